From an optimization exercise on the open Yosys and OpenROAD flow, aimed at small area; shortcuts taken in it are not production practice.
Where RTL was checked, it was by simulation tests only, not by an equivalence proof against the original.
The runs stand in the order in which they began. Some may have run side by side, so a run need not build on the results above it, and the first need not be the original design.
Some runs may be left out. An edit can pass the tests and still lose a function that they never use.
The RTL of runs 4 to 7 was laid out without a check of its function.
Power is estimated from default activity; no workload was simulated.

**design/flow/run.sh**
```bash
#!/bin/bash
# synth_recipe.tcl (not shown) runs the flow's synth.tcl, then flattens the netlist and writes it again
# the make line also repeats each setting of config.mk as NAME=value (left out here)
make -C /OpenROAD-flow-scripts/flow DESIGN_CONFIG=/design/flow/config.mk WORK_HOME=/design/flow/orfs CLKGATE_MAP_FILE= SYNTH_SCRIPT=/design/flow/synth_recipe.tcl finish
```
**design/flow/config.mk**
```make
export PLATFORM = sky130hd
export DESIGN_NAME = top
export DESIGN_NICKNAME = top
export VERILOG_FILES = /design/flow/design.v
export SDC_FILE = /design/flow/constraint.sdc
export NUM_CORES = 4
export LEC_CHECK = 0
export CAP_MARGIN = 20
export CORE_MARGIN = 2
export CORE_UTILIZATION = 55
export SLEW_MARGIN = 20
```
**design/flow/constraint.sdc**
```tcl
create_clock -name core_clock -period 20.0 [get_ports {clk}]
set_input_delay 4.0000 -clock core_clock [delete_from_list [all_inputs] [get_ports {clk}]]
set_output_delay 4.0000 -clock core_clock [all_outputs]
set_load 0.01 [all_outputs]
```
**design/flow/design.v**
```verilog
module  mixer (
    input  wire signed [7:0]  adc_input,
    input  wire signed [7:0] carrier_input,
    output wire signed [15:0] mixer_output
);
assign mixer_output = adc_input*carrier_input;
endmodule
module integrator
    #(parameter NIN     = 16,
      parameter NOUT    = 40,
      parameter SYS_CLK_FREQ = 6400_000,
      parameter MIXING_FREQ  = 320_000,
      parameter DEMOD_FREQ   = 16_000,
      parameter SAMPLE_RATE  = 800 )
    (
      input               clk ,
      input               rstn ,
      input               en ,
      input  signed [NIN-1:0]     din ,
      output              valid ,
      output signed [NOUT-1:0]   dout) ;
   localparam SAMPLE_DIV = SYS_CLK_FREQ / MIXING_FREQ;
   reg [31:0] sample_counter;
   reg sample_en;
   always @(posedge clk or negedge rstn) begin
      if(!rstn) begin
         sample_counter <= 0;
         sample_en <= 0;
      end else begin
         if(sample_counter == SAMPLE_DIV-1) begin
               sample_counter <= 0;
               sample_en <= 1;
         end else begin
               sample_counter <= sample_counter + 1;
               sample_en <= 0;
         end
      end
   end
   reg signed [NOUT-1:0]         int_d0  ;
   reg signed [NOUT-1:0]         int_d1  ;
   wire signed [NIN-1:0]        sxtx;
   assign sxtx = {{(NOUT-NIN){1'b0}}, din} ;
   reg [1:0]              en_r ;
   always @(posedge clk or negedge rstn) begin
      if (!rstn) begin
         en_r   <= 'b0 ;
      end
      else if(sample_en) begin
         en_r   <= {en_r[1:0], en};
      end else begin
         en_r  <= en_r;
      end
   end
   always @(posedge clk or negedge rstn) begin
      if (!rstn) begin
         int_d0        <= 'b0 ;
      end
      else if (sample_en&&en) begin
         int_d0        <= int_d0 + sxtx ;
      end
      else begin
         int_d0        <= int_d0;
      end
   end
   always @(posedge clk or negedge rstn) begin
      if (!rstn) begin
         int_d1        <= 'b0 ;
      end
      else if (sample_en&&en_r[0]) begin
         int_d1         <= int_d1 + int_d0 ;
      end else begin
         int_d1  <= int_d1;
      end
   end
    assign dout  = int_d1 ;
    assign valid = en_r[1];
endmodule
module  decimation
    #(parameter NDEC = 40,
      parameter SYS_CLK_FREQ = 6400_000,
      parameter MIXING_FREQ  = 320_000,
      parameter DEMOD_FREQ   = 16_000,
      parameter SAMPLE_RATE  = 800 )
    (
     input                             clk,
     input                            rstn,
     input                              en,
     input  signed[NDEC-1:0]           din,
     output wire                     valid,
     output wire signed[NDEC-1:0]    dout);
localparam SAMPLE_DIV = SYS_CLK_FREQ / MIXING_FREQ;
reg [31:0] sample_counter; 
reg sample_en; 
always @(posedge clk or negedge rstn) begin
    if(!rstn) begin
        sample_counter <= 0;
        sample_en <= 0;
    end else begin
        if(sample_counter == SAMPLE_DIV-1) begin
            sample_counter <= 0;
            sample_en <= 1;
        end else begin
            sample_counter <= sample_counter + 1;
            sample_en <= 0;
        end
    end
end
   reg                  valid_r ;
   reg [8:0]            cnt ;
   reg [NDEC-1:0]       dout_r ;
   always @(posedge clk or negedge rstn) begin
      if (!rstn) begin
         cnt <= 'b0;
      end else if (sample_en)begin
         if (en) begin
            if (cnt== 'd199) begin
               cnt <= 'b0 ;
            end
            else begin
               cnt <= cnt + 'd1 ;
            end
         end
      end else begin
          cnt <= cnt;
      end
   end
   always @(posedge clk or negedge rstn) begin
      if (!rstn) begin
         valid_r        <= 'd0 ;
         dout_r         <= 'd0 ;
      end
      else if (sample_en) begin
         if (en) begin
            if (cnt== 'd199) begin
               valid_r     <= 1'd1;
               dout_r      <= din;
            end
            else begin
               dout_r      <= dout_r;
               valid_r     <= 1'b0;
            end
         end else begin
               dout_r      <= dout_r;
               valid_r     <= 1'b0 ;
         end
      end else begin
               dout_r      <= dout_r;
               valid_r     <= 1'b0 ;
      end
   end
   assign dout          = dout_r ;
   assign valid         = valid_r ;
endmodule
module comb
    #(parameter NIN  = 40,
      parameter NOUT = 16,
      parameter SYS_CLK_FREQ = 6400_000,
      parameter MIXING_FREQ  = 320_000,
      parameter DEMOD_FREQ   = 16_000,
      parameter SAMPLE_RATE  = 800 )
    (
     input                             clk,
     input                            rstn,
     input                              en,
     input  signed[NIN-1:0]            din,
     output wire                     valid,
     output wire signed[NOUT-1:0]    dout);
   localparam SAMPLE_DIV = SYS_CLK_FREQ / MIXING_FREQ;
   reg [31:0] sample_counter;
   reg sample_en;
   always @(posedge clk or negedge rstn) begin
      if(!rstn) begin
         sample_counter <= 0;
         sample_en <= 0;
      end else begin
         if(sample_counter == SAMPLE_DIV-1) begin
               sample_counter <= 0;
               sample_en <= 0;
         end else if(sample_counter == 0) begin
               sample_counter <= 1;
               sample_en <= 0;
         end else begin
               sample_counter <= sample_counter + 1;
               sample_en <= 0;
         end
      end
   end
   reg [3:0]                 en_r ;
   always @(posedge clk or negedge rstn) begin
      if (!rstn) begin
         en_r <= 'b0 ;
      end
      else if (en) begin
         en_r <= {en_r[2:0], en} ;
      end else begin
         en_r <= en_r;
      end
   end
    reg  signed [NIN-1:0]            d1, d1_d, d2, d2_d ;
   always @(posedge clk or negedge rstn) begin
      if (!rstn)        d1     <= 'b0 ;
      else if (en)      d1     <= din ;
      else              d1 <= d1;
   end
   always @(posedge clk or negedge rstn) begin
      if (!rstn)        d1_d   <= 'b0 ;
      else if (en)      d1_d   <= d1 ;
      else              d1_d <= d1_d;
   end
   wire signed [NIN-1:0]      s1_out;
   assign s1_out = d1 - d1_d ;
   always @(posedge clk or negedge rstn) begin
      if (!rstn)        d2     <= 'b0 ;
      else if (en)      d2     <= s1_out ;
      else              d2 <= d2;
   end
   always @(posedge clk or negedge rstn) begin
      if (!rstn)        d2_d   <= 'b0 ;
      else if (en)      d2_d   <= d2 ;
      else              d2_d <= d2_d;
   end
   wire signed [NIN-1:0]      s2_out;
   assign s2_out = d2 - d2_d ;
    reg [NOUT-1:0]       dout_r ;
    reg                  valid_r ;
    always @(posedge clk or negedge rstn) begin
        if (!rstn) begin
            dout_r         <= 'b0 ;
            valid_r        <= 'b0 ;
        end
        else if (en) begin
            dout_r         <= s2_out[30:15] ;
            valid_r        <= 1'b1 ;
        end
        else begin
            dout_r         <= dout_r ;
            valid_r        <= 1'b0 ;
        end
    end
   assign       dout    = dout_r;
   assign       valid   = valid_r ;
endmodule
module cic
    #(parameter NIN  = 16,
      parameter NMAX = 40,
      parameter NOUT = 16,
      parameter SYS_CLK_FREQ = 6400_000,
      parameter MIXING_FREQ  = 320_000,
      parameter DEMOD_FREQ   = 16_000,
      parameter SAMPLE_RATE  = 800  )
    (
     input               clk,
     input               rstn,
     input               en,
     input signed[NIN-1:0]     din,
     output               valid,
     output signed[NOUT-1:0]   dout);
   wire signed [NMAX-1:0]      itg_out ;
   wire signed [NMAX-1:0]      dec_out ;
   wire [1:0]           en_r ;
   integrator   #(.NIN(NIN), .NOUT(NMAX), .SYS_CLK_FREQ(SYS_CLK_FREQ), .MIXING_FREQ(MIXING_FREQ), .DEMOD_FREQ(DEMOD_FREQ), .SAMPLE_RATE(SAMPLE_RATE))
   u_integrator (
       .clk         (clk),
       .rstn        (rstn),
       .en          (en),
       .din         (din),
       .valid       (en_r[0]),
       .dout        (itg_out));
   decimation   #(.NDEC(NMAX), .SYS_CLK_FREQ(SYS_CLK_FREQ), .MIXING_FREQ(MIXING_FREQ), .DEMOD_FREQ(DEMOD_FREQ), .SAMPLE_RATE(SAMPLE_RATE))
   u_decimator (
       .clk         (clk),
       .rstn        (rstn),
       .en          (en_r[0]),
       .din         (itg_out),
       .dout        (dec_out),
       .valid       (en_r[1]));
   comb         #(.NIN(NMAX), .NOUT(NOUT), .SYS_CLK_FREQ(SYS_CLK_FREQ), .MIXING_FREQ(MIXING_FREQ), .DEMOD_FREQ(DEMOD_FREQ), .SAMPLE_RATE(SAMPLE_RATE))
   u_comb (
       .clk         (clk),
       .rstn        (rstn),
       .en          (en_r[1]),
       .din         (dec_out),
       .valid       (valid),
       .dout        (dout));
endmodule
module hamming_filter#(
    parameter TAPS        = 16,
    parameter DATA_WIDTH  = 16,
    parameter SYS_CLK_FREQ = 6400_000,
    parameter MIXING_FREQ  = 320_000,
    parameter DEMOD_FREQ   = 16_000,
    parameter SAMPLE_RATE  = 800 
)(
    input clk,
    input rst,
    input start,
    input signed [DATA_WIDTH-1:0] sample_in,
    output wire signed [DATA_WIDTH-1:0] sample_out
    );
localparam SAMPLE_DIV = SYS_CLK_FREQ / SAMPLE_RATE;
reg [31:0] sample_counter;
reg sample_en;
always @(posedge clk or negedge rst) begin
    if(!rst) begin
        sample_counter <= 0;
        sample_en <= 0;
    end else begin
        if(sample_counter == SAMPLE_DIV-1) begin
            sample_counter <= 0;
            sample_en <= 1;
        end else begin
            sample_counter <= sample_counter + 1;
            sample_en <= 0;
        end
    end
end
    parameter h0  = 16'sd173;
    parameter h1  = 16'sd288;
    parameter h2  = 16'sd548;
    parameter h3  = 16'sd1001;
    parameter h4  = 16'sd1691;
    parameter h5  = 16'sd2633;
    parameter h6  = 16'sd3787;
    parameter h7  = 16'sd5053;
    parameter h8  = 16'sd5053;
    parameter h9  = 16'sd3787;
    parameter h10 = 16'sd2633;
    parameter h11 = 16'sd1691;
    parameter h12 = 16'sd1001;
    parameter h13 = 16'sd548;
    parameter h14 = 16'sd288;
    parameter h15 = 16'sd173;
    reg signed [DATA_WIDTH - 1:0] FIR [0:TAPS-1];
    reg signed [33:0] acc;
    integer i;
    always @ (posedge clk) begin
        if (!rst) begin  
            for (i = 0; i < TAPS; i = i + 1) FIR[i] <= 0; 
            acc <= 0;
        end
        else if(start && sample_en) begin
            FIR[0] <= sample_in;
            for (i = 1; i < TAPS; i = i + 1) FIR [i] <= FIR[i - 1];
            acc <=      h0   * FIR[0]  +
                        h1   * FIR[1]  +
                        h2   * FIR[2]  +
                        h3   * FIR[3]  +
                        h4   * FIR[4]  +
                        h5   * FIR[5]  +
                        h6   * FIR[6]  +
                        h7   * FIR[7]  +
                        h8   * FIR[8]  +
                        h9   * FIR[9]  +
                        h10  * FIR[10]  +
                        h11  * FIR[11]  +
                        h12  * FIR[12]  +
                        h13  * FIR[13]  +
                        h14  * FIR[14]  +
                        h15  * FIR[15];
        end else begin
            for (i = 0; i < TAPS; i = i + 1) FIR[i] <= FIR[i]; 
            acc <= acc;
        end
    end                
    assign sample_out = acc[32:17];
endmodule
module cordic(
input 			clk,
input 			rst_n,
input	[15:0]	angle,
input			start,
output wire finished,
output reg signed[7:0]	  Sin,
output reg signed[7:0]    Cos
);
parameter angle_0 = 32'd294912000;		 
parameter angle_1 = 32'd174099200;      
parameter angle_2 = 32'd91987200;       
parameter angle_3 = 32'd46694400;       
parameter angle_4 = 32'd23436800;       
parameter angle_5 = 32'd11731200;      
parameter angle_6 = 32'd5868800;       
parameter angle_7 = 32'd2931200;       
parameter pipeline = 8;
parameter K = 32'd3979690;			 
reg signed 	[31:0] 		x0,y0,z0;
reg signed 	[31:0] 		x1,y1,z1;
reg signed 	[31:0] 		x2,y2,z2;
reg signed 	[31:0] 		x3,y3,z3;
reg signed 	[31:0] 		x4,y4,z4;
reg signed 	[31:0] 		x5,y5,z5;
reg signed 	[31:0] 		x6,y6,z6;
reg signed 	[31:0] 		x7,y7,z7;
reg signed 	[31:0] 		x8,y8,z8;
reg  [3:0]           count;
reg  [15:0]           cordic_angle;
reg  sin_sign,cos_sign;
reg  signed [7:0] r_sin,r_cos;    
always @(*) begin
    if (angle <= 'd9000) begin  
        cordic_angle = angle;
        sin_sign = 0;
        cos_sign = 0;
    end else if (angle <= 'd18000) begin  
        cordic_angle = 'd18000 - angle;
        sin_sign = 0;
        cos_sign = 1;
    end else if (angle <= 'd27000) begin  
        cordic_angle = angle - 'd18000;
        sin_sign = 1;
        cos_sign = 1;
    end else begin  
        cordic_angle = 'd36000 - angle;
        sin_sign = 1;
        cos_sign = 0;
    end
end
always@(posedge clk or negedge rst_n)begin
	if(!rst_n)
		count <= 'b0;
	else if(start)begin
		if(count != 4'd8)
			count <= count + 1'b1;
		else if (finished)
			count <= 'b0;
		else 
			count <= count;
	end
end
assign finished = (count == 4'd8)?1'b1:1'b0;
always@(posedge clk or negedge rst_n)begin
	if(!rst_n)begin
		x0 <= 'b0;
		y0 <= 'b0;
		z0 <= 'b0;
	end
	else begin
		x0 <= K;
		y0 <= 32'd0;
		z0 <= cordic_angle << 16;
	end
end 
always@(posedge clk or negedge rst_n)begin
	if(!rst_n)begin
		x1 <= 'b0;
		y1 <= 'b0;
		z1 <= 'b0;
	end
	else if(z0[31]) begin
		x1 <= x0 + y0;
		y1 <= y0 - x0;
		z1 <= z0 + angle_0;
	end
	else begin
		x1 <= x0 - y0;
		y1 <= y0 + x0;
		z1 <= z0 - angle_0;		
	end
end 
always@(posedge clk or negedge rst_n)begin
	if(!rst_n)begin
		x2 <= 'b0;
		y2 <= 'b0;
		z2 <= 'b0;
	end
	else if(z1[31]) begin
		x2 <= x1 + (y1>>>1);
		y2 <= y1 - (x1>>>1);
		z2 <= z1 + angle_1;
	end
	else begin
		x2 <= x1 - (y1>>>1);
		y2 <= y1 + (x1>>>1);
		z2 <= z1 - angle_1;	
	end
end 
always@(posedge clk or negedge rst_n)begin 
	if(!rst_n)begin
		x3 <= 'b0;
		y3 <= 'b0;
		z3 <= 'b0;
	end
	else if(z2[31]) begin
		x3 <= x2 + (y2>>>2);
		y3 <= y2 - (x2>>>2);
		z3 <= z2 + angle_2;
	end
	else begin
		x3 <= x2 - (y2>>>2);
		y3 <= y2 + (x2>>>2);
		z3 <= z2 - angle_2;	
	end
end 
always@(posedge clk or negedge rst_n)begin 
	if(!rst_n)begin
		x4 <= 'b0;
		y4 <= 'b0;
		z4 <= 'b0;
	end
	else if(z3[31]) begin
		x4 <= x3 + (y3>>>3);
		y4 <= y3 - (x3>>>3);
		z4 <= z3 + angle_3;
	end
	else begin
		x4 <= x3 - (y3>>>3);
		y4 <= y3 + (x3>>>3);
		z4 <= z3 - angle_3;	
	end
end 
always@(posedge clk or negedge rst_n)begin 
	if(!rst_n)begin
		x5 <= 'b0;
		y5 <= 'b0;
		z5 <= 'b0;
	end
	else if(z4[31]) begin
		x5 <= x4 + (y4>>>4);
		y5 <= y4 - (x4>>>4);
		z5 <= z4 + angle_4;
	end
	else begin
		x5 <= x4 - (y4>>>4);
		y5 <= y4 + (x4>>>4);
		z5 <= z4 - angle_4;	
	end
end 
always@(posedge clk or negedge rst_n)begin 
	if(!rst_n)begin
		x6 <= 'b0;
		y6 <= 'b0;
		z6 <= 'b0;
	end
	else if(z5[31]) begin
		x6 <= x5 + (y5>>>5);
		y6 <= y5 - (x5>>>5);
		z6 <= z5 + angle_5;
	end
	else begin
		x6 <= x5 - (y5>>>5);
		y6 <= y5 + (x5>>>5);
		z6 <= z5 - angle_5;	
	end
end 
always@(posedge clk or negedge rst_n)begin 
	if(!rst_n)begin
		x7 <= 'b0;
		y7 <= 'b0;
		z7 <= 'b0;
	end
	else if(z6[31]) begin
		x7 <= x6 + (y6>>>6);
		y7 <= y6 - (x6>>>6);
		z7 <= z6 + angle_6;
	end
	else begin
		x7 <= x6 - (y6>>>6);
		y7 <= y6 + (x6>>>6);
		z7 <= z6 - angle_6;	
	end
end 
always@(posedge clk or negedge rst_n)begin 
	if(!rst_n)begin
		x8 <= 'b0;
		y8 <= 'b0;
		z8 <= 'b0;
	end
	else if(z7[31]) begin
		x8 <= x7 + (y7>>>7);
		y8 <= y7 - (x7>>>7);
		z8 <= z7 + angle_7;
	end
	else begin
		x8 <= x7 - (y7>>>7);
		y8 <= y7 + (x7>>>7);
		z8 <= z7 - angle_7;	
	end
end 
reg signed [7:0] x10_temp,y10_temp;
reg signed [7:0] x10_temp_neg,y10_temp_neg;
always@(*) begin
	x10_temp = $signed(x8[23:16]);
	y10_temp = $signed(y8[23:16]);
	x10_temp_neg = -$signed(x8[23:16]);
	y10_temp_neg = -$signed(y8[23:16]);
end
always@(posedge clk)begin
	if(!rst_n)begin
		r_sin <= 'b0;
		r_cos <= 'b0;
	end
	else begin
		if(sin_sign)
         		r_sin <=  y10_temp_neg;
		else	
			r_sin <=  y10_temp;
		if(cos_sign)		
         		r_cos <= x10_temp_neg;
		else
			r_cos <= x10_temp;    
	end
end 
always@(*) begin
	Sin = r_sin;
	Cos = r_cos;
end
endmodule
module dds_cordic
    (
    input           clk,             
    input           rstn ,           
    input           sweep_flag,      
    input [15:0]     f_word ,         
    output wire signed [7:0]    sin_dout,            
    output wire signed [7:0]    cos_dout           
);
    wire                  finished;     
    reg [15:0]            phase_acc_r ;
    parameter    IDLE = 3'd0;
    parameter    INIT= 3'd1;
    parameter    GEN = 3'd2;
    parameter    WAIT = 3'd3;
    parameter    DONE = 3'd4;
    parameter    REVERT = 3'd5;
    reg[2:0] state, next_state;
    always @(posedge clk or negedge rstn) begin
        if(!rstn) begin
            state <=IDLE;
        end else begin
            state <= next_state;
        end
    end
    always @(*) begin
        case (state)
            IDLE:  next_state = GEN;
            INIT:  next_state = GEN;
            GEN:   next_state = WAIT;
            WAIT:  next_state = (finished)? DONE:WAIT; 
            DONE:  next_state = (sweep_flag)? INIT:GEN;
            default: next_state = IDLE;
        endcase
    end
    always @(posedge clk or negedge rstn) begin
        if (!rstn) begin
            phase_acc_r    <= 'b0 ;
        end
        else if (state == INIT) begin
            phase_acc_r    <= 'b0 ;
        end
        else if (state == DONE) begin
                phase_acc_r <= phase_acc_r + f_word ;
        end
        else if (phase_acc_r > 'd36000) begin
                phase_acc_r <= phase_acc_r - 'd36000;
        end
        else begin
            phase_acc_r    <= phase_acc_r ;
        end
    end
   reg start;
    always @(*) begin
        case (state)
            IDLE:  start = 0;
            INIT:  start = 0;
            GEN:   start = 1;
            WAIT:  start = 1; 
            DONE:  start = 0;
            REVERT:start = 1;
            default: start = 0;
        endcase
    end
    wire signed [7:0] sin_dout_temp;
    wire signed [7:0] cos_dout_temp;
    reg signed [7:0] r_sin_out;
    reg signed [7:0] r_cos_out;
    cordic u_cordic(
        .clk (clk),
        .rst_n(rstn),
        .angle(phase_acc_r),
        .start(start),
        .finished(finished),
        .Sin(sin_dout_temp),
        .Cos(cos_dout_temp)
    );
    always @(posedge clk) begin
        if(state == DONE) begin
            r_sin_out <= sin_dout_temp;
            r_cos_out <= cos_dout_temp;
        end
        else begin
            r_sin_out <= r_sin_out;
            r_cos_out <= r_cos_out;
        end
    end
    assign       sin_dout = -1*r_sin_out; 
    assign       cos_dout = r_cos_out; 
endmodule
module downmixer_recovery 
    #(parameter CIC_NIN  = 16,
      parameter CIC_NMAX = 40,
      parameter CIC_NOUT = 16,
      parameter SYS_CLK_FREQ = 3200_000,
      parameter MIXING_FREQ  = 160_000,
      parameter DEMOD_FREQ   = 16_000,
      parameter SAMPLE_RATE  = 800 )(
      input clk,      
      input rst,
      input en,
      input  wire signed [7:0] adc_in,
      output wire signed [CIC_NOUT-1:0] I_out,
      output wire signed [CIC_NOUT-1:0] Q_out,
      output wire sweep_done
);
      localparam SAMPLE_DIV = SYS_CLK_FREQ / MIXING_FREQ;
      reg [31:0] sample_counter;
      reg sample_en;
      always @(posedge clk or negedge rst) begin
      if(!rst) begin
            sample_counter <= 0;
            sample_en <= 0;
      end else begin
            if(sample_counter == SAMPLE_DIV-1) begin
                  sample_counter <= 0;
                  sample_en <= 1;
            end else begin
                  sample_counter <= sample_counter + 1;
                  sample_en <= 0;
            end
      end
      end
      function [15:0] sweep_steps(input [3:0] idx);
            case (idx)
                  4'd0: sweep_steps = 16'd4386;
                  4'd1: sweep_steps = 16'd4410;
                  4'd2: sweep_steps = 16'd4432;
                  4'd3: sweep_steps = 16'd4454;
                  4'd4: sweep_steps = 16'd4476;
                  4'd5: sweep_steps = 16'd4500;
                  4'd6: sweep_steps = 16'd4522;
                  4'd7: sweep_steps = 16'd4546;
                  4'd8: sweep_steps = 16'd4568;
                  4'd9: sweep_steps = 16'd4590;
                  4'd10: sweep_steps = 16'd4612;
                  default: sweep_steps = 16'd0;
            endcase
      endfunction
      localparam IDLE         = 3'd1; 
      localparam START_SWEEP  = 3'd2; 
      localparam ACCUMULATE   = 3'd3; 
      localparam NEXT_FREQ    = 3'd4; 
      localparam DONE_SWEEP   = 3'd5; 
      localparam START_MIXING = 3'd6; 
      localparam MIXING       = 3'd7;
      reg [2:0] state,next_state;
      reg [3:0] sweep_index; 
      reg [15:0] current_step;
      wire signed [CIC_NOUT-1:0] I_out_cic;
      wire signed [CIC_NOUT-1:0] Q_out_cic;
      reg signed [CIC_NOUT-1:0] I_out_reg;
      reg signed [CIC_NOUT-1:0] Q_out_reg;
      wire signed [15:0] I_mixer;
      wire signed [15:0] Q_mixer;
      wire signed [7:0] sin_carrier;
      wire signed [7:0] cos_carrier;
      reg    sweep_flag ;
      reg    sweep_done_flag;
      wire [15:0]    step ;
      wire I_valid,Q_valid;
      reg [7:0] sample_count;    
      parameter SAMPLE_ACCUM_NUM = 50;   
      reg [37:0] best_energy;
      reg [15:0] best_step;
      wire finished_accumulate;
      always @(posedge clk or negedge rst) begin
            if(!rst) begin
                  state <=IDLE;
            end else if(sample_en)begin
                  state <= next_state;
            end else begin
                  state <= state;
            end
      end
    always @(*) begin
        case (state)
            IDLE:         next_state = START_SWEEP;
            START_SWEEP:  next_state = ACCUMULATE;
            ACCUMULATE:   next_state = (finished_accumulate)? NEXT_FREQ : ACCUMULATE;
            NEXT_FREQ:    next_state = (sweep_index == 10)? DONE_SWEEP:START_SWEEP; 
            DONE_SWEEP:   next_state = START_MIXING;
            START_MIXING: next_state = MIXING;
            MIXING:       next_state = MIXING;
            default:      next_state = IDLE;
        endcase
    end
      assign step     = current_step;
      reg unsigned [31:0] I_squared; 
      reg unsigned [31:0] Q_squared; 
      reg unsigned [32:0] magnitude_sq; 
      reg unsigned [37:0] accumulated_energy;
      always @(*) begin
                  I_squared = I_out_reg * I_out_reg;
                  Q_squared = Q_out_reg * Q_out_reg;
                  magnitude_sq = I_squared + Q_squared;
      end
      assign finished_accumulate = (sample_count == SAMPLE_ACCUM_NUM)? 1:0;
      always @(posedge clk) begin
                  if (state == IDLE) begin
                        sample_count       <= 0;
                        accumulated_energy <=0;
                        sweep_index  <= 0;
                        best_energy  <= 0;
                        best_step    <= 0;
                        current_step <= 0;
                        sweep_flag   <= 0;
                        sweep_done_flag <= 0;
                  end else if (state == ACCUMULATE && I_valid && Q_valid) begin
                        sample_count <= sample_count + 1;
                        accumulated_energy <= accumulated_energy + magnitude_sq;
                        sweep_index  <= sweep_index;
                        best_energy  <= best_energy;
                        best_step    <= best_step;
                        current_step <= sweep_steps(sweep_index);
                        sweep_flag   <= 0;
                        sweep_done_flag <= 0;
                  end else if (state == ACCUMULATE && sample_en) begin
                        sample_count <= sample_count;
                        accumulated_energy <= accumulated_energy;
                        sweep_index  <= sweep_index;
                        best_energy  <= best_energy;
                        best_step    <= best_step;
                        current_step <= current_step;
                        sweep_flag   <= 0;
                        sweep_done_flag <= 0;
                  end else if (state == NEXT_FREQ && sample_en) begin
                        sample_count <= sample_count;
                        sweep_index  <= sweep_index;
                        accumulated_energy <= accumulated_energy;
                        if(accumulated_energy > best_energy) begin
                              best_energy <= accumulated_energy;
                              best_step   <= sweep_steps(sweep_index);
                        end else begin
                              best_energy <= best_energy;
                              best_step   <= best_step;
                        end
                        current_step <= sweep_steps(sweep_index);
                        sweep_flag   <= 1;
                        sweep_done_flag <= 0;
                  end else if (state == START_SWEEP && sample_en) begin
                        sample_count <= 0;
                        sweep_index  <= sweep_index+1 ;
                        accumulated_energy <=0;
                        best_energy  <= best_energy;
                        best_step    <= best_step;
                        current_step <= sweep_steps(sweep_index);
                        sweep_flag <= 0;
                        sweep_done_flag <= 0;
                  end else if (state == DONE_SWEEP && sample_en) begin
                        sample_count <= 0;
                        sweep_index  <= 0 ;
                        accumulated_energy <=accumulated_energy;
                        best_energy  <= best_energy;
                        best_step    <= best_step;
                        current_step <= best_step;
                        sweep_flag   <= 0;
                        sweep_done_flag <= 1;
                  end else begin
                        sample_count <= sample_count;
                        sweep_index  <= sweep_index;
                        accumulated_energy <=accumulated_energy;
                        best_energy  <= best_energy;
                        best_step    <= best_step;
                        current_step <= current_step;
                        sweep_flag   <= sweep_flag;
                        sweep_done_flag <= sweep_done_flag;
                  end
      end
      mixer u_mixer_I(
         .adc_input(adc_in),
         .carrier_input(cos_carrier),
         .mixer_output(I_mixer)
      );
      mixer u_mixer_Q(
         .adc_input(adc_in),
         .carrier_input(sin_carrier),
         .mixer_output(Q_mixer)
      );
      dds_cordic u_dds_cordic(
         .clk (clk),
         .rstn(rst),
         .sweep_flag (sweep_flag),
         .f_word(step),
         .sin_dout(sin_carrier),
         .cos_dout(cos_carrier)
      );
      assign sweep_done = sweep_done_flag;
      cic #(.NIN(CIC_NIN), .NMAX(CIC_NMAX), .NOUT(CIC_NOUT), .SYS_CLK_FREQ(SYS_CLK_FREQ), .MIXING_FREQ(MIXING_FREQ), .DEMOD_FREQ(DEMOD_FREQ), .SAMPLE_RATE(SAMPLE_RATE))
      u_cic_I (
            .clk    (clk),
            .rstn   (rst),
            .en     (en),
            .din    (I_mixer),
            .valid  (I_valid),
            .dout   (I_out_cic)
      );
      cic #(.NIN(CIC_NIN), .NMAX(CIC_NMAX), .NOUT(CIC_NOUT), .SYS_CLK_FREQ(SYS_CLK_FREQ), .MIXING_FREQ(MIXING_FREQ), .DEMOD_FREQ(DEMOD_FREQ), .SAMPLE_RATE(SAMPLE_RATE))
      u_cic_Q (
            .clk    (clk),
            .rstn   (rst),
            .en     (en),
            .din    (Q_mixer),
            .valid  (Q_valid),
            .dout   (Q_out_cic)
      );
      hamming_filter #( .SYS_CLK_FREQ(SYS_CLK_FREQ), .MIXING_FREQ(MIXING_FREQ), .DEMOD_FREQ(DEMOD_FREQ), .SAMPLE_RATE(SAMPLE_RATE))
      real_filter (
      .clk        (clk),
      .rst        (rst),
      .start    	(en     ),
      .sample_in  (I_out_cic),
      .sample_out (I_out_reg)
      );
      hamming_filter #( .SYS_CLK_FREQ(SYS_CLK_FREQ), .MIXING_FREQ(MIXING_FREQ), .DEMOD_FREQ(DEMOD_FREQ), .SAMPLE_RATE(SAMPLE_RATE)) 
      imag_filter (
      .clk        (clk),
      .rst        (rst),
      .start    	(en     ),
      .sample_in  (Q_out_cic),
      .sample_out (Q_out_reg)
      );
      assign I_out = I_out_reg;
      assign Q_out = Q_out_reg;
endmodule
module cordic_vector#(
      parameter SYS_CLK_FREQ = 3200_000,
      parameter MIXING_FREQ  = 160_000,
      parameter DEMOD_FREQ   = 8_000,
      parameter SAMPLE_RATE  = 800 
)(
input 						clk,
input 						rst_n,
input	signed [15:0]		x,
input	signed [15:0]		y,
input						start,
output 	reg    [8:0]	    angle,
output	wire				finished
);
localparam SAMPLE_DIV = SYS_CLK_FREQ / DEMOD_FREQ;
reg [31:0] sample_counter;
reg sample_en;
always @(posedge clk or negedge rst_n) begin
    if(!rst_n) begin
        sample_counter <= 0;
        sample_en <= 0;
    end else begin
        if(sample_counter == SAMPLE_DIV-1) begin
            sample_counter <= 0;
            sample_en <= 1;
        end else begin
            sample_counter <= sample_counter + 1;
            sample_en <= 0;
        end
    end
end
    parameter angle_0 = 16'd11520;		 
    parameter angle_1 = 16'd6800;      
    parameter angle_2 = 16'd3593;       
    parameter angle_3 = 16'd1824;       
    parameter angle_4 = 16'd915;       
    parameter angle_5 = 16'd458;      
    parameter angle_6 = 16'd229;       
    parameter angle_7 = 16'd114;       
    reg signed 	[15:0] 		x0,y0,z0;
    reg signed 	[15:0] 		x1,y1,z1;
    reg signed 	[15:0] 		x2,y2,z2;
    reg signed 	[15:0] 		x3,y3,z3;
    reg signed 	[15:0] 		x4,y4,z4;
    reg signed 	[15:0] 		x5,y5,z5;
    reg signed 	[15:0] 		x6,y6,z6;
    reg signed 	[15:0] 		x7,y7,z7;
    reg  [4:0]           count;
    always@(posedge clk or negedge rst_n)begin
        if(!rst_n)
            count <= 'b0;
        else if(start && sample_en)begin
            if(count == 5'd19)
			    count <= 'b0;    
            else
                count <= count + 1'b1;        
        end else 
                count <= count;
    end
    assign finished  = (count == 5'd8)?1'b1:1'b0;
    reg  [8:0] angle_ref;
    reg signed [15:0] x_new,y_new;
    always@(*) begin
         case ({x[15], y[15]})
        2'b00: begin  
            x_new = x;
            y_new = y;
            angle_ref = 'd0;
        end
        2'b10: begin  
            x_new = y;
            y_new = -(x);
            angle_ref = 'd90;
        end
        2'b11: begin  
            x_new = -(x);
            y_new = -(y);
            angle_ref = 'd180;
        end
        2'b01: begin  
            x_new = -(y);
            y_new = (x);
            angle_ref = 'd270;
        end
        default: begin
            x_new = 0;
            y_new = 0;
            angle_ref = 'd0;
        end
    endcase
    end
    always@(posedge clk or negedge rst_n)begin
        if(!rst_n)begin
            x0 <= 'b0;
            y0 <= 'b0;
            z0 <= 'b0;
        end
        else if(start && sample_en)begin
            x0 <= x_new ;
            y0 <= y_new ;
            z0 <= 'b0;
        end else begin
            x0 <= x0;
            y0 <= y0;
            z0 <= z0;
        end
    end 
    always@(posedge clk or negedge rst_n)begin 
        if(!rst_n)begin
            x1 <= 'b0;
            y1 <= 'b0;
            z1 <= 'b0;
        end
        else if (start&&sample_en) begin
            if(!y0[15] ) begin					 
                x1 <= x0 + y0;
                y1 <= y0 - x0;
                z1 <= z0 + angle_0;
            end else begin
                x1 <= x0 - y0;
                y1 <= y0 + x0;
                z1 <= z0 - angle_0;		
            end
        end else begin
            x1 <= x1;
            y1 <= y1;
            z1 <= z1;	
        end
    end 
    always@(posedge clk or negedge rst_n)begin 
        if(!rst_n)begin
            x2 <= 'b0;
            y2 <= 'b0;
            z2 <= 'b0;
        end else if (start&&sample_en) begin
            if(!y1[15]) begin
                x2 <= x1 + (y1>>>1);
                y2 <= y1 - (x1>>>1);
                z2 <= z1 + angle_1;
            end else begin
                x2 <= x1 - (y1>>>1);
                y2 <= y1 + (x1>>>1);
                z2 <= z1 - angle_1;	
            end
        end else begin
            x2 <= x2;
            y2 <= y2;
            z2 <= z2;
        end
    end
    always@(posedge clk or negedge rst_n)begin 
        if(!rst_n)begin
            x3 <= 'b0;
            y3 <= 'b0;
            z3 <= 'b0;
        end else if (start&&sample_en) begin
            if(!y2[15]) begin
                x3 <= x2 + (y2>>>2);
                y3 <= y2 - (x2>>>2);
                z3 <= z2 + angle_2;
            end
            else begin
                x3 <= x2 - (y2>>>2);
                y3 <= y2 + (x2>>>2);
                z3 <= z2 - angle_2;	
            end
        end else begin
            x3 <= x3;
            y3 <= y3;
            z3 <= z3;
        end
    end 
    always@(posedge clk or negedge rst_n)begin 
        if(!rst_n)begin
            x4 <= 'b0;
            y4 <= 'b0;
            z4 <= 'b0;
        end else if (start&&sample_en) begin
            if(!y3[15]) begin
                x4 <= x3 + (y3>>>3);
                y4 <= y3 - (x3>>>3);
                z4 <= z3 + angle_3;
            end
            else begin
                x4 <= x3 - (y3>>>3);
                y4 <= y3 + (x3>>>3);
                z4 <= z3 - angle_3;	
            end
        end else begin
            x4 <= x4;
            y4 <= y4;
            z4 <= z4;
        end
    end 
    always@(posedge clk or negedge rst_n)begin 
        if(!rst_n)begin
            x5 <= 'b0;
            y5 <= 'b0;
            z5 <= 'b0;
        end else if (start&&sample_en) begin
            if(!y4[15]) begin
                x5 <= x4 + (y4>>>4);
                y5 <= y4 - (x4>>>4);
                z5 <= z4 + angle_4;
            end
            else begin
                x5 <= x4 - (y4>>>4);
                y5 <= y4 + (x4>>>4);
                z5 <= z4 - angle_4;	
            end
        end else begin
            x5 <= x5;
            y5 <= y5;
            z5 <= z5;
        end
    end 
    always@(posedge clk or negedge rst_n)begin 
        if(!rst_n)begin
            x6 <= 'b0;
            y6 <= 'b0;
            z6 <= 'b0;
        end else if (start&&sample_en) begin 
            if(!y5[15]) begin
            x6 <= x5 + (y5>>>5);
            y6 <= y5 - (x5>>>5);
            z6 <= z5 + angle_5;
            end
            else begin
                x6 <= x5 - (y5>>>5);
                y6 <= y5 + (x5>>>5);
                z6 <= z5 - angle_5;	
            end
        end else begin
            x6 <= x6;
            y6 <= y6;
            z6 <= z6;
        end
    end 
    always@(posedge clk or negedge rst_n)begin 
        if(!rst_n)begin
            x7 <= 'b0;
            y7 <= 'b0;
            z7 <= 'b0;
        end else if (start&&sample_en) begin 
            if(!y6[15]) begin
            x7 <= x6 + (y6>>>6);
            y7 <= y6 - (x6>>>6);
            z7 <= z6 + angle_6;
            end
            else begin
                x7 <= x6 - (y6>>>6);
                y7 <= y6 + (x6>>>6);
                z7 <= z6 - angle_6;	
            end
        end else begin
            x7 <= x7;
            y7 <= y7;
            z7 <= z7;
        end
    end 
    reg  [15:0]	angle_abs;
    always@(posedge clk or negedge rst_n)begin
        if(!rst_n)begin
            angle_abs <= 'b0;
        end
        else if (start&& sample_en)begin
            angle_abs <= z7;  
        end else begin
            angle_abs  <= angle_abs;
        end
    end 
    always @(*) begin
        if(angle_abs[15]==1)
            angle = angle_ref;
        else
            angle = angle_abs[15:8]+angle_ref;
    end
endmodule
module demod_gmsk #(
      parameter SYS_CLK_FREQ = 6400_000,
      parameter MIXING_FREQ  = 320_000,
      parameter DEMOD_FREQ   = 16_000,
      parameter SAMPLE_RATE  = 800,
      parameter TAPS         = 4 
)(
    input  signed [15:0] I,     
    input  signed [15:0] Q,    
    input         start,
    input         resetn,     
    input         clk,         
    output reg  [8:0] phase,   
    output wire signed  [6:0] freq 
);
localparam SAMPLE_DIV = SYS_CLK_FREQ / SAMPLE_RATE;
reg [31:0] sample_counter;
reg sample_en;
always @(posedge clk or negedge resetn) begin
    if(!resetn) begin
        sample_counter <= 0;
        sample_en <= 0;
    end else begin
        if(sample_counter == SAMPLE_DIV-1) begin
            sample_counter <= 0;
            sample_en <= 1;
        end else begin
            sample_counter <= sample_counter + 1;
            sample_en <= 0;
        end
    end
end
wire       cordic_valid;
wire       one_start;
wire [8:0] cordic_phase;
reg  [8:0]  prev_phase;
reg  signed [6:0]  freq_origin;
always @(posedge clk) begin
    if (!resetn) begin
        phase             <= 0;
        freq_origin       <= 0;
        prev_phase        <= 0;
    end 
    else if (sample_en && start ) begin
        phase               <= cordic_phase;
        if (({cordic_phase[8],cordic_phase[7]}=='b00) &&  (prev_phase[8]==1)) begin
            freq_origin     <= (cordic_phase - prev_phase) + 360;
        end 
        else if ((cordic_phase[8] == 1) &&({prev_phase[8],prev_phase[7]}=='b00)) begin
            freq_origin     <= (cordic_phase - prev_phase) - 360;
        end 
        else begin
            freq_origin     <= cordic_phase - prev_phase;
        end
        prev_phase          <= cordic_phase;
    end else begin
        freq_origin       <= freq_origin;
        prev_phase        <= prev_phase;
        phase             <= phase;
    end
end
cordic_vector#(
    .SYS_CLK_FREQ 	(SYS_CLK_FREQ  ),
    .MIXING_FREQ  	(MIXING_FREQ   ),
    .DEMOD_FREQ   	(DEMOD_FREQ    ),
    .SAMPLE_RATE  	(SAMPLE_RATE   ))
 u_cordic_vector(
    .clk      	(clk       ),
    .rst_n    	(resetn     ),
    .x        	(I         ),
    .y        	(Q         ),
    .start    	(start     ),
    .angle    	(cordic_phase  ),
    .finished 	(cordic_valid  )
);
assign freq = freq_origin;
endmodule
module clk_rec_zerox #(
    parameter IN_WIDTH = 6,
    parameter MAIN_CLK = 6400_000,
    parameter OSR = 8,
    parameter SYS_CLK_FREQ = 6400_000,
    parameter MIXING_FREQ  = 320_000,
    parameter DEMOD_FREQ   = 16_000,
    parameter SAMPLE_RATE  = 800 
)(
    input  wire                       clk,
    input  wire                       rst,
    input  wire                       enable,
    input  wire signed [IN_WIDTH-1:0] diff_phase_in,  
    output reg symbol_sample_tick,   
    output reg out_bit
);
localparam SAMPLE_DIV = SYS_CLK_FREQ / SAMPLE_RATE;
reg [31:0] enable_counter;
reg sample_en ;
always @(posedge clk or negedge rst) begin
    if(!rst) begin
        enable_counter <= 0;
        sample_en <= 0;
    end else begin
        if(enable_counter == SAMPLE_DIV-1) begin
            enable_counter <= 0;
            sample_en <= 1;
        end else begin
            enable_counter <= enable_counter + 1;
            sample_en <= 0;
        end
    end
end
    reg signed [IN_WIDTH-1:0] sample_previous; 
    reg [OSR-1:0] sample_counter;
    reg sample_valid;  
    always@(posedge clk)begin
        if (!rst) begin
        sample_previous <= 0;
        sample_valid <= 0;  
    end else begin
        if(sample_en)begin   
            sample_previous <= diff_phase_in;
            sample_valid <= 1;  
        end else begin
            sample_previous <= sample_previous;
            sample_valid <= sample_valid;  
        end
    end
    end
    localparam 
        IDLE        = 2'b00,
        SP_cross    = 2'b01,
        SP_wait     = 2'b10,
        SP_out      = 2'b11;
    reg [1:0] state,next_state;   
    always@(posedge clk)
     state <= (!rst) ? IDLE : next_state; 
    always @(posedge clk) begin
        if (!rst) begin
            next_state <= IDLE;
        end else begin
            if (sample_en) begin
                case (state)
                IDLE: begin
                    if (enable&&sample_valid&&(diff_phase_in[IN_WIDTH-1] != sample_previous[IN_WIDTH-1])) begin
                        next_state <= SP_cross;
                    end
                    else begin
                        next_state <= IDLE;
                    end
                end
                SP_cross:begin
                        next_state <= SP_wait;
                end
                SP_wait:begin
                    next_state <= (sample_counter==OSR-1)?SP_out:SP_wait;
                end
                SP_out:begin
                    next_state <= SP_wait;
                end
                default:begin
                    next_state <= IDLE;
                end 
                endcase     
            end
            else begin
                next_state <= next_state;
            end
        end
    end
    always @(posedge clk) begin
        if (!rst) begin
            sample_counter <= OSR>>1; 
        end else begin
            if (sample_en) begin
                case (state)
                IDLE: begin
                    if (enable) begin
                        sample_counter <= (sample_counter==OSR)?1:sample_counter+1; 
                    end
                    else begin
                        sample_counter <= sample_counter;
                    end
                end 
                SP_cross:begin
                    sample_counter <= (OSR>>1)+1; 
                end
                SP_wait: begin
                    sample_counter <= sample_counter+1;
                end
                SP_out: begin
                    sample_counter <= 1;
                end
                default: begin
                    sample_counter <= OSR>>1;
                end
                endcase
            end
            else begin
                sample_counter <= sample_counter;       
            end
        end
    end
    always @(posedge clk) begin
        if (!rst) begin
           out_bit <= 'b0;
           symbol_sample_tick <= 0;
        end
        else begin
            if (sample_en) begin
                symbol_sample_tick <= (sample_counter==OSR-1)?1:0;
                out_bit <= (symbol_sample_tick) ? (((diff_phase_in+sample_previous)>>>1)>0):out_bit;
            end
            else begin
                symbol_sample_tick <= symbol_sample_tick;
                out_bit <= out_bit;
            end
        end
    end
endmodule
module varicode_lut (
    input enable,
    input [9:0] varicode, 
    output reg [7:0] ascii  
);
    always @(*) begin
        if(enable==1) begin
        case(varicode)
            10'b1:          ascii = 8'h20;
            10'b111111111:  ascii = 8'h21; 
            10'b101011111:  ascii = 8'h22; 
            10'b111110101:  ascii = 8'h23; 
            10'b111011011:  ascii = 8'h24; 
            10'b1011010101: ascii = 8'h25; 
            10'b1010111011: ascii = 8'h26; 
            10'b101111111:  ascii = 8'h27; 
            10'b11111011:   ascii = 8'h28; 
            10'b11110111:   ascii = 8'h29; 
            10'b101101111:  ascii = 8'h2a; 
            10'b111011111:  ascii = 8'h2b; 
            10'b1110101:    ascii = 8'h2c; 
            10'b110101:     ascii = 8'h2d; 
            10'b1010111:    ascii = 8'h2e; 
            10'b110101111:  ascii = 8'h2f; 
            10'b10110111:   ascii = 8'h30; 
            10'b10111101:   ascii = 8'h31; 
            10'b11101101:   ascii = 8'h32; 
            10'b11111111:   ascii = 8'h33; 
            10'b101110111:  ascii = 8'h34; 
            10'b101011011:  ascii = 8'h35; 
            10'b101101011:  ascii = 8'h36; 
            10'b110101101:  ascii = 8'h37; 
            10'b110101011:  ascii = 8'h38; 
            10'b110110111:  ascii = 8'h39; 
            10'b11110101:   ascii = 8'h3a; 
            10'b110111101:  ascii = 8'h3b; 
            10'b111101101:  ascii = 8'h3c; 
            10'b1010101:    ascii = 8'h3d;
            10'b111010111:  ascii = 8'h3e;
            10'b1010101111: ascii = 8'h3f;
            10'b1010111101: ascii = 8'h40;
            10'b1111101:    ascii = 8'h41;
            10'b11101011:   ascii = 8'h42;
            10'b10101101:   ascii = 8'h43;
            10'b10110101:   ascii = 8'h44;
            10'b1110111:    ascii = 8'h45;
            10'b11011011:   ascii = 8'h46;
            10'b11111101:   ascii = 8'h47;
            10'b101010101:  ascii = 8'h48;
            10'b1111111:    ascii = 8'h49;
            10'b111111101:  ascii = 8'h4a;
            10'b101111101:  ascii = 8'h4b;
            10'b11010111:   ascii = 8'h4c;
            10'b10111011:   ascii = 8'h4d;
            10'b11011101:   ascii = 8'h4e;
            10'b10101011:   ascii = 8'h4f;
            10'b11010101:   ascii = 8'h50;
            10'b111011101:  ascii = 8'h51;
            10'b10101111:   ascii = 8'h52;
            10'b1101111:    ascii = 8'h53;
            10'b1101101:    ascii = 8'h54;
            10'b101010111:  ascii = 8'h55;
            10'b110110101:  ascii = 8'h56;
            10'b101011101:  ascii = 8'h57;
            10'b101110101:  ascii = 8'h58;
            10'b101111011:  ascii = 8'h59;
            10'b1010101101: ascii = 8'h5a;
            10'b111110111:  ascii = 8'h5b;
            10'b111101111:  ascii = 8'h5c;
            10'b111111011:  ascii = 8'h5d;
            10'b1010111111: ascii = 8'h5e;
            10'b101101101:  ascii = 8'h5f;
            10'b1011011111: ascii = 8'h60;
            10'b1011:       ascii = 8'h61;
            10'b1011111:    ascii = 8'h62;
            10'b101111:     ascii = 8'h63;
            10'b101101:     ascii = 8'h64;
            10'b11:         ascii = 8'h65;
            10'b111101:     ascii = 8'h66;
            10'b1011011:    ascii = 8'h67;
            10'b101011:     ascii = 8'h68;
            10'b1101:       ascii = 8'h69;
            10'b111101011:  ascii = 8'h6a;
            10'b10111111:   ascii = 8'h6b;
            10'b11011:      ascii = 8'h6c;
            10'b111011:     ascii = 8'h6d;
            10'b1111:       ascii = 8'h6e;
            10'b111:        ascii = 8'h6f;
            10'b111111:     ascii = 8'h70;
            10'b110111111:  ascii = 8'h71;
            10'b10101:      ascii = 8'h72;
            10'b10111:      ascii = 8'h73;
            10'b101:        ascii = 8'h74;
            10'b110111:     ascii = 8'h75;
            10'b1111011:    ascii = 8'h76;
            10'b1101011:    ascii = 8'h77;
            10'b11011111:   ascii = 8'h78;
            10'b1011101:    ascii = 8'h79;
            10'b111010101:  ascii = 8'h7a;
            10'b1010110111: ascii = 8'h7b;
            10'b110111011:  ascii = 8'h7c;
            10'b1010110101: ascii = 8'h7d;
            10'b1011010111: ascii = 8'h7e;
            10'b1110110101: ascii = 8'h7f;
            default:        ascii = 8'h00;   
        endcase
        end
        else begin
            ascii = 8'h00; 
        end
    end
endmodule
module varicode_decoder#(
    parameter OSR = 8,
    parameter BR  = 100,
    parameter SYS_CLK_FREQ = 6400_000,
    parameter MIXING_FREQ  = 320_000,
    parameter DEMOD_FREQ   = 16_000,
    parameter SAMPLE_RATE  = 800   
)(
    input wire clk,
    input wire rst,
    input wire bit_in,                
    input wire bit_valid,             
    output wire [7:0] char_out,   
    output reg char_valid        
    );
localparam SAMPLE_DIV = SYS_CLK_FREQ / SAMPLE_RATE;
reg [31:0] enable_counter;
reg sample_en;
always @(posedge clk or negedge rst) begin
    if(!rst) begin
        enable_counter <= 0;
        sample_en <= 0;
    end else begin
        if(enable_counter == SAMPLE_DIV-1) begin
            enable_counter <= 0;
            sample_en <= 1;
        end else begin
            enable_counter <= enable_counter + 1;
            sample_en <= 0;
        end
    end
end
reg [15:0] shift_reg;    
reg [3:0] bit_count;      
reg [1:0] zero_count;     
reg [1:0] previous_two;
reg [9:0] varicode; 
wire [7:0] ascii;
varicode_lut u_varicode_lut(
    .enable   	(char_valid),
    .varicode 	(varicode  ),
    .ascii    	(ascii  )
);
localparam 
    IDLE        = 3'b000,
    RECV        = 3'b001,
    END_CHECK   = 3'b010,
    DECODE      = 3'b011,
    ERROR       = 3'b100;
reg [2:0] state;    
always @(posedge clk or negedge rst) begin
    if (!rst) begin
      state<= IDLE;
    end else begin
        if(bit_valid&&sample_en)begin
            case (state)
            IDLE: 
                begin
                    if ((shift_reg[1:0]==2'b00)&&(bit_in!=0)) begin  
                        state<= RECV;
                    end else begin
                        state<= IDLE;
                    end
                end
            RECV:
                begin
                    if (bit_in==1) begin
                        state<= RECV;
                    end else begin
                        state<= END_CHECK;
                    end
                end
            END_CHECK:
                begin
                    if (bit_in==1) begin
                        state<= RECV;
                    end else begin
                        state<= DECODE;
                    end
                end       
            DECODE:
                begin
                    if (bit_in==1) begin
                        state<= RECV;
                    end else begin
                        state<= IDLE;
                    end
                end 
            default: 
                state<= IDLE;
            endcase
        end else begin
            state<= state;
        end
end
end
always @(posedge clk) begin
    if (!rst) begin
        shift_reg <= 16'b11111111_11111111;
    end else begin
        shift_reg <=(bit_valid&&sample_en)?{shift_reg[14:0],bit_in}:shift_reg;
    end
end
always @(posedge clk) begin
    if (!rst) begin
        bit_count <= 0;
        varicode <= 10'b0;
        char_valid <= 0;
    end
    else begin
        if (bit_valid&&sample_en) begin
           case (state)
            IDLE:
            begin
                bit_count  <= 0;
                varicode   <= varicode;
                char_valid <= 0;
            end
            RECV:
            begin
                bit_count<= bit_count+1;
                varicode <= varicode;
                char_valid <= 0;
            end
            END_CHECK:
            begin
                bit_count<= bit_count+1;
                varicode <= varicode;
                char_valid <= 0;
            end       
            DECODE:
            begin 
                case (bit_count-1)
                1: varicode <= {9'd0, shift_reg[2]};
                2: varicode <= {8'd0, shift_reg[3:2]};
                3: varicode <= {7'd0, shift_reg[4:2]};
                4: varicode <= {6'd0, shift_reg[5:2]};
                5: varicode <= {5'd0, shift_reg[6:2]};
                6: varicode <= {4'd0, shift_reg[7:2]};
                7: varicode <= {3'd0, shift_reg[8:2]};
                8: varicode <= {2'd0, shift_reg[9:2]};
                9: varicode <= {1'd0, shift_reg[10:2]};
                10: varicode <= shift_reg[11:2];
                default: varicode <= 10'd0;
                endcase
                bit_count <= 0;  
                char_valid <= 1;
            end
            default: 
            begin
                bit_count <= 0;
                varicode <= 10'b0;
            end   
            endcase   
        end else begin
            bit_count<= bit_count;
            varicode <= varicode;
            char_valid <= char_valid;
        end
    end 
end
assign char_out = ascii;  
endmodule
module top#(
      parameter CIC_NIN  = 16,
      parameter CIC_NMAX = 40,
      parameter CIC_NOUT = 16,
      parameter DEMOD_OUT = 7,
      parameter CLOCK_REC_OSR = 8,
      parameter SYS_CLK_FREQ = 6400_000,
      parameter MIXING_FREQ  = 320_000,
      parameter DEMOD_FREQ   = 8_000,
      parameter SAMPLE_RATE  = 800,
      parameter SWEEP_SAMPLE_ACCUM_NUM = 32,
      parameter TAPS = 12 
)(
    input  clk,      
    input  rst,
    input  en,
    input  signed [7:0] adc_in,
    output wire [7:0] char_out,   
    output wire char_valid,
    output wire signed [CIC_NOUT-1:0] I_out,
    output wire signed [CIC_NOUT-1:0] Q_out,
    output wire sweep_done,
    output wire signed [DEMOD_OUT-1:0] freq,
    output wire bit_tick,
    output wire bit_out
);
    wire [8:0]  phase;
    wire symbol_sample_tick;
    wire out_bit;
    assign bit_tick = symbol_sample_tick;
    assign bit_out  = out_bit;
    downmixer_recovery #(
        .CIC_NIN              	(CIC_NIN                        ),
        .CIC_NMAX             	(CIC_NMAX                       ),
        .CIC_NOUT             	(CIC_NOUT                       ),
        .SYS_CLK_FREQ     	    (SYS_CLK_FREQ                   ),
        .MIXING_FREQ      	    (MIXING_FREQ                    ),
        .DEMOD_FREQ       	    (DEMOD_FREQ                     ),
        .SAMPLE_RATE      	    (SAMPLE_RATE                    ))
    u_downmixer_recovery(
        .clk        	(clk         ),
        .rst        	(rst         ),
        .en         	(en          ),
        .adc_in     	(adc_in      ),
        .I_out      	(I_out       ),
        .Q_out      	(Q_out       ),
        .sweep_done 	(sweep_done  )
    );
    demod_gmsk#(
        .SYS_CLK_FREQ     	    (SYS_CLK_FREQ                   ),
        .MIXING_FREQ      	    (MIXING_FREQ                    ),
        .DEMOD_FREQ       	    (DEMOD_FREQ                     ),
        .SAMPLE_RATE      	    (SAMPLE_RATE                    ))
     u_demod_gmsk(
        .I      	(I_out     ),
        .Q      	(Q_out     ),
        .start      (sweep_done),
        .resetn 	(rst       ),
        .clk    	(clk       ),
        .phase  	(phase     ),
        .freq   	(freq      )
    );
    clk_rec_zerox #(
    .SYS_CLK_FREQ     	    (SYS_CLK_FREQ                   ),
    .MIXING_FREQ      	    (MIXING_FREQ                    ),
    .DEMOD_FREQ       	    (DEMOD_FREQ                     ),
    .SAMPLE_RATE      	    (SAMPLE_RATE                    ),
    .IN_WIDTH 	(DEMOD_OUT  ),
    .OSR      	(CLOCK_REC_OSR  ))
    u_clk_rec_zerox(
        .clk                	(clk                 ),
        .rst                	(rst                 ),
        .enable             	(sweep_done              ),
        .diff_phase_in      	(freq       ),
        .symbol_sample_tick 	(symbol_sample_tick  ),
        .out_bit            	(out_bit             )
    );
    varicode_decoder #(
        .SYS_CLK_FREQ     	    (SYS_CLK_FREQ                   ),
        .MIXING_FREQ      	    (MIXING_FREQ                    ),
        .DEMOD_FREQ       	    (DEMOD_FREQ                     ),
        .SAMPLE_RATE      	    (SAMPLE_RATE                    ))
    u_varicode_decoder(
        .clk        	(clk         ),
        .rst        	(rst         ),
        .bit_in     	(out_bit      ),
        .bit_valid  	(symbol_sample_tick   ),
        .char_out   	(char_out    ),
        .char_valid 	(char_valid  )
    );
endmodule  
```
==> Implementation_results.wiki, run 1 <==
{| class="wikitable"
! Metric !! Value
|-
| Post-Route Skew || about 95 ps
|-
| Routability congestion estimate || approximately 0.93
|-
| Worst path buffer plus inverter count || 5
|-
| Global-route wire length before repair || roughly 1200 mm
|-
| Tightest slew margin relative to the limit || about a quarter
|-
| Clock tree from TritonCTS || yes
|-
| Worst path slowest cell || sky130_fd_sc_hd__o41ai_1
|-
| Total GRT Usage || slightly below 30%
|-
| Largest registers || u_downmixer_recovery.imag_filter.FIR (256), u_downmixer_recovery.real_filter.FIR (256)
|-
| Clock root buffer || sky130_fd_sc_hd__clkbuf_16
|-
| Met1 routed wirelength after detailed routing || between 300 and 400 mm
|-
| Mean routed wirelength per cell || ~21 um
|-
| Cell type with the highest aggregate area in the netlist || sky130_fd_sc_hd__fa_1
|-
| Classification of the worst-slack hold path || reg -> reg
|-
| # hold bufs at CTS || 0
|-
| Post-route cell area || just over 300000 um^2
|-
| Fmax || approximately 89 MHz
|-
| Total count of max-transition violations in the final report || 0
|-
| Leading post-synthesis cells by cell area || sky130_fd_sc_hd__fa_1 (28%), sky130_fd_sc_hd__ha_1 (16%), sky130_fd_sc_hd__dfrtp_1 (15%)
|-
| Launching element type of the critical path || flop
|-
| Vias in the first global route || 206491
|-
| Final WL || around 760 mm
|-
| Clock net sink count || between 2000 and 2500
|-
| Worst path most repeated cell || sky130_fd_sc_hd__fa_1
|-
| Area after detailed placement || 292000 um^2
|-
| Category of the worst setup path capture point || flop
|-
| Proportion of register bits with asynchronous set or reset after synthesis || between 60 and 70%
|-
| GRT Residual Overflow || 0
|-
| Starting density of the core || 55.3%
|-
| Antenna violations before repair || 19
|-
| Port-buffer cells || 60
|-
| Data required time at the worst endpoint || roughly 21000 ps
|-
| Leak || roughly 160 nW
|-
| # Post-CTS Setup Buffers || 0
|-
| Final count of hold timing violations || 0
|-
| Register bit count reported by yosys || ~2500
|-
| Slew at the pin with the worst max-slew slack || 1140 ps
|-
| Number of nets in the final layout || between 30000 and 40000
|-
| Final worst path period need || 11300 ps
|-
| Clk slew on worst S/H paths || 70 ps
|-
| Synthesis warning total || 13
|-
| Filler-free cell count of the finished design || about 37000
|-
| Final Hold Slack || between 300 and 400 ps
|-
| Final Cycle Share || 56.5%
|-
| PwrDens || between 60 and 70 nW/um^2
|-
| CTS Buf Count || approximately 320
|-
| Detail Route Antenna Nets || 0
|-
| Length of routed met2 wiring || 348 mm
|-
| Final setup TNS || 0 ps
|-
| Per-instance average area after synthesis || roughly 9.6 um^2
|-
| Count of placed standard cells including taps || about 36000
|-
| Delay of the slowest cell on the worst path || between 600 and 700 ps
|-
| Most frequent cells after synthesis || sky130_fd_sc_hd__inv_1 (5837), sky130_fd_sc_hd__fa_1 (3954), sky130_fd_sc_hd__ha_1 (3608)
|-
| Row count || roughly 260
|-
| Post-synthesis cell area || approximately 280000 um^2
|-
| Status || complete, no violations
|-
| Maximum number of pins on one net before global-route repair || 270
|-
| Number of I/O pins || 62
|-
| Number of library cell types mapped by synthesis || 103
|-
| Met3 wirelength from detailed routing || approximately 40 mm
|-
| Setup repair after global routing missed its margin || false
|-
| Crit path arrival time || 12120 ps
|-
| Fraction of the yosys area taken by sequential cells || around a fifth
|-
| Fraction of layout instances using a drive strength above 1 || about 4%
|-
| Final setup violating endpoints || 0
|-
| Number of remaining DRC errors || 0
|-
| Number of design-rule violations left by the first detailed-router iteration || about 13000
|-
| Post-synthesis instance total || 29615
|-
| TritonRoute pass-1 iters || 6
|-
| Relative area change from synthesis to final layout || 6.88%
|-
| Die footprint || 522000 um^2
|-
| Peak ir drop on the vdd network || 0.122 mV
|-
| Fraction of synthesized cell area taken by the top area cell type || around 28%
|-
| Primary flip-flop cell chosen by synthesis mapping || sky130_fd_sc_hd__dfrtp_1
|-
| Crit Path Class || reg -> reg
|-
| CTS H-tree depth || 5
|-
| Highest fanout seen on the critical path || 5
|-
| Die X-Extent || 722 um
|-
| Total of max-cap violations || 0
|-
| Top layer reached by signal wires || met5
|-
| Die Y || 722 um
|-
| Total half-perimeter wirelength after legalization and detailed placement || approximately 620 mm
|-
| Worst-skew pair later-pin latency || between 1000 and 1500 ps
|-
| Detailed-route via count || about 200k
|-
| Cell with the most instances after synthesis || sky130_fd_sc_hd__inv_1
|-
| Max Buffers Root-to-Sink || 4
|-
| Count of cells resized by post-cts repair || 0
|-
| EDFF count, synth || 16
|-
| Total core area || between 500000 and 600000 um^2
|-
| Delay-heaviest family, CP || adder cells
|-
| Routed vias/inst || ~5.5
|}
worst register-to-register path: cells and delay by family, from the launching register on:
family          cells  cell delay [ps]
simple gates        3              530
compound gates     16             3820
xor+xnor            1              140
flops               1              450
buf+inv             5              280
fa+ha+maj          14             5960
logic make-up after synthesis:
| family | after synthesis | share of synthesized area [%] |
|---|---|---|
| AO/OA/AOI/OAI | 4541 | 9.74 |
| multiplexers | 330 | 1.28 |
| AND/OR/NAND/NOR | 6152 | 9.78 |
| buffers and inverters | 6517 | 8.62 |
| other | 2 | 0.00265 |
| flip-flops | 2465 | 20.5 |
| adder cells (fa/ha/maj) | 7563 | 43.8 |
| XOR/XNOR | 2045 | 6.32 |
report_power, final:
part / switching, mW / internal [mW] / total, mW
Combinational: 4.65 / 3.61 / 8.26
Sequential: 0.678 / 5.49 / 6.17
Clock: 2.54 / 3.62 / 6.15
cells in the final DEF (no fill, tap or decap), types with 738 or more instances in the layout:
cell type,instances
sky130_fd_sc_hd__a21oi_1,1723
sky130_fd_sc_hd__o21ai_0,1077
sky130_fd_sc_hd__xnor2_1,1398
sky130_fd_sc_hd__fa_1,3954
sky130_fd_sc_hd__dfrtp_1,1696
sky130_fd_sc_hd__dfxtp_1,738
sky130_fd_sc_hd__inv_1,5836
sky130_fd_sc_hd__ha_1,3607
sky130_fd_sc_hd__nor2_1,1336
sky130_fd_sc_hd__nand2_1,2694
routing by layer:
layer / global-route usage [%] / vias to the layer above
met5: 0 / -
met4: 7.97 / 6
met3: 3.99 / 941
met2: 47.8 / 4140
met1: 42.1 / 99782
li1: - / 94623
final timing paths:
kind / endpoint / cells past startpoint / start / slack (ps)
setup / recovery: u_downmixer_recovery.imag_filter.acc[32] / 39 / u_downmixer_recovery.imag_filter.FIR[2][4] / 8700
hold / removal: u_downmixer_recovery.u_dds_cordic.u_cordic.z4[8] / 0 / u_downmixer_recovery.u_dds_cordic.u_cordic.z3[8] / 350
setup reg to reg: u_downmixer_recovery.imag_filter.acc[32] / 39 / u_downmixer_recovery.imag_filter.FIR[2][4] / 8700
hold reg to reg: u_downmixer_recovery.u_dds_cordic.u_cordic.z4[8] / 0 / u_downmixer_recovery.u_dds_cordic.u_cordic.z3[8] / 350
max in group asynchronous: u_downmixer_recovery.u_dds_cordic.u_cordic.x2[21] / 7 / rst / 12180
min in group asynchronous: u_demod_gmsk.sample_counter[23] / 1 / rst / 2950
stage by stage:
stage,setup slack [ps],utilization [%],power (mW)
final,8700,59.1,20.6
after global routing,8100,59.1,22.0
after CTS,8740,59.1,20.8
after detailed placement,8690,56.9,14.5
after global placement,8770,56.9,14.4
after floorplan,9520,-,12.4
cell type report:
| type | count | area [um^2] |
|---|---|---|
| flip-flops and latches | 2465 | 58100 |
| repair buffers | 280 | 2380 |
| clock inverters | 162 | 2180 |
| fillers | 45391 | 210000 |
| multi-input cells | 20634 | 201000 |
| well taps | 6757 | 8450 |
| diodes | 4 | 10.0 |
| clock buffers | 422 | 8850 |
| inverters | 5855 | 22000 |
==> run 2, diff against run 1 <==
==> design/flow/design.v (replaced) <==
module clk_rec_zerox #(
    parameter IN_WIDTH = 7,
    parameter OSR = 8
)(
    input  wire                       clk,
    input  wire                       rst,
    input  wire                       sample_en,
    input  wire                       enable,
    input  wire signed [IN_WIDTH-1:0] diff_phase_in,
    output reg symbol_sample_tick,
    output reg out_bit
);
    reg signed [IN_WIDTH-1:0] sample_previous;
    reg [3:0] sample_counter;
    reg sample_valid;
    always @(posedge clk) begin
        if (!rst) begin
            sample_previous <= 0;
            sample_valid <= 0;
        end else if (sample_en) begin
            sample_previous <= diff_phase_in;
            sample_valid <= 1;
        end
    end
    localparam IDLE = 2'b00, SP_cross = 2'b01, SP_wait = 2'b10, SP_out = 2'b11;
    reg [1:0] state, next_state;
    always @(posedge clk)
        state <= (!rst) ? IDLE : next_state;
    always @(posedge clk) begin
        if (!rst) begin
            next_state <= IDLE;
        end else if (sample_en) begin
            case (state)
                IDLE:     next_state <= (enable && sample_valid &&
                                         (diff_phase_in[IN_WIDTH-1] != sample_previous[IN_WIDTH-1])) ? SP_cross : IDLE;
                SP_cross: next_state <= SP_wait;
                SP_wait:  next_state <= (sample_counter == OSR-1) ? SP_out : SP_wait;
                default:  next_state <= SP_wait;
            endcase
        end
    end
    always @(posedge clk) begin
        if (!rst) begin
            sample_counter <= OSR >> 1;
        end else if (sample_en) begin
            case (state)
                IDLE:     if (enable) sample_counter <= (sample_counter == OSR) ? 4'd1 : sample_counter + 4'd1;
                SP_cross: sample_counter <= (OSR >> 1) + 1;
                SP_wait:  sample_counter <= sample_counter + 4'd1;
                default:  sample_counter <= 4'd1;
            endcase
        end
    end
    always @(posedge clk) begin
        if (!rst) begin
            out_bit <= 1'b0;
            symbol_sample_tick <= 1'b0;
        end else if (sample_en) begin
            symbol_sample_tick <= (sample_counter == OSR-1) ? 1'b1 : 1'b0;
            out_bit <= (symbol_sample_tick) ? (((diff_phase_in + sample_previous) >>> 1) > 0) : out_bit;
        end
    end
endmodule
module varicode_lut (
    input enable,
    input [9:0] varicode, 
    output reg [7:0] ascii  
);
    always @(*) begin
        if(enable==1) begin
        case(varicode)
            10'b1:          ascii = 8'h20;
            10'b111111111:  ascii = 8'h21; 
            10'b101011111:  ascii = 8'h22; 
            10'b111110101:  ascii = 8'h23; 
            10'b111011011:  ascii = 8'h24; 
            10'b1011010101: ascii = 8'h25; 
            10'b1010111011: ascii = 8'h26; 
            10'b101111111:  ascii = 8'h27; 
            10'b11111011:   ascii = 8'h28; 
            10'b11110111:   ascii = 8'h29; 
            10'b101101111:  ascii = 8'h2a; 
            10'b111011111:  ascii = 8'h2b; 
            10'b1110101:    ascii = 8'h2c; 
            10'b110101:     ascii = 8'h2d; 
            10'b1010111:    ascii = 8'h2e; 
            10'b110101111:  ascii = 8'h2f; 
            10'b10110111:   ascii = 8'h30; 
            10'b10111101:   ascii = 8'h31; 
            10'b11101101:   ascii = 8'h32; 
            10'b11111111:   ascii = 8'h33; 
            10'b101110111:  ascii = 8'h34; 
            10'b101011011:  ascii = 8'h35; 
            10'b101101011:  ascii = 8'h36; 
            10'b110101101:  ascii = 8'h37; 
            10'b110101011:  ascii = 8'h38; 
            10'b110110111:  ascii = 8'h39; 
            10'b11110101:   ascii = 8'h3a; 
            10'b110111101:  ascii = 8'h3b; 
            10'b111101101:  ascii = 8'h3c; 
            10'b1010101:    ascii = 8'h3d;
            10'b111010111:  ascii = 8'h3e;
            10'b1010101111: ascii = 8'h3f;
            10'b1010111101: ascii = 8'h40;
            10'b1111101:    ascii = 8'h41;
            10'b11101011:   ascii = 8'h42;
            10'b10101101:   ascii = 8'h43;
            10'b10110101:   ascii = 8'h44;
            10'b1110111:    ascii = 8'h45;
            10'b11011011:   ascii = 8'h46;
            10'b11111101:   ascii = 8'h47;
            10'b101010101:  ascii = 8'h48;
            10'b1111111:    ascii = 8'h49;
            10'b111111101:  ascii = 8'h4a;
            10'b101111101:  ascii = 8'h4b;
            10'b11010111:   ascii = 8'h4c;
            10'b10111011:   ascii = 8'h4d;
            10'b11011101:   ascii = 8'h4e;
            10'b10101011:   ascii = 8'h4f;
            10'b11010101:   ascii = 8'h50;
            10'b111011101:  ascii = 8'h51;
            10'b10101111:   ascii = 8'h52;
            10'b1101111:    ascii = 8'h53;
            10'b1101101:    ascii = 8'h54;
            10'b101010111:  ascii = 8'h55;
            10'b110110101:  ascii = 8'h56;
            10'b101011101:  ascii = 8'h57;
            10'b101110101:  ascii = 8'h58;
            10'b101111011:  ascii = 8'h59;
            10'b1010101101: ascii = 8'h5a;
            10'b111110111:  ascii = 8'h5b;
            10'b111101111:  ascii = 8'h5c;
            10'b111111011:  ascii = 8'h5d;
            10'b1010111111: ascii = 8'h5e;
            10'b101101101:  ascii = 8'h5f;
            10'b1011011111: ascii = 8'h60;
            10'b1011:       ascii = 8'h61;
            10'b1011111:    ascii = 8'h62;
            10'b101111:     ascii = 8'h63;
            10'b101101:     ascii = 8'h64;
            10'b11:         ascii = 8'h65;
            10'b111101:     ascii = 8'h66;
            10'b1011011:    ascii = 8'h67;
            10'b101011:     ascii = 8'h68;
            10'b1101:       ascii = 8'h69;
            10'b111101011:  ascii = 8'h6a;
            10'b10111111:   ascii = 8'h6b;
            10'b11011:      ascii = 8'h6c;
            10'b111011:     ascii = 8'h6d;
            10'b1111:       ascii = 8'h6e;
            10'b111:        ascii = 8'h6f;
            10'b111111:     ascii = 8'h70;
            10'b110111111:  ascii = 8'h71;
            10'b10101:      ascii = 8'h72;
            10'b10111:      ascii = 8'h73;
            10'b101:        ascii = 8'h74;
            10'b110111:     ascii = 8'h75;
            10'b1111011:    ascii = 8'h76;
            10'b1101011:    ascii = 8'h77;
            10'b11011111:   ascii = 8'h78;
            10'b1011101:    ascii = 8'h79;
            10'b111010101:  ascii = 8'h7a;
            10'b1010110111: ascii = 8'h7b;
            10'b110111011:  ascii = 8'h7c;
            10'b1010110101: ascii = 8'h7d;
            10'b1011010111: ascii = 8'h7e;
            10'b1110110101: ascii = 8'h7f;
            default:        ascii = 8'h00;   
        endcase
        end
        else begin
            ascii = 8'h00; 
        end
    end
endmodule
module varicode_decoder (
    input wire clk,
    input wire rst,
    input wire sample_en,
    input wire bit_in,
    input wire bit_valid,
    output wire [7:0] char_out,
    output reg char_valid
);
    reg [11:0] shift_reg;
    reg [3:0] bit_count;
    reg [9:0] varicode;
    varicode_lut u_varicode_lut (
        .enable   (char_valid),
        .varicode (varicode),
        .ascii    (char_out)
    );
    localparam IDLE = 3'b000, RECV = 3'b001, END_CHECK = 3'b010, DECODE = 3'b011;
    reg [2:0] state;
    wire step = bit_valid && sample_en;
    always @(posedge clk or negedge rst) begin
        if (!rst) begin
            state <= IDLE;
        end else if (step) begin
            case (state)
                IDLE:      state <= ((shift_reg[1:0] == 2'b00) && (bit_in != 0)) ? RECV : IDLE;
                RECV:      state <= bit_in ? RECV : END_CHECK;
                END_CHECK: state <= bit_in ? RECV : DECODE;
                DECODE:    state <= bit_in ? RECV : IDLE;
                default:   state <= IDLE;
            endcase
        end
    end
    always @(posedge clk) begin
        if (!rst) shift_reg <= 12'hfff;
        else if (step) shift_reg <= {shift_reg[10:0], bit_in};
    end
    always @(posedge clk) begin
        if (!rst) begin
            bit_count <= 0;
            varicode <= 10'b0;
            char_valid <= 0;
        end else if (step) begin
            case (state)
                IDLE: begin
                    bit_count <= 0;
                    char_valid <= 0;
                end
                RECV, END_CHECK: begin
                    bit_count <= bit_count + 4'd1;
                    char_valid <= 0;
                end
                DECODE: begin
                    case (bit_count - 4'd1)
                        4'd1: varicode <= {9'd0, shift_reg[2]};
                        4'd2: varicode <= {8'd0, shift_reg[3:2]};
                        4'd3: varicode <= {7'd0, shift_reg[4:2]};
                        4'd4: varicode <= {6'd0, shift_reg[5:2]};
                        4'd5: varicode <= {5'd0, shift_reg[6:2]};
                        4'd6: varicode <= {4'd0, shift_reg[7:2]};
                        4'd7: varicode <= {3'd0, shift_reg[8:2]};
                        4'd8: varicode <= {2'd0, shift_reg[9:2]};
                        4'd9: varicode <= {1'd0, shift_reg[10:2]};
                        4'd10: varicode <= shift_reg[11:2];
                        default: varicode <= 10'd0;
                    endcase
                    bit_count <= 0;
                    char_valid <= 1;
                end
                default: begin
                    bit_count <= 0;
                    varicode <= 10'b0;
                end
            endcase
        end
    end
endmodule
module top (
    input  clk,
    input  rst,
    input  en,
    input  signed [7:0] adc_in,
    output wire [7:0] char_out,
    output wire char_valid,
    output wire signed [15:0] I_out,
    output wire signed [15:0] Q_out,
    output wire sweep_done,
    output wire signed [6:0] freq,
    output wire bit_tick,
    output wire bit_out
);
    reg [4:0] c20;
    reg [5:0] c40;
    reg [3:0] c10;
    reg en20, en800, en8000;
    wire w20 = (c20 == 5'd19);
    wire w40 = (c40 == 6'd39);
    wire w10 = (c10 == 4'd9);
    always @(posedge clk or negedge rst) begin
        if (!rst) begin
            c20 <= 0; c40 <= 0; c10 <= 0;
            en20 <= 0; en800 <= 0; en8000 <= 0;
        end else begin
            c20 <= w20 ? 5'd0 : c20 + 5'd1;
            if (w20) c40 <= w40 ? 6'd0 : c40 + 6'd1;
            if (w20 && w40) c10 <= w10 ? 4'd0 : c10 + 4'd1;
            en20   <= w20;
            en800  <= w20 && w40;
            en8000 <= w20 && w40 && w10;
        end
    end
    wire fhead = (c10 == 4'd0) && (c40 == 6'd0);
    wire f_mac = (c10 == 4'd0) && (c40 == 6'd1) && (c20 == 5'd11);    
    localparam IDLE = 3'd1, START_SWEEP = 3'd2, ACCUMULATE = 3'd3, NEXT_FREQ = 3'd4,
               DONE_SWEEP = 3'd5, START_MIXING = 3'd6, MIXING = 3'd7;
    reg [2:0] st;
    reg [5:0] scount;
    reg [3:0] sidx, bcode, ccode;
    reg [32:0] eacc, ebest;
    reg sflag, sdone;
    reg [27:0] mag;
    wire cvalid;
    function [15:0] sweep_steps(input [3:0] idx);
        case (idx)
            4'd0: sweep_steps = 16'd4386;
            4'd1: sweep_steps = 16'd4410;
            4'd2: sweep_steps = 16'd4432;
            4'd3: sweep_steps = 16'd4454;
            4'd4: sweep_steps = 16'd4476;
            4'd5: sweep_steps = 16'd4500;
            4'd6: sweep_steps = 16'd4522;
            4'd7: sweep_steps = 16'd4546;
            4'd8: sweep_steps = 16'd4568;
            4'd9: sweep_steps = 16'd4590;
            4'd10: sweep_steps = 16'd4612;
            default: sweep_steps = 16'd0;
        endcase
    endfunction
    always @(posedge clk or negedge rst) begin
        if (!rst) st <= IDLE;
        else if (en20) begin
            case (st)
                IDLE:         st <= START_SWEEP;
                START_SWEEP:  st <= ACCUMULATE;
                ACCUMULATE:   st <= (scount == 6'd50) ? NEXT_FREQ : ACCUMULATE;
                NEXT_FREQ:    st <= (sidx == 4'd10) ? DONE_SWEEP : START_SWEEP;
                DONE_SWEEP:   st <= START_MIXING;
                START_MIXING: st <= MIXING;
                MIXING:       st <= MIXING;
                default:      st <= IDLE;
            endcase
        end
    end
    always @(posedge clk) begin
        if (st == IDLE) begin
            scount <= 0; eacc <= 0; sidx <= 0; ebest <= 0;
            bcode <= 4'd15; ccode <= 4'd15; sflag <= 0; sdone <= 0;
        end else if (st == ACCUMULATE && cvalid) begin
            scount <= scount + 6'd1;
            eacc   <= eacc + mag;
            ccode  <= sidx;
            sflag  <= 0; sdone <= 0;
        end else if (st == ACCUMULATE && en20) begin
            sflag  <= 0; sdone <= 0;
        end else if (st == NEXT_FREQ && en20) begin
            if (eacc > ebest) begin
                ebest <= eacc;
                bcode <= sidx;
            end
            ccode <= sidx;
            sflag <= 1; sdone <= 0;
        end else if (st == START_SWEEP && en20) begin
            scount <= 0;
            sidx   <= sidx + 4'd1;
            eacc   <= 0;
            ccode  <= sidx;
            sflag  <= 0; sdone <= 0;
        end else if (st == DONE_SWEEP && en20) begin
            scount <= 0;
            sidx   <= 0;
            ccode  <= bcode;
            sflag  <= 0; sdone <= 1;
        end
    end
    assign sweep_done = sdone;
    reg [3:0] ds;
    always @(posedge clk or negedge rst) begin
        if (!rst) ds <= 4'd0;
        else if (ds == 4'd10) ds <= sflag ? 4'd11 : 4'd1;
        else if (ds == 4'd11) ds <= 4'd1;
        else ds <= ds + 4'd1;
    end
    wire ds_done = (ds == 4'd10);
    wire ds_load = (ds == 4'd0) || (ds == 4'd10) || (ds == 4'd11);
    reg [15:0] pacc;
    wire [15:0] fword = sweep_steps(ccode);
    always @(posedge clk or negedge rst) begin
        if (!rst) pacc <= 16'd0;
        else if (ds == 4'd11) pacc <= 16'd0;
        else if (ds_done) pacc <= pacc + fword;
        else if (pacc > 16'd36000) pacc <= pacc - 16'd36000;
    end
    reg [15:0] cang;
    reg ssign, csign;
    always @(*) begin
        if (pacc <= 16'd9000) begin
            cang = pacc; ssign = 1'b0; csign = 1'b0;
        end else if (pacc <= 16'd18000) begin
            cang = 16'd18000 - pacc; ssign = 1'b0; csign = 1'b1;
        end else if (pacc <= 16'd27000) begin
            cang = pacc - 16'd18000; ssign = 1'b1; csign = 1'b1;
        end else begin
            cang = 16'd36000 - pacc; ssign = 1'b1; csign = 1'b0;
        end
    end
    reg [23:0] dz;
    reg [7:0] dd;
    reg [23:0] za;
    always @(*) begin
        case (ds[2:0])
            3'd1: za = 24'd1152000;
            3'd2: za = 24'd680075;
            3'd3: za = 24'd359325;
            3'd4: za = 24'd182400;
            3'd5: za = 24'd91550;
            3'd6: za = 24'd45825;
            3'd7: za = 24'd22925;
            default: za = 24'd11450;
        endcase
    end
    always @(posedge clk) begin
        if (ds_load) dz <= {cang, 8'd0};
        else begin
            dz <= dz[23] ? dz + za : dz - za;
            if (ds <= 4'd8) dd <= {dd[6:0], dz[23]};
        end
    end
    reg [15:0] xy;
    always @(*) begin
        case (dd)
      8'd0: xy = 16'hef62;
      8'd1: xy = 16'hf162;
      8'd2: xy = 16'hf263;
      8'd3: xy = 16'hf463;
      8'd4: xy = 16'hf563;
      8'd5: xy = 16'hf763;
      8'd6: xy = 16'hf863;
      8'd7: xy = 16'hfa63;
      8'd8: xy = 16'hfc63;
      8'd9: xy = 16'hfd63;
      8'd10: xy = 16'hff63;
      8'd11: xy = 16'h0063;
      8'd12: xy = 16'h0263;
      8'd13: xy = 16'h0363;
      8'd14: xy = 16'h0563;
      8'd15: xy = 16'h0663;
      8'd16: xy = 16'h0863;
      8'd17: xy = 16'h0963;
      8'd18: xy = 16'h0b63;
      8'd19: xy = 16'h0d63;
      8'd20: xy = 16'h0e62;
      8'd21: xy = 16'h1062;
      8'd22: xy = 16'h1162;
      8'd23: xy = 16'h1362;
      8'd24: xy = 16'h1461;
      8'd25: xy = 16'h1661;
      8'd26: xy = 16'h1761;
      8'd27: xy = 16'h1960;
      8'd28: xy = 16'h1a60;
      8'd29: xy = 16'h1c5f;
      8'd30: xy = 16'h1d5f;
      8'd31: xy = 16'h1f5e;
      8'd32: xy = 16'h1f5e;
      8'd33: xy = 16'h215e;
      8'd34: xy = 16'h225d;
      8'd35: xy = 16'h245d;
      8'd36: xy = 16'h255c;
      8'd37: xy = 16'h275b;
      8'd38: xy = 16'h285b;
      8'd39: xy = 16'h2a5a;
      8'd40: xy = 16'h2b5a;
      8'd41: xy = 16'h2c59;
      8'd42: xy = 16'h2e58;
      8'd43: xy = 16'h2f57;
      8'd44: xy = 16'h3157;
      8'd45: xy = 16'h3256;
      8'd46: xy = 16'h3355;
      8'd47: xy = 16'h3554;
      8'd48: xy = 16'h3653;
      8'd49: xy = 16'h3753;
      8'd50: xy = 16'h3852;
      8'd51: xy = 16'h3a51;
      8'd52: xy = 16'h3b50;
      8'd53: xy = 16'h3c4f;
      8'd54: xy = 16'h3d4e;
      8'd55: xy = 16'h3f4d;
      8'd56: xy = 16'h404c;
      8'd57: xy = 16'h414b;
      8'd58: xy = 16'h424a;
      8'd59: xy = 16'h4349;
      8'd60: xy = 16'h4448;
      8'd61: xy = 16'h4647;
      8'd62: xy = 16'h4746;
      8'd63: xy = 16'h4845;
      8'd64: xy = 16'h4548;
      8'd65: xy = 16'h4647;
      8'd66: xy = 16'h4746;
      8'd67: xy = 16'h4844;
      8'd68: xy = 16'h4943;
      8'd69: xy = 16'h4a42;
      8'd70: xy = 16'h4b41;
      8'd71: xy = 16'h4c40;
      8'd72: xy = 16'h4d3f;
      8'd73: xy = 16'h4e3d;
      8'd74: xy = 16'h4f3c;
      8'd75: xy = 16'h503b;
      8'd76: xy = 16'h513a;
      8'd77: xy = 16'h5238;
      8'd78: xy = 16'h5337;
      8'd79: xy = 16'h5336;
      8'd80: xy = 16'h5435;
      8'd81: xy = 16'h5533;
      8'd82: xy = 16'h5632;
      8'd83: xy = 16'h5731;
      8'd84: xy = 16'h572f;
      8'd85: xy = 16'h582e;
      8'd86: xy = 16'h592c;
      8'd87: xy = 16'h5a2b;
      8'd88: xy = 16'h5a2a;
      8'd89: xy = 16'h5b28;
      8'd90: xy = 16'h5b27;
      8'd91: xy = 16'h5c25;
      8'd92: xy = 16'h5d24;
      8'd93: xy = 16'h5d22;
      8'd94: xy = 16'h5e21;
      8'd95: xy = 16'h5e1f;
      8'd96: xy = 16'h5e1f;
      8'd97: xy = 16'h5f1d;
      8'd98: xy = 16'h5f1c;
      8'd99: xy = 16'h601a;
      8'd100: xy = 16'h6019;
      8'd101: xy = 16'h6117;
      8'd102: xy = 16'h6116;
      8'd103: xy = 16'h6114;
      8'd104: xy = 16'h6213;
      8'd105: xy = 16'h6211;
      8'd106: xy = 16'h6210;
      8'd107: xy = 16'h620e;
      8'd108: xy = 16'h630d;
      8'd109: xy = 16'h630b;
      8'd110: xy = 16'h6309;
      8'd111: xy = 16'h6308;
      8'd112: xy = 16'h6306;
      8'd113: xy = 16'h6305;
      8'd114: xy = 16'h6303;
      8'd115: xy = 16'h6302;
      8'd116: xy = 16'h6300;
      8'd117: xy = 16'h63ff;
      8'd118: xy = 16'h63fd;
      8'd119: xy = 16'h63fc;
      8'd120: xy = 16'h63fa;
      8'd121: xy = 16'h63f8;
      8'd122: xy = 16'h63f7;
      8'd123: xy = 16'h63f5;
      8'd124: xy = 16'h63f4;
      8'd125: xy = 16'h63f2;
      8'd126: xy = 16'h62f1;
      8'd127: xy = 16'h62ef;
      8'd128: xy = 16'h6210;
      8'd129: xy = 16'h620e;
      8'd130: xy = 16'h630d;
      8'd131: xy = 16'h630b;
      8'd132: xy = 16'h630a;
      8'd133: xy = 16'h6308;
      8'd134: xy = 16'h6307;
      8'd135: xy = 16'h6305;
      8'd136: xy = 16'h6303;
      8'd137: xy = 16'h6302;
      8'd138: xy = 16'h6300;
      8'd139: xy = 16'h63ff;
      8'd140: xy = 16'h63fd;
      8'd141: xy = 16'h63fc;
      8'd142: xy = 16'h63fa;
      8'd143: xy = 16'h63f9;
      8'd144: xy = 16'h63f7;
      8'd145: xy = 16'h63f6;
      8'd146: xy = 16'h63f4;
      8'd147: xy = 16'h63f2;
      8'd148: xy = 16'h62f1;
      8'd149: xy = 16'h62ef;
      8'd150: xy = 16'h62ee;
      8'd151: xy = 16'h62ec;
      8'd152: xy = 16'h61eb;
      8'd153: xy = 16'h61e9;
      8'd154: xy = 16'h61e8;
      8'd155: xy = 16'h60e6;
      8'd156: xy = 16'h60e5;
      8'd157: xy = 16'h5fe3;
      8'd158: xy = 16'h5fe2;
      8'd159: xy = 16'h5ee0;
      8'd160: xy = 16'h5ee0;
      8'd161: xy = 16'h5ede;
      8'd162: xy = 16'h5ddd;
      8'd163: xy = 16'h5ddb;
      8'd164: xy = 16'h5cda;
      8'd165: xy = 16'h5bd8;
      8'd166: xy = 16'h5bd7;
      8'd167: xy = 16'h5ad5;
      8'd168: xy = 16'h5ad4;
      8'd169: xy = 16'h59d3;
      8'd170: xy = 16'h58d1;
      8'd171: xy = 16'h57d0;
      8'd172: xy = 16'h57ce;
      8'd173: xy = 16'h56cd;
      8'd174: xy = 16'h55cc;
      8'd175: xy = 16'h54ca;
      8'd176: xy = 16'h53c9;
      8'd177: xy = 16'h53c8;
      8'd178: xy = 16'h52c7;
      8'd179: xy = 16'h51c5;
      8'd180: xy = 16'h50c4;
      8'd181: xy = 16'h4fc3;
      8'd182: xy = 16'h4ec2;
      8'd183: xy = 16'h4dc0;
      8'd184: xy = 16'h4cbf;
      8'd185: xy = 16'h4bbe;
      8'd186: xy = 16'h4abd;
      8'd187: xy = 16'h49bc;
      8'd188: xy = 16'h48bb;
      8'd189: xy = 16'h47b9;
      8'd190: xy = 16'h46b8;
      8'd191: xy = 16'h45b7;
      8'd192: xy = 16'h48ba;
      8'd193: xy = 16'h47b9;
      8'd194: xy = 16'h46b8;
      8'd195: xy = 16'h44b7;
      8'd196: xy = 16'h43b6;
      8'd197: xy = 16'h42b5;
      8'd198: xy = 16'h41b4;
      8'd199: xy = 16'h40b3;
      8'd200: xy = 16'h3fb2;
      8'd201: xy = 16'h3db1;
      8'd202: xy = 16'h3cb0;
      8'd203: xy = 16'h3baf;
      8'd204: xy = 16'h3aae;
      8'd205: xy = 16'h38ad;
      8'd206: xy = 16'h37ac;
      8'd207: xy = 16'h36ac;
      8'd208: xy = 16'h35ab;
      8'd209: xy = 16'h33aa;
      8'd210: xy = 16'h32a9;
      8'd211: xy = 16'h31a8;
      8'd212: xy = 16'h2fa8;
      8'd213: xy = 16'h2ea7;
      8'd214: xy = 16'h2ca6;
      8'd215: xy = 16'h2ba5;
      8'd216: xy = 16'h2aa5;
      8'd217: xy = 16'h28a4;
      8'd218: xy = 16'h27a4;
      8'd219: xy = 16'h25a3;
      8'd220: xy = 16'h24a2;
      8'd221: xy = 16'h22a2;
      8'd222: xy = 16'h21a1;
      8'd223: xy = 16'h1fa1;
      8'd224: xy = 16'h1fa1;
      8'd225: xy = 16'h1da0;
      8'd226: xy = 16'h1ca0;
      8'd227: xy = 16'h1a9f;
      8'd228: xy = 16'h199f;
      8'd229: xy = 16'h179e;
      8'd230: xy = 16'h169e;
      8'd231: xy = 16'h149e;
      8'd232: xy = 16'h139d;
      8'd233: xy = 16'h119d;
      8'd234: xy = 16'h109d;
      8'd235: xy = 16'h0e9d;
      8'd236: xy = 16'h0d9c;
      8'd237: xy = 16'h0b9c;
      8'd238: xy = 16'h099c;
      8'd239: xy = 16'h089c;
      8'd240: xy = 16'h069c;
      8'd241: xy = 16'h059c;
      8'd242: xy = 16'h039c;
      8'd243: xy = 16'h029c;
      8'd244: xy = 16'h009c;
      8'd245: xy = 16'hff9c;
      8'd246: xy = 16'hfd9c;
      8'd247: xy = 16'hfc9c;
      8'd248: xy = 16'hfa9c;
      8'd249: xy = 16'hf89c;
      8'd250: xy = 16'hf79c;
      8'd251: xy = 16'hf59c;
      8'd252: xy = 16'hf49c;
      8'd253: xy = 16'hf29c;
      8'd254: xy = 16'hf19d;
      8'd255: xy = 16'hef9d;
        endcase
    end
    wire [7:0] lx = xy[15:8];
    wire [7:0] ly = xy[7:0];
    reg signed [7:0] nsin, cosr;    
    always @(posedge clk) begin
        if (ds_done) begin
            nsin <= ssign ? ly : 8'd0 - ly;
            cosr <= csign ? 8'd0 - lx : lx;
        end
    end
    wire signed [15:0] I_mix = adc_in * cosr;
    wire signed [15:0] Q_mix = adc_in * nsin;
    reg [1:0] enr;
    reg [7:0] dcnt;
    reg dvalid, cvalid_r;
    wire de = en20 && enr[1] && (dcnt == 8'd199);
    always @(posedge clk or negedge rst) begin
        if (!rst) begin
            enr <= 0; dcnt <= 0; dvalid <= 0; cvalid_r <= 0;
        end else begin
            if (en20) enr <= {enr[0], en};
            if (en20 && enr[1]) dcnt <= (dcnt == 8'd199) ? 8'd0 : dcnt + 8'd1;
            dvalid   <= de;
            cvalid_r <= dvalid;
        end
    end
    assign cvalid = cvalid_r;
    wire [15:0] combI, combQ;
    cic_ch u_cic_I (.clk(clk), .rst(rst), .int0_en(en20 && en), .int1_en(en20 && enr[0]),
                    .enr0(enr[0]), .de(de), .din(I_mix), .dout(combI));
    cic_ch u_cic_Q (.clk(clk), .rst(rst), .int0_en(en20 && en), .int1_en(en20 && enr[0]),
                    .enr0(enr[0]), .de(de), .din(Q_mix), .dout(combQ));
    wire ins = en && en8000;       
    reg [3:0] rho, wptr;
    reg [4:0] nval;
    reg insf;
    reg [15:0] holdI, holdQ;
    reg [255:0] ringI, ringQ;
    wire wr = insf && (rho == wptr);
    always @(posedge clk or negedge rst) begin
        if (!rst) begin
            rho <= 0; wptr <= 0; nval <= 0; insf <= 0;
        end else begin
            rho <= rho + 4'd1;
            if (ins) begin
                insf <= 1'b1;
                if (nval != 5'd16) nval <= nval + 5'd1;
            end else if (wr) begin
                insf <= 1'b0;
                wptr <= wptr - 4'd1;
            end
        end
    end
    always @(posedge clk) begin
        if (ins) begin
            holdI <= combI;
            holdQ <= combQ;
        end
        ringI <= {ringI[239:0], wr ? holdI : ringI[255:240]};
        ringQ <= {ringQ[239:0], wr ? holdQ : ringQ[255:240]};
    end
    wire [15:0] tapI = ringI[255:240];
    wire [15:0] tapQ = ringQ[255:240];
    wire [3:0] jl = rho - wptr - 4'd1;
    wire jv = ({1'b0, jl} < nval);
    reg [12:0] hc;
    always @(*) begin
        case (jl)
            4'd0, 4'd15: hc = 13'd173;
            4'd1, 4'd14: hc = 13'd288;
            4'd2, 4'd13: hc = 13'd548;
            4'd3, 4'd12: hc = 13'd1001;
            4'd4, 4'd11: hc = 13'd1691;
            4'd5, 4'd10: hc = 13'd2633;
            4'd6, 4'd9:  hc = 13'd3787;
            default:     hc = 13'd5053;
        endcase
    end
    reg [30:0] acc;
    reg [1:0] mph;       
    reg [3:0] pb;
    reg mtog;
    reg [13:0] Inext, Qnext, Iout, Qout;
    wire hb = hc[pb];
    wire [15:0] tap = mph[0] ? tapQ : tapI;
    wire [13:0] mop = mtog ? Qnext : Inext;
    wire mbit = mop[pb];
    reg [30:0] term;
    reg [30:0] abase;
    always @(*) begin
        term = 31'd0;
        abase = acc;
        if (mph[1] == 1'b0) begin
            if (hb && jv) term = {{15{tap[15]}}, tap};
            if (rho == 4'd0) abase = (pb == 4'd12) ? 31'd0 : {acc[29:0], 1'b0};
        end else begin
            if (mbit) term = (pb == 4'd13) ? 31'd0 - {{17{mop[13]}}, mop} : {{17{mop[13]}}, mop};
            if (!mtog) abase = {acc[29:0], 1'b0};
        end
    end
    wire [30:0] asum = abase + term;
    always @(posedge clk or negedge rst) begin
        if (!rst) begin
            mph <= 2'd3; pb <= 0; mtog <= 0;
        end else if (f_mac) begin
            mph <= 2'd0; pb <= 4'd12; mtog <= 0;
        end else if (mph[1] == 1'b0) begin
            if (rho == 4'd15) begin
                if (pb == 4'd0) begin
                    mph <= mph + 2'd1;
                    pb  <= mph[0] ? 4'd14 : 4'd12;
                end else pb <= pb - 4'd1;
            end
        end else if (mph == 2'd2) begin
            if (pb == 4'd14) begin
                pb <= 4'd13; mtog <= 0;
            end else begin
                mtog <= ~mtog;
                if (mtog) begin
                    if (pb == 4'd0) mph <= 2'd3;
                    else pb <= pb - 4'd1;
                end
            end
        end
    end
    always @(posedge clk) begin
        if (mph[1] == 1'b0) begin
            acc <= asum;
            if (mph[0] && pb == 4'd12 && rho == 4'd0) Inext <= acc[30:17];
        end else if (mph == 2'd2) begin
            if (pb == 4'd14) begin
                Qnext <= acc[30:17];
                acc <= 31'd0;
            end else acc <= asum;
        end
    end
    always @(posedge clk) begin
        if (!rst) begin
            Iout <= 0; Qout <= 0; mag <= 0;
        end else if (ins) begin
            Iout <= Inext; Qout <= Qnext; mag <= acc[27:0];
        end
    end
    assign I_out = {{2{Iout[13]}}, Iout};
    assign Q_out = {{2{Qout[13]}}, Qout};
    reg  [8:0] aref;
    reg signed [15:0] xnew, ynew;
    always @(*) begin
        case ({I_out[15], Q_out[15]})
            2'b00: begin xnew = I_out;  ynew = Q_out;  aref = 9'd0;   end
            2'b10: begin xnew = Q_out;  ynew = -I_out; aref = 9'd90;  end
            2'b11: begin xnew = -I_out; ynew = -Q_out; aref = 9'd180; end
            default: begin xnew = -Q_out; ynew = I_out; aref = 9'd270; end
        endcase
    end
    reg signed [15:0] vx, vy;
    reg [15:0] vz;
    wire [2:0] vi = c20[2:0] - 3'd2;
    wire vload = fhead && (c20 == 5'd1);
    wire vrun  = fhead && (c20 >= 5'd2) && (c20 <= 5'd8);
    reg [15:0] va;
    always @(*) begin
        case (vi)
            3'd0: va = 16'd11520;
            3'd1: va = 16'd6800;
            3'd2: va = 16'd3593;
            3'd3: va = 16'd1824;
            3'd4: va = 16'd915;
            3'd5: va = 16'd458;
            default: va = 16'd229;
        endcase
    end
    wire signed [15:0] vys = vy >>> vi;
    wire signed [15:0] vxs = vx >>> vi;
    always @(posedge clk) begin
        if (vload) begin
            vx <= xnew; vy <= ynew; vz <= 16'd0;
        end else if (vrun) begin
            if (!vy[15]) begin
                vx <= vx + vys; vy <= vy - vxs; vz <= vz + va;
            end else begin
                vx <= vx - vys; vy <= vy + vxs; vz <= vz - va;
            end
        end
    end
    reg [3:0] actc;
    always @(posedge clk or negedge rst) begin
        if (!rst) actc <= 0;
        else if (en800 && sdone && actc != 4'd9) actc <= actc + 4'd1;
    end
    reg [15:0] aabs;
    always @(*) begin
        case (actc)
            4'd0, 4'd1: aabs = 16'd0;
            4'd2: aabs = 16'd229;
            4'd3: aabs = 16'd687;
            4'd4: aabs = 16'd1602;
            4'd5: aabs = 16'd3426;
            4'd6: aabs = 16'd7019;
            4'd7: aabs = 16'd13819;
            4'd8: aabs = 16'd25339;
            default: aabs = vz;
        endcase
    end
    wire [8:0] cphase = aabs[15] ? aref : aabs[15:8] + aref;
    reg [8:0] prev_phase;
    reg signed [6:0] freq_origin;
    always @(posedge clk) begin
        if (!rst) begin
            freq_origin <= 0;
            prev_phase  <= 0;
        end else if (en8000 && sdone) begin
            if (({cphase[8], cphase[7]} == 2'b00) && (prev_phase[8] == 1))
                freq_origin <= (cphase - prev_phase) + 360;
            else if ((cphase[8] == 1) && ({prev_phase[8], prev_phase[7]} == 2'b00))
                freq_origin <= (cphase - prev_phase) - 360;
            else
                freq_origin <= cphase - prev_phase;
            prev_phase <= cphase;
        end
    end
    assign freq = freq_origin;
    clk_rec_zerox u_clk_rec_zerox (
        .clk(clk), .rst(rst), .sample_en(en8000), .enable(sdone),
        .diff_phase_in(freq_origin), .symbol_sample_tick(bit_tick), .out_bit(bit_out));
    varicode_decoder u_varicode_decoder (
        .clk(clk), .rst(rst), .sample_en(en8000), .bit_in(bit_out), .bit_valid(bit_tick),
        .char_out(char_out), .char_valid(char_valid));
endmodule
module cic_ch (
    input clk,
    input rst,
    input int0_en,
    input int1_en,
    input enr0,
    input de,
    input signed [15:0] din,
    output wire [15:0] dout
);
    reg [30:0] int0, facc, fprev;
    reg [15:0] h1, h2, dreg;
    wire [30:0] gk = facc - fprev;
    always @(posedge clk or negedge rst) begin
        if (!rst) begin
            int0 <= 0; facc <= 0; fprev <= 0; h1 <= 0; h2 <= 0; dreg <= 0;
        end else begin
            if (int0_en) int0 <= int0 + {{15{din[15]}}, din};
            if (de) begin
                fprev <= facc;
                h1 <= gk[30:15];
                h2 <= h1;
                dreg <= h2;
                facc <= enr0 ? int0 : 31'd0;
            end else if (int1_en) begin
                facc <= facc + int0;
            end
        end
    end
    assign dout = dreg;
endmodule
==> run 2 against run 1 <==
  * Still clean
  * Sequential cell count decreased by 1176
  * Synthesized cell count decreased by 74%
  * Sequential power decreased by 55%
  * Non-clock buffer count decreased by 163
  * Sequential share of layout area increased by 18 points
  * Count of clock-buffer cells in the layout decreased by 223
  * First-iteration DRC count decreased by 70%
  * Worst setup slack improved by 300 ps
  * Critical path depth decreased by 10
  * Combinational power decreased by 65%
  * Critical path type is now in -> reg
==> Implementation_results.wiki, run 2 <==
{| class="wikitable"
! Metric !! Value
|-
| Most common library cell in the layout ignoring fill and taps || sky130_fd_sc_hd__nand2_1
|-
| Leak || 34.3 nW
|-
| Per-instance average area after synthesis || between 9 and 10 um^2
|-
| Source of the worst hold timing path || ringI[89]
|-
| Placement Setup Slack || 8140 ps
|-
| EDFF count, synth || about 150
|-
| CTS H-tree depth || 4
|-
| Die footprint || 132000 um^2
|-
| Synthesis warning total || 5
|-
| Simple-gate area share of the yosys netlist || 15.0%
|-
| Total of max-cap violations || 0
|-
| Delay of the slowest cell on the worst path || between 800 and 900 ps
|-
| Post-Route Skew || ~50 ps
|-
| Part of the power in registers || 33.3%
|-
| Clock tree from TritonCTS || yes
|-
| Total count of max-transition violations in the final report || 0
|-
| Startpoint of the worst register-to-register path || cosr[3]
|-
| Final worst slack || approximately 9000 ps
|-
| Largest registers || ringI (256), ringQ (256)
|-
| FILL cells || roughly 11000
|-
| Total core area || ~130000 um^2
|-
| Worst path most repeated cell || sky130_fd_sc_hd__a21o_1
|-
| Post-layout total power || 8.40 mW
|-
| PwrDens || between 100 and 150 nW/um^2
|-
| Total GRT Usage || between 20% and 30%
|-
| Worst r2r dst || u_cic_I.int0[30]
|-
| Leading post-synthesis cells by cell area || sky130_fd_sc_hd__dfxtp_1 (22%), sky130_fd_sc_hd__dfrtp_1 (13%), sky130_fd_sc_hd__ha_1 (9.3%)
|-
| Combinational family with the most area after synthesis || compound AO/OA/AOI/OAI gates
|-
| Die X-Extent || between 300 and 400 um
|-
| Final count of hold timing violations || 0
|-
| Final WL || between 150 and 200 mm
|-
| Global-route layer with the greatest usage || met2
|-
| Number of nets in the final layout || about 8400
|-
| # hold bufs at CTS || 0
|-
| Global Route met2 Usage || ~43%
|-
| Crit Path Class || in -> reg
|-
| Endpoint of the worst hold path || ringI[105]
|-
| Antenna violations before repair || 1
|-
| Cell with the most instances after synthesis || sky130_fd_sc_hd__nand2_1
|-
| CTS Buf Count || 138
|-
| Routability congestion estimate || 0.916
|-
| Cell type with the highest aggregate area in the netlist || sky130_fd_sc_hd__dfxtp_1
|-
| Tightest slew margin relative to the limit || between 30% and 40%
|-
| R2R cell count || 28
|-
| Met1 capacity usage during global routing || about 34%
|-
| Slew at the pin with the worst max-slew slack || 977 ps
|-
| Crit path arrival time || 11710 ps
|-
| Starting density of the core || about 56%
|-
| Clock root buffer || sky130_fd_sc_hd__clkbuf_16
|-
| Most frequent cells after synthesis || sky130_fd_sc_hd__nand2_1 (950), sky130_fd_sc_hd__dfxtp_1 (781), sky130_fd_sc_hd__nor2_1 (547)
|-
| Combinational power share || about a third
|-
| Final core occ || 60.9%
|-
| Primary flip-flop cell chosen by synthesis mapping || sky130_fd_sc_hd__dfxtp_1
|-
| Row count || roughly 130
|-
| Number of I/O pins || 62
|-
| Fmax || 90.9 MHz
|-
| Port-buffer cells || 60
|-
| Switching Power || between 2 and 3 mW
|-
| Mean routed wirelength per cell || 17.7 um
|-
| Category of the worst setup path capture point || flop
|-
| Number of library cell types mapped by synthesis || 99
|-
| Register bit count reported by yosys || roughly 1300
|-
| Internal Dissipation || between 5 and 6 mW
|-
| Highest fanout seen on the critical path || 16
|-
| Data required time at the worst endpoint || approximately 21000 ps
|-
| Die Y || between 300 and 400 um
|-
| Count of cells resized by post-cts repair || 0
|-
| Post-synthesis cell area || 71100 um^2
|-
| Peak ir drop on the vdd network || between 0.15 and 0.2 mV
|-
| Worst Hold Path Cells || 0
|-
| Switching portion of total power || about a third
|-
| TritonRoute pass-1 iters || 6
|-
| Met3 layer usage reported by global route || around 3.2%
|-
| Status || complete, no violations
|-
| Slack of the worst reg-to-reg path || ~12000 ps
|-
| Maximum number of pins on one net before global-route repair || 172
|-
| Fraction of power consumed by the clock network || a little under a third
|-
| Number of remaining DRC errors || 0
|-
| Final Cycle Share || 55.0%
|-
| Routed vias/inst || about 5.7
|-
| Number of design-rule violations left by the first detailed-router iteration || 3830
|-
| Proportion of register bits with asynchronous set or reset after synthesis || between 20% and 30%
|-
| Final setup TNS || 0 ps
|-
| Fraction of synthesized cell area taken by the top area cell type || between 20% and 30%
|-
| Leading cell types in the layout, fill and taps excluded || sky130_fd_sc_hd__nand2_1 (947), sky130_fd_sc_hd__dfxtp_1 (781), sky130_fd_sc_hd__nor2_1 (544)
|-
| Fraction of layout instances using a drive strength above 1 || between 5 and 6%
|-
| Final setup violating endpoints || 0
|-
| Final Hold Slack || slightly above 300 ps
|-
| Fraction of the yosys area taken by sequential cells || ~40%
|-
| Final worst path period need || 11000 ps
|-
| Global-route wire length before repair || 277 mm
|-
| Total area of multi-input combinational cells || a little under 40000 um^2
|-
| GRT Residual Overflow || 0
|-
| Detailed-route via count || ~54000
|-
| Worst-skew pair later-pin latency || around 790 ps
|-
| Antenna fix cells || 0
|-
| Post-synthesis instance total || roughly 7800
|-
| Worst path slowest cell || sky130_fd_sc_hd__clkdlybuf4s50_1
|-
| Classification of the worst-slack hold path || reg -> reg
|-
| Adder and majority gate portion of the synthesized area || between 10% and 20%
|-
| Synth Area in Compound Gates || 18.0%
|-
| Proportion of synthesized area in mux cells || under 10%
|-
| Total half-perimeter wirelength after legalization and detailed placement || around 120 mm
|-
| Clk slew on worst S/H paths || approximately 70 ps
|-
| Relative area change from synthesis to final layout || 9.62%
|-
| Setup repair after global routing missed its margin || false
|-
| Launching element type of the critical path || input pin
|-
| # Post-CTS Setup Buffers || 0
|-
| Clock net sink count || 1289
|-
| Max Buffers Root-to-Sink || 3
|-
| Post-synthesis xor/xnor area fraction || approximately 5.2%
|-
| Sequential standard cell area || 29100 um^2
|-
| Vias in the first global route || 52616
|-
| Detail Route Antenna Nets || 0
|}
-- run 2: cell types whose count changed in the layout (fill, tap and decap cells not counted), sizes merged, moves of 1130 or more --
cell / previous run / this run
xnor2: 1399 / 269
a21oi: 1725 / 514
nand2: 2700 / 950
dfrtp: 1703 / 358
fa: 3954 / 125
ha: 3608 / 529
inv: 5868 / 504
-- run 2: worst max path at each step --
| stage | slack [ps] | to | cells past startpoint | start |
|---|---|---|---|---|
| floorplan | 9250 | u_cic_Q.int0[29] | 29 | adc_in[3] |
| global placement | 8190 | u_cic_I.int0[30] | 30 | adc_in[4] |
| detailed placement | 8140 | u_cic_I.int0[30] | 30 | adc_in[5] |
| CTS | 8980 | u_cic_I.int0[30] | 30 | adc_in[5] |
| global route | 8530 | u_cic_I.int0[30] | 29 | adc_in[0] |
| finish | 9000 | u_cic_I.int0[30] | 29 | adc_in[1] |
-- run 2: area by class of cell --
| cell class | count | area share [%] |
|---|---|---|
| clock buffers | 199 | 5.22 |
| clock inverters | 53 | 1.07 |
| inverters | 498 | 2.41 |
| multi-input cells | 5659 | 49.9 |
| flip-flops and latches | 1289 | 37.3 |
| well taps | 1729 | 2.77 |
| repair buffers | 117 | 1.33 |
-- run 2: metal layers --
layer / up-vias / share of wire [%]
li1: 27081 / -
met1: 26005 / 46
met5: - / 0.0077
met2: 1064 / 47
met3: 292 / 3.4
met4: 2 / 3.1
-- run 2: critical path: cells and delay by family --
kind | cells | cell delay, ps
adder cells (fa/ha/maj) | 6 | 2920
AO/OA/AOI/OAI | 12 | 2280
buffers and inverters | 5 | 1350
AND/OR/NAND/NOR | 4 | 710
XOR/XNOR | 2 | 430
-- run 2: cells by family (layout without fill, tap and decap cells) --
group	after synthesis	count (layout)
AOI/OAI and AO/OA	2017	2017
xor gates and xnor gates	423	423
adders and majority gates	655	655
buffers and inverters	846	867
DFF	1289	1289
muxes	211	211
other	1	1
and+or+nand+nor	2352	2352
-- run 2: metrics by stage --
step / cell area (um^2) / instances
2_1_floorplan: 71100 / 7794
5_1_grt: 78000 / 9544
3_5_place_dp: 73000 / 9292
6_report: 78000 / 9544
3_3_place_gp: 73000 / 9291
4_1_cts: 78000 / 9544
-- run 2: power groups by stage --
stage	Sequential (mW)	Combinational, mW	Clock (mW)
6_report	2.80	2.93	2.67
5_1_grt	2.81	3.29	2.85
4_1_cts	2.80	2.94	2.74
3_5_place_dp	2.85	2.92	0
3_3_place_gp	2.85	2.88	0
2_1_floorplan	2.81	2.38	0
==> run 3, diff against run 2 <==
--- a/design/flow/design.v
+++ b/design/flow/design.v
@@ -375,39 +375,47 @@
         else if (ds_done) pacc <= pacc + fword;
         else if (pacc > 16'd36000) pacc <= pacc - 16'd36000;
     end
-    reg [15:0] cang;
-    reg ssign, csign;
-    always @(*) begin
-        if (pacc <= 16'd9000) begin
-            cang = pacc; ssign = 1'b0; csign = 1'b0;
-        end else if (pacc <= 16'd18000) begin
-            cang = 16'd18000 - pacc; ssign = 1'b0; csign = 1'b1;
-        end else if (pacc <= 16'd27000) begin
-            cang = pacc - 16'd18000; ssign = 1'b1; csign = 1'b1;
-        end else begin
-            cang = 16'd36000 - pacc; ssign = 1'b1; csign = 1'b0;
-        end
-    end
+    wire q_le1 = (pacc <= 16'd9000);
+    wire q_le2 = (pacc <= 16'd18000);
+    wire q_le3 = (pacc <= 16'd27000);
+    wire ssign = !q_le2;
+    wire csign = !q_le1 && q_le3;
     reg [23:0] dz;
     reg [7:0] dd;
-    reg [23:0] za;
+    reg [1:0] qd;
+    reg [23:0] zk;
+    reg inva, invb;
     always @(*) begin
-        case (ds[2:0])
-            3'd1: za = 24'd1152000;
-            3'd2: za = 24'd680075;
-            3'd3: za = 24'd359325;
-            3'd4: za = 24'd182400;
-            3'd5: za = 24'd91550;
-            3'd6: za = 24'd45825;
-            3'd7: za = 24'd22925;
-            default: za = 24'd11450;
-        endcase
+        inva = 1'b0; invb = 1'b0;
+        if (ds == 4'd1) begin
+            case (qd)
+                2'd0: zk = 24'd0;
+                2'd1: begin zk = 24'd4608000; inva = 1'b1; end
+                2'd2: begin zk = 24'd4608000; invb = 1'b1; end
+                default: begin zk = 24'd9216000; inva = 1'b1; end
+            endcase
+        end else begin
+            case (ds[2:0])
+                3'd2: zk = 24'd1152000;
+                3'd3: zk = 24'd680075;
+                3'd4: zk = 24'd359325;
+                3'd5: zk = 24'd182400;
+                3'd6: zk = 24'd91550;
+                3'd7: zk = 24'd45825;
+                3'd0: zk = 24'd22925;
+                default: zk = 24'd11450;
+            endcase
+            invb = ~dz[23];
+        end
     end
+    wire [23:0] dz_n = (dz ^ {24{inva}}) + (zk ^ {24{invb}}) + {23'd0, inva | invb};
     always @(posedge clk) begin
-        if (ds_load) dz <= {cang, 8'd0};
-        else begin
-            dz <= dz[23] ? dz + za : dz - za;
-            if (ds <= 4'd8) dd <= {dd[6:0], dz[23]};
+        if (ds_load) begin
+            dz <= {pacc, 8'd0};
+            qd <= q_le1 ? 2'd0 : q_le2 ? 2'd1 : q_le3 ? 2'd2 : 2'd3;
+        end else begin
+            dz <= dz_n;
+            if (ds >= 4'd2 && ds <= 4'd9) dd <= {dd[6:0], dz[23]};
         end
     end
     reg [15:0] xy;
@@ -673,15 +681,16 @@
     end
     wire [7:0] lx = xy[15:8];
     wire [7:0] ly = xy[7:0];
-    reg signed [7:0] nsin, cosr;    
+    reg signed [7:0] nsin, cosr;
+    reg done_d, ssign_d;
     always @(posedge clk) begin
+        done_d <= ds_done;
         if (ds_done) begin
-            nsin <= ssign ? ly : 8'd0 - ly;
+            ssign_d <= ssign;
             cosr <= csign ? 8'd0 - lx : lx;
         end
+        if (done_d) nsin <= ssign_d ? ly : 8'd0 - ly;
     end
-    wire signed [15:0] I_mix = adc_in * cosr;
-    wire signed [15:0] Q_mix = adc_in * nsin;
     reg [1:0] enr;
     reg [7:0] dcnt;
     reg dvalid, cvalid_r;
@@ -697,11 +706,42 @@
         end
     end
     assign cvalid = cvalid_r;
-    wire [15:0] combI, combQ;
-    cic_ch u_cic_I (.clk(clk), .rst(rst), .int0_en(en20 && en), .int1_en(en20 && enr[0]),
-                    .enr0(enr[0]), .de(de), .din(I_mix), .dout(combI));
-    cic_ch u_cic_Q (.clk(clk), .rst(rst), .int0_en(en20 && en), .int1_en(en20 && enr[0]),
-                    .enr0(enr[0]), .de(de), .din(Q_mix), .dout(combQ));
+    reg tick_d;
+    reg en_d, enr0_d, de_d;
+    reg signed [7:0] adc_d;
+    always @(posedge clk or negedge rst) begin
+        if (!rst) tick_d <= 1'b0;
+        else tick_d <= en20;
+    end
+    always @(posedge clk) begin
+        en_d <= en; enr0_d <= enr[0]; de_d <= de; adc_d <= adc_in;
+    end
+    wire u_int0 = en20 ? en : (tick_d && en_d);
+    wire u_int1 = en20 ? enr[0] : (tick_d && enr0_d);
+    wire u_de   = en20 ? de : (tick_d && de_d);
+    wire signed [7:0] m_a = en20 ? adc_in : adc_d;
+    wire signed [7:0] m_b = en20 ? cosr : nsin;
+    wire signed [15:0] mix = m_a * m_b;
+    reg [30:0] int0_0, int0_1, facc_0, facc_1, fprev_0, fprev_1;
+    reg [15:0] h1_0, h1_1, h2_0, h2_1, dreg_0, dreg_1;
+    wire [30:0] gk = facc_0 - fprev_0;
+    wire [30:0] int0_n = int0_0 + (u_int0 ? {{15{mix[15]}}, mix} : 31'd0);
+    wire [30:0] facc_n = (u_de ? 31'd0 : facc_0) + (u_int1 ? int0_0 : 31'd0);
+    always @(posedge clk or negedge rst) begin
+        if (!rst) begin
+            int0_0 <= 0; int0_1 <= 0; facc_0 <= 0; facc_1 <= 0; fprev_0 <= 0; fprev_1 <= 0;
+            h1_0 <= 0; h1_1 <= 0; h2_0 <= 0; h2_1 <= 0; dreg_0 <= 0; dreg_1 <= 0;
+        end else begin
+            int0_0 <= int0_1;  int0_1 <= int0_n;
+            facc_0 <= facc_1;  facc_1 <= facc_n;
+            fprev_0 <= fprev_1; fprev_1 <= u_de ? facc_0 : fprev_0;
+            h1_0 <= h1_1;      h1_1 <= u_de ? gk[30:15] : h1_0;
+            h2_0 <= h2_1;      h2_1 <= u_de ? h1_0 : h2_0;
+            dreg_0 <= dreg_1;  dreg_1 <= u_de ? h2_0 : dreg_0;
+        end
+    end
+    wire [15:0] combI = dreg_0;
+    wire [15:0] combQ = dreg_1;
     wire ins = en && en8000;       
     reg [3:0] rho, wptr;
     reg [4:0] nval;
@@ -759,18 +799,21 @@
     wire mbit = mop[pb];
     reg [30:0] term;
     reg [30:0] abase;
+    reg tneg;
     always @(*) begin
         term = 31'd0;
         abase = acc;
+        tneg = 1'b0;
         if (mph[1] == 1'b0) begin
             if (hb && jv) term = {{15{tap[15]}}, tap};
             if (rho == 4'd0) abase = (pb == 4'd12) ? 31'd0 : {acc[29:0], 1'b0};
         end else begin
-            if (mbit) term = (pb == 4'd13) ? 31'd0 - {{17{mop[13]}}, mop} : {{17{mop[13]}}, mop};
+            if (mbit) term = {{17{mop[13]}}, mop};
+            tneg = mbit && (pb == 4'd13);
             if (!mtog) abase = {acc[29:0], 1'b0};
         end
     end
-    wire [30:0] asum = abase + term;
+    wire [30:0] asum = abase + (term ^ {31{tneg}}) + {30'd0, tneg};
     always @(posedge clk or negedge rst) begin
         if (!rst) begin
             mph <= 2'd3; pb <= 0; mtog <= 0;
@@ -815,66 +858,215 @@
     end
     assign I_out = {{2{Iout[13]}}, Iout};
     assign Q_out = {{2{Qout[13]}}, Qout};
-    reg  [8:0] aref;
-    reg signed [15:0] xnew, ynew;
+    reg [8:0] aref;
     always @(*) begin
         case ({I_out[15], Q_out[15]})
-            2'b00: begin xnew = I_out;  ynew = Q_out;  aref = 9'd0;   end
-            2'b10: begin xnew = Q_out;  ynew = -I_out; aref = 9'd90;  end
-            2'b11: begin xnew = -I_out; ynew = -Q_out; aref = 9'd180; end
-            default: begin xnew = -Q_out; ynew = I_out; aref = 9'd270; end
+            2'b00: aref = 9'd0;
+            2'b10: aref = 9'd90;
+            2'b11: aref = 9'd180;
+            default: aref = 9'd270;
         endcase
     end
-    reg signed [15:0] vx, vy;
-    reg [15:0] vz;
-    wire [2:0] vi = c20[2:0] - 3'd2;
-    wire vload = fhead && (c20 == 5'd1);
-    wire vrun  = fhead && (c20 >= 5'd2) && (c20 <= 5'd8);
-    reg [15:0] va;
+    wire vload = fhead && (c20 == 5'd15);
+    reg [15:0] X, Y;
+    reg [3:0] vp;
+    reg cx, cy, vs;
+    reg [6:0] dv;
+    wire [2:0] vi = vp[2:0] - 3'd1;
+    wire [3:0] lim = 4'd15 - rho;
+    wire [3:0] tpos = ({1'b0, vi} < lim) ? {1'b0, vi} : lim;
+    wire xt = X[tpos];
+    wire yt = Y[tpos];
+    wire k0 = (rho == 4'd0);
+    wire vs_n = k0 ? ~Y[15] : vs;
+    reg xa, xb, xc0, ya, yb, yc0;
     always @(*) begin
-        case (vi)
-            3'd0: va = 16'd11520;
-            3'd1: va = 16'd6800;
-            3'd2: va = 16'd3593;
-            3'd3: va = 16'd1824;
-            3'd4: va = 16'd915;
-            3'd5: va = 16'd458;
-            default: va = 16'd229;
-        endcase
+        if (vp == 4'd0) begin
+            xb = 1'b0; yb = 1'b0;
+            case ({Iout[13], Qout[13]})
+                2'b00: begin xa = X[0];  xc0 = 1'b0; ya = Y[0];  yc0 = 1'b0; end
+                2'b10: begin xa = Y[0];  xc0 = 1'b0; ya = ~X[0]; yc0 = 1'b1; end
+                2'b11: begin xa = ~X[0]; xc0 = 1'b1; ya = ~Y[0]; yc0 = 1'b1; end
+                default: begin xa = ~Y[0]; xc0 = 1'b1; ya = X[0]; yc0 = 1'b0; end
+            endcase
+        end else begin
+            xa = X[0]; xb = vs_n ? yt : ~yt; xc0 = ~vs_n;
+            ya = Y[0]; yb = vs_n ? ~xt : xt; yc0 = vs_n;
+        end
     end
-    wire signed [15:0] vys = vy >>> vi;
-    wire signed [15:0] vxs = vx >>> vi;
+    wire xci = k0 ? xc0 : cx;
+    wire yci = k0 ? yc0 : cy;
+    wire xs = xa ^ xb ^ xci;
+    wire ys = ya ^ yb ^ yci;
     always @(posedge clk) begin
         if (vload) begin
-            vx <= xnew; vy <= ynew; vz <= 16'd0;
-        end else if (vrun) begin
-            if (!vy[15]) begin
-                vx <= vx + vys; vy <= vy - vxs; vz <= vz + va;
-            end else begin
-                vx <= vx - vys; vy <= vy + vxs; vz <= vz - va;
-            end
+            X <= I_out; Y <= Q_out;
+        end else begin
+            X <= {xs, X[15:1]};
+            Y <= {ys, Y[15:1]};
         end
+        cx <= (xa & xb) | (xa & xci) | (xb & xci);
+        cy <= (ya & yb) | (ya & yci) | (yb & yci);
+        vs <= vs_n;
+        if (k0 && vp != 4'd0 && vp[3] == 1'b0) dv <= {dv[5:0], ~Y[15]};
+    end
+    always @(posedge clk or negedge rst) begin
+        if (!rst) vp <= 4'd8;
+        else if (vload) vp <= 4'd0;
+        else if (rho == 4'd15 && vp[3] == 1'b0) vp <= vp + 4'd1;
+    end
+    reg [8:0] zl;
+    always @(*) begin
+        case (dv)
+            7'd0: zl = 9'h19d;
+            7'd1: zl = 9'h19e;
+            7'd2: zl = 9'h1a0;
+            7'd3: zl = 9'h1a2;
+            7'd4: zl = 9'h1a4;
+            7'd5: zl = 9'h1a5;
+            7'd6: zl = 9'h1a7;
+            7'd7: zl = 9'h1a9;
+            7'd8: zl = 9'h1ab;
+            7'd9: zl = 9'h1ad;
+            7'd10: zl = 9'h1ae;
+            7'd11: zl = 9'h1b0;
+            7'd12: zl = 9'h1b2;
+            7'd13: zl = 9'h1b4;
+            7'd14: zl = 9'h1b5;
+            7'd15: zl = 9'h1b7;
+            7'd16: zl = 9'h1b9;
+            7'd17: zl = 9'h1ba;
+            7'd18: zl = 9'h1bc;
+            7'd19: zl = 9'h1be;
+            7'd20: zl = 9'h1c0;
+            7'd21: zl = 9'h1c2;
+            7'd22: zl = 9'h1c3;
+            7'd23: zl = 9'h1c5;
+            7'd24: zl = 9'h1c7;
+            7'd25: zl = 9'h1c9;
+            7'd26: zl = 9'h1ca;
+            7'd27: zl = 9'h1cc;
+            7'd28: zl = 9'h1ce;
+            7'd29: zl = 9'h1d0;
+            7'd30: zl = 9'h1d2;
+            7'd31: zl = 9'h1d3;
+            7'd32: zl = 9'h1d2;
+            7'd33: zl = 9'h1d3;
+            7'd34: zl = 9'h1d5;
+            7'd35: zl = 9'h1d7;
+            7'd36: zl = 9'h1d9;
+            7'd37: zl = 9'h1db;
+            7'd38: zl = 9'h1dc;
+            7'd39: zl = 9'h1de;
+            7'd40: zl = 9'h1e0;
+            7'd41: zl = 9'h1e2;
+            7'd42: zl = 9'h1e3;
+            7'd43: zl = 9'h1e5;
+            7'd44: zl = 9'h1e7;
+            7'd45: zl = 9'h1e9;
+            7'd46: zl = 9'h1eb;
+            7'd47: zl = 9'h1ec;
+            7'd48: zl = 9'h1ee;
+            7'd49: zl = 9'h1f0;
+            7'd50: zl = 9'h1f1;
+            7'd51: zl = 9'h1f3;
+            7'd52: zl = 9'h1f5;
+            7'd53: zl = 9'h1f7;
+            7'd54: zl = 9'h1f8;
+            7'd55: zl = 9'h1fa;
+            7'd56: zl = 9'h1fc;
+            7'd57: zl = 9'h1fe;
+            7'd58: zl = 9'h000;
+            7'd59: zl = 9'h001;
+            7'd60: zl = 9'h003;
+            7'd61: zl = 9'h005;
+            7'd62: zl = 9'h007;
+            7'd63: zl = 9'h008;
+            7'd64: zl = 9'h1f7;
+            7'd65: zl = 9'h1f8;
+            7'd66: zl = 9'h1fa;
+            7'd67: zl = 9'h1fc;
+            7'd68: zl = 9'h1fe;
+            7'd69: zl = 9'h1ff;
+            7'd70: zl = 9'h001;
+            7'd71: zl = 9'h003;
+            7'd72: zl = 9'h005;
+            7'd73: zl = 9'h007;
+            7'd74: zl = 9'h008;
+            7'd75: zl = 9'h00a;
+            7'd76: zl = 9'h00c;
+            7'd77: zl = 9'h00e;
+            7'd78: zl = 9'h00f;
+            7'd79: zl = 9'h011;
+            7'd80: zl = 9'h013;
+            7'd81: zl = 9'h014;
+            7'd82: zl = 9'h016;
+            7'd83: zl = 9'h018;
+            7'd84: zl = 9'h01a;
+            7'd85: zl = 9'h01c;
+            7'd86: zl = 9'h01d;
+            7'd87: zl = 9'h01f;
+            7'd88: zl = 9'h021;
+            7'd89: zl = 9'h023;
+            7'd90: zl = 9'h024;
+            7'd91: zl = 9'h026;
+            7'd92: zl = 9'h028;
+            7'd93: zl = 9'h02a;
+            7'd94: zl = 9'h02c;
+            7'd95: zl = 9'h02d;
+            7'd96: zl = 9'h02c;
+            7'd97: zl = 9'h02d;
+            7'd98: zl = 9'h02f;
+            7'd99: zl = 9'h031;
+            7'd100: zl = 9'h033;
+            7'd101: zl = 9'h035;
+            7'd102: zl = 9'h036;
+            7'd103: zl = 9'h038;
+            7'd104: zl = 9'h03a;
+            7'd105: zl = 9'h03c;
+            7'd106: zl = 9'h03d;
+            7'd107: zl = 9'h03f;
+            7'd108: zl = 9'h041;
+            7'd109: zl = 9'h043;
+            7'd110: zl = 9'h045;
+            7'd111: zl = 9'h046;
+            7'd112: zl = 9'h048;
+            7'd113: zl = 9'h04a;
+            7'd114: zl = 9'h04b;
+            7'd115: zl = 9'h04d;
+            7'd116: zl = 9'h04f;
+            7'd117: zl = 9'h051;
+            7'd118: zl = 9'h052;
+            7'd119: zl = 9'h054;
+            7'd120: zl = 9'h056;
+            7'd121: zl = 9'h058;
+            7'd122: zl = 9'h05a;
+            7'd123: zl = 9'h05b;
+            7'd124: zl = 9'h05d;
+            7'd125: zl = 9'h05f;
+            7'd126: zl = 9'h061;
+            7'd127: zl = 9'h062;
+        endcase
     end
     reg [3:0] actc;
     always @(posedge clk or negedge rst) begin
         if (!rst) actc <= 0;
         else if (en800 && sdone && actc != 4'd9) actc <= actc + 4'd1;
     end
-    reg [15:0] aabs;
+    reg [8:0] aabs;    
     always @(*) begin
         case (actc)
-            4'd0, 4'd1: aabs = 16'd0;
-            4'd2: aabs = 16'd229;
-            4'd3: aabs = 16'd687;
-            4'd4: aabs = 16'd1602;
-            4'd5: aabs = 16'd3426;
-            4'd6: aabs = 16'd7019;
-            4'd7: aabs = 16'd13819;
-            4'd8: aabs = 16'd25339;
-            default: aabs = vz;
+            4'd0, 4'd1, 4'd2: aabs = 9'd0;
+            4'd3: aabs = 9'd2;
+            4'd4: aabs = 9'd6;
+            4'd5: aabs = 9'd13;
+            4'd6: aabs = 9'd27;
+            4'd7: aabs = 9'd53;
+            4'd8: aabs = 9'd98;
+            default: aabs = zl;
         endcase
     end
-    wire [8:0] cphase = aabs[15] ? aref : aabs[15:8] + aref;
+    wire [8:0] cphase = aabs[8] ? aref : aabs[7:0] + aref;
     reg [8:0] prev_phase;
     reg signed [6:0] freq_origin;
     always @(posedge clk) begin
@@ -899,34 +1091,3 @@
         .clk(clk), .rst(rst), .sample_en(en8000), .bit_in(bit_out), .bit_valid(bit_tick),
         .char_out(char_out), .char_valid(char_valid));
 endmodule
-module cic_ch (
-    input clk,
-    input rst,
-    input int0_en,
-    input int1_en,
-    input enr0,
-    input de,
-    input signed [15:0] din,
-    output wire [15:0] dout
-);
-    reg [30:0] int0, facc, fprev;
-    reg [15:0] h1, h2, dreg;
-    wire [30:0] gk = facc - fprev;
-    always @(posedge clk or negedge rst) begin
-        if (!rst) begin
-            int0 <= 0; facc <= 0; fprev <= 0; h1 <= 0; h2 <= 0; dreg <= 0;
-        end else begin
-            if (int0_en) int0 <= int0 + {{15{din[15]}}, din};
-            if (de) begin
-                fprev <= facc;
-                h1 <= gk[30:15];
-                h2 <= h1;
-                dreg <= h2;
-                facc <= enr0 ? int0 : 31'd0;
-            end else if (int1_en) begin
-                facc <= facc + int0;
-            end
-        end
-    end
-    assign dout = dreg;
-endmodule
--- a/design/flow/config.mk
+++ b/design/flow/config.mk
@@ -5,6 +5,7 @@
 export SDC_FILE = /design/flow/constraint.sdc
 export NUM_CORES = 4
 export LEC_CHECK = 0
+export ABC_AREA = 1
 export CAP_MARGIN = 20
 export CORE_MARGIN = 2
 export CORE_UTILIZATION = 55
==> run 3 against run 2 <==
  * Cell count fell by 13%
  * Count of clock-buffer cells in the layout fell by 2
  * Sequential share of layout area rose by 7.4 points
  * Area after synthesis fell by 17%
  * Die area fell by 17%
  * Register-to-register slack got worse by 130 ps
  * Final area fell by 16%
  * Worst setup slack improved by 920 ps
  * Critical path type unchanged
==> Implementation_results.wiki, run 3 <==
{| class="wikitable"
! Metric !! Value
|-
| Final count of hold timing violations || 0
|-
| Port-buffer cells || 60
|-
| Worst path slowest cell || sky130_fd_sc_hd__mux2i_1
|-
| Final WL || between 100 and 150 mm
|-
| Cell with the most instances after synthesis || sky130_fd_sc_hd__nand2_1
|-
| Post-synthesis cell area || between 50000 and 60000 um^2
|-
| TritonRoute pass-1 iters || 6
|-
| Register bit count reported by yosys || 1311
|-
| Post-Route Skew || between 50 and 60 ps
|-
| Number of design-rule violations left by the first detailed-router iteration || ~3100
|-
| Tightest slew margin relative to the limit || approximately a third
|-
| Routed vias/inst || 5.31
|-
| Global-route wire length before repair || 222 mm
|-
| Maximum number of pins on one net before global-route repair || 122
|-
| Mean routed wirelength per cell || around 16 um
|-
| Vias in the first global route || 43164
|-
| Worst-skew pair later-pin latency || around 760 ps
|-
| Total core area || about 110000 um^2
|-
| Final setup TNS || 0 ps
|-
| # hold bufs at CTS || 0
|-
| CTS Buf Count || 135
|-
| Largest registers || ringI (256), ringQ (256)
|-
| Total GRT Usage || roughly 25%
|-
| Total half-perimeter wirelength after legalization and detailed placement || 98.8 mm
|-
| Combinational power share || ~8.5%
|-
| Final setup violating endpoints || 0
|-
| Clk slew on worst S/H paths || ~60 ps
|-
| Count of placed standard cells including taps || roughly 8100
|-
| EDFF count, synth || 125
|-
| Classification of the worst-slack hold path || reg -> reg
|-
| Cell type with the highest aggregate area in the netlist || sky130_fd_sc_hd__dfxtp_1
|-
| Delay of the slowest cell on the worst path || between 500 and 600 ps
|-
| Detail Route Antenna Nets || 0
|-
| Peak ir drop on the vdd network || roughly 0.07 mV
|-
| Antenna fix cells || 0
|-
| Routability congestion estimate || approximately 0.93
|-
| Most common library cell in the layout ignoring fill and taps || sky130_fd_sc_hd__nand2_1
|-
| Number of I/O pins || a little over 60
|-
| Leading cell types in the layout, fill and taps excluded || sky130_fd_sc_hd__nand2_1 (1183), sky130_fd_sc_hd__inv_1 (868), sky130_fd_sc_hd__dfxtp_1 (820)
|-
| Antenna violations before repair || 1
|-
| Switching Power || around 1.5 mW
|-
| Primary flip-flop cell chosen by synthesis mapping || sky130_fd_sc_hd__dfxtp_1
|-
| Final worst path period need || 10080 ps
|-
| Leak || slightly above 30 nW
|-
| Internal Dissipation || 4.43 mW
|-
| Proportion of register bits with asynchronous set or reset after synthesis || between 20 and 30%
|-
| Filler-free cell count of the finished design || between 8000 and 9000
|-
| Leading post-synthesis cells by cell area || sky130_fd_sc_hd__dfxtp_1 (28%), sky130_fd_sc_hd__dfrtp_1 (15%), sky130_fd_sc_hd__nand2_1 (7.6%)
|-
| Post-synthesis instance total || between 6000 and 7000
|-
| Crit path arrival time || ~11000 ps
|-
| Clock net sink count || 1311
|-
| Highest fanout seen on the critical path || 8
|-
| Number of library cell types mapped by synthesis || between 70 and 80
|-
| Total count of max-transition violations in the final report || 0
|-
| Fraction of synthesized cell area taken by the top area cell type || 27.9%
|-
| PwrDens || approximately 90 nW/um^2
|-
| Row count || 120
|-
| Total of max-cap violations || 0
|-
| Fraction of the yosys area taken by sequential cells || around half
|-
| Max Buffers Root-to-Sink || 3
|-
| Final Cycle Share || between 50 and 60%
|-
| Clock root buffer || sky130_fd_sc_hd__clkbuf_16
|-
| Post-layout total power || 5.92 mW
|-
| Launching element type of the critical path || input pin
|-
| Number of remaining DRC errors || 0
|-
| Switching portion of total power || approximately a quarter
|-
| Detailed-route via count || 44271
|-
| Number of nets in the final layout || 7239
|-
| Fraction of layout instances using a drive strength above 1 || 5.77%
|-
| Fmax || roughly 99 MHz
|-
| Crit Path Class || in -> reg
|-
| Fraction of power consumed by the clock network || 43.7%
|-
| Synthesis warning total || 4
|-
| Clock tree from TritonCTS || yes
|-
| Status || complete, no violations
|-
| Die X-Extent || 331 um
|-
| Slew at the pin with the worst max-slew slack || ~1000 ps
|-
| Relative area change from synthesis to final layout || 11.5%
|-
| Part of the power in registers || 47.8%
|-
| Setup repair after global routing missed its margin || false
|-
| CTS H-tree depth || 4
|-
| Category of the worst setup path capture point || flop
|-
| Most frequent cells after synthesis || sky130_fd_sc_hd__nand2_1 (1185), sky130_fd_sc_hd__inv_1 (870), sky130_fd_sc_hd__dfxtp_1 (820)
|-
| Data required time at the worst endpoint || between 20000 and 25000 ps
|-
| Die footprint || 110000 um^2
|-
| Count of cells resized by post-cts repair || 0
|-
| Per-instance average area after synthesis || between 8 and 9 um^2
|-
| Die Y || about 330 um
|-
| GRT Residual Overflow || 0
|-
| Starting density of the core || between 50% and 60%
|-
| # Post-CTS Setup Buffers || 0
|}
run 3: layout make-up:
cell class / instances / area (um^2)
Timing Repair Buffer: 98 / 895
Clock inverter: 54 / 803
Fill cell: 9319 / 41000
Clock buffer: 197 / 3970
Multi-Input combinational cell: 4378 / 25500
Sequential cell: 1311 / 29300
Inverter: 890 / 3340
Tap cell: 1403 / 1760
run 3: logic make-up after synthesis:
family	Yosys count	synth area share (%)
flops	1311	49.8
simple gates	2346	16.6
fa+ha+maj	414	9.66
mux	42	0.769
xor+xnor	208	3.11
buf+inv	1067	6.90
other cells	1	0.00637
compound gates	1367	13.2
run 3: power by group through the flow:
stage / combinational [mW] / sequential, mW / clock [mW]
CTS: 0.504 / 2.83 / 2.65
global placement: 0.498 / 2.88 / 0
global route: 0.572 / 2.84 / 2.75
floorplan: 0.371 / 2.85 / 0
finish: 0.503 / 2.83 / 2.59
detailed placement: 0.500 / 2.88 / 0
run 3: per-stage QoR:
stage	setup slack, ps	hold WS (ps)	util, %	cell area [um^2]
after detailed placement	9230	312	57.1	60900
final	9920	301	61.6	65600
after global placement	9270	309	57.1	60800
after floorplan	10380	310	-	58900
after CTS	10010	290	61.6	65600
after global routing	9380	295	61.6	65600
run 3: routing by layer:
metal	up-vias	track usage (%)	part of all wire, %
li1	22359	-	-
met5	-	0	0
met2	969	42.0	48
met3	271	3.06	3.8
met4	0	8.22	2.9
met1	20672	32.6	45
run 3: worst max-delay path, delay by kind of cell:
kind / cells / cell delay, ps
adder cells (fa/ha/maj): 6 / 2780
multiplexers: 1 / 570
AO/OA/AOI/OAI: 4 / 590
buffers and inverters: 8 / 840
AND/OR/NAND/NOR: 17 / 1930
run 3: path summary, 6_finish.rpt:
path,startpoint,endpoint,slack (ps),cells after the start
max reg2reg,en20,int0_1[29],12260,40
max,adc_in[0],int0_1[29],9920,36
min,ringQ[15],ringQ[31],300,0
min reg2reg,ringQ[15],ringQ[31],300,0
min in group asynchronous,rst,u_varicode_decoder.state[1],3300,1
max in group asynchronous,rst,facc_1[28],13870,4
==> run 4, diff against run 3 <==
--- a/design/flow/design.v
+++ b/design/flow/design.v
@@ -722,28 +722,27 @@
     wire signed [7:0] m_a = en20 ? adc_in : adc_d;
     wire signed [7:0] m_b = en20 ? cosr : nsin;
     wire signed [15:0] mix = m_a * m_b;
+    reg zr_d;
+    always @(posedge clk) zr_d <= ~rst;
+    wire zr = ~rst | zr_d;
     reg [30:0] int0_0, int0_1, facc_0, facc_1, fprev_0, fprev_1;
     reg [15:0] h1_0, h1_1, h2_0, h2_1, dreg_0, dreg_1;
     wire [30:0] gk = facc_0 - fprev_0;
-    wire [30:0] int0_n = int0_0 + (u_int0 ? {{15{mix[15]}}, mix} : 31'd0);
-    wire [30:0] facc_n = (u_de ? 31'd0 : facc_0) + (u_int1 ? int0_0 : 31'd0);
-    always @(posedge clk or negedge rst) begin
-        if (!rst) begin
-            int0_0 <= 0; int0_1 <= 0; facc_0 <= 0; facc_1 <= 0; fprev_0 <= 0; fprev_1 <= 0;
-            h1_0 <= 0; h1_1 <= 0; h2_0 <= 0; h2_1 <= 0; dreg_0 <= 0; dreg_1 <= 0;
-        end else begin
-            int0_0 <= int0_1;  int0_1 <= int0_n;
-            facc_0 <= facc_1;  facc_1 <= facc_n;
-            fprev_0 <= fprev_1; fprev_1 <= u_de ? facc_0 : fprev_0;
-            h1_0 <= h1_1;      h1_1 <= u_de ? gk[30:15] : h1_0;
-            h2_0 <= h2_1;      h2_1 <= u_de ? h1_0 : h2_0;
-            dreg_0 <= dreg_1;  dreg_1 <= u_de ? h2_0 : dreg_0;
-        end
+    wire [30:0] int0_n = (zr ? 31'd0 : int0_0) + (u_int0 ? {{15{mix[15]}}, mix} : 31'd0);
+    wire [30:0] facc_n = ((u_de | zr) ? 31'd0 : facc_0) + (u_int1 ? int0_0 : 31'd0);
+    always @(posedge clk) begin
+        int0_0 <= int0_1;  int0_1 <= int0_n;
+        facc_0 <= facc_1;  facc_1 <= facc_n;
+        fprev_0 <= fprev_1; fprev_1 <= zr ? 31'd0 : u_de ? facc_0 : fprev_0;
+        h1_0 <= h1_1;      h1_1 <= zr ? 16'd0 : u_de ? gk[30:15] : h1_0;
+        h2_0 <= h2_1;      h2_1 <= zr ? 16'd0 : u_de ? h1_0 : h2_0;
+        dreg_0 <= dreg_1;  dreg_1 <= zr ? 16'd0 : u_de ? h2_0 : dreg_0;
     end
     wire [15:0] combI = dreg_0;
     wire [15:0] combQ = dreg_1;
     wire ins = en && en8000;       
-    reg [3:0] rho, wptr;
+    reg [3:0] wptr;
+    wire [3:0] rho = c20[3:0] + {c40[1:0], 2'b00};
     reg [4:0] nval;
     reg insf;
     reg [15:0] holdI, holdQ;
@@ -751,9 +750,8 @@
     wire wr = insf && (rho == wptr);
     always @(posedge clk or negedge rst) begin
         if (!rst) begin
-            rho <= 0; wptr <= 0; nval <= 0; insf <= 0;
+            wptr <= 0; nval <= 0; insf <= 0;
         end else begin
-            rho <= rho + 4'd1;
             if (ins) begin
                 insf <= 1'b1;
                 if (nval != 5'd16) nval <= nval + 5'd1;
--- a/design/flow/config.mk
+++ b/design/flow/config.mk
@@ -9,4 +9,6 @@
 export CAP_MARGIN = 20
 export CORE_MARGIN = 2
 export CORE_UTILIZATION = 55
+export CTS_BUF_LIST = sky130_fd_sc_hd__clkbuf_4
+export CTS_CLUSTER_SIZE = 20
 export SLEW_MARGIN = 20
==> run 4 against run 3 <==
  * Still clean on timing, DRC and antenna
  * Core utilization is 0.15 points lower
  * Count of clock-buffer cells in the layout rose by 319
  * Synthesized cell count down 0.15%
  * Die area shrank 2.5%
  * First-iteration DRC count up 2.7%
  * Global-route usage increased by 0.15 points
  * Sequential share of layout area is 0.89 points lower
  * Wire length is 3.0% lower
  * Final area is 3.2% lower
  * Fmax up 3.5%
  * Critical path type unchanged
  * Critical endpoint is now int0_1[23]
  * Highest routed layer unchanged
==> Implementation_results.wiki, run 4 <==
{| class="wikitable"
! Metric !! Value
|-
| Status || complete, no violations
|-
| Slack of the worst reg-to-reg path || between 10000 and 15000 ps
|-
| Starting density of the core || between 50% and 60%
|-
| Startpoint of the worst register-to-register path || en20
|-
| Proportion of register bits with asynchronous set or reset after synthesis || under 10%
|-
| Routed vias/inst || approximately 5.2
|-
| Number of I/O pins || between 60 and 70
|-
| Crit Path Class || in -> reg
|-
| GRT Residual Overflow || 0
|-
| # hold bufs at CTS || 0
|-
| Worst-skew pair later-pin latency || 1230 ps
|-
| Leading cell types in the layout, fill and taps excluded || sky130_fd_sc_hd__dfxtp_1 (1103), sky130_fd_sc_hd__nand2_1 (985), sky130_fd_sc_hd__nor2_1 (846)
|-
| Per-instance average area after synthesis || between 8 and 9 um^2
|-
| Most common library cell in the layout ignoring fill and taps || sky130_fd_sc_hd__dfxtp_1
|-
| Tightest slew margin relative to the limit || 30.6%
|-
| Clk slew on worst S/H paths || 60 ps
|-
| Simple-gate area share of the yosys netlist || 16.8%
|-
| Total GRT Usage || 24.8%
|-
| Classification of the worst-slack hold path || reg -> reg
|-
| Total core area || just over 100000 um^2
|-
| Global-route wire length before repair || approximately 220 mm
|-
| Data required time at the worst endpoint || roughly 21000 ps
|-
| Total half-perimeter wirelength after legalization and detailed placement || around 94 mm
|-
| Vias in the first global route || between 40000 and 50000
|-
| Row count || ~120
|-
| Fraction of the yosys area taken by sequential cells || between 40% and 50%
|-
| CTS H-tree depth || 5
|-
| Combinational family with the most area after synthesis || simple AND/OR/NAND/NOR gates
|-
| Routability congestion estimate || between 0.9 and 1
|-
| Proportion of synthesized area in mux cells || less than 1%
|-
| Setup repair after global routing missed its margin || false
|-
| Leading post-synthesis cells by cell area || sky130_fd_sc_hd__dfxtp_1 (38%), sky130_fd_sc_hd__ha_1 (7.6%), sky130_fd_sc_hd__edfxtp_1 (6.5%)
|-
| Source of the worst hold timing path || facc_1[15]
|-
| Clock root buffer || sky130_fd_sc_hd__clkbuf_4
|-
| Adder and majority gate portion of the synthesized area || between 10% and 20%
|-
| Clock net sink count || about 1300
|-
| Most frequent cells after synthesis || sky130_fd_sc_hd__dfxtp_1 (1103), sky130_fd_sc_hd__nand2_1 (987), sky130_fd_sc_hd__nor2_1 (847)
|-
| Largest registers || ringI (256), ringQ (256)
|-
| Final setup violating endpoints || 0
|-
| Category of the worst setup path capture point || flop
|-
| Maximum number of pins on one net before global-route repair || roughly 110
|-
| Final Cycle Share || roughly half
|-
| Final setup TNS || 0 ps
|-
| Fraction of layout instances using a drive strength above 1 || under 10%
|-
| Final worst path period need || around 10000 ps
|-
| Die footprint || about 110000 um^2
|-
| R2R cell count || 30
|-
| Worst r2r dst || int0_1[23]
|-
| Port-buffer cells || 60
|-
| Worst Hold Path Cells || 0
|-
| Slew at the pin with the worst max-slew slack || approximately 1000 ps
|-
| Crit path arrival time || 10790 ps
|-
| Highest fanout seen on the critical path || 17
|-
| Fmax || just over 100 MHz
|-
| Final WL || between 100 and 150 mm
|-
| Number of nets in the final layout || between 7000 and 8000
|-
| Post-Route Skew || between 100 and 150 ps
|-
| Antenna violations before repair || 3
|-
| Die X-Extent || 327 um
|-
| Total count of max-transition violations in the final report || 0
|-
| Fraction of synthesized cell area taken by the top area cell type || around 38%
|-
| TritonRoute pass-1 iters || 6
|-
| Primary flip-flop cell chosen by synthesis mapping || sky130_fd_sc_hd__dfxtp_1
|-
| Number of remaining DRC errors || 0
|-
| CTS Buf Count || 345
|-
| Synthesis warning total || 4
|-
| Final count of hold timing violations || 0
|-
| Number of design-rule violations left by the first detailed-router iteration || approximately 3100
|-
| Cell type with the highest aggregate area in the netlist || sky130_fd_sc_hd__dfxtp_1
|-
| EDFF count, synth || about 130
|-
| Endpoint of the worst hold path || facc_0[15]
|-
| Synth Area in Compound Gates || between 10% and 20%
|-
| Post-synthesis instance total || a little under 7000
|-
| Max Buffers Root-to-Sink || 4
|-
| Count of cells resized by post-cts repair || 0
|-
| Post-synthesis cell area || between 50000 and 60000 um^2
|-
| Mean routed wirelength per cell || approximately 15 um
|-
| Die Y || between 300 and 400 um
|-
| Relative area change from synthesis to final layout || 10.7%
|-
| Detailed-route via count || 45260
|-
| Number of library cell types mapped by synthesis || 83
|-
| Launching element type of the critical path || input pin
|-
| Cell with the most instances after synthesis || sky130_fd_sc_hd__dfxtp_1
|-
| Detail Route Antenna Nets || 0
|-
| FILL cells || 9309
|-
| Clock tree from TritonCTS || yes
|-
| Register bit count reported by yosys || between 1000 and 1500
|-
| Total of max-cap violations || 0
|-
| # Post-CTS Setup Buffers || 0
|-
| Post-synthesis xor/xnor area fraction || between 3 and 4%
|}
## run 4: cell types whose count changed after synthesis, moves of 26 or more
cell                      delta
sky130_fd_sc_hd__dfrtp_1   -286
sky130_fd_sc_hd__dfxtp_1   +283
sky130_fd_sc_hd__inv_1      -40
sky130_fd_sc_hd__mux2_2     -26
sky130_fd_sc_hd__nand2_1   -198
sky130_fd_sc_hd__nand3_1    -60
sky130_fd_sc_hd__nor2_1    +214
## run 4: worst max-delay path, cell delays in order
cell,delay [ps]
sky130_fd_sc_hd__clkdlybuf4s50_1,420
sky130_fd_sc_hd__mux2i_1,560
sky130_fd_sc_hd__nor2_1,220
sky130_fd_sc_hd__fa_1,660
sky130_fd_sc_hd__inv_1,150
sky130_fd_sc_hd__fa_1,550
sky130_fd_sc_hd__inv_1,50
sky130_fd_sc_hd__fa_1,530
sky130_fd_sc_hd__inv_1,60
sky130_fd_sc_hd__fa_1,520
sky130_fd_sc_hd__inv_1,40
sky130_fd_sc_hd__ha_1,320
sky130_fd_sc_hd__nand2_1,90
sky130_fd_sc_hd__nor2_1,140
sky130_fd_sc_hd__nand3_1,100
sky130_fd_sc_hd__nand3_1,110
sky130_fd_sc_hd__inv_1,40
sky130_fd_sc_hd__nand2_1,50
sky130_fd_sc_hd__nand3_1,340
sky130_fd_sc_hd__inv_1,550
sky130_fd_sc_hd__ha_1,280
sky130_fd_sc_hd__inv_1,70
sky130_fd_sc_hd__o21ai_0,240
sky130_fd_sc_hd__inv_1,100
sky130_fd_sc_hd__nand3_1,100
sky130_fd_sc_hd__nand2_1,110
sky130_fd_sc_hd__o21ai_0,210
sky130_fd_sc_hd__xor2_1,170
## run 4: how the worst max path moves through the flow
stage,cells after the start,slack [ps],start,to
after global routing,28,9520,adc_in[7],int0_1[23]
after floorplan,36,10410,adc_in[3],int0_1[26]
after CTS,28,10340,adc_in[7],int0_1[23]
after global placement,26,9110,adc_in[7],int0_1[24]
final,28,10260,adc_in[7],int0_1[23]
after detailed placement,29,9120,adc_in[7],int0_1[26]
## run 4: final cells by class
class	instances	area, um^2	area share (%)
tap	1380	1730	2.72
inverter	859	3230	5.08
clock buffer	516	3870	6.09
clock inverter	69	372	0.585
antenna	13	32.5	0.0512
sequential	1308	27800	43.8
multi-input combinational	4395	25600	40.3
timing repair buffer	94	865	1.36
## run 4: logic make-up (layout without fill, tap and decap cells)
family | count (synthesis) | after routing
mux | 9 | 9
flops | 1308 | 1308
fa+ha+maj | 419 | 419
compound gates | 1437 | 1437
xor+xnor | 215 | 215
simple gates | 2314 | 2314
buf+inv | 1043 | 1538
other cells | 1 | 14
## run 4: layer usage
metal / part of all wire [%] / vias to the layer above / wire length [um] / global-route usage [%]
li1: - / 22995 / - / -
met1: 47 / 20936 / 62500 / 33.6
met2: 46 / 1092 / 60700 / 40.2
met3: 4.5 / 237 / 6010 / 4.11
met4: 2.2 / 0 / 2900 / 8.75
met5: 0 / - / 0 / 0
## run 4: per-stage QoR
step                setup WS, ps  hold WS [ps]  std cells  area (um^2)  utilization, %
floorplan                  10410           310       6746        57400               -
global placement            9110           309       8035        59300            57.3
detailed placement          9120           312       8035        59300            57.3
CTS                        10340           250       8620        63500            61.4
global route                9520           233       8631        63600            61.4
finish                     10260           267       8634        63600            61.4
Power of run 4 is not shown: the default activity estimate is doubtful for this run.
==> run 5, diff against run 4 <==
--- a/design/flow/design.v
+++ b/design/flow/design.v
@@ -285,7 +285,7 @@
         end
     end
     wire fhead = (c10 == 4'd0) && (c40 == 6'd0);
-    wire f_mac = (c10 == 4'd0) && (c40 == 6'd1) && (c20 == 5'd11);    
+    wire f_mac = (c10 == 4'd9) && (c40 == 6'd17) && (c20 == 5'd11);   
     localparam IDLE = 3'd1, START_SWEEP = 3'd2, ACCUMULATE = 3'd3, NEXT_FREQ = 3'd4,
                DONE_SWEEP = 3'd5, START_MIXING = 3'd6, MIXING = 3'd7;
     reg [2:0] st;
@@ -369,11 +369,11 @@
     wire ds_load = (ds == 4'd0) || (ds == 4'd10) || (ds == 4'd11);
     reg [15:0] pacc;
     wire [15:0] fword = sweep_steps(ccode);
+    wire [15:0] padd = pacc + (ds_done ? fword : 16'd29536);
     always @(posedge clk or negedge rst) begin
         if (!rst) pacc <= 16'd0;
         else if (ds == 4'd11) pacc <= 16'd0;
-        else if (ds_done) pacc <= pacc + fword;
-        else if (pacc > 16'd36000) pacc <= pacc - 16'd36000;
+        else if (ds_done || (pacc > 16'd36000)) pacc <= padd;
     end
     wire q_le1 = (pacc <= 16'd9000);
     wire q_le2 = (pacc <= 16'd18000);
@@ -761,11 +761,13 @@
             end
         end
     end
+    wire capI = (mph == 2'd1) && (pb == 4'd12) && (rho == 4'd0);
+    wire capQ = (mph == 2'd2) && (pb == 4'd15) && !mtog;
     always @(posedge clk) begin
-        if (ins) begin
-            holdI <= combI;
-            holdQ <= combQ;
-        end
+        if (ins) holdI <= combI;
+        else if (capI) holdI <= {2'b00, acc[30:17]};
+        if (ins) holdQ <= combQ;
+        else if (capQ) holdQ <= {2'b00, acc[30:17]};
         ringI <= {ringI[239:0], wr ? holdI : ringI[255:240]};
         ringQ <= {ringQ[239:0], wr ? holdQ : ringQ[255:240]};
     end
@@ -790,11 +792,11 @@
     reg [1:0] mph;       
     reg [3:0] pb;
     reg mtog;
-    reg [13:0] Inext, Qnext, Iout, Qout;
+    reg [13:0] Iout, Qout;
     wire hb = hc[pb];
     wire [15:0] tap = mph[0] ? tapQ : tapI;
-    wire [13:0] mop = mtog ? Qnext : Inext;
-    wire mbit = mop[pb];
+    wire [13:0] mop = mtog ? holdQ[13:0] : holdI[13:0];
+    wire mbit = (pb <= 4'd13) ? mop[pb] : 1'b0;
     reg [30:0] term;
     reg [30:0] abase;
     reg tneg;
@@ -805,13 +807,14 @@
         if (mph[1] == 1'b0) begin
             if (hb && jv) term = {{15{tap[15]}}, tap};
             if (rho == 4'd0) abase = (pb == 4'd12) ? 31'd0 : {acc[29:0], 1'b0};
-        end else begin
+        end else if (mph == 2'd2) begin
             if (mbit) term = {{17{mop[13]}}, mop};
             tneg = mbit && (pb == 4'd13);
-            if (!mtog) abase = {acc[29:0], 1'b0};
+            if (!mtog) abase = (pb == 4'd15) ? 31'd0 : {acc[29:0], 1'b0};
         end
     end
     wire [30:0] asum = abase + (term ^ {31{tneg}}) + {30'd0, tneg};
+    always @(posedge clk) acc <= asum;
     always @(posedge clk or negedge rst) begin
         if (!rst) begin
             mph <= 2'd3; pb <= 0; mtog <= 0;
@@ -821,37 +824,22 @@
             if (rho == 4'd15) begin
                 if (pb == 4'd0) begin
                     mph <= mph + 2'd1;
-                    pb  <= mph[0] ? 4'd14 : 4'd12;
+                    pb  <= mph[0] ? 4'd15 : 4'd12;
                 end else pb <= pb - 4'd1;
             end
         end else if (mph == 2'd2) begin
-            if (pb == 4'd14) begin
-                pb <= 4'd13; mtog <= 0;
-            end else begin
-                mtog <= ~mtog;
-                if (mtog) begin
-                    if (pb == 4'd0) mph <= 2'd3;
-                    else pb <= pb - 4'd1;
-                end
+            mtog <= ~mtog;
+            if (mtog) begin
+                if (pb == 4'd0) mph <= 2'd3;
+                else pb <= pb - 4'd1;
             end
         end
     end
     always @(posedge clk) begin
-        if (mph[1] == 1'b0) begin
-            acc <= asum;
-            if (mph[0] && pb == 4'd12 && rho == 4'd0) Inext <= acc[30:17];
-        end else if (mph == 2'd2) begin
-            if (pb == 4'd14) begin
-                Qnext <= acc[30:17];
-                acc <= 31'd0;
-            end else acc <= asum;
-        end
-    end
-    always @(posedge clk) begin
         if (!rst) begin
             Iout <= 0; Qout <= 0; mag <= 0;
         end else if (ins) begin
-            Iout <= Inext; Qout <= Qnext; mag <= acc[27:0];
+            Iout <= holdI[13:0]; Qout <= holdQ[13:0]; mag <= acc[27:0];
         end
     end
     assign I_out = {{2{Iout[13]}}, Iout};
==> design/flow/flow/run.sh (new file) <==
#!/bin/bash
# The standard layout (standard.sh), with two synthesis changes: adders keep
# Yosys's default carry logic instead of the Kogge-Stone carry map (a non-empty
# SYNTH_OPERATIONS_ARGS replaces ORFS's "-extra-map lcu_kogge_stone.v"), and no
# full/half-adder cell extraction (empty ADDER_MAP_FILE), leaving adders to abc.
# Registers are mapped exactly as in the standard synthesis.
set -euo pipefail
export SYNTH_OPERATIONS_ARGS="-nofsm"
export ADDER_MAP_FILE=""
bash standard.sh > standard.log 2>&1
==> design/flow/standard.sh (new file) <==
#!/bin/bash
# synth_recipe.tcl (not shown) runs the flow's synth.tcl, then flattens the netlist and writes it again
# the make line also repeats each setting of config.mk as NAME=value (left out here)
make -C /OpenROAD-flow-scripts/flow DESIGN_CONFIG=/design/flow/config.mk WORK_HOME=/design/flow/orfs CLKGATE_MAP_FILE= SYNTH_SCRIPT=/design/flow/synth_recipe.tcl "${@:-finish}"
--- a/design/flow/config.mk
+++ b/design/flow/config.mk
@@ -9,6 +9,4 @@
 export CAP_MARGIN = 20
 export CORE_MARGIN = 2
 export CORE_UTILIZATION = 55
-export CTS_BUF_LIST = sky130_fd_sc_hd__clkbuf_4
-export CTS_CLUSTER_SIZE = 20
 export SLEW_MARGIN = 20
removed: design/flow/run.sh
==> run 5 against run 4 <==
  * Still clean on timing, DRC and antenna
  * Worst setup slack better by 1100 ps
  * Wire length down 5.4%
  * Core utilization up 0.66 points
  * First-iteration DRC count up 8.7%
  * Count of clock-buffer cells in the layout down 323
  * Register-to-register slack better by 2000 ps
  * Clock skew down 95 ps
  * Sequential share of layout area up 1.4 points
  * Non-clock buffer count up 8
==> Implementation_results.wiki, run 5 <==
{| class="wikitable"
! Metric !! Value
|-
| Largest registers || ringI (256), ringQ (256)
|-
| Most frequent cells after synthesis || sky130_fd_sc_hd__nand2_1 (1622), sky130_fd_sc_hd__dfxtp_1 (1134), sky130_fd_sc_hd__inv_1 (890)
|-
| Detailed-route via count || between 40000 and 50000
|-
| Global-route wire length before repair || 203 mm
|-
| Combinational family with the most area after synthesis || simple AND/OR/NAND/NOR gates
|-
| Launching element type of the critical path || input pin
|-
| Setup crit end || facc_1[30]
|-
| Setup repair after global routing missed its margin || false
|-
| Post-synthesis cell area || about 53000 um^2
|-
| Register bit count reported by yosys || 1280
|-
| Filler-free cell count of the finished design || roughly 8300
|-
| Routability congestion estimate || ~0.9
|-
| Worst r2r dst || acc[30]
|-
| Final worst slack || 11380 ps
|-
| Delay of the slowest cell on the worst path || about 550 ps
|-
| Data required time at the worst endpoint || around 21000 ps
|-
| Highest fanout seen on the critical path || 53
|-
| Leading post-synthesis cells by cell area || sky130_fd_sc_hd__dfxtp_1 (43%), sky130_fd_sc_hd__nand2_1 (12%), sky130_fd_sc_hd__inv_1 (6.3%)
|-
| Status || complete, no violations
|-
| Number of nets in the final layout || 6961
|-
| Slack of the worst reg-to-reg path || 14150 ps
|-
| Clock net sink count || ~1300
|-
| Die Y || ~310 um
|-
| Worst path slowest cell || sky130_fd_sc_hd__clkinv_2
|-
| Critical Path Start || rst
|-
| Vias in the first global route || approximately 40000
|-
| Crit path arrival time || 9240 ps
|-
| GRT Residual Overflow || 0
|-
| Synthesis warning total || 4
|-
| Clk slew on worst S/H paths || 60 ps
|-
| Worst-skew pair later-pin latency || 740 ps
|-
| Number of library cell types mapped by synthesis || roughly 80
|-
| Post-Route Skew || around 43 ps
|-
| Count of cells resized by post-cts repair || 0
|-
| Primary flip-flop cell chosen by synthesis mapping || sky130_fd_sc_hd__dfxtp_1
|-
| Crit Path Class || in -> reg
|-
| Number of I/O pins || 62
|-
| Final count of hold timing violations || 0
|-
| Placement Setup Slack || 10650 ps
|-
| Fmax || ~120 MHz
|-
| Startpoint of the worst register-to-register path || c40[0]
|-
| Relative area change from synthesis to final layout || 11.7%
|-
| CTS H-tree depth || 4
|-
| # hold bufs at CTS || 0
|-
| Total count of max-transition violations in the final report || 0
|-
| Total core area || between 90000 and 100000 um^2
|-
| Tightest slew margin relative to the limit || 31.5%
|-
| Adder and majority gate portion of the synthesized area || less than 1%
|-
| Total of max-cap violations || 0
|-
| Total GRT Usage || roughly a quarter
|-
| R2R cell count || 36
|-
| Count of placed standard cells including taps || ~8000
|-
| Most common library cell in the layout ignoring fill and taps || sky130_fd_sc_hd__nand2_1
|-
| Worst path most repeated cell || sky130_fd_sc_hd__nand2_1
|-
| Fraction of the yosys area taken by sequential cells || roughly half
|-
| # Post-CTS Setup Buffers || 0
|-
| Number of design-rule violations left by the first detailed-router iteration || between 3000 and 4000
|-
| Category of the worst setup path capture point || flop
|-
| Fraction of layout instances using a drive strength above 1 || 5.81%
|-
| Antenna fix cells || 0
|-
| Simple-gate area share of the yosys netlist || around a quarter
|-
| Final worst path period need || 8620 ps
|-
| Clock tree from TritonCTS || yes
|-
| EDFF count, synth || 66
|-
| Final setup TNS || 0 ps
|-
| Max Buffers Root-to-Sink || 3
|-
| Final WL || approximately 120 mm
|-
| Mean routed wirelength per cell || 15.0 um
|-
| Die X-Extent || between 300 and 400 um
|-
| CTS Buf Count || 130
|-
| Final Cycle Share || approximately 43%
|-
| Fraction of synthesized cell area taken by the top area cell type || a little over two fifths
|-
| Die footprint || slightly below 100000 um^2
|-
| Antenna violations before repair || 2
|-
| Post-synthesis xor/xnor area fraction || 3.89%
|-
| Slew at the pin with the worst max-slew slack || just over 1000 ps
|-
| Maximum number of pins on one net before global-route repair || 106
|-
| Proportion of register bits with asynchronous set or reset after synthesis || 6.25%
|-
| Total half-perimeter wirelength after legalization and detailed placement || 87.4 mm
|-
| Detail Route Antenna Nets || 0
|-
| Proportion of synthesized area in mux cells || less than 1%
|-
| Leading cell types in the layout, fill and taps excluded || sky130_fd_sc_hd__nand2_1 (1620), sky130_fd_sc_hd__dfxtp_1 (1134), sky130_fd_sc_hd__inv_1 (889)
|-
| Classification of the worst-slack hold path || reg -> reg
|-
| Clock root buffer || sky130_fd_sc_hd__clkbuf_16
|-
| TritonRoute pass-1 iters || 6
|-
| Synth Area in Compound Gates || 14.0%
|-
| Cell type with the highest aggregate area in the netlist || sky130_fd_sc_hd__dfxtp_1
|-
| Row count || between 100 and 150
|-
| Post-synthesis instance total || around 7000
|-
| Port-buffer cells || 60
|-
| Cell with the most instances after synthesis || sky130_fd_sc_hd__nand2_1
|-
| Per-instance average area after synthesis || 7.66 um^2
|-
| Final setup violating endpoints || 0
|-
| Starting density of the core || a little under three fifths
|-
| Routed vias/inst || 5.23
|-
| Number of remaining DRC errors || 0
|}
## run 5: per-layer routing
metal / GRT usage, % / up-vias / share of wire, %
li1: - / 22407 / -
met1: 34.4 / 19955 / 47
met2: 41.2 / 981 / 46
met3: 3.44 / 207 / 4.7
met4: 7.80 / 0 / 2.4
met5: 0 / - / 0
## run 5: area by class of cell
type / count / area (um^2)
Fill cell: 8529 / 36100
Sequential cell: 1280 / 26700
Multi-Input combinational cell: 4515 / 21900
Clock buffer: 193 / 3910
Inverter: 921 / 3460
Tap cell: 1265 / 1580
Timing Repair Buffer: 102 / 917
Clock inverter: 44 / 557
## run 5: cell families after synthesis
logic type	Yosys count
xor gates and xnor gates	233
other	1
and+or+nand+nor	2968
buffers and inverters	1110
adders and majority gates	7
DFF	1280
muxes	3
AOI/OAI and AO/OA	1303
## run 5: worst min-delay path by stage
stage | to | cells past startpoint | from | slack [ps]
floorplan | facc_0[0] | 0 | facc_1[0] | 310
global placement | facc_0[6] | 0 | facc_1[6] | 310
detailed placement | ringI[252] | 0 | ringI[236] | 310
CTS | ringQ[157] | 0 | ringQ[141] | 310
global route | ringQ[157] | 0 | ringQ[141] | 300
finish | ringQ[157] | 0 | ringQ[141] | 300
## run 5: critical path: cells and delay by family
kind,cells,cell delay [ps]
buffers and inverters,5,1590
AO/OA/AOI/OAI,4,1010
AND/OR/NAND/NOR,23,2540
## run 5: metrics by stage
| stage | hold slack, ps | area [um^2] | utilization [%] |
|---|---|---|---|
| finish | 304 | 59100 | 62.1 |
| CTS | 308 | 59100 | 62.1 |
| global route | 304 | 59100 | 62.1 |
| detailed placement | 312 | 54600 | 57.4 |
| floorplan | 310 | 52900 | - |
| global placement | 309 | 54600 | 57.4 |
Power of run 5 is not shown: the default activity estimate is doubtful for this run.
==> run 6, diff against run 5 <==
--- a/design/flow/config.mk
+++ b/design/flow/config.mk
@@ -9,4 +9,7 @@
 export CAP_MARGIN = 20
 export CORE_MARGIN = 2
 export CORE_UTILIZATION = 55
+export CTS_BUF_LIST = sky130_fd_sc_hd__clkbuf_16
+export CTS_CLUSTER_DIAMETER = 100
+export CTS_CLUSTER_SIZE = 22
 export SLEW_MARGIN = 20
==> run 6 against run 5 <==
  * Clock skew is 5.9 ps lower
  * Sequential share of layout area increased by 1.9 points
  * Sequential cell count did not move
==> Implementation_results.wiki, run 6 <==
{| class="wikitable"
! Metric !! Value
|-
| Row count || about 110
|-
| Primary flip-flop cell chosen by synthesis mapping || sky130_fd_sc_hd__dfxtp_1
|-
| Die Y || between 300 and 400 um
|-
| Number of design-rule violations left by the first detailed-router iteration || roughly 3300
|-
| Starting density of the core || between 50% and 60%
|-
| Leading cell types in the layout, fill and taps excluded || sky130_fd_sc_hd__nand2_1 (1620), sky130_fd_sc_hd__dfxtp_1 (1134), sky130_fd_sc_hd__inv_1 (910)
|-
| Routability congestion estimate || 0.921
|-
| Proportion of register bits with asynchronous set or reset after synthesis || about 6.3%
|-
| Clock net sink count || 1280
|-
| Most frequent cells after synthesis || sky130_fd_sc_hd__nand2_1 (1622), sky130_fd_sc_hd__dfxtp_1 (1134), sky130_fd_sc_hd__inv_1 (890)
|-
| Placement Setup Slack || 10650 ps
|-
| Maximum number of pins on one net before global-route repair || roughly 110
|-
| Post-Route Skew || approximately 38 ps
|-
| Post-synthesis instance total || around 7000
|-
| Startpoint of the worst register-to-register path || c40[0]
|-
| Fraction of layout instances using a drive strength above 1 || between 4 and 5%
|-
| Die X-Extent || around 310 um
|-
| Category of the worst setup path capture point || flop
|-
| Total GRT Usage || approximately 24%
|-
| Fraction of the yosys area taken by sequential cells || 50.5%
|-
| Setup repair after global routing missed its margin || false
|-
| Relative area change from synthesis to final layout || 7.19%
|-
| Worst r2r dst || acc[30]
|-
| Status || complete, no violations
|-
| Count of placed standard cells including taps || 8083
|-
| Classification of the worst-slack hold path || reg -> reg
|-
| Worst-skew pair later-pin latency || roughly 670 ps
|-
| R2R cell count || 36
|-
| Clk slew on worst S/H paths || approximately 80 ps
|-
| Per-instance average area after synthesis || 7.66 um^2
|-
| GRT Residual Overflow || 0
|-
| Vias in the first global route || 39133
|-
| Antenna violations before repair || 1
|-
| Delay of the slowest cell on the worst path || roughly 550 ps
|-
| Fmax || around 120 MHz
|-
| Final Cycle Share || between 40% and 50%
|-
| Detailed-route via count || roughly 43000
|-
| Crit Path Class || in -> reg
|-
| Endpoint of the worst hold path || int0_0[15]
|-
| Source of the worst hold timing path || int0_1[15]
|-
| Register bit count reported by yosys || between 1000 and 1500
|-
| Mean routed wirelength per cell || roughly 15 um
|-
| Final worst path period need || between 8000 and 9000 ps
|-
| Final setup violating endpoints || 0
|-
| Highest fanout seen on the critical path || 53
|-
| FILL cells || a little under 9000
|-
| Number of I/O pins || 62
|-
| Number of library cell types mapped by synthesis || 78
|-
| Clock tree from TritonCTS || yes
|-
| Final worst slack || 11310 ps
|-
| Total of max-cap violations || 0
|-
| # hold bufs at CTS || 0
|-
| CTS H-tree depth || 3
|-
| TritonRoute pass-1 iters || 6
|-
| EDFF count, synth || between 60 and 70
|-
| Total count of max-transition violations in the final report || 0
|-
| Slew at the pin with the worst max-slew slack || around 1000 ps
|-
| Number of nets in the final layout || between 6000 and 7000
|-
| Slack of the worst reg-to-reg path || around 14000 ps
|-
| Cell type with the highest aggregate area in the netlist || sky130_fd_sc_hd__dfxtp_1
|-
| Final core occ || between 50% and 60%
|-
| Final setup TNS || 0 ps
|-
| Largest registers || ringI (256), ringQ (256)
|-
| # Post-CTS Setup Buffers || 0
|-
| Worst Hold Path Cells || 0
|-
| Synthesis warning total || 4
|-
| Number of remaining DRC errors || 0
|-
| Worst path most repeated cell || sky130_fd_sc_hd__nand2_1
|-
| Filler-free cell count of the finished design || between 8000 and 9000
|-
| Port-buffer cells || 60
|-
| CTS Buf Count || 70
|-
| Final WL || 122 mm
|-
| Worst path slowest cell || sky130_fd_sc_hd__clkinv_2
|-
| Most common library cell in the layout ignoring fill and taps || sky130_fd_sc_hd__nand2_1
|-
| Routed vias/inst || 5.23
|-
| Final count of hold timing violations || 0
|-
| Total half-perimeter wirelength after legalization and detailed placement || slightly below 90 mm
|-
| Detail Route Antenna Nets || 0
|-
| Max Buffers Root-to-Sink || 3
|-
| Total core area || 95200 um^2
|-
| Critical Path Start || rst
|-
| Global-route wire length before repair || 198 mm
|-
| Die footprint || 98700 um^2
|-
| Crit path arrival time || approximately 9200 ps
|-
| Tightest slew margin relative to the limit || about a third
|-
| Count of cells resized by post-cts repair || 0
|-
| Launching element type of the critical path || input pin
|-
| Cell with the most instances after synthesis || sky130_fd_sc_hd__nand2_1
|-
| Data required time at the worst endpoint || approximately 21000 ps
|-
| Leading post-synthesis cells by cell area || sky130_fd_sc_hd__dfxtp_1 (43%), sky130_fd_sc_hd__nand2_1 (12%), sky130_fd_sc_hd__inv_1 (6.3%)
|-
| Clock root buffer || sky130_fd_sc_hd__clkbuf_16
|-
| Post-synthesis cell area || ~53000 um^2
|-
| Fraction of synthesized cell area taken by the top area cell type || between 40% and 50%
|}
[run 6: critical path, delay by kind of cell]
| family | cells | cell delay (ps) |
|---|---|---|
| and+or+nand+nor | 23 | 2520 |
| AOI/OAI and AO/OA | 4 | 1010 |
| buffers and inverters | 5 | 1580 |
[run 6: worst max path at each step]
stage	endpoint	slack [ps]	cells after the start
2_1_floorplan	int0_1[29]	12720	30
3_3_place_gp	facc_1[30]	10760	32
3_5_place_dp	facc_1[30]	10650	32
4_1_cts	facc_1[30]	11340	32
5_1_grt	facc_1[29]	10580	32
6_report	facc_1[30]	11310	32
[run 6: cell families after synthesis]
family | count (synthesis) | share of synthesized area (%)
AND/OR/NAND/NOR | 2968 | 23.3
AO/OA/AOI/OAI | 1303 | 14.0
flip-flops | 1280 | 50.5
buffers and inverters | 1110 | 8.07
XOR/XNOR | 233 | 3.89
adder cells (fa/ha/maj) | 7 | 0.135
multiplexers | 3 | 0.0568
other | 1 | 0.00709
[run 6: routing by layer]
metal	track usage [%]	vias to the layer above	part of all wire [%]	wire length, um
met5	0	-	0	0
met4	6.59	0	2.4	2970
met3	2.72	176	4.3	5280
met2	40.0	864	45	55400
met1	34.0	19565	48	58200
li1	-	22213	-	-
[run 6: layout make-up]
class	instances	area (um^2)	area share, %
Inverter	921	3460	6.11
Sequential cell	1280	26700	47.1
Tap cell	1265	1580	2.79
Clock inverter	35	262	0.461
Timing Repair Buffer	102	917	1.62
Multi-Input combinational cell	4515	21900	38.7
Antenna cell	1	2.50	0.00441
Clock buffer	73	1830	3.22
[run 6: per-stage QoR]
step	hold slack, ps	cell area, um^2
final	311	56700
after global routing	318	56700
after CTS	306	56700
after detailed placement	312	54600
after global placement	309	54600
after floorplan	310	52900
Power of run 6 is not shown: the default activity estimate is doubtful for this run.
==> run 7, diff against run 6 <==
==> design/flow/flow/run.sh (replaced) <==
#!/bin/bash
# The standard layout (standard.sh) with these synthesis changes only:
#  - adders keep Yosys's default carry logic: a non-empty SYNTH_OPERATIONS_ARGS
#    replaces ORFS's "-extra-map lcu_kogge_stone.v";
#  - no full/half-adder cell extraction (empty ADDER_MAP_FILE);
#  - abc maps logic with Yosys's default area-oriented liberty script
#    (flow/abc_area.script) instead of ORFS's abc_area.script.
# The ORFS scripts are used from a copy in which only abc_area.script differs.
# Registers are mapped exactly as in the standard synthesis.
set -euo pipefail
rm -rf scripts_mod
cp -r "$FLOW_HOME/scripts" scripts_mod
cp flow/abc_area.script scripts_mod/abc_area.script
export SYNTH_OPERATIONS_ARGS="-nofsm"
export ADDER_MAP_FILE=""
bash standard.sh SCRIPTS_DIR="$PWD/scripts_mod" finish > standard.log 2>&1
==> design/flow/flow/abc_area.script (new file) <==
strash
&get -n
&fraig -x
&put
scorr
dc2
dretime
strash
&get -n
&dch -f
&nf
&put
--- a/design/flow/config.mk
+++ b/design/flow/config.mk
@@ -9,7 +9,4 @@
 export CAP_MARGIN = 20
 export CORE_MARGIN = 2
 export CORE_UTILIZATION = 55
-export CTS_BUF_LIST = sky130_fd_sc_hd__clkbuf_16
-export CTS_CLUSTER_DIAMETER = 100
-export CTS_CLUSTER_SIZE = 22
 export SLEW_MARGIN = 20
==> run 7 against run 6 <==
  * Still clean on timing, DRC and antenna
  * Wire length decreased by 12%
  * Critical path depth increased by 2
  * Hold slack got worse by 5.3 ps
  * Global-route usage decreased by 0.97 points
  * Clock skew decreased by 2.7 ps
  * Area after synthesis decreased by 7.6%
  * Fmax decreased by 35%
  * Synthesized cell count decreased by 28%
  * Die area decreased by 7.5%
  * Via count decreased by 17%
  * Critical path type unchanged
  * Critical endpoint is now int0_1[30]
  * Largest cell class unchanged
  * Highest routed layer unchanged
==> Implementation_results.wiki, run 7 <==
{| class="wikitable"
! Metric !! Value
|-
| Data required time at the worst endpoint || between 20000 and 25000 ps
|-
| Cell with the most instances after synthesis || sky130_fd_sc_hd__dfxtp_1
|-
| Die footprint || ~90000 um^2
|-
| Final setup TNS || 0 ps
|-
| Crit path arrival time || 13920 ps
|-
| Total GRT Usage || a little under a quarter
|-
| Category of the worst setup path capture point || flop
|-
| Count of cells resized by post-cts repair || 0
|-
| Primary flip-flop cell chosen by synthesis mapping || sky130_fd_sc_hd__dfxtp_1
|-
| Total core area || 88200 um^2
|-
| CTS Buf Count || 130
|-
| TritonRoute pass-1 iters || 6
|-
| Fraction of the yosys area taken by sequential cells || between 50% and 60%
|-
| Number of nets in the final layout || between 5000 and 6000
|-
| Combinational family with the most area after synthesis || simple AND/OR/NAND/NOR gates
|-
| Cell type with the highest aggregate area in the netlist || sky130_fd_sc_hd__dfxtp_1
|-
| Status || complete, no violations
|-
| Proportion of register bits with asynchronous set or reset after synthesis || ~6.3%
|-
| Register bit count reported by yosys || approximately 1300
|-
| Relative area change from synthesis to final layout || 14.6%
|-
| Most frequent cells after synthesis || sky130_fd_sc_hd__dfxtp_1 (1134), sky130_fd_sc_hd__nor2_1 (611), sky130_fd_sc_hd__nand2_1 (499)
|-
| Largest registers || ringI (256), ringQ (256)
|-
| Die Y || just over 300 um
|-
| Starting density of the core || 55.4%
|-
| Synth Area in Compound Gates || approximately 14%
|-
| Max Buffers Root-to-Sink || 3
|-
| Port-buffer cells || 60
|-
| Most common library cell in the layout ignoring fill and taps || sky130_fd_sc_hd__dfxtp_1
|-
| EDFF count, synth || 66
|-
| Final setup violating endpoints || 0
|-
| Final worst path period need || 13290 ps
|-
| Total count of max-transition violations in the final report || 0
|-
| Detailed-route via count || ~36000
|-
| Slack of the worst reg-to-reg path || approximately 8100 ps
|-
| Final Cycle Share || about two thirds
|-
| Antenna violations before repair || 1
|-
| Area after detailed placement || ~51000 um^2
|-
| Number of I/O pins || 62
|-
| Final core occ || between 60% and 70%
|-
| Leading post-synthesis cells by cell area || sky130_fd_sc_hd__dfxtp_1 (46%), sky130_fd_sc_hd__xnor2_1 (5.4%), sky130_fd_sc_hd__nor2_1 (4.7%)
|-
| Total of max-cap violations || 0
|-
| Final count of hold timing violations || 0
|-
| Worst path most repeated cell || sky130_fd_sc_hd__maj3_1
|-
| Maximum number of pins on one net before global-route repair || 75
|-
| Number of design-rule violations left by the first detailed-router iteration || 2461
|-
| Routed vias/inst || ~5.5
|-
| Launching element type of the critical path || input pin
|-
| Per-instance average area after synthesis || 9.90 um^2
|-
| Clk slew on worst S/H paths || roughly 60 ps
|-
| Mean routed wirelength per cell || around 17 um
|-
| Total half-perimeter wirelength after legalization and detailed placement || ~73 mm
|-
| Fraction of layout instances using a drive strength above 1 || roughly 5.6%
|-
| GRT Residual Overflow || 0
|-
| Fmax || around 75 MHz
|-
| Proportion of synthesized area in mux cells || 3.57%
|-
| Simple-gate area share of the yosys netlist || between 10% and 20%
|-
| Number of library cell types mapped by synthesis || between 70 and 80
|-
| Post-route cell area || approximately 56000 um^2
|-
| Synthesis warning total || 4
|-
| Adder and majority gate portion of the synthesized area || under 10%
|-
| Slew at the pin with the worst max-slew slack || 941 ps
|-
| Die X-Extent || ~300 um
|-
| Clock root buffer || sky130_fd_sc_hd__clkbuf_16
|-
| Delay of the slowest cell on the worst path || between 700 and 800 ps
|-
| Fraction of synthesized cell area taken by the top area cell type || 46.4%
|-
| Setup repair after global routing missed its margin || false
|-
| Post-synthesis cell area || just under 50000 um^2
|-
| Worst-skew pair later-pin latency || between 700 and 800 ps
|-
| # hold bufs at CTS || 0
|-
| Final WL || between 100 and 150 mm
|-
| Tightest slew margin relative to the limit || 35.5%
|-
| Detail Route Antenna Nets || 0
|-
| CTS H-tree depth || 4
|-
| Worst path slowest cell || sky130_fd_sc_hd__mux2i_1
|-
| Clock net sink count || between 1000 and 1500
|-
| Classification of the worst-slack hold path || reg -> reg
|-
| Routability congestion estimate || between 0.9 and 1
|-
| Post-Route Skew || between 30 and 40 ps
|-
| Post-synthesis xor/xnor area fraction || under 10%
|-
| Number of remaining DRC errors || 0
|-
| Antenna fix cells || 0
|-
| Vias in the first global route || ~33000
|-
| Leading cell types in the layout, fill and taps excluded || sky130_fd_sc_hd__dfxtp_1 (1134), sky130_fd_sc_hd__nor2_1 (609), sky130_fd_sc_hd__nand2_1 (498)
|-
| Global-route wire length before repair || ~170 mm
|-
| Row count || about 110
|-
| Clock tree from TritonCTS || yes
|-
| # Post-CTS Setup Buffers || 0
|-
| Post-synthesis instance total || around 4900
|-
| FILL cells || approximately 7300
|-
| Highest fanout seen on the critical path || 12
|-
| Crit Path Class || in -> reg
|}
## run 7: critical path: cells and delay by family
family	cells	cell delay [ps]
xor gates and xnor gates	2	220
buffers and inverters	1	420
and+or+nand+nor	6	1360
muxes	1	750
AOI/OAI and AO/OA	12	2300
adders and majority gates	12	4870
## run 7: worst paths after layout
| kind | from | endpoint | cells past startpoint |
|---|---|---|---|
| min reg2reg | ringI[112] | ringI[128] | 0 |
| min | ringI[112] | ringI[128] | 0 |
| max | adc_in[2] | int0_1[30] | 34 |
| max in group asynchronous | rst | c10[1] | 3 |
| min in group asynchronous | rst | pb[2] | 1 |
| max reg2reg | c20[1] | acc[30] | 34 |
## run 7: per-layer routing
layer | vias to the layer above | share of wire [%] | global-route usage [%] | wire length, um
met4 | 0 | 3.0 | 9.04 | 3200
met1 | 16554 | 47 | 31.5 | 49800
li1 | 17961 | - | - | -
met3 | 202 | 4.0 | 3.34 | 4300
met2 | 786 | 46 | 38.0 | 49500
met5 | - | 0 | 0 | 0
## run 7: cell type report
cell class | count | area, um^2 | area share [%]
clock buffer | 176 | 3730 | 6.66
timing repair buffer | 119 | 1040 | 1.87
clock inverter | 58 | 838 | 1.50
sequential | 1280 | 26700 | 47.7
tap | 1165 | 1460 | 2.60
inverter | 108 | 405 | 0.724
multi-input combinational | 3546 | 21800 | 39.0
## run 7: cell families after synthesis
group,count (synthesis)
mux,165
other cells,1
fa+ha+maj,85
simple gates,1683
buf+inv,113
compound gates,1116
flops,1280
xor+xnor,496
## run 7: metrics by stage
step | setup slack [ps] | instances | hold slack [ps]
global route | 6080 | 6452 | 303
finish | 6710 | 6452 | 306
global placement | 5970 | 6217 | 310
CTS | 6730 | 6451 | 305
detailed placement | 6000 | 6217 | 312
floorplan | 2590 | 4939 | 310
Power of run 7 is not shown: the default activity estimate is doubtful for this run.
==> run 8, diff against run 7 <==
--- a/design/flow/design.v
+++ b/design/flow/design.v
@@ -184,12 +184,15 @@
 );
     reg [11:0] shift_reg;
     reg [3:0] bit_count;
-    reg [9:0] varicode;
+    reg [9:0] vnext;
+    reg [7:0] ascii_r;
+    wire [7:0] ascii;
     varicode_lut u_varicode_lut (
-        .enable   (char_valid),
-        .varicode (varicode),
-        .ascii    (char_out)
+        .enable   (1'b1),
+        .varicode (vnext),
+        .ascii    (ascii)
     );
+    assign char_out = ascii_r;
     localparam IDLE = 3'b000, RECV = 3'b001, END_CHECK = 3'b010, DECODE = 3'b011;
     reg [2:0] state;
     wire step = bit_valid && sample_en;
@@ -210,41 +213,46 @@
         if (!rst) shift_reg <= 12'hfff;
         else if (step) shift_reg <= {shift_reg[10:0], bit_in};
     end
+    always @(*) begin
+        case (bit_count - 4'd1)
+            4'd1: vnext = {9'd0, shift_reg[2]};
+            4'd2: vnext = {8'd0, shift_reg[3:2]};
+            4'd3: vnext = {7'd0, shift_reg[4:2]};
+            4'd4: vnext = {6'd0, shift_reg[5:2]};
+            4'd5: vnext = {5'd0, shift_reg[6:2]};
+            4'd6: vnext = {4'd0, shift_reg[7:2]};
+            4'd7: vnext = {3'd0, shift_reg[8:2]};
+            4'd8: vnext = {2'd0, shift_reg[9:2]};
+            4'd9: vnext = {1'd0, shift_reg[10:2]};
+            4'd10: vnext = shift_reg[11:2];
+            default: vnext = 10'd0;
+        endcase
+    end
     always @(posedge clk) begin
         if (!rst) begin
             bit_count <= 0;
-            varicode <= 10'b0;
+            ascii_r <= 8'd0;
             char_valid <= 0;
         end else if (step) begin
             case (state)
                 IDLE: begin
                     bit_count <= 0;
+                    ascii_r <= 8'd0;
                     char_valid <= 0;
                 end
                 RECV, END_CHECK: begin
                     bit_count <= bit_count + 4'd1;
+                    ascii_r <= 8'd0;
                     char_valid <= 0;
                 end
                 DECODE: begin
-                    case (bit_count - 4'd1)
-                        4'd1: varicode <= {9'd0, shift_reg[2]};
-                        4'd2: varicode <= {8'd0, shift_reg[3:2]};
-                        4'd3: varicode <= {7'd0, shift_reg[4:2]};
-                        4'd4: varicode <= {6'd0, shift_reg[5:2]};
-                        4'd5: varicode <= {5'd0, shift_reg[6:2]};
-                        4'd6: varicode <= {4'd0, shift_reg[7:2]};
-                        4'd7: varicode <= {3'd0, shift_reg[8:2]};
-                        4'd8: varicode <= {2'd0, shift_reg[9:2]};
-                        4'd9: varicode <= {1'd0, shift_reg[10:2]};
-                        4'd10: varicode <= shift_reg[11:2];
-                        default: varicode <= 10'd0;
-                    endcase
                     bit_count <= 0;
+                    ascii_r <= ascii;
                     char_valid <= 1;
                 end
                 default: begin
                     bit_count <= 0;
-                    varicode <= 10'b0;
+                    if (char_valid) ascii_r <= 8'd0;
                 end
             endcase
         end
--- a/design/flow/config.mk
+++ b/design/flow/config.mk
@@ -9,4 +9,7 @@
 export CAP_MARGIN = 20
 export CORE_MARGIN = 2
 export CORE_UTILIZATION = 55
+export CTS_BUF_LIST = sky130_fd_sc_hd__clkbuf_16
+export CTS_CLUSTER_DIAMETER = 100
+export CTS_CLUSTER_SIZE = 22
 export SLEW_MARGIN = 20
==> run 8 against run 7 <==
  * Still clean on timing, DRC and antenna
  * Via count is 1.4% lower
  * Critical path depth decreased by 1
  * Register-to-register slack gained 180 ps
  * First-iteration DRC count fell by 2.2%
  * Non-clock buffer count shrank 4
  * Hold slack improved by 9.7 ps
  * Sequential cell count decreased by 3
  * Worst setup slack worse by 890 ps
  * Sequential share of layout area grew 2.4 points
  * Core utilization fell by 3.0 points
  * Wire length shrank 1.7%
  * Clock skew fell by 5.3 ps
  * Critical path type unchanged
==> Implementation_results.wiki, run 8 <==
{| class="wikitable"
! Metric !! Value
|-
| Global Route met2 Usage || 36.3%
|-
| EDFF count, synth || 66
|-
| Highest fanout seen on the critical path || between 100 and 150
|-
| Fraction of the yosys area taken by sequential cells || between 50% and 60%
|-
| Vias in the first global route || 32708
|-
| R2R cell count || 35
|-
| Routability congestion estimate || between 0.9 and 1
|-
| Per-instance average area after synthesis || around 10 um^2
|-
| Fmax || 70.5 MHz
|-
| Die footprint || around 90000 um^2
|-
| Clock root buffer || sky130_fd_sc_hd__clkbuf_16
|-
| Post-synthesis instance total || 4996
|-
| TritonRoute pass-1 iters || 6
|-
| Total core area || slightly below 90000 um^2
|-
| Clock net sink count || around 1300
|-
| Count of cells resized by post-cts repair || 0
|-
| Global-route wire length before repair || 171 mm
|-
| Most common library cell in the layout ignoring fill and taps || sky130_fd_sc_hd__dfxtp_1
|-
| GRT Residual Overflow || 0
|-
| Worst Hold Path Cells || 0
|-
| Post-Route Skew || approximately 30 ps
|-
| Category of the worst setup path capture point || flop
|-
| Number of design-rule violations left by the first detailed-router iteration || approximately 2400
|-
| Number of nets in the final layout || 5188
|-
| Final core occ || between 60% and 70%
|-
| Clock tree from TritonCTS || yes
|-
| Fraction of synthesized cell area taken by the top area cell type || between 40% and 50%
|-
| Worst path most repeated cell || sky130_fd_sc_hd__maj3_1
|-
| Register bit count reported by yosys || between 1000 and 1500
|-
| Proportion of register bits with asynchronous set or reset after synthesis || 6.26%
|-
| Source of the worst hold timing path || ringQ[211]
|-
| Total half-perimeter wirelength after legalization and detailed placement || 72.2 mm
|-
| Starting density of the core || 55.3%
|-
| Count of placed standard cells including taps || 6270
|-
| Final Cycle Share || 70.9%
|-
| Detail Route Antenna Nets || 0
|-
| Final count of hold timing violations || 0
|-
| Met3 layer usage reported by global route || under 10%
|-
| Cell type with the highest aggregate area in the netlist || sky130_fd_sc_hd__dfxtp_1
|-
| Crit path arrival time || between 10000 and 15000 ps
|-
| Fraction of layout instances using a drive strength above 1 || ~3.1%
|-
| Post-synthesis cell area || between 40000 and 50000 um^2
|-
| CTS Buf Count || between 60 and 70
|-
| Primary flip-flop cell chosen by synthesis mapping || sky130_fd_sc_hd__dfxtp_1
|-
| Detailed-route via count || ~35000
|-
| # Post-CTS Setup Buffers || 0
|-
| Port-buffer cells || 60
|-
| Status || complete, no violations
|-
| Row count || between 100 and 150
|-
| Maximum number of pins on one net before global-route repair || 106
|-
| Synthesis warning total || 4
|-
| # hold bufs at CTS || 0
|-
| Data required time at the worst endpoint || just over 20000 ps
|-
| Final setup TNS || 0 ps
|-
| Tightest slew margin relative to the limit || 27.6%
|-
| Largest registers || ringI (256), ringQ (256)
|-
| Slack of the worst reg-to-reg path || 8320 ps
|-
| Final worst path period need || ~14000 ps
|-
| Leading cell types in the layout, fill and taps excluded || sky130_fd_sc_hd__dfxtp_1 (1131), sky130_fd_sc_hd__nor2_1 (644), sky130_fd_sc_hd__nand2_1 (618)
|-
| Slew at the pin with the worst max-slew slack || roughly 1100 ps
|-
| Number of remaining DRC errors || 0
|-
| Met1 capacity usage during global routing || about a third
|-
| Number of library cell types mapped by synthesis || 73
|-
| Final WL || roughly 100 mm
|-
| Classification of the worst-slack hold path || reg -> reg
|-
| Endpoint of the worst hold path || ringQ[227]
|-
| Crit Path Class || in -> reg
|-
| Worst r2r dst || acc[30]
|-
| Clk slew on worst S/H paths || approximately 80 ps
|-
| Final setup violating endpoints || 0
|-
| Number of I/O pins || 62
|-
| Global-route layer with the greatest usage || met2
|-
| Setup repair after global routing missed its margin || false
|-
| Antenna violations before repair || 2
|-
| Worst-skew pair later-pin latency || approximately 650 ps
|-
| Mean routed wirelength per cell || roughly 16 um
|-
| Worst path slowest cell || sky130_fd_sc_hd__clkinv_1
|-
| Max Buffers Root-to-Sink || 3
|-
| Die Y || roughly 300 um
|-
| Leading post-synthesis cells by cell area || sky130_fd_sc_hd__dfxtp_1 (47%), sky130_fd_sc_hd__xnor2_1 (5.4%), sky130_fd_sc_hd__nor2_1 (5.0%)
|-
| Total GRT Usage || a little under a quarter
|-
| Total count of max-transition violations in the final report || 0
|-
| Startpoint of the worst register-to-register path || c20[1]
|-
| CTS H-tree depth || 3
|-
| Final Hold Slack || between 300 and 400 ps
|-
| Relative area change from synthesis to final layout || 9.39%
|-
| Delay of the slowest cell on the worst path || 810 ps
|-
| Routed vias/inst || about 5.5
|-
| Filler-free cell count of the finished design || ~6400
|-
| Total of max-cap violations || 0
|-
| Die X-Extent || roughly 300 um
|-
| Most frequent cells after synthesis || sky130_fd_sc_hd__dfxtp_1 (1131), sky130_fd_sc_hd__nor2_1 (647), sky130_fd_sc_hd__nand2_1 (619)
|-
| Launching element type of the critical path || input pin
|-
| Cell with the most instances after synthesis || sky130_fd_sc_hd__dfxtp_1
|}
run 8: cell count changes after synthesis, moves of 8 or more:
cell / before / now
sky130_fd_sc_hd__a21o_1: 23 / 15
sky130_fd_sc_hd__mux2_1: 75 / 50
sky130_fd_sc_hd__mux2i_1: 90 / 100
sky130_fd_sc_hd__nand2_1: 499 / 619
sky130_fd_sc_hd__nand2b_1: 69 / 60
sky130_fd_sc_hd__nand3_1: 82 / 68
sky130_fd_sc_hd__nor2_1: 611 / 647
sky130_fd_sc_hd__o21a_1: 34 / 22
sky130_fd_sc_hd__o21ai_0: 329 / 339
sky130_fd_sc_hd__xor2_1: 186 / 195
run 8: cells by family after synthesis:
family / count (synthesis) / share of synthesized area [%]
simple gates: 1779 / 16.0
flops: 1277 / 54.7
compound gates: 1086 / 14.0
xor+xnor: 502 / 9.24
mux: 150 / 3.21
buf+inv: 110 / 0.887
fa+ha+maj: 91 / 1.87
other cells: 1 / 0.00771
run 8: cell type report:
type | count | area [um^2]
flip-flops and latches | 1277 | 26600
repair buffers | 115 | 1030
clock inverters | 33 | 231
inverters | 105 | 394
diodes | 1 | 2.50
fillers | 7607 | 34700
multi-input cells | 3609 | 21700
well taps | 1165 | 1460
clock buffers | 71 | 1780
run 8: metal layers:
layer | vias to the layer above | wire length, um
met3 | 166 | 3700
met1 | 16400 | 52000
met5 | - | 0
li1 | 17808 | -
met2 | 638 | 46600
met4 | 0 | 2630
run 8: worst max-delay path, delay by kind of cell:
family / cells / cell delay [ps]
fa+ha+maj: 14 / 5700
simple gates: 9 / 2090
buf+inv: 2 / 1390
compound gates: 7 / 1380
xor+xnor: 1 / 100
run 8: worst max path at each step:
stage	start	to	slack [ps]	cells after the start
2_1_floorplan	rst	facc_1[30]	2420	33
3_3_place_gp	rst	int0_1[30]	4720	33
3_5_place_dp	rst	int0_1[30]	4500	33
4_1_cts	rst	int0_1[30]	5150	33
5_1_grt	rst	int0_1[30]	4970	33
6_report	rst	int0_1[30]	5820	33
run 8: through the flow:
step	cell area, um^2	setup slack [ps]
floorplan	48700	2420
global route	53200	4970
global placement	51200	4720
CTS	53200	5150
detailed placement	51200	4500
finish	53200	5820
Power of run 8 is not shown: the default activity estimate is doubtful for this run.
==> run 9, diff against run 8 <==
==> design/flow/flow/run.sh (replaced) <==
#!/bin/bash
# The standard layout (standard.sh) with these synthesis changes only:
#  - multipliers are Booth-encoded and adders keep Yosys's default carry logic:
#    SYNTH_OPERATIONS_ARGS="-booth"
#    replaces ORFS's "-extra-map lcu_kogge_stone.v";
#  - no full/half-adder cell extraction (empty ADDER_MAP_FILE);
#  - abc maps logic with Yosys's default area-oriented liberty script
#    (flow/abc_area.script) instead of ORFS's abc_area.script.
# The ORFS scripts are used from a copy in which only abc_area.script differs.
# Registers are mapped exactly as in the standard synthesis.
set -euo pipefail
rm -rf scripts_mod
cp -r "$FLOW_HOME/scripts" scripts_mod
cp flow/abc_area.script scripts_mod/abc_area.script
export SYNTH_OPERATIONS_ARGS="-booth"
export ADDER_MAP_FILE=""
bash standard.sh SCRIPTS_DIR="$PWD/scripts_mod" finish > standard.log 2>&1
--- a/design/flow/config.mk
+++ b/design/flow/config.mk
@@ -10,6 +10,6 @@
 export CORE_MARGIN = 2
 export CORE_UTILIZATION = 55
 export CTS_BUF_LIST = sky130_fd_sc_hd__clkbuf_16
-export CTS_CLUSTER_DIAMETER = 100
-export CTS_CLUSTER_SIZE = 22
+export CTS_CLUSTER_DIAMETER = 110
+export CTS_CLUSTER_SIZE = 28
 export SLEW_MARGIN = 20
==> run 9 against run 8 <==
  * Worst setup slack improved by 290 ps
  * Synthesized cell count fell by 1.6%
  * Critical endpoint unchanged
  * Register-to-register slack got worse by 270 ps
  * Still clean on timing, DRC and antenna
  * Fmax rose by 2.1%
  * Area after synthesis fell by 1.3%
  * Count of clock-buffer cells in the layout fell by 17
  * Sequential share of layout area rose by 1.1 points
  * Hold slack got worse by 2.1 ps
  * Clock skew rose by 8.3 ps
==> Implementation_results.wiki, run 9 <==
{| class="wikitable"
! Metric !! Value
|-
| Post-synthesis xor/xnor area fraction || 8.65%
|-
| Number of I/O pins || slightly above 60
|-
| Clock root buffer || sky130_fd_sc_hd__clkbuf_16
|-
| Worst path most repeated cell || sky130_fd_sc_hd__maj3_1
|-
| Final Cycle Share || a little over two thirds
|-
| Fraction of layout instances using a drive strength above 1 || 2.66%
|-
| Primary flip-flop cell chosen by synthesis mapping || sky130_fd_sc_hd__dfxtp_1
|-
| Mean routed wirelength per cell || 16.3 um
|-
| Delay of the slowest cell on the worst path || approximately 680 ps
|-
| Die Y || between 200 and 300 um
|-
| Cell with the most instances after synthesis || sky130_fd_sc_hd__dfxtp_1
|-
| Placement Setup Slack || roughly 5400 ps
|-
| GRT Residual Overflow || 0
|-
| Slew at the pin with the worst max-slew slack || around 1100 ps
|-
| Status || complete, no violations
|-
| Detail Route Antenna Nets || 0
|-
| Count of cells resized by post-cts repair || 0
|-
| Antenna violations before repair || 0
|-
| Crit Path Class || in -> reg
|-
| Setup repair after global routing missed its margin || false
|-
| Simple-gate area share of the yosys netlist || 15.4%
|-
| Final worst slack || about 6100 ps
|-
| Synthesis warning total || 4
|-
| Routability congestion estimate || about 0.94
|-
| Die X-Extent || roughly 300 um
|-
| Final setup violating endpoints || 0
|-
| Proportion of synthesized area in mux cells || approximately 2.8%
|-
| Final worst path period need || ~14000 ps
|-
| Antenna fix cells || 0
|-
| # Post-CTS Setup Buffers || 0
|-
| Post-route cell area || ~52000 um^2
|-
| Data required time at the worst endpoint || 20530 ps
|-
| # hold bufs at CTS || 0
|-
| Adder and majority gate portion of the synthesized area || ~1.8%
|-
| Worst path slowest cell || sky130_fd_sc_hd__clkinv_1
|-
| Number of library cell types mapped by synthesis || 73
|-
| Number of remaining DRC errors || 0
|-
| Final Hold Slack || between 300 and 400 ps
|-
| Total half-perimeter wirelength after legalization and detailed placement || between 70 and 80 mm
|-
| Most common library cell in the layout ignoring fill and taps || sky130_fd_sc_hd__dfxtp_1
|-
| Routed vias/inst || 5.49
|-
| Clk slew on worst S/H paths || ~100 ps
|-
| Fraction of the yosys area taken by sequential cells || between 50% and 60%
|-
| Post-synthesis cell area || between 40000 and 50000 um^2
|-
| Classification of the worst-slack hold path || reg -> reg
|-
| Highest fanout seen on the critical path || between 50 and 60
|-
| TritonRoute pass-1 iters || 5
|-
| Global-route wire length before repair || between 150 and 200 mm
|-
| CTS Buf Count || 53
|-
| Total of max-cap violations || 0
|-
| Final count of hold timing violations || 0
|-
| Tightest slew margin relative to the limit || 26.2%
|-
| Register bit count reported by yosys || about 1300
|-
| Cell type with the highest aggregate area in the netlist || sky130_fd_sc_hd__dfxtp_1
|-
| Total core area || roughly 87000 um^2
|-
| FILL cells || around 7600
|-
| Relative area change from synthesis to final layout || 8.41%
|-
| Starting density of the core || a little under three fifths
|-
| Synth Area in Compound Gates || between 10% and 20%
|-
| Per-instance average area after synthesis || roughly 9.8 um^2
|-
| Launching element type of the critical path || input pin
|-
| Post-synthesis instance total || just under 5000
|-
| Leading post-synthesis cells by cell area || sky130_fd_sc_hd__dfxtp_1 (47%), sky130_fd_sc_hd__nand2_1 (4.8%), sky130_fd_sc_hd__nor2_1 (4.5%)
|-
| Crit path arrival time || 14420 ps
|-
| Total GRT Usage || 22.4%
|-
| Vias in the first global route || between 30000 and 40000
|-
| Leading cell types in the layout, fill and taps excluded || sky130_fd_sc_hd__dfxtp_1 (1131), sky130_fd_sc_hd__nand2_1 (618), sky130_fd_sc_hd__nor2_1 (574)
|-
| Maximum number of pins on one net before global-route repair || approximately 130
|-
| Clock net sink count || 1277
|-
| Proportion of register bits with asynchronous set or reset after synthesis || 6.26%
|-
| Category of the worst setup path capture point || flop
|-
| EDFF count, synth || 66
|-
| Number of design-rule violations left by the first detailed-router iteration || about 2100
|-
| Clock tree from TritonCTS || yes
|-
| Most frequent cells after synthesis || sky130_fd_sc_hd__dfxtp_1 (1131), sky130_fd_sc_hd__nand2_1 (620), sky130_fd_sc_hd__nor2_1 (579)
|-
| Final setup TNS || 0 ps
|-
| Post-Route Skew || approximately 38 ps
|-
| Max Buffers Root-to-Sink || 3
|-
| CTS H-tree depth || 2
|-
| Final WL || around 100 mm
|-
| Row count || 108
|-
| Detailed-route via count || about 34000
|-
| Port-buffer cells || 60
|-
| Fmax || just over 70 MHz
|-
| Largest registers || ringI (256), ringQ (256)
|-
| Die footprint || 89700 um^2
|-
| Combinational family with the most area after synthesis || simple AND/OR/NAND/NOR gates
|-
| Total count of max-transition violations in the final report || 0
|-
| Fraction of synthesized cell area taken by the top area cell type || between 40% and 50%
|-
| Worst-skew pair later-pin latency || 670 ps
|-
| Area after detailed placement || 50500 um^2
|-
| Number of nets in the final layout || roughly 5100
|}
==> run 9: changes by cell type after synthesis, moves of 13 or more <==
cell and delta:
sky130_fd_sc_hd__a211oi_1 -14, sky130_fd_sc_hd__a21oi_1 +59, sky130_fd_sc_hd__clkinv_1 +28, sky130_fd_sc_hd__mux2i_1 -30, sky130_fd_sc_hd__nor2_1 -68, sky130_fd_sc_hd__nor3_1 -13, sky130_fd_sc_hd__o21ai_0 +24, sky130_fd_sc_hd__xnor2_1 -57
==> run 9: logic make-up after synthesis <==
| family | count (synthesis) |
|---|---|
| fa+ha+maj | 85 |
| flops | 1277 |
| compound gates | 1153 |
| simple gates | 1681 |
| xor+xnor | 457 |
| buf+inv | 138 |
| mux | 126 |
| other cells | 1 |
==> run 9: area by class of cell <==
cell class / count / area [um^2] / area share, %
clock buffer: 54 / 1350 / 2.60
clock inverter: 28 / 188 / 0.360
timing repair buffer: 112 / 1000 / 1.93
multi-input combinational: 3503 / 20900 / 40.2
sequential: 1277 / 26600 / 51.1
inverter: 133 / 499 / 0.959
tap: 1155 / 1450 / 2.78
==> run 9: per-stage QoR <==
step | util, % | instances
floorplan | - | 4918
global placement | 58.3 | 6179
detailed placement | 58.3 | 6180
CTS | 60.1 | 6262
global route | 60.1 | 6262
finish | 60.1 | 6262
==> run 9: layer usage <==
layer / up-vias / track usage (%) / part of all wire, %
li1: 17513 / - / -
met1: 16082 / 33.0 / 50
met2: 608 / 35.7 / 44
met3: 145 / 2.13 / 3.6
met4: 0 / 5.26 / 2.1
met5: - / 0 / 0
==> run 9: path summary, 6_finish.rpt <==
| check | from | endpoint | slack [ps] | depth (start not counted) |
|---|---|---|---|---|
| max | rst | int0_1[30] | 6110 | 33 |
| min | ringQ[229] | ringQ[245] | 310 | 0 |
| max reg2reg | c20[1] | acc[30] | 8050 | 35 |
| min reg2reg | ringQ[229] | ringQ[245] | 310 | 0 |
| max in group asynchronous | rst | en20 | 15700 | 2 |
| min in group asynchronous | rst | ds[2] | 3270 | 1 |
==> run 9: critical path, delay by kind of cell <==
kind            cells  cell delay [ps]
xor+xnor            1               90
fa+ha+maj          14             5600
simple gates        6             1250
compound gates      8             1810
buf+inv             4             1590
Power of run 9 is not shown: the default activity estimate is doubtful for this run.
==> run 10, diff against run 9 <==
--- a/design/flow/config.mk
+++ b/design/flow/config.mk
@@ -8,8 +8,8 @@
 export ABC_AREA = 1
 export CAP_MARGIN = 20
 export CORE_MARGIN = 2
-export CORE_UTILIZATION = 55
+export CORE_UTILIZATION = 65
 export CTS_BUF_LIST = sky130_fd_sc_hd__clkbuf_16
-export CTS_CLUSTER_DIAMETER = 110
-export CTS_CLUSTER_SIZE = 28
+export CTS_CLUSTER_DIAMETER = 100
+export CTS_CLUSTER_SIZE = 25
 export SLEW_MARGIN = 20
==> run 10 against run 9 <==
  * Die area down 15%
  * Register-to-register slack about the same
  * Fmax up 1.3%
  * Critical path depth unchanged
  * Sequential cell count unchanged
  * Critical path type unchanged
==> Implementation_results.wiki, run 10 <==
{| class="wikitable"
! Metric !! Value
|-
| # Post-CTS Setup Buffers || 0
|-
| Post-Route Skew || roughly 19 ps
|-
| Crit path arrival time || ~14000 ps
|-
| Total core area || ~73000 um^2
|-
| Total GRT Usage || a little over a quarter
|-
| Post-synthesis cell area || ~48000 um^2
|-
| Classification of the worst-slack hold path || reg -> reg
|-
| Worst-skew pair later-pin latency || around 670 ps
|-
| Worst path most repeated cell || sky130_fd_sc_hd__maj3_1
|-
| Number of design-rule violations left by the first detailed-router iteration || between 2000 and 2500
|-
| Die Y || between 200 and 300 um
|-
| Cell with the most instances after synthesis || sky130_fd_sc_hd__dfxtp_1
|-
| TritonRoute pass-1 iters || 27
|-
| Data required time at the worst endpoint || just over 20000 ps
|-
| Highest fanout seen on the critical path || 54
|-
| Category of the worst setup path capture point || flop
|-
| Final setup TNS || 0 ps
|-
| # hold bufs at CTS || 0
|-
| Final Cycle Share || 68.6%
|-
| Fraction of the yosys area taken by sequential cells || between 50% and 60%
|-
| Final worst path period need || approximately 14000 ps
|-
| Startpoint of the worst register-to-register path || c20[1]
|-
| CTS Buf Count || 59
|-
| Largest registers || ringI (256), ringQ (256)
|-
| GRT Residual Overflow || 0
|-
| Maximum number of pins on one net before global-route repair || 76
|-
| Clk slew on worst S/H paths || 110 ps
|-
| Worst r2r dst || acc[30]
|-
| Crit Path Class || in -> reg
|-
| Final setup violating endpoints || 0
|-
| Total of max-cap violations || 0
|-
| EDFF count, synth || between 60 and 70
|-
| Number of I/O pins || 62
|-
| Detailed-route via count || around 35000
|-
| Total count of max-transition violations in the final report || 0
|-
| Filler-free cell count of the finished design || approximately 6100
|-
| Antenna violations before repair || 1
|-
| Worst path slowest cell || sky130_fd_sc_hd__clkinv_1
|-
| Count of placed standard cells including taps || ~6000
|-
| Relative area change from synthesis to final layout || 8.10%
|-
| Register bit count reported by yosys || between 1000 and 1500
|-
| Per-instance average area after synthesis || slightly below 10 um^2
|-
| Clock tree from TritonCTS || yes
|-
| Critical Path Start || rst
|-
| Routability congestion estimate || between 0.9 and 1
|-
| Starting density of the core || around two thirds
|-
| Fraction of layout instances using a drive strength above 1 || about 2.6%
|-
| Most frequent cells after synthesis || sky130_fd_sc_hd__dfxtp_1 (1131), sky130_fd_sc_hd__nand2_1 (620), sky130_fd_sc_hd__nor2_1 (579)
|-
| Cell type with the highest aggregate area in the netlist || sky130_fd_sc_hd__dfxtp_1
|-
| Count of cells resized by post-cts repair || 0
|-
| Post-synthesis instance total || between 4000 and 5000
|-
| Port-buffer cells || 60
|-
| Routed vias/inst || ~5.8
|-
| Total half-perimeter wirelength after legalization and detailed placement || about 71 mm
|-
| Number of library cell types mapped by synthesis || 73
|-
| Setup repair after global routing missed its margin || false
|-
| Final WL || 103 mm
|-
| Fraction of synthesized cell area taken by the top area cell type || a little under half
|-
| Primary flip-flop cell chosen by synthesis mapping || sky130_fd_sc_hd__dfxtp_1
|-
| Delay of the slowest cell on the worst path || ~670 ps
|-
| Status || complete, no violations
|-
| CTS H-tree depth || 2
|-
| Vias in the first global route || between 30000 and 40000
|-
| Fmax || roughly 73 MHz
|-
| Tightest slew margin relative to the limit || 27.5%
|-
| Number of remaining DRC errors || 0
|-
| Detail Route Antenna Nets || 0
|-
| Mean routed wirelength per cell || 16.9 um
|-
| Leading post-synthesis cells by cell area || sky130_fd_sc_hd__dfxtp_1 (47%), sky130_fd_sc_hd__nand2_1 (4.8%), sky130_fd_sc_hd__nor2_1 (4.5%)
|-
| Source of the worst hold timing path || fprev_1[2]
|-
| Die footprint || about 76000 um^2
|-
| Max Buffers Root-to-Sink || 3
|-
| Clock net sink count || approximately 1300
|-
| Row count || a little under 100
|-
| Global-route wire length before repair || about 170 mm
|-
| Synthesis warning total || 4
|-
| Slew at the pin with the worst max-slew slack || 1070 ps
|-
| Die X-Extent || 276 um
|-
| Slack of the worst reg-to-reg path || 8060 ps
|-
| Leading cell types in the layout, fill and taps excluded || sky130_fd_sc_hd__dfxtp_1 (1131), sky130_fd_sc_hd__nand2_1 (618), sky130_fd_sc_hd__nor2_1 (574)
|-
| Setup crit end || int0_1[30]
|-
| Clock root buffer || sky130_fd_sc_hd__clkbuf_16
|-
| Final count of hold timing violations || 0
|-
| Number of nets in the final layout || 5091
|-
| Launching element type of the critical path || input pin
|-
| Proportion of register bits with asynchronous set or reset after synthesis || between 6 and 7%
|-
| Most common library cell in the layout ignoring fill and taps || sky130_fd_sc_hd__dfxtp_1
|-
| R2R cell count || 35
|}
run 10: cell counts after synthesis:
No cell type changed its count.
run 10: cell type report:
| class | instances | area, um^2 |
|---|---|---|
| Antenna cell | 3 | 7.51 |
| Clock buffer | 59 | 1480 |
| Clock inverter | 33 | 220 |
| Fill cell | 5602 | 21200 |
| Inverter | 133 | 499 |
| Multi-Input combinational cell | 3503 | 20900 |
| Sequential cell | 1277 | 26600 |
| Tap cell | 959 | 1200 |
| Timing Repair Buffer | 106 | 943 |
run 10: cell families (layout without fill, tap and decap cells):
group	after synthesis	in the layout	synth area share [%]
mux	126	126	2.82
buf+inv	138	331	1.12
xor+xnor	457	457	8.65
simple gates	1681	1681	15.4
compound gates	1153	1153	14.8
other cells	1	4	0.00781
fa+ha+maj	85	85	1.77
flops	1277	1277	55.4
run 10: metal layers:
layer / track usage, % / part of all wire, %
met5: 0 / 0
met3: 2.87 / 4.7
met4: 6.25 / 2.0
met1: 37.6 / 47
met2: 44.0 / 46
run 10: worst min-delay path by stage:
stage / end / cells past startpoint
floorplan: facc_0[0] / 0
detailed placement: ringI[218] / 0
global route: ringQ[182] / 0
finish: fprev_0[2] / 0
CTS: fprev_0[10] / 0
global placement: ringI[149] / 0
run 10: critical path, delay by kind of cell:
| family | cells | cell delay, ps |
|---|---|---|
| AOI/OAI and AO/OA | 8 | 1820 |
| adders and majority gates | 14 | 5530 |
| xor gates and xnor gates | 1 | 90 |
| buffers and inverters | 4 | 1530 |
| and+or+nand+nor | 6 | 1250 |
run 10: stage by stage:
step | area, um^2 | hold WS, ps | utilization (%) | worst slack [ps]
after floorplan | 48000 | 310 | - | 5010
after global placement | 50200 | 310 | 68.7 | 5760
after detailed placement | 50200 | 312 | 68.7 | 5530
after CTS | 51900 | 326 | 71.0 | 6240
after global routing | 51900 | 335 | 71.0 | 5490
final | 51900 | 323 | 71.0 | 6290
Power of run 10 is not shown: the default activity estimate is doubtful for this run.
==> run 11, diff against run 10 <==
--- a/design/flow/flow/run.sh
+++ b/design/flow/flow/run.sh
@@ -4,8 +4,9 @@
 #    SYNTH_OPERATIONS_ARGS="-booth"
 #    replaces ORFS's "-extra-map lcu_kogge_stone.v";
 #  - no full/half-adder cell extraction (empty ADDER_MAP_FILE);
-#  - abc maps logic with Yosys's default area-oriented liberty script
-#    (flow/abc_area.script) instead of ORFS's abc_area.script.
+#  - abc maps logic with an area-oriented script (flow/abc_area.script:
+#    Yosys's default liberty-mapping script with extra AIG rewriting and
+#    area recovery) instead of ORFS's abc_area.script.
 # The ORFS scripts are used from a copy in which only abc_area.script differs.
 # Registers are mapped exactly as in the standard synthesis.
 set -euo pipefail
==> design/flow/flow/abc_area.script (replaced) <==
strash
&get -n
&fraig -x
&put
scorr
dc2
dretime
strash
balance
rewrite
refactor
balance
rewrite
rewrite -z
balance
refactor -z
rewrite -z
balance
dc2
balance
rewrite
refactor
balance
rewrite
rewrite -z
balance
refactor -z
rewrite -z
balance
dc2
strash
&get -n
&dch -f
&nf -R 1000
&put
strash
&get -n
&dch -f
&nf -R 1000
&put
--- a/design/flow/config.mk
+++ b/design/flow/config.mk
@@ -8,7 +8,7 @@
 export ABC_AREA = 1
 export CAP_MARGIN = 20
 export CORE_MARGIN = 2
-export CORE_UTILIZATION = 65
+export CORE_UTILIZATION = 55
 export CTS_BUF_LIST = sky130_fd_sc_hd__clkbuf_16
 export CTS_CLUSTER_DIAMETER = 100
 export CTS_CLUSTER_SIZE = 25
==> run 11 against run 10 <==
  * Hold slack lost 9.9 ps
  * Highest routed layer unchanged
  * First-iteration DRC count shrank 7.6%
  * Register-to-register slack lost 890 ps
  * Sequential share of layout area grew 0.80 points
  * Wire length shrank 1.3%
  * Die area grew 15%
  * Sequential cell count is the same
  * Global-route usage shrank 3.8 points
==> Implementation_results.wiki, run 11 <==
{| class="wikitable"
! Metric !! Value
|-
| Detail Route Antenna Nets || 0
|-
| Largest registers || ringI (256), ringQ (256)
|-
| Worst path most repeated cell || sky130_fd_sc_hd__maj3_1
|-
| GRT Residual Overflow || 0
|-
| Clock net sink count || 1277
|-
| Detailed-route via count || roughly 34000
|-
| CTS H-tree depth || 2
|-
| Highest fanout seen on the critical path || 67
|-
| Port-buffer cells || 60
|-
| Cell type with the highest aggregate area in the netlist || sky130_fd_sc_hd__dfxtp_1
|-
| Fmax || 68.6 MHz
|-
| Post-synthesis instance total || roughly 4800
|-
| EDFF count, synth || between 60 and 70
|-
| Crit path arrival time || 15130 ps
|-
| Proportion of register bits with asynchronous set or reset after synthesis || between 6 and 7%
|-
| Routability congestion estimate || roughly 0.88
|-
| Leading post-synthesis cells by cell area || sky130_fd_sc_hd__dfxtp_1 (48%), sky130_fd_sc_hd__nor2_1 (4.9%), sky130_fd_sc_hd__xnor2_1 (4.8%)
|-
| Most common library cell in the layout ignoring fill and taps || sky130_fd_sc_hd__dfxtp_1
|-
| FILL cells || around 7500
|-
| Primary flip-flop cell chosen by synthesis mapping || sky130_fd_sc_hd__dfxtp_1
|-
| Number of I/O pins || between 60 and 70
|-
| Final worst path period need || about 15000 ps
|-
| Final WL || between 100 and 150 mm
|-
| Most frequent cells after synthesis || sky130_fd_sc_hd__dfxtp_1 (1131), sky130_fd_sc_hd__nor2_1 (617), sky130_fd_sc_hd__nand2_1 (487)
|-
| Die X-Extent || about 300 um
|-
| Final Cycle Share || 72.8%
|-
| Synthesis warning total || 4
|-
| Routed vias/inst || 5.51
|-
| TritonRoute pass-1 iters || 6
|-
| Number of nets in the final layout || between 4000 and 5000
|-
| Clock tree from TritonCTS || yes
|-
| Final setup TNS || 0 ps
|-
| Post-synthesis cell area || about 47000 um^2
|-
| Classification of the worst-slack hold path || reg -> reg
|-
| Delay of the slowest cell on the worst path || between 500 and 600 ps
|-
| Clk slew on worst S/H paths || 90 ps
|-
| Max Buffers Root-to-Sink || 3
|-
| Die Y || 296 um
|-
| Number of library cell types mapped by synthesis || 66
|-
| Total core area || roughly 85000 um^2
|-
| Data required time at the worst endpoint || slightly above 20000 ps
|-
| Clock root buffer || sky130_fd_sc_hd__clkbuf_16
|-
| Crit Path Class || in -> reg
|-
| Relative area change from synthesis to final layout || 8.80%
|-
| Per-instance average area after synthesis || 9.89 um^2
|-
| Fraction of synthesized cell area taken by the top area cell type || between 40% and 50%
|-
| Register bit count reported by yosys || about 1300
|-
| Final setup violating endpoints || 0
|-
| # hold bufs at CTS || 0
|-
| Number of remaining DRC errors || 0
|-
| Worst path slowest cell || sky130_fd_sc_hd__buf_4
|-
| Total count of max-transition violations in the final report || 0
|-
| Tightest slew margin relative to the limit || between 30 and 40%
|-
| Post-Route Skew || 44.9 ps
|-
| Leading cell types in the layout, fill and taps excluded || sky130_fd_sc_hd__dfxtp_1 (1131), sky130_fd_sc_hd__nor2_1 (613), sky130_fd_sc_hd__nand2_1 (486)
|-
| Number of design-rule violations left by the first detailed-router iteration || 2306
|-
| Cell with the most instances after synthesis || sky130_fd_sc_hd__dfxtp_1
|-
| Total half-perimeter wirelength after legalization and detailed placement || between 70 and 80 mm
|-
| Global-route wire length before repair || roughly 160 mm
|-
| Category of the worst setup path capture point || flop
|-
| Count of cells resized by post-cts repair || 0
|-
| Mean routed wirelength per cell || between 15 and 20 um
|-
| Antenna fix cells || 0
|-
| Worst-skew pair later-pin latency || 690 ps
|-
| Die footprint || 87800 um^2
|-
| Slew at the pin with the worst max-slew slack || 1000 ps
|-
| Total GRT Usage || 22.8%
|-
| Maximum number of pins on one net before global-route repair || 84
|-
| Status || complete, no violations
|-
| Total of max-cap violations || 0
|-
| Launching element type of the critical path || input pin
|-
| Antenna violations before repair || 0
|-
| Fraction of the yosys area taken by sequential cells || 56.7%
|-
| Setup repair after global routing missed its margin || false
|-
| Final count of hold timing violations || 0
|-
| Vias in the first global route || slightly above 30000
|-
| Row count || roughly 110
|-
| # Post-CTS Setup Buffers || 0
|-
| CTS Buf Count || 59
|-
| Starting density of the core || a little under three fifths
|-
| Fraction of layout instances using a drive strength above 1 || under 10%
|}
-- run 11: cell types whose count changed after synthesis, sizes merged, moves of 8 or more --
cell and change:
a22oi +26, nand3 -11, nor2 +38, a22o +13, nand2 -133, o21a +8, clkinv -15, and4 -8
or2 -13, xnor2 +13, o21ai +12, xnor3 -8, o311ai -13, xor2 -30
-- run 11: through the flow --
stage	cell area (um^2)	setup WS [ps]	std cells	util, %	hold slack (ps)
finish	51100	5430	6090	60.2	313
global route	51100	4460	6090	60.2	325
CTS	51100	5390	6090	60.2	306
detailed placement	49400	4710	6003	58.2	312
global placement	49400	4740	6003	58.2	310
floorplan	47000	2380	4752	-	310
-- run 11: layer usage --
layer	routed length, um	share of wire [%]	vias up	track usage (%)
met5	0	0	-	0
met4	2200	2.2	0	5.96
met2	46800	46	641	37.7
met1	48900	48	15775	31.9
met3	3700	3.6	122	2.23
li1	-	-	16990	-
-- run 11: worst max-delay path, delay by kind of cell --
family	cells	cell delay (ps)
buf+inv	7	1600
simple gates	11	1480
xor+xnor	1	130
compound gates	13	2650
fa+ha+maj	14	5220
-- run 11: cells by family after synthesis --
group,count (synthesis),share of synthesized area (%)
flip-flops,1277,56.7
multiplexers,124,2.78
buffers and inverters,123,1.02
AO/OA/AOI/OAI,1183,15.5
XOR/XNOR,431,8.09
other,1,0.00798
adder cells (fa/ha/maj),82,1.75
AND/OR/NAND/NOR,1531,14.2
-- run 11: final cells by class --
cell class | count | area, um^2 | area share, %
repair buffers | 112 | 992 | 1.94
multi-input cells | 3352 | 19900 | 39.0
flip-flops and latches | 1277 | 26600 | 52.1
inverters | 118 | 443 | 0.866
clock buffers | 59 | 1480 | 2.89
well taps | 1144 | 1430 | 2.80
clock inverters | 28 | 219 | 0.428
-- run 11: final timing paths --
check | startpoint | to | slack, ps | cells after the start
setup / recovery | rst | facc_1[30] | 5430 | 46
hold / removal | ringI[117] | ringI[133] | 310 | 0
setup reg to reg | c40[0] | acc[30] | 7170 | 55
hold reg to reg | ringI[117] | ringI[133] | 310 | 0
max in group asynchronous | rst | nval[1] | 15360 | 2
min in group asynchronous | rst | ds[2] | 3280 | 1
Power of run 11 is not shown: the default activity estimate is doubtful for this run.
==> run 12, diff against run 11 <==
--- a/design/flow/design.v
+++ b/design/flow/design.v
@@ -865,7 +865,6 @@
     reg [15:0] X, Y;
     reg [3:0] vp;
     reg cx, cy, vs;
-    reg [6:0] dv;
     wire [2:0] vi = vp[2:0] - 3'd1;
     wire [3:0] lim = 4'd15 - rho;
     wire [3:0] tpos = ({1'b0, vi} < lim) ? {1'b0, vi} : lim;
@@ -892,6 +891,24 @@
     wire yci = k0 ? yc0 : cy;
     wire xs = xa ^ xb ^ xci;
     wire ys = ya ^ yb ^ yci;
+    reg [15:0] Z;
+    reg cz;
+    reg [15:0] vang;
+    always @(*) begin
+        case (vi)
+            3'd0: vang = 16'd11520;
+            3'd1: vang = 16'd6800;
+            3'd2: vang = 16'd3593;
+            3'd3: vang = 16'd1824;
+            3'd4: vang = 16'd915;
+            3'd5: vang = 16'd458;
+            default: vang = 16'd229;
+        endcase
+    end
+    wire za_ = Z[0];
+    wire zb_ = (vang[rho] & (vp[3] == 1'b0)) ^ ~vs_n;
+    wire zci = k0 ? ~vs_n : cz;
+    wire zs = (vp == 4'd0) ? 1'b0 : (vp[3] ? Z[0] : (za_ ^ zb_ ^ zci));
     always @(posedge clk) begin
         if (vload) begin
             X <= I_out; Y <= Q_out;
@@ -902,146 +919,15 @@
         cx <= (xa & xb) | (xa & xci) | (xb & xci);
         cy <= (ya & yb) | (ya & yci) | (yb & yci);
         vs <= vs_n;
-        if (k0 && vp != 4'd0 && vp[3] == 1'b0) dv <= {dv[5:0], ~Y[15]};
+        Z <= {zs, Z[15:1]};
+        cz <= (za_ & zb_) | (za_ & zci) | (zb_ & zci);
     end
     always @(posedge clk or negedge rst) begin
         if (!rst) vp <= 4'd8;
         else if (vload) vp <= 4'd0;
         else if (rho == 4'd15 && vp[3] == 1'b0) vp <= vp + 4'd1;
     end
-    reg [8:0] zl;
-    always @(*) begin
-        case (dv)
-            7'd0: zl = 9'h19d;
-            7'd1: zl = 9'h19e;
-            7'd2: zl = 9'h1a0;
-            7'd3: zl = 9'h1a2;
-            7'd4: zl = 9'h1a4;
-            7'd5: zl = 9'h1a5;
-            7'd6: zl = 9'h1a7;
-            7'd7: zl = 9'h1a9;
-            7'd8: zl = 9'h1ab;
-            7'd9: zl = 9'h1ad;
-            7'd10: zl = 9'h1ae;
-            7'd11: zl = 9'h1b0;
-            7'd12: zl = 9'h1b2;
-            7'd13: zl = 9'h1b4;
-            7'd14: zl = 9'h1b5;
-            7'd15: zl = 9'h1b7;
-            7'd16: zl = 9'h1b9;
-            7'd17: zl = 9'h1ba;
-            7'd18: zl = 9'h1bc;
-            7'd19: zl = 9'h1be;
-            7'd20: zl = 9'h1c0;
-            7'd21: zl = 9'h1c2;
-            7'd22: zl = 9'h1c3;
-            7'd23: zl = 9'h1c5;
-            7'd24: zl = 9'h1c7;
-            7'd25: zl = 9'h1c9;
-            7'd26: zl = 9'h1ca;
-            7'd27: zl = 9'h1cc;
-            7'd28: zl = 9'h1ce;
-            7'd29: zl = 9'h1d0;
-            7'd30: zl = 9'h1d2;
-            7'd31: zl = 9'h1d3;
-            7'd32: zl = 9'h1d2;
-            7'd33: zl = 9'h1d3;
-            7'd34: zl = 9'h1d5;
-            7'd35: zl = 9'h1d7;
-            7'd36: zl = 9'h1d9;
-            7'd37: zl = 9'h1db;
-            7'd38: zl = 9'h1dc;
-            7'd39: zl = 9'h1de;
-            7'd40: zl = 9'h1e0;
-            7'd41: zl = 9'h1e2;
-            7'd42: zl = 9'h1e3;
-            7'd43: zl = 9'h1e5;
-            7'd44: zl = 9'h1e7;
-            7'd45: zl = 9'h1e9;
-            7'd46: zl = 9'h1eb;
-            7'd47: zl = 9'h1ec;
-            7'd48: zl = 9'h1ee;
-            7'd49: zl = 9'h1f0;
-            7'd50: zl = 9'h1f1;
-            7'd51: zl = 9'h1f3;
-            7'd52: zl = 9'h1f5;
-            7'd53: zl = 9'h1f7;
-            7'd54: zl = 9'h1f8;
-            7'd55: zl = 9'h1fa;
-            7'd56: zl = 9'h1fc;
-            7'd57: zl = 9'h1fe;
-            7'd58: zl = 9'h000;
-            7'd59: zl = 9'h001;
-            7'd60: zl = 9'h003;
-            7'd61: zl = 9'h005;
-            7'd62: zl = 9'h007;
-            7'd63: zl = 9'h008;
-            7'd64: zl = 9'h1f7;
-            7'd65: zl = 9'h1f8;
-            7'd66: zl = 9'h1fa;
-            7'd67: zl = 9'h1fc;
-            7'd68: zl = 9'h1fe;
-            7'd69: zl = 9'h1ff;
-            7'd70: zl = 9'h001;
-            7'd71: zl = 9'h003;
-            7'd72: zl = 9'h005;
-            7'd73: zl = 9'h007;
-            7'd74: zl = 9'h008;
-            7'd75: zl = 9'h00a;
-            7'd76: zl = 9'h00c;
-            7'd77: zl = 9'h00e;
-            7'd78: zl = 9'h00f;
-            7'd79: zl = 9'h011;
-            7'd80: zl = 9'h013;
-            7'd81: zl = 9'h014;
-            7'd82: zl = 9'h016;
-            7'd83: zl = 9'h018;
-            7'd84: zl = 9'h01a;
-            7'd85: zl = 9'h01c;
-            7'd86: zl = 9'h01d;
-            7'd87: zl = 9'h01f;
-            7'd88: zl = 9'h021;
-            7'd89: zl = 9'h023;
-            7'd90: zl = 9'h024;
-            7'd91: zl = 9'h026;
-            7'd92: zl = 9'h028;
-            7'd93: zl = 9'h02a;
-            7'd94: zl = 9'h02c;
-            7'd95: zl = 9'h02d;
-            7'd96: zl = 9'h02c;
-            7'd97: zl = 9'h02d;
-            7'd98: zl = 9'h02f;
-            7'd99: zl = 9'h031;
-            7'd100: zl = 9'h033;
-            7'd101: zl = 9'h035;
-            7'd102: zl = 9'h036;
-            7'd103: zl = 9'h038;
-            7'd104: zl = 9'h03a;
-            7'd105: zl = 9'h03c;
-            7'd106: zl = 9'h03d;
-            7'd107: zl = 9'h03f;
-            7'd108: zl = 9'h041;
-            7'd109: zl = 9'h043;
-            7'd110: zl = 9'h045;
-            7'd111: zl = 9'h046;
-            7'd112: zl = 9'h048;
-            7'd113: zl = 9'h04a;
-            7'd114: zl = 9'h04b;
-            7'd115: zl = 9'h04d;
-            7'd116: zl = 9'h04f;
-            7'd117: zl = 9'h051;
-            7'd118: zl = 9'h052;
-            7'd119: zl = 9'h054;
-            7'd120: zl = 9'h056;
-            7'd121: zl = 9'h058;
-            7'd122: zl = 9'h05a;
-            7'd123: zl = 9'h05b;
-            7'd124: zl = 9'h05d;
-            7'd125: zl = 9'h05f;
-            7'd126: zl = 9'h061;
-            7'd127: zl = 9'h062;
-        endcase
-    end
+    wire [8:0] zl = {Z[15], Z[15:8]};
     reg [3:0] actc;
     always @(posedge clk or negedge rst) begin
         if (!rst) actc <= 0;
==> run 12 against run 11 <==
  * Still clean
  * Critical path depth decreased by 1
  * Clock skew increased by 6.9 ps
  * Area after synthesis decreased by 0.46%
  * Fmax decreased by 0.56%
  * Critical path type unchanged
  * Critical endpoint unchanged
  * Largest cell class unchanged
  * Highest routed layer unchanged
==> Implementation_results.wiki, run 12 <==
{| class="wikitable"
! Metric !! Value
|-
| Clock root buffer || sky130_fd_sc_hd__clkbuf_16
|-
| Final setup violating endpoints || 0
|-
| Final setup TNS || 0 ps
|-
| Total half-perimeter wirelength after legalization and detailed placement || 68.8 mm
|-
| Cell with the most instances after synthesis || sky130_fd_sc_hd__dfxtp_1
|-
| Crit Path Class || in -> reg
|-
| Clock tree from TritonCTS || yes
|-
| Worst path buffer plus inverter count || 6
|-
| Top layer reached by signal wires || met4
|-
| Per-instance average area after synthesis || 9.94 um^2
|-
| Final count of hold timing violations || 0
|-
| Category of the worst setup path capture point || flop
|-
| FILL cells || 7272
|-
| Register bit count reported by yosys || 1279
|-
| Fraction of the yosys area taken by sequential cells || 56.9%
|-
| Met3 wirelength from detailed routing || approximately 3.7 mm
|-
| Die Y || a little under 300 um
|-
| GRT Residual Overflow || 0
|-
| Antenna violations before repair || 3
|-
| Maximum number of pins on one net before global-route repair || 76
|-
| Die X-Extent || around 300 um
|-
| Most frequent cells after synthesis || sky130_fd_sc_hd__dfxtp_1 (1140), sky130_fd_sc_hd__nor2_1 (646), sky130_fd_sc_hd__nand2_1 (491)
|-
| Number of library cell types mapped by synthesis || 69
|-
| Length of routed met2 wiring || 43.6 mm
|-
| Vias in the first global route || a little over 30000
|-
| Final Hold Slack || between 200 and 300 ps
|-
| Routed vias/inst || around 5.5
|-
| EDFF count, synth || 59
|-
| Final worst path period need || 14650 ps
|-
| CTS H-tree depth || 2
|-
| CTS Buf Count || just under 60
|-
| Global-route wire length before repair || ~160 mm
|-
| Worst path most repeated cell || sky130_fd_sc_hd__maj3_1
|-
| Worst-skew pair later-pin latency || between 600 and 700 ps
|-
| Routability congestion estimate || 0.949
|-
| Worst path slowest cell || sky130_fd_sc_hd__buf_4
|-
| Number of nets in the final layout || just under 5000
|-
| Max Buffers Root-to-Sink || 3
|-
| Clk slew on worst S/H paths || ~110 ps
|-
| Total of max-cap violations || 0
|-
| Delay of the slowest cell on the worst path || about 700 ps
|-
| Die footprint || 87400 um^2
|-
| Highest fanout seen on the critical path || between 70 and 80
|-
| Data required time at the worst endpoint || between 20000 and 25000 ps
|-
| Post-synthesis cell area || approximately 47000 um^2
|-
| Largest registers || ringI (256), ringQ (256)
|-
| TritonRoute pass-1 iters || 6
|-
| Launching element type of the critical path || input pin
|-
| Port-buffer cells || 60
|-
| Starting density of the core || a little under three fifths
|-
| Detailed-route via count || approximately 33000
|-
| Total count of max-transition violations in the final report || 0
|-
| Mean routed wirelength per cell || approximately 17 um
|-
| Setup repair after global routing missed its margin || false
|-
| Final Cycle Share || around three quarters
|-
| Status || complete, no violations
|-
| Slew at the pin with the worst max-slew slack || ~1100 ps
|-
| Post-Route Skew || 51.8 ps
|-
| Number of remaining DRC errors || 0
|-
| Final WL || 99.5 mm
|-
| Met1 routed wirelength after detailed routing || roughly 50 mm
|-
| Leading cell types in the layout, fill and taps excluded || sky130_fd_sc_hd__dfxtp_1 (1140), sky130_fd_sc_hd__nor2_1 (643), sky130_fd_sc_hd__nand2_1 (490)
|-
| Crit path arrival time || roughly 15000 ps
|-
| Proportion of register bits with asynchronous set or reset after synthesis || between 6 and 7%
|-
| Cell type with the highest aggregate area in the netlist || sky130_fd_sc_hd__dfxtp_1
|-
| Synthesis warning total || 4
|-
| Primary flip-flop cell chosen by synthesis mapping || sky130_fd_sc_hd__dfxtp_1
|-
| Number of I/O pins || 62
|-
| Most common library cell in the layout ignoring fill and taps || sky130_fd_sc_hd__dfxtp_1
|-
| Delay-heaviest family, CP || adder cells
|-
| Count of cells resized by post-cts repair || 0
|-
| Row count || ~110
|-
| Leading post-synthesis cells by cell area || sky130_fd_sc_hd__dfxtp_1 (49%), sky130_fd_sc_hd__nor2_1 (5.2%), sky130_fd_sc_hd__xnor2_1 (4.9%)
|-
| Fmax || roughly 68 MHz
|-
| Classification of the worst-slack hold path || reg -> reg
|-
| Relative area change from synthesis to final layout || 8.82%
|-
| Total GRT Usage || between 20 and 25%
|-
| Tightest slew margin relative to the limit || between 20% and 30%
|-
| Total core area || approximately 84000 um^2
|-
| Post-synthesis instance total || 4704
|-
| Fraction of layout instances using a drive strength above 1 || under 10%
|-
| Detail Route Antenna Nets || 0
|-
| Number of design-rule violations left by the first detailed-router iteration || 2245
|-
| # Post-CTS Setup Buffers || 0
|-
| Clock net sink count || around 1300
|-
| # hold bufs at CTS || 0
|-
| Fraction of synthesized cell area taken by the top area cell type || slightly below 50%
|}
-- run 12: cell count changes in the layout (fill, tap and decap cells not counted), sizes merged, moves of 10 or more --
cell	delta
a211oi	+31
o21ai	-56
o21a	-11
nor2	+29
and2	-10
a22o	-13
maj3	-12
a21oi	-56
and3	+10
nor3	-14
xor2	+12
-- run 12: worst paths after layout --
path	from	end	slack, ps	cells past startpoint
worst min register to register	ringI[31]	ringI[47]	290	0
worst max-delay path	rst	facc_1[30]	5350	45
worst max register to register	c20[0]	acc[30]	7830	63
min in group asynchronous	rst	u_varicode_decoder.state[1]	3330	1
max in group asynchronous	rst	nval[0]	14990	3
worst min-delay path	ringI[31]	ringI[47]	290	0
-- run 12: cells by family after synthesis --
family          Yosys count  synth area share, %
compound gates         1090                 14.6
xor+xnor                449                 8.44
fa+ha+maj                70                 1.50
buf+inv                 126                 1.05
flops                  1279                 56.9
mux                     135                 3.09
other cells               1              0.00802
simple gates           1554                 14.4
-- run 12: area by class of cell --
cell class | instances | area, um^2 | area share, %
Sequential cell | 1279 | 26600 | 52.3
Clock buffer | 59 | 1480 | 2.90
Timing Repair Buffer | 107 | 955 | 1.88
Multi-Input combinational cell | 3299 | 19800 | 38.8
Clock inverter | 31 | 230 | 0.452
Inverter | 121 | 454 | 0.892
Antenna cell | 1 | 2.50 | 0.00492
Tap cell | 1134 | 1420 | 2.79
-- run 12: stage by stage --
step	util [%]	setup WS [ps]	cells	instance area, um^2
finish	60.6	5350	6031	50900
global route	60.6	4320	6030	50900
CTS	60.6	5330	6030	50900
detailed placement	58.6	4610	5940	49200
global placement	58.6	4670	5940	49200
floorplan	-	172	4704	46800
-- run 12: layer usage --
metal  vias to the layer above  track usage, %
met5                         -               0
met4                         0            5.32
met3                       141            2.32
met2                       635            35.2
met1                     15447            33.3
li1                      16745               -
Power of run 12 is not shown: the default activity estimate is doubtful for this run.
==> run 13, diff against run 12 <==
--- a/design/flow/config.mk
+++ b/design/flow/config.mk
@@ -6,10 +6,10 @@
 export NUM_CORES = 4
 export LEC_CHECK = 0
 export ABC_AREA = 1
-export CAP_MARGIN = 20
+export CAP_MARGIN = 5
 export CORE_MARGIN = 2
 export CORE_UTILIZATION = 55
 export CTS_BUF_LIST = sky130_fd_sc_hd__clkbuf_16
 export CTS_CLUSTER_DIAMETER = 100
 export CTS_CLUSTER_SIZE = 25
-export SLEW_MARGIN = 20
+export SLEW_MARGIN = 5
==> run 13 against run 12 <==
  * Fmax is essentially flat
  * Sequential share of layout area is the same
  * Critical endpoint unchanged
  * Worst setup slack is essentially flat
  * Critical path depth is the same
  * Largest cell class unchanged
==> Implementation_results.wiki, run 13 <==
{| class="wikitable"
! Metric !! Value
|-
| Global Route met2 Usage || about a third
|-
| Starting density of the core || around 56%
|-
| R2R cell count || 63
|-
| Number of remaining DRC errors || 0
|-
| Number of nets in the final layout || 4878
|-
| Count of placed standard cells including taps || 5940
|-
| Endpoint of the worst hold path || ringI[47]
|-
| Routability congestion estimate || 0.949
|-
| Total core area || around 84000 um^2
|-
| Proportion of register bits with asynchronous set or reset after synthesis || around 6.3%
|-
| Critical Path Start || rst
|-
| TritonRoute pass-1 iters || 6
|-
| Die X-Extent || approximately 300 um
|-
| Final setup TNS || 0 ps
|-
| Total count of max-transition violations in the final report || 0
|-
| Worst-skew pair later-pin latency || approximately 700 ps
|-
| Fraction of layout instances using a drive strength above 1 || under 10%
|-
| Post-synthesis instance total || about 4700
|-
| Die footprint || between 80000 and 90000 um^2
|-
| Global-route wire length before repair || between 150 and 200 mm
|-
| Clock root buffer || sky130_fd_sc_hd__clkbuf_16
|-
| Cell with the most instances after synthesis || sky130_fd_sc_hd__dfxtp_1
|-
| Most frequent cells after synthesis || sky130_fd_sc_hd__dfxtp_1 (1140), sky130_fd_sc_hd__nor2_1 (646), sky130_fd_sc_hd__nand2_1 (491)
|-
| Count of cells resized by post-cts repair || 0
|-
| Total half-perimeter wirelength after legalization and detailed placement || between 60 and 70 mm
|-
| Number of library cell types mapped by synthesis || a little under 70
|-
| Final setup violating endpoints || 0
|-
| Fraction of synthesized cell area taken by the top area cell type || about half
|-
| Total GRT Usage || 22.4%
|-
| Final Cycle Share || between 70% and 80%
|-
| CTS H-tree depth || 2
|-
| Maximum number of pins on one net before global-route repair || 76
|-
| Met3 layer usage reported by global route || under 10%
|-
| Worst r2r dst || acc[30]
|-
| Port-buffer cells || 60
|-
| EDFF count, synth || just under 60
|-
| Slack of the worst reg-to-reg path || around 7800 ps
|-
| Detailed-route via count || 32963
|-
| Worst path buffer plus inverter count || 6
|-
| Crit path arrival time || around 15000 ps
|-
| Die Y || 296 um
|-
| Post-Route Skew || ~52 ps
|-
| Final worst path period need || roughly 15000 ps
|-
| Cell type with the highest aggregate area in the netlist || sky130_fd_sc_hd__dfxtp_1
|-
| Classification of the worst-slack hold path || reg -> reg
|-
| Largest registers || ringI (256), ringQ (256)
|-
| Max Buffers Root-to-Sink || 3
|-
| Setup repair after global routing missed its margin || false
|-
| Final count of hold timing violations || 0
|-
| Per-instance average area after synthesis || 9.94 um^2
|-
| Tightest slew margin relative to the limit || 23.8%
|-
| Filler-free cell count of the finished design || slightly above 6000
|-
| Register bit count reported by yosys || about 1300
|-
| Number of design-rule violations left by the first detailed-router iteration || between 2000 and 2500
|-
| Fmax || 68.3 MHz
|-
| Status || complete, no violations
|-
| CTS Buf Count || 59
|-
| Vias in the first global route || around 30000
|-
| Detail Route Antenna Nets || 0
|-
| Worst path most repeated cell || sky130_fd_sc_hd__maj3_1
|-
| Post-synthesis cell area || about 47000 um^2
|-
| Worst Hold Path Cells || 0
|-
| Final Hold Slack || 295 ps
|-
| Number of I/O pins || between 60 and 70
|-
| Most common library cell in the layout ignoring fill and taps || sky130_fd_sc_hd__dfxtp_1
|-
| Final core occ || between 60% and 70%
|-
| # hold bufs at CTS || 0
|-
| Fraction of the yosys area taken by sequential cells || between 50% and 60%
|-
| Leading post-synthesis cells by cell area || sky130_fd_sc_hd__dfxtp_1 (49%), sky130_fd_sc_hd__nor2_1 (5.2%), sky130_fd_sc_hd__xnor2_1 (4.9%)
|-
| Highest fanout seen on the critical path || between 70 and 80
|-
| Primary flip-flop cell chosen by synthesis mapping || sky130_fd_sc_hd__dfxtp_1
|-
| Row count || roughly 110
|-
| Clk slew on worst S/H paths || between 100 and 150 ps
|-
| Relative area change from synthesis to final layout || 8.82%
|-
| Source of the worst hold timing path || ringI[31]
|-
| Antenna violations before repair || 3
|-
| Clock tree from TritonCTS || yes
|-
| Startpoint of the worst register-to-register path || c20[0]
|-
| Clock net sink count || about 1300
|-
| Launching element type of the critical path || input pin
|-
| Slew at the pin with the worst max-slew slack || around 1100 ps
|-
| GRT Residual Overflow || 0
|-
| Worst path slowest cell || sky130_fd_sc_hd__buf_4
|-
| # Post-CTS Setup Buffers || 0
|-
| Category of the worst setup path capture point || flop
|-
| Crit Path Class || in -> reg
|-
| Mean routed wirelength per cell || ~17 um
|-
| Delay of the slowest cell on the worst path || around 700 ps
|-
| Leading cell types in the layout, fill and taps excluded || sky130_fd_sc_hd__dfxtp_1 (1140), sky130_fd_sc_hd__nor2_1 (643), sky130_fd_sc_hd__nand2_1 (490)
|-
| Final WL || between 90 and 100 mm
|-
| FILL cells || slightly above 7000
|-
| Synthesis warning total || 4
|-
| Total of max-cap violations || 0
|-
| Data required time at the worst endpoint || 20560 ps
|-
| Met1 capacity usage during global routing || between 30% and 40%
|-
| Global-route layer with the greatest usage || met2
|-
| Delay-heaviest family, CP || adder cells
|-
| Routed vias/inst || 5.47
|}
run 13: cell counts after synthesis:
Identical to the previous run, type by type.
run 13: logic make-up (layout without fill, tap and decap cells):
| group | count (synthesis) | count (layout) | share of synthesized area (%) |
|---|---|---|---|
| other cells | 1 | 2 | 0.00802 |
| xor+xnor | 449 | 449 | 8.44 |
| fa+ha+maj | 70 | 70 | 1.50 |
| compound gates | 1090 | 1090 | 14.6 |
| mux | 135 | 135 | 3.09 |
| buf+inv | 126 | 318 | 1.05 |
| flops | 1279 | 1279 | 56.9 |
| simple gates | 1554 | 1554 | 14.4 |
run 13: cell type report:
class	instances	area [um^2]	share of cell area [%]
clock buffers	59	1480	2.90
well taps	1134	1420	2.79
multi-input cells	3299	19800	38.8
diodes	1	2.50	0.00492
clock inverters	31	230	0.452
flip-flops and latches	1279	26600	52.3
repair buffers	107	955	1.88
inverters	121	454	0.892
run 13: how the worst max path moves through the flow:
stage | cells after the start | to | slack (ps)
2_1_floorplan | 45 | facc_1[30] | 170
3_3_place_gp | 45 | facc_1[30] | 4670
3_5_place_dp | 45 | facc_1[30] | 4610
4_1_cts | 45 | facc_1[30] | 5330
5_1_grt | 45 | facc_1[30] | 4320
6_report | 45 | facc_1[30] | 5350
run 13: through the flow:
step / setup slack [ps] / cell area, um^2
after global routing: 4320 / 50900
after CTS: 5330 / 50900
after detailed placement: 4610 / 49200
after global placement: 4670 / 49200
after floorplan: 172 / 46800
final: 5350 / 50900
run 13: metal layers:
metal	wire length [um]	share of wire, %
met5	0	0
met4	2100	2.1
met3	3680	3.7
met2	43600	44
met1	50100	50
Power of run 13 is not shown: the default activity estimate is doubtful for this run.
==> run 14, diff against run 13 <==
--- a/design/flow/config.mk
+++ b/design/flow/config.mk
@@ -6,10 +6,12 @@
 export NUM_CORES = 4
 export LEC_CHECK = 0
 export ABC_AREA = 1
-export CAP_MARGIN = 5
+export CAP_MARGIN = 20
 export CORE_MARGIN = 2
 export CORE_UTILIZATION = 55
 export CTS_BUF_LIST = sky130_fd_sc_hd__clkbuf_16
 export CTS_CLUSTER_DIAMETER = 100
 export CTS_CLUSTER_SIZE = 25
-export SLEW_MARGIN = 5
+export GPL_ROUTABILITY_DRIVEN = 0
+export GPL_TIMING_DRIVEN = 0
+export SLEW_MARGIN = 20
==> run 14 against run 13 <==
  * Area after synthesis stayed put
  * Sequential share of layout area is 0.34 points lower
  * Clock skew is 8.5 ps higher
  * Still clean
  * Largest cell class unchanged
  * Sequential cell count stayed put
  * Cell count is 0.18% lower
  * Wire length is 3.6% lower
  * Die area stayed put
  * Fmax is 6.1% lower
  * Worst setup slack worse by 960 ps
  * First-iteration DRC count is 7.2% higher
  * Final area is 0.66% higher
==> Implementation_results.wiki, run 14 <==
{| class="wikitable"
! Metric !! Value
|-
| Status || complete, no violations
|-
| Largest registers || ringI (256), ringQ (256)
|-
| Primary flip-flop cell chosen by synthesis mapping || sky130_fd_sc_hd__dfxtp_1
|-
| CTS H-tree depth || 2
|-
| Max Buffers Root-to-Sink || 3
|-
| Register bit count reported by yosys || ~1300
|-
| Synthesis warning total || 4
|-
| Starting density of the core || roughly 56%
|-
| Source of the worst hold timing path || fprev_1[9]
|-
| Detail Route Antenna Nets || 0
|-
| Fraction of synthesized cell area taken by the top area cell type || approximately half
|-
| Slew at the pin with the worst max-slew slack || ~1100 ps
|-
| Clock tree from TritonCTS || yes
|-
| Data required time at the worst endpoint || between 20000 and 25000 ps
|-
| Tightest slew margin relative to the limit || roughly 27%
|-
| Worst path slowest cell || sky130_fd_sc_hd__clkinv_1
|-
| Per-instance average area after synthesis || ~9.9 um^2
|-
| Launching element type of the critical path || input pin
|-
| Post-synthesis instance total || around 4700
|-
| Total count of max-transition violations in the final report || 0
|-
| GRT Residual Overflow || 0
|-
| Delay of the slowest cell on the worst path || 860 ps
|-
| Row count || ~110
|-
| Clock root buffer || sky130_fd_sc_hd__clkbuf_16
|-
| Cell type with the highest aggregate area in the netlist || sky130_fd_sc_hd__dfxtp_1
|-
| Antenna violations before repair || 2
|-
| Vias in the first global route || between 30000 and 40000
|-
| Highest fanout seen on the critical path || 98
|-
| # Post-CTS Setup Buffers || 0
|-
| Global-route wire length before repair || 157 mm
|-
| Worst-skew pair later-pin latency || approximately 700 ps
|-
| Number of library cell types mapped by synthesis || 69
|-
| Antenna fix cells || 0
|-
| TritonRoute pass-1 iters || 8
|-
| Total core area || roughly 84000 um^2
|-
| Most common library cell in the layout ignoring fill and taps || sky130_fd_sc_hd__dfxtp_1
|-
| Crit path arrival time || around 16000 ps
|-
| Crit Path Class || in -> reg
|-
| Most frequent cells after synthesis || sky130_fd_sc_hd__dfxtp_1 (1140), sky130_fd_sc_hd__nor2_1 (646), sky130_fd_sc_hd__nand2_1 (491)
|-
| Number of design-rule violations left by the first detailed-router iteration || approximately 2400
|-
| Startpoint of the worst register-to-register path || en20
|-
| Post-route cell area || between 50000 and 60000 um^2
|-
| Die footprint || a little under 90000 um^2
|-
| Final Cycle Share || 78.1%
|-
| Fraction of layout instances using a drive strength above 1 || around 3.0%
|-
| Leading cell types in the layout, fill and taps excluded || sky130_fd_sc_hd__dfxtp_1 (1140), sky130_fd_sc_hd__nor2_1 (643), sky130_fd_sc_hd__nand2_1 (488)
|-
| Total of max-cap violations || 0
|-
| Sequential standard cell area || 26600 um^2
|-
| Total half-perimeter wirelength after legalization and detailed placement || approximately 67 mm
|-
| Post-synthesis cell area || 46800 um^2
|-
| Port-buffer cells || 60
|-
| Clk slew on worst S/H paths || 90 ps
|-
| Final count of hold timing violations || 0
|-
| Proportion of register bits with asynchronous set or reset after synthesis || approximately 6.3%
|-
| Relative area change from synthesis to final layout || 9.54%
|-
| Total area of multi-input combinational cells || roughly 20000 um^2
|-
| Cell with the most instances after synthesis || sky130_fd_sc_hd__dfxtp_1
|-
| Detailed-route via count || 33168
|-
| Classification of the worst-slack hold path || reg -> reg
|-
| Area after detailed placement || ~50000 um^2
|-
| Clock net sink count || roughly 1300
|-
| Number of remaining DRC errors || 0
|-
| # hold bufs at CTS || 0
|-
| EDFF count, synth || 59
|-
| Final WL || 96.0 mm
|-
| Fraction of the yosys area taken by sequential cells || between 50% and 60%
|-
| Final worst path period need || approximately 16000 ps
|-
| Count of cells resized by post-cts repair || 0
|-
| Mean routed wirelength per cell || roughly 16 um
|-
| CTS Buf Count || 58
|-
| Die X-Extent || roughly 300 um
|-
| Category of the worst setup path capture point || flop
|-
| Number of I/O pins || just over 60
|-
| Fmax || 64.1 MHz
|-
| Leading post-synthesis cells by cell area || sky130_fd_sc_hd__dfxtp_1 (49%), sky130_fd_sc_hd__nor2_1 (5.2%), sky130_fd_sc_hd__xnor2_1 (4.9%)
|-
| Number of nets in the final layout || between 4000 and 5000
|-
| Total GRT Usage || 21.8%
|-
| Final setup violating endpoints || 0
|-
| Die Y || a little under 300 um
|-
| Critical Path Start || rst
|-
| Worst path most repeated cell || sky130_fd_sc_hd__maj3_1
|-
| Routed vias/inst || roughly 5.5
|-
| Maximum number of pins on one net before global-route repair || a little under 100
|-
| Setup repair after global routing missed its margin || false
|-
| Post-Route Skew || approximately 60 ps
|-
| FILL cells || a little over 7000
|}
[run 14: cell counts after synthesis]
No cell type changed its count.
[run 14: worst max-delay path: cells and delay by family]
| kind | cells | cell delay, ps |
|---|---|---|
| and+or+nand+nor | 14 | 2350 |
| buffers and inverters | 5 | 1840 |
| xor gates and xnor gates | 2 | 280 |
| adders and majority gates | 12 | 4630 |
| AOI/OAI and AO/OA | 15 | 3000 |
[run 14: final timing paths]
path | end | slack, ps | depth (start not counted)
setup / recovery | facc_1[30] | 4390 | 48
setup reg to reg | facc_1[30] | 7460 | 51
hold / removal | fprev_0[9] | 280 | 0
min in group asynchronous | pacc[2] | 3330 | 1
max in group asynchronous | mph[0] | 15810 | 2
hold reg to reg | fprev_0[9] | 280 | 0
[run 14: metrics by stage]
stage	hold WS, ps	TNS [ps]	cells	setup WS (ps)	util (%)
after floorplan	310	0	4704	172	-
after global placement	310	-740850	5898	-15520	58.1
after detailed placement	312	0	5935	3610	59.0
after CTS	273	0	6020	4310	61.0
after global routing	304	0	6020	3370	61.0
final	281	0	6020	4390	61.0
[run 14: area by class of cell]
type	count	area share, %
inverter	121	0.887
tap	1134	2.77
clock buffer	59	2.88
buffer	5	0.0733
multi-input combinational	3299	38.7
sequential	1279	51.9
clock inverter	26	0.418
timing repair buffer	97	2.31
[run 14: cells by family after synthesis]
group / share of synthesized area, %
AND/OR/NAND/NOR: 14.4
AO/OA/AOI/OAI: 14.6
other: 0.00802
multiplexers: 3.09
XOR/XNOR: 8.44
flip-flops: 56.9
adder cells (fa/ha/maj): 1.50
buffers and inverters: 1.05
[run 14: routing by layer]
layer	wire (um)	global-route usage [%]	vias to the layer above
met3	4010	2.44	200
met1	47700	31.9	15504
met4	2430	5.27	0
met2	41800	34.5	719
met5	0	0	-
li1	-	-	16745
Power of run 14 is not shown: the default activity estimate is doubtful for this run.
==> run 15, diff against run 14 <==
--- a/design/flow/flow/abc_area.script
+++ b/design/flow/flow/abc_area.script
@@ -38,3 +38,8 @@
 &dch -f
 &nf -R 1000
 &put
+strash
+&get -n
+&dch -f
+&nf -R 1000
+&put
--- a/design/flow/config.mk
+++ b/design/flow/config.mk
@@ -12,6 +12,4 @@
 export CTS_BUF_LIST = sky130_fd_sc_hd__clkbuf_16
 export CTS_CLUSTER_DIAMETER = 100
 export CTS_CLUSTER_SIZE = 25
-export GPL_ROUTABILITY_DRIVEN = 0
-export GPL_TIMING_DRIVEN = 0
 export SLEW_MARGIN = 20
==> run 15 against run 14 <==
  * Register-to-register slack got worse by 1500 ps
  * First-iteration DRC count decreased by 22%
  * Cell count fell by 0.38%
  * Critical endpoint unchanged
  * Via count shrank 1.1%
  * Clock skew is 32 ps lower
  * Die area about the same
  * Hold slack improved by 29 ps
  * Wire length grew 1.8%
  * Critical path depth shrank 1
  * Sequential share of layout area increased by 0.46 points
  * Core utilization fell by 0.54 points
  * Largest cell class unchanged
==> Implementation_results.wiki, run 15 <==
{| class="wikitable"
! Metric !! Value
|-
| Relative area change from synthesis to final layout || 8.60%
|-
| Routability congestion estimate || between 0.9 and 1
|-
| Number of design-rule violations left by the first detailed-router iteration || approximately 1900
|-
| Mean routed wirelength per cell || 16.3 um
|-
| Antenna fix cells || 0
|-
| Slew at the pin with the worst max-slew slack || roughly 1000 ps
|-
| Global-route wire length before repair || approximately 160 mm
|-
| Per-instance average area after synthesis || between 10 and 15 um^2
|-
| Worst Hold Path Cells || 0
|-
| Count of cells resized by post-cts repair || 0
|-
| Worst r2r dst || acc[30]
|-
| Maximum number of pins on one net before global-route repair || 75
|-
| Worst-skew pair later-pin latency || 680 ps
|-
| TritonRoute pass-1 iters || 6
|-
| Final core occ || roughly three fifths
|-
| Critical Path Start || rst
|-
| Fmax || approximately 70 MHz
|-
| # hold bufs at CTS || 0
|-
| Tightest slew margin relative to the limit || about a third
|-
| Final WL || 97.7 mm
|-
| Total half-perimeter wirelength after legalization and detailed placement || around 68 mm
|-
| Starting density of the core || 55.7%
|-
| Final setup violating endpoints || 0
|-
| Proportion of register bits with asynchronous set or reset after synthesis || under 10%
|-
| CTS Buf Count || 57
|-
| Final Hold Slack || 310 ps
|-
| Status || complete, no violations
|-
| Number of library cell types mapped by synthesis || 67
|-
| Max Buffers Root-to-Sink || 3
|-
| Source of the worst hold timing path || ringI[96]
|-
| Total of max-cap violations || 0
|-
| Cell with the most instances after synthesis || sky130_fd_sc_hd__dfxtp_1
|-
| Total GRT Usage || roughly 22%
|-
| Fraction of synthesized cell area taken by the top area cell type || between 40 and 50%
|-
| Die Y || approximately 300 um
|-
| Number of remaining DRC errors || 0
|-
| EDFF count, synth || between 50 and 60
|-
| Total count of max-transition violations in the final report || 0
|-
| Post-synthesis cell area || ~47000 um^2
|-
| Die footprint || between 80000 and 90000 um^2
|-
| R2R cell count || 49
|-
| Final Cycle Share || 71.3%
|-
| Post-synthesis instance total || 4674
|-
| Slack of the worst reg-to-reg path || 5950 ps
|-
| Most common library cell in the layout ignoring fill and taps || sky130_fd_sc_hd__dfxtp_1
|-
| Setup repair after global routing missed its margin || false
|-
| Primary flip-flop cell chosen by synthesis mapping || sky130_fd_sc_hd__dfxtp_1
|-
| Clock tree from TritonCTS || yes
|-
| Final count of hold timing violations || 0
|-
| GRT Residual Overflow || 0
|-
| Number of I/O pins || 62
|-
| Crit Path Class || in -> reg
|-
| Largest registers || ringI (256), ringQ (256)
|-
| FILL cells || 7214
|-
| Leading post-synthesis cells by cell area || sky130_fd_sc_hd__dfxtp_1 (49%), sky130_fd_sc_hd__xnor2_1 (4.8%), sky130_fd_sc_hd__nor2_1 (4.6%)
|-
| Post-route cell area || 50800 um^2
|-
| Most frequent cells after synthesis || sky130_fd_sc_hd__dfxtp_1 (1140), sky130_fd_sc_hd__nor2_1 (574), sky130_fd_sc_hd__nand2_1 (503)
|-
| Detailed-route via count || approximately 33000
|-
| Antenna violations before repair || 2
|-
| Delay of the slowest cell on the worst path || around 750 ps
|-
| Cell type with the highest aggregate area in the netlist || sky130_fd_sc_hd__dfxtp_1
|-
| Port-buffer cells || 60
|-
| Classification of the worst-slack hold path || reg -> reg
|-
| Post-Route Skew || 28.7 ps
|-
| Clock net sink count || 1279
|-
| Routed vias/inst || approximately 5.5
|-
| Startpoint of the worst register-to-register path || c20[0]
|-
| Leading cell types in the layout, fill and taps excluded || sky130_fd_sc_hd__dfxtp_1 (1140), sky130_fd_sc_hd__nor2_1 (572), sky130_fd_sc_hd__nand2_1 (502)
|-
| Clock root buffer || sky130_fd_sc_hd__clkbuf_16
|-
| Endpoint of the worst hold path || ringI[112]
|-
| Final setup TNS || 0 ps
|-
| Synthesis warning total || 4
|-
| Vias in the first global route || roughly 31000
|-
| Crit path arrival time || between 10000 and 15000 ps
|-
| Category of the worst setup path capture point || flop
|-
| Launching element type of the critical path || input pin
|-
| Total core area || approximately 84000 um^2
|-
| Highest fanout seen on the critical path || 62
|-
| Register bit count reported by yosys || approximately 1300
|-
| CTS H-tree depth || 2
|-
| Delay-heaviest family, CP || compound AO/OA/AOI/OAI gates
|-
| Final worst path period need || between 10000 and 15000 ps
|-
| Fraction of the yosys area taken by sequential cells || between 50% and 60%
|-
| Detail Route Antenna Nets || 0
|-
| Number of nets in the final layout || between 4000 and 5000
|-
| Data required time at the worst endpoint || between 20000 and 25000 ps
|-
| Die X-Extent || just under 300 um
|-
| Clk slew on worst S/H paths || 100 ps
|-
| Worst path slowest cell || sky130_fd_sc_hd__clkinv_1
|-
| # Post-CTS Setup Buffers || 0
|-
| Fraction of layout instances using a drive strength above 1 || 2.67%
|-
| Area after detailed placement || slightly below 50000 um^2
|-
| Worst path buffer plus inverter count || 5
|-
| Row count || between 100 and 150
|}
==> run 15: through the flow <==
step / setup WS [ps] / instances
finish: 5740 / 5997
global route: 4600 / 5997
CTS: 5630 / 5997
detailed placement: 4960 / 5913
global placement: 5090 / 5913
floorplan: 3090 / 4674
==> run 15: how the worst max path moves through the flow <==
stage,cells past startpoint,slack [ps],end
finish,47,5740,facc_1[30]
global route,47,4600,facc_1[30]
CTS,47,5630,facc_1[30]
detailed placement,47,4960,facc_1[30]
global placement,47,5090,facc_1[30]
floorplan,44,3090,facc_1[30]
==> run 15: per-layer routing <==
metal,part of all wire (%),track usage (%),vias up
li1,-,-,16656
met1,49,31.9,15449
met2,45,36.0,549
met3,3.6,2.28,147
met4,2.2,5.50,0
met5,0,0,-
==> run 15: area by class of cell <==
cell class                 instances  area [um^2]  share of cell area, %
timing repair buffer             110          977                   1.92
multi-input combinational       3276        19800                   38.9
sequential                      1279        26600                   52.4
inverter                         114          428                  0.843
clock inverter                    27          168                  0.330
tap                             1134         1420                   2.79
clock buffer                      57         1430                   2.81
==> run 15: cells by family after synthesis <==
logic type	after synthesis	synth area share, %
AND/OR/NAND/NOR	1513	14.3
flip-flops	1279	56.9
AO/OA/AOI/OAI	1096	14.6
XOR/XNOR	441	8.26
multiplexers	159	3.61
buffers and inverters	119	0.995
adder cells (fa/ha/maj)	66	1.41
other	1	0.00802
Power of run 15 is not shown: the default activity estimate is doubtful for this run.
==> run 16, diff against run 15 <==
--- a/design/flow/config.mk
+++ b/design/flow/config.mk
@@ -9,7 +9,7 @@
 export CAP_MARGIN = 20
 export CORE_MARGIN = 2
 export CORE_UTILIZATION = 55
-export CTS_BUF_LIST = sky130_fd_sc_hd__clkbuf_16
+export CTS_BUF_LIST = sky130_fd_sc_hd__clkbuf_8 sky130_fd_sc_hd__clkbuf_16
 export CTS_CLUSTER_DIAMETER = 100
 export CTS_CLUSTER_SIZE = 25
 export SLEW_MARGIN = 20
==> run 16 against run 15 <==
  * Sequential share of layout area about the same
  * Final area barely moved
  * Worst setup slack got worse by 4.2 ps
  * Clock skew is 1.1 ps higher
  * Die area stayed put
  * Core utilization about the same
  * Area after synthesis unchanged
  * Wire length about the same
  * Synthesized cell count unchanged
  * Critical path type unchanged
==> Implementation_results.wiki, run 16 <==
{| class="wikitable"
! Metric !! Value
|-
| Antenna violations before repair || 2
|-
| TritonRoute pass-1 iters || 6
|-
| # Post-CTS Setup Buffers || 0
|-
| Fraction of the yosys area taken by sequential cells || 56.9%
|-
| Max Buffers Root-to-Sink || 3
|-
| Delay of the slowest cell on the worst path || 750 ps
|-
| Number of library cell types mapped by synthesis || 67
|-
| Routability congestion estimate || ~0.9
|-
| Setup repair after global routing missed its margin || false
|-
| Total of max-cap violations || 0
|-
| Placement Setup Slack || between 4000 and 5000 ps
|-
| Starting density of the core || between 50% and 60%
|-
| Critical Path Start || rst
|-
| Fraction of layout instances using a drive strength above 1 || approximately 2.7%
|-
| Die footprint || ~87000 um^2
|-
| Final setup violating endpoints || 0
|-
| Status || complete, no violations
|-
| Startpoint of the worst register-to-register path || c20[0]
|-
| GRT Residual Overflow || 0
|-
| R2R cell count || 49
|-
| CTS H-tree depth || 2
|-
| Proportion of register bits with asynchronous set or reset after synthesis || under 10%
|-
| Worst r2r dst || acc[30]
|-
| Maximum number of pins on one net before global-route repair || 75
|-
| Clock root buffer || sky130_fd_sc_hd__clkbuf_16
|-
| Total half-perimeter wirelength after legalization and detailed placement || 68.0 mm
|-
| Final Cycle Share || between 70% and 80%
|-
| Setup crit end || facc_1[30]
|-
| Slew at the pin with the worst max-slew slack || a little over 1000 ps
|-
| Leading cell types in the layout, fill and taps excluded || sky130_fd_sc_hd__dfxtp_1 (1140), sky130_fd_sc_hd__nor2_1 (572), sky130_fd_sc_hd__nand2_1 (502)
|-
| CTS Buf Count || 57
|-
| Tightest slew margin relative to the limit || 33.0%
|-
| Mean routed wirelength per cell || 16.3 um
|-
| Cell with the most instances after synthesis || sky130_fd_sc_hd__dfxtp_1
|-
| Die X-Extent || between 200 and 300 um
|-
| Launching element type of the critical path || input pin
|-
| Cell type with the highest aggregate area in the netlist || sky130_fd_sc_hd__dfxtp_1
|-
| Primary flip-flop cell chosen by synthesis mapping || sky130_fd_sc_hd__dfxtp_1
|-
| Number of nets in the final layout || ~4800
|-
| Number of remaining DRC errors || 0
|-
| Total GRT Usage || between 20% and 30%
|-
| Clock net sink count || between 1000 and 1500
|-
| Per-instance average area after synthesis || about 10 um^2
|-
| Most frequent cells after synthesis || sky130_fd_sc_hd__dfxtp_1 (1140), sky130_fd_sc_hd__nor2_1 (574), sky130_fd_sc_hd__nand2_1 (503)
|-
| Port-buffer cells || 60
|-
| Antenna fix cells || 0
|-
| Final setup TNS || 0 ps
|-
| Category of the worst setup path capture point || flop
|-
| Final WL || ~98 mm
|-
| Data required time at the worst endpoint || roughly 21000 ps
|-
| Clk slew on worst S/H paths || 100 ps
|-
| Die Y || approximately 300 um
|-
| Final Hold Slack || 315 ps
|-
| Worst path slowest cell || sky130_fd_sc_hd__clkinv_1
|-
| Register bit count reported by yosys || between 1000 and 1500
|-
| Row count || 106
|-
| Classification of the worst-slack hold path || reg -> reg
|-
| Highest fanout seen on the critical path || between 60 and 70
|-
| Slack of the worst reg-to-reg path || 5990 ps
|-
| Fmax || ~70 MHz
|-
| Count of cells resized by post-cts repair || 0
|-
| Synthesis warning total || 4
|-
| Final worst slack || approximately 5700 ps
|-
| # hold bufs at CTS || 0
|-
| Largest registers || ringI (256), ringQ (256)
|-
| Number of design-rule violations left by the first detailed-router iteration || slightly below 2000
|-
| Crit path arrival time || ~15000 ps
|-
| EDFF count, synth || a little under 60
|-
| Final count of hold timing violations || 0
|-
| Vias in the first global route || roughly 30000
|-
| Clock tree from TritonCTS || yes
|-
| Total core area || 84000 um^2
|-
| Fraction of synthesized cell area taken by the top area cell type || about half
|-
| Routed vias/inst || ~5.5
|-
| Global-route wire length before repair || around 160 mm
|-
| Detail Route Antenna Nets || 0
|-
| Post-synthesis instance total || 4674
|-
| Relative area change from synthesis to final layout || 8.62%
|-
| Post-synthesis cell area || about 47000 um^2
|-
| Most common library cell in the layout ignoring fill and taps || sky130_fd_sc_hd__dfxtp_1
|-
| Worst-skew pair later-pin latency || 680 ps
|-
| Detailed-route via count || 32887
|-
| Total count of max-transition violations in the final report || 0
|-
| Post-Route Skew || just under 30 ps
|-
| Final worst path period need || around 14000 ps
|-
| Number of I/O pins || 62
|-
| Crit Path Class || in -> reg
|-
| Leading post-synthesis cells by cell area || sky130_fd_sc_hd__dfxtp_1 (49%), sky130_fd_sc_hd__xnor2_1 (4.8%), sky130_fd_sc_hd__nor2_1 (4.6%)
|}
run 16: cell counts after synthesis:
Identical to the previous run, type by type.
run 16: cells by family (layout without fill, tap and decap cells):
logic type | after synthesis | after routing | share of synthesized area, %
compound gates | 1096 | 1096 | 14.6
xor+xnor | 441 | 441 | 8.26
fa+ha+maj | 66 | 66 | 1.41
buf+inv | 119 | 308 | 0.995
flops | 1279 | 1279 | 56.9
mux | 159 | 159 | 3.61
other cells | 1 | 1 | 0.00802
simple gates | 1513 | 1513 | 14.3
run 16: final cells by class:
cell class	count	area (um^2)
Clock buffer	58	1440
Clock inverter	26	164
Fill cell	7212	33200
Inverter	114	428
Multi-Input combinational cell	3276	19800
Sequential cell	1279	26600
Tap cell	1134	1420
Timing Repair Buffer	110	977
run 16: how the worst min path moves through the flow:
stage,startpoint,end,slack (ps),cells past startpoint
finish,ringI[96],ringI[112],310,0
global route,ringI[20],ringI[36],330,0
CTS,fprev_1[2],fprev_0[2],320,0
detailed placement,Z[4],Z[3],310,0
global placement,ringQ[90],ringQ[106],310,0
floorplan,Z[1],Z[0],310,0
run 16: metal layers:
layer,share of wire [%],track usage (%)
met1,49,31.8
met5,0,0
met3,3.6,2.28
met4,2.2,5.50
met2,45,36.0
run 16: stage by stage:
step | cell area (um^2) | util [%] | cells
after floorplan | 46800 | - | 4674
after CTS | 50800 | 60.5 | 5997
after global routing | 50800 | 60.5 | 5997
final | 50800 | 60.5 | 5997
after detailed placement | 49200 | 58.6 | 5913
after global placement | 49200 | 58.6 | 5913
run 16: worst max-delay path: cells and delay by family:
kind,cells,cell delay [ps]
compound gates,18,3550
buf+inv,5,1840
simple gates,13,1820
xor+xnor,2,270
fa+ha+maj,9,3230
Power of run 16 is not shown: the default activity estimate is doubtful for this run.

==> separate check: timing with driven ports <==
How much do the figures lean on ideal ports? The routed layouts below were timed once more, with nothing changed but the port constraints. Step 1 assumes that a clkbuf_16 drives the clock port and a buf_2 every other input. Step 2 adds t to the input delays and takes it off the output delays; t is the mean of the earliest and latest rising clock arrival at the registers after step 1. Input paths then give back, and output paths get back, about the clock's delay inside the block. Slacks: ideal / step 1 / step 2; pairs: ideal / step 1.
run | t (ns) | setup WS [ns] | hold slack, ns | worst register clock-pin slew, ns | worst slew at a driven data input, ns
run 1 | 1.099 | 8.703 / 8.703 / 8.703 | 0.349 / 0.349 / 0.349 | 0.07 / 0.07 | 0.08
run 2 | 0.847 | 9.001 / 9.055 / 8.209 | 0.310 / 0.310 / 0.310 | 0.07 / 0.07 | 0.07
run 3 | 0.808 | 9.917 / 9.970 / 9.162 | 0.301 / 0.301 / 0.301 | 0.07 / 0.07 | 0.13
run 4 | 1.228 | 10.255 / 10.297 / 9.070 | 0.267 / 0.267 / 0.267 | 0.08 / 0.08 | 0.04
run 5 | 0.790 | 11.378 / 11.309 / 10.519 | 0.304 / 0.304 / 0.304 | 0.07 / 0.07 | 0.13
run 6 | 0.717 | 11.312 / 11.238 / 10.521 | 0.311 / 0.311 / 0.311 | 0.10 / 0.10 | 0.14
run 7 | 0.784 | 6.707 / 6.750 / 5.966 | 0.306 / 0.306 / 0.306 | 0.07 / 0.07 | 0.07
run 8 | 0.709 | 5.820 / 5.850 / 5.141 | 0.316 / 0.316 / 0.316 | 0.10 / 0.10 | 0.04
run 9 | 0.714 | 6.111 / 6.139 / 5.425 | 0.313 / 0.313 / 0.313 | 0.12 / 0.12 | 0.04
run 10 | 0.726 | 6.286 / 6.315 / 5.589 | 0.323 / 0.323 / 0.323 | 0.11 / 0.11 | 0.04
run 11 | 0.730 | 5.430 / 5.460 / 4.730 | 0.313 / 0.313 / 0.313 | 0.11 / 0.11 | 0.04
run 12 | 0.726 | 5.349 / 5.379 / 4.653 | 0.295 / 0.295 / 0.295 | 0.11 / 0.11 | 0.09
run 13 | 0.726 | 5.348 / 5.378 / 4.652 | 0.295 / 0.295 / 0.295 | 0.11 / 0.11 | 0.09
run 14 | 0.732 | 4.388 / 4.406 / 3.673 | 0.281 / 0.281 / 0.281 | 0.11 / 0.11 | 0.12
run 15 | 0.722 | 5.743 / 5.769 / 5.047 | 0.310 / 0.310 / 0.310 | 0.11 / 0.11 | 0.10
run 16 | 0.722 | 5.739 / 5.765 / 5.043 | 0.315 / 0.315 / 0.315 | 0.11 / 0.11 | 0.10
After both steps setup and hold are still met in every run listed. For run 4, which loses most, drivers alone change the setup slack by +0.042 ns; drivers and shift together by -1.185 ns.
